Source: an optimization exercise on an open RTL-to-GDS flow (aim: small area). Production flows keep margins and buffers that such runs may drop.
RTL that was checked went through simulation tests only; none was proved equivalent to the original.
Order is by start time. A run may have started before the one above it ended, and the first run may already hold edits.
Not every run is shown, and edits may drop behaviour that the tests do not exercise.
For runs 2 to 7, 15 and 16, only the layout was checked, not whether the RTL still works.
Power and IR drop assume default switching activity.

`design/flow/design.v`:
```
`timescale 1ns / 1ps
module Split(A, B, exponenti, mantise);
    input [15:0] A, B;
    output reg [9:0] exponenti;
    output reg [21:0] mantise;
    reg semn1, semn2;
    reg [4:0] exp1, exp2;
    reg [10:0] mant1, mant2;
    always @(*)
        begin
            semn1 = A[15];
            semn2 = B[15];
            exp1 = A[14:10];
            exp2 = B[14:10];
            mant1[9:0] = A[9:0];
            mant2[9:0] = B[9:0];
            mant1[10] = semn1;
            mant2[10] = semn2;
            exponenti = {exp1, exp2};
            mantise = {mant1, mant2}; 
        end   
endmodule
`timescale 1ns / 1ps
module Init(clear, clk, A, B, A_out, B_out);
    input clear, clk;
    input wire [15:0] A, B;
    output reg [15:0] A_out, B_out;
    always @(posedge clk)
        begin
            if(clear)
                begin
                    A_out <= 0;
                    B_out <= 0;
                end
            else
                begin
                    A_out <= A;
                    B_out <= B;
                end
        end
endmodule
`timescale 1ns / 1ps
module Exponentii(clear, load, clk, exponenti, exponenti_out);
    input clear, load, clk;
    input wire [9:0] exponenti;
    output reg [9:0] exponenti_out;
    always @(posedge clk)
        begin
                    exponenti_out <= exponenti;
        end
endmodule
`timescale 1ns / 1ps
module Mantisele(clear, load, clk, mantise, mantise_out);
    input clear, load, clk;
    input wire [27:0] mantise;
    output reg [27:0] mantise_out;
    always @(posedge clk)
        begin
            if(clear)
                mantise_out <= 0;
            else
                if(load)
                    mantise_out <= mantise;
        end
endmodule
`timescale 1ns / 1ps
module ComparaExponenti(exponenti, valoare, exponenti_out);
    input wire [9:0] exponenti;
    output reg [5:0] valoare;
    output reg [9:0] exponenti_out;
    reg [4:0] exp1, exp2;
    always @(*)
        begin
            exp1 = exponenti[9:5];
            exp2 = exponenti[4:0];
            valoare = 5'b0;
            exponenti_out = 10'b0;
            if(exp1 > exp2)
                begin
                    valoare[4:0] = exp1 - exp2;
                    valoare[5] = 1'b1;
                    exponenti_out = {exp1, exp2};
                end
            else if (exp2 > exp1)
                begin
                    valoare[4:0] = exp2 - exp1;
                    valoare[5] = 1'b0;
                    exponenti_out = {exp2, exp1};
                end
        end
endmodule
`timescale 1ns / 1ps
module Concatenare(mantise, valoare, out);
    input wire [21:0] mantise;
    input wire [5:0] valoare;
    output reg [27:0] out;
    always @(*)
        begin
            out = {valoare, mantise};
        end
endmodule
`timescale 1ns / 1ps
module AlegeExponent(exponenti, exponent);
    input wire [9:0] exponenti;
    output reg [4:0] exponent;
    always @(*)
        begin
            exponent = exponenti[9:5];
        end
endmodule
`timescale 1ns / 1ps
module AliniereMantise(mantise, mantise_out, semn);
    input wire [27:0] mantise;
    output reg [21:0] mantise_out;
    output reg semn;
    reg [5:0] valoare;
	reg [10:0] mantisa1, mantisa2;
	reg semn1, semn2;
    always @(*)
        begin
            valoare = mantise[27:22];
            mantisa1 = mantise[21:11];
			mantisa2 = mantise[10:0];
			semn1 = mantisa1[10];
			semn2 = mantisa2[10];
			mantisa1[10] = 1'b1;
			mantisa2[10] = 1'b1;
			semn = semn1 ^ semn2;
			if (valoare[5] == 1'b1)  
				begin
					mantisa2 = mantisa2 >> valoare[4:0];
					mantise_out = {mantisa1, mantisa2};
				end
			else  
				begin
					mantisa1 = mantisa1 >> valoare[4:0];
					mantise_out = {mantisa2, mantisa1};
				end
        end
endmodule
`timescale 1ns / 1ps
module Exponent(clear, load, clk, exponent, exponent_out);
    input clear, load, clk;
    input wire [4:0] exponent;
    output reg [4:0] exponent_out;
    always @(posedge clk)
        begin
            if(clear)
                exponent_out <= 0;
            else
                if(load)
                    exponent_out <= exponent;
        end
endmodule
`timescale 1ns / 1ps
module AdunaScadeMantisele(mantise, semn, operatie, mantisa_out);
    input wire [21:0] mantise;
    input wire semn, operatie;
    output reg [11:0] mantisa_out;
    reg [9:0] mantisa1, mantisa2;
    always @(*)
        begin
            mantisa1 = mantise[20:11];
            mantisa2 = mantise[9:0];
            if(operatie == 1)
			     begin 
			         mantisa_out[10:0] = mantisa1 + ~mantisa2 + 1'b1;
			     end 
			 else 
			     begin 
			         mantisa_out[10:0] = mantisa1 + mantisa2;
			     end
			mantisa_out[11] = semn;	
        end
endmodule
`timescale 1ns / 1ps
module Mantisa(clear, load, clk, mantisa, mantisa_out);
    input clear, load, clk;
    input wire [11:0] mantisa;
    output reg [11:0] mantisa_out;
    always @(posedge clk)
        begin
            if(clear)
                mantisa_out <= 0;
            else
                if(load)
                    mantisa_out <= mantisa;
        end
endmodule
`timescale 1ns / 1ps
module Normalizare (mantise, valoare, mantisa_out);
	input wire [11:0] mantise;
	output reg valoare;
	output reg [10:0] mantisa_out;
	reg [9:0] mantisa;
	reg depasire;
	reg semn;
    always @(*)
        begin
            semn = mantise[11];
            depasire = mantise[10];
            mantisa = mantise[9:0];
            valoare = 1'b0;
            if(depasire == 1'b1)
                begin
                    mantisa_out[9:0] = mantisa >> 1'b1;
                    valoare = 1'b1;
                end
            else
                begin
                    mantisa_out = mantisa;
                end
            mantisa_out[10] = semn;
        end
endmodule
`timescale 1ns / 1ps
module AjustareExponent (exponent, valoarea2, exponent_out);
	input wire [4:0] exponent;
	input wire valoarea2;
	output reg [4:0] exponent_out;
    always @(*)
        begin
            if (valoarea2 == 1'b1)
                begin
                    exponent_out = exponent + 1'b1;		
                end
            else
                begin
                    exponent_out = exponent;
                end
        end
endmodule
`timescale 1ns / 1ps
module BandaAsamblare(clear, load, clk, A, B, operatie, Result, exp);
    input clear, load, clk;
    input wire [15:0] A, B;
    input wire operatie;
    output wire [15:0] Result;
    output wire [9:0] exp;
    wire [15:0]  A1, B1;
    wire [9:0] exponenti_0_in, exponenti_0_out;
    wire [27:0] mantise_0_in, mantise_0_out;
    Init init(clear, clk, A, B, A1, B1);
    Split split(A1, B1, exponenti_0_in, mantise_0_in);
    Exponentii e0(clear, load, clk, exponenti_0_in, exponenti_0_out);
    Mantisele m0(clear, load, clk, mantise_0_in, mantise_0_out);
    wire [5:0] valoare;  
    wire [9:0] exponenti_1_in, exponenti_1_out;
    wire [27:0] mantise_1_in, mantise_1_out;     
    ComparaExponenti comparaExponenti(exponenti_0_out, valoare, exponenti_1_in);
    Concatenare concatenare(mantise_0_out, valoare, mantise_1_in);
    Exponentii e1(clear, load, clk, exponenti_1_in, exponenti_1_out);
    Mantisele m1(clear, load, clk, mantise_1_in, mantise_1_out);
    wire [4:0] exponenti_2_in, exponenti_2_out;
    wire [21:0] mantise_2_in, mantise_2_out;
    wire semn, operatie_2_out;
    AlegeExponent alegeExponent(exponenti_1_out, exponenti_2_in);
    AliniereMantise aliniereMantise(mantise_1_out, mantise_2_in, semn);
    Exponent e2(clear, load, clk, exponenti_2_in, exponenti_2_out);
    Mantisele m2(clear, load, clk, mantise_2_in, mantise_2_out);
    Exponent op2(clear, load, clk, operatie, operatie_2_out);
    wire [4:0] exponent_3_out;
    wire [11:0] mantise_3_in, mantise_3_out;
    AdunaScadeMantisele adunaScadeMantisele(mantise_2_out, semn, operatie_2_out, mantise_3_in);
    Exponent e3(clear, load, clk, exponenti_2_out, exponent_3_out);
    Mantisa m3(clear, load, clk, mantise_3_in, mantise_3_out);
    wire [4:0] exponent_4_in, exponent_4_out;
    wire [11:0] mantise_4_in, mantise_4_out;
    wire valoare2;
    Normalizare norm(mantise_3_out, valoare2, mantise_4_in);
    AjustareExponent ajustareExponent(exponent_3_out, valoare2, exponent_4_in);
    Exponent e4(clear, load, clk, exponent_4_in, exponent_4_out);
    Mantisa m4(clear, load, clk, mantise_4_in, mantise_4_out);
    assign exp = mantise_4_out;
    assign Result = {mantise_4_out[10], exponent_4_out, mantise_4_out[9:0]};
endmodule
```
`design/flow/run.sh`:
```
#!/bin/bash
# synth_recipe.tcl (not shown) runs the flow's synth.tcl, then flattens the netlist and writes it again
# the make line also repeats each setting of config.mk as NAME=value (left out here)
make -C /OpenROAD-flow-scripts/flow DESIGN_CONFIG=/design/flow/config.mk WORK_HOME=/design/flow/orfs CLKGATE_MAP_FILE= SYNTH_SCRIPT=/design/flow/synth_recipe.tcl finish
```
`design/flow/config.mk`:
```
export PLATFORM = sky130hd
export DESIGN_NAME = BandaAsamblare
export DESIGN_NICKNAME = BandaAsamblare
export VERILOG_FILES = /design/flow/design.v
export SDC_FILE = /design/flow/constraint.sdc
export NUM_CORES = 4
export LEC_CHECK = 0
export CAP_MARGIN = 20
export CORE_MARGIN = 2
export CORE_UTILIZATION = 40
export SLEW_MARGIN = 20
```
`design/flow/constraint.sdc`:
```
create_clock -name core_clock -period 4.0 [get_ports {clk}]
set_input_delay 0.8000 -clock core_clock [delete_from_list [all_inputs] [get_ports {clk}]]
set_output_delay 0.8000 -clock core_clock [all_outputs]
set_load 0.01 [all_outputs]
```
==> impl_metrics.env, run 1 <==
export IMPL_outcome="complete, no violations"
export IMPL_reg2reg_depth=8
export IMPL_crit_path_top_delay_cell="nor4b_4"
export IMPL_insertion_delay_ns=0.42
export IMPL_synth_edff_count=0
export IMPL_met2_usage=0.266
export IMPL_cts_root_buffer="clkbuf_16"
export IMPL_hp_start="init.A_out[12]$_SDFF_PP0_"
export IMPL_finalHoldViolCount=0
export IMPL_relSlewSlack=0.296
export IMPL_die_h_um=138
export IMPL_vdd_ir_drop_max_mv=0.304
export IMPL_viasPerCell=5.12
export IMPL_async_flop_share=0
export IMPL_finalCriticalPeriod_ns=2.37
export IMPL_setup_viol=0
export IMPL_drv_slew=0
export IMPL_ioPinCount=62
export IMPL_port_buffers=61
export IMPL_post_cts_setup_buffer_count=0
export IMPL_die_area_sq_mm=0.0190
export IMPL_layout_worst_path_cycle_share=0.592
export IMPL_finalPower_mw=3.73
export IMPL_power_density_mw_per_mm2=443
export IMPL_cts_resized=0
export IMPL_cp_arrival_ns=2.70
export IMPL_max_freq_mhz=422
export IMPL_holdWs_ns=0.325
export IMPL_num_antenna_cells=0
export IMPL_worst_slew_pin_transition_ns=1.06
export IMPL_use_met1=0.212
export IMPL_drt_iter0_drc=343
export IMPL_ys_seq_area_frac=0.436
export IMPL_hpwl_um=10300
export IMPL_clkSinkCount=156
export IMPL_grt_pass1_wl_um=24400
export IMPL_crit_path_max_fanout=9
export IMPL_core_sq_mm=0.0174
export IMPL_ys_warnings_count=20
export IMPL_drt_pre_antenna_iters=8
export IMPL_gr_usage_all_layers=0.163
export IMPL_cts_htree_levels=4
export IMPL_cap_violations=0
export IMPL_grt_max_degree=134
export IMPL_path_cells="inv_1 -> ha_1 -> nor2b_1 -> o31a_4 -> o21ai_2 -> nor4b_4 -> a22oi_1 -> a211oi_1"
export IMPL_die_w_um=138
export IMPL_synth_cells=745
export IMPL_cp_data_required_time_ns=4.33
export IMPL_tns_ns=0
export IMPL_avgSynthCellArea_sq_um=9.62
export IMPL_clock_skew_ns=0.00498
export IMPL_worstReg2RegStart="e0.exponenti_out[1]$_DFF_P_"
export IMPL_min_path_type="flip-flop to flip-flop"
export IMPL_grt_pass1_vias=4957
export IMPL_grt_setup_unrepaired="no"
export IMPL_wire_per_inst_um=14.3
export IMPL_multi_input_area_sq_mm=0.00363
export IMPL_routabilityCongestion=0.902
export IMPL_cts_buffer_depth=2
export IMPL_crit_type="flip-flop to flip-flop"
export IMPL_globalRouteOverflowTotal=0
export IMPL_holdPathStages=0
export IMPL_ys_ff_latch=156
export IMPL_grtUsageMet3=0.0417
export IMPL_worst_setup_path_start_kind="flip-flop"
export IMPL_fin_nets=844
export IMPL_p_leak_nw=3.36
export IMPL_slowest_delay_ns=0.47
export IMPL_area_growth_syn_to_layout_pct=17.5
export IMPL_dp_slack_ns=1.64
export IMPL_worst_setup_path_end_kind="flip-flop"
export IMPL_via_count=5174
export IMPL_busiest_layer="met2"
export IMPL_tritoncts="yes"
export IMPL_syn_cell_area_sq_mm=0.00717
export IMPL_fin_ws_ns=1.63
export IMPL_yosysUniqueCellTypes=55
export IMPL_cts_hold_buf=0
export IMPL_synth_top_flop_cell="dfxtp_1"
export IMPL_routed_wl_um=14500
export IMPL_clkTransAtPathRegs_ns=0.06
export IMPL_layout_area_seq_sq_mm=0.00312
export IMPL_initial_utilization=0.412
export IMPL_hold_end="e0.exponenti_out[7]$_DFF_P_"
export IMPL_antenna_found_initial=0
export IMPL_row_count=48
export IMPL_fillerInstances=1619
export IMPL_timing_rr_end="m1.mantise_out[24]$_SDFFE_PP0P_"
export IMPL_cts_made_buffers=17
export IMPL_drc=0
export IMPL_r2r_slack_ns=1.63
export IMPL_drtAntennaViolNets=0
export IMPL_layout_drive_gt1_share=0.0700
kinds of logic after synthesis:
logic type	after synthesis	share of synthesized area
compound gates	133	0.130
simple gates	216	0.138
buf+inv	93	0.0576
flops	156	0.436
mux	97	0.155
fa+ha+maj	35	0.0653
xor+xnor	15	0.0183
power breakdown:
group / switching [mW] / leakage (nW) / total [mW] / internal (mW)
clock: 0.610 / 0.294 / 1.59 / 0.985
sequential: 0.0697 / 1.28 / 1.70 / 1.63
combinational: 0.221 / 1.79 / 0.435 / 0.214
total: 0.900 / 3.36 / 3.73 / 2.83
area by class of cell:
cell class	instances	share of cell area
Clock buffer	23	0.0579
Clock inverter	9	0.0129
Inverter	38	0.0169
Multi-Input combinational cell	496	0.431
Sequential cell	156	0.371
Tap cell	225	0.0334
Timing Repair Buffer	64	0.0765
per-layer routing:
metal  routed length (um)  part of all wire
met5                    0                 0
met2                 6700              0.46
met3                  764             0.053
met1                 6780              0.47
met4                  222             0.015
metrics by stage:
step	util	instance area, sq um	cells
finish	0.483	8420	1011
global route	0.483	8420	1011
CTS	0.483	8420	1011
detailed placement	0.449	7820	979
global placement	0.449	7820	979
floorplan	-	7170	745
Yosys cell counts (5+ instances only):
cell type | instances | area share
nand2_1 | 28 | 0.015
buf_2 | 12 | 0.0084
inv_1 | 38 | 0.020
xor2_1 | 5 | 0.0061
xnor2_1 | 10 | 0.012
a211oi_1 | 35 | 0.037
ha_1 | 31 | 0.054
mux2i_1 | 83 | 0.12
dfxtp_1 | 156 | 0.44
buf_4 | 11 | 0.012
nor2_1 | 122 | 0.064
a22o_1 | 5 | 0.0061
mux4_2 | 11 | 0.035
nor2b_1 | 39 | 0.034
nand2b_1 | 5 | 0.0044
a21oi_1 | 26 | 0.018
a31oi_1 | 9 | 0.0079
o21ai_1 | 6 | 0.0042
nor3_1 | 10 | 0.0070
clkbuf_1 | 31 | 0.016
o21ai_0 | 9 | 0.0063
state kept, by name (all words and copies together) (netlist names), 10 cells and up:
signal	count
init.B_out	16
m1.mantise_out	28
init.A_out	16
m3.mantisa_out	12
m4.mantisa_out	11
m2.mantise_out	20
m0.mantise_out	22
e0.exponenti_out	10
worst max-delay path, delay by kind of cell (launching register included):
family | cells | cell delay, ns
AO/OA/AOI/OAI | 4 | 0.84
adder cells (fa/ha/maj) | 1 | 0.31
buffers and inverters | 1 | 0.07
flip-flops | 1 | 0.44
AND/OR/NAND/NOR | 2 | 0.62
placed cells by master, fill, tap and decap left out, types with 11 or more instances in the layout:
cell / instances
clkdlybuf4s50_1: 59
clkbuf_16: 17
mux2i_1: 83
nand2_1: 28
ha_1: 31
a21oi_1: 26
nor2b_1: 39
inv_1: 38
dfxtp_1: 156
mux4_2: 11
nor2_1: 122
a211oi_1: 35
worst max-delay path by stage:
| stage | end | slack (ns) | cells past startpoint | from |
|---|---|---|---|---|
| after global routing | m1.mantise_out[24]$_SDFFE_PP0P_ | 1.39 | 8 | e0.exponenti_out[1]$_DFF_P_ |
| after floorplan | m1.mantise_out[24]$_SDFFE_PP0P_ | 1.89 | 8 | e0.exponenti_out[1]$_DFF_P_ |
| final | m1.mantise_out[24]$_SDFFE_PP0P_ | 1.63 | 8 | e0.exponenti_out[1]$_DFF_P_ |
| after detailed placement | m1.mantise_out[24]$_SDFFE_PP0P_ | 1.64 | 8 | e0.exponenti_out[1]$_DFF_P_ |
| after CTS | m1.mantise_out[24]$_SDFFE_PP0P_ | 1.63 | 8 | e0.exponenti_out[1]$_DFF_P_ |
| after global placement | m1.mantise_out[26]$_SDFFE_PP0P_ | 1.67 | 8 | e0.exponenti_out[1]$_DFF_P_ |
==> run 2: changes to the inputs <==
==> design/flow/design.v (replaced) <==
`timescale 1ns / 1ps
module BandaAsamblare(clear, load, clk, A, B, operatie, Result, exp);
    input clear, load, clk;
    input wire [15:0] A, B;
    input wire operatie;
    output wire [15:0] Result;
    output wire [9:0] exp;
    reg [9:0]  e0;    
    reg [19:0] f0;    
    reg        s0;    
    always @(posedge clk) begin
        e0 <= clear ? 10'd0 : {A[14:10], B[14:10]};
        f0 <= clear ? 20'd0 : {A[9:0], B[9:0]};
        s0 <= clear ? 1'b0  : A[15] ^ B[15];
    end
    reg [9:0] e1;
    reg [4:0] e2;
    wire [4:0] ea = e1[9:5];
    wire [4:0] eb = e1[4:0];
    wire gt = ea > eb;
    wire lt = eb > ea;
    wire [4:0] d = gt ? ea - eb : eb - ea;
    wire [4:0] emax = gt ? ea : (lt ? eb : 5'd0);
    always @(posedge clk) begin
        e1 <= e0;
        e2 <= emax;
    end
    reg [19:0] f1;
    reg        s1;
    always @(posedge clk) begin
        if (clear) begin
            f1 <= 20'd0;
            s1 <= 1'b0;
        end else if (load) begin
            f1 <= f0;
            s1 <= s0;
        end
    end
    wire [9:0]  fa = f1[19:10];
    wire [9:0]  fb = f1[9:0];
    wire [9:0]  xb = gt ? fa : fb;
    wire [10:0] sm = {1'b1, gt ? fb : fa};
    wire [10:0] sh = sm >> d;
    reg  [9:0]  x2, y2;
    reg         s2;
    always @(posedge clk) begin
        if (clear) begin
            x2 <= 10'd0;
            y2 <= 10'd0;
            s2 <= 1'b0;
        end else if (load) begin
            x2 <= xb;
            y2 <= sh[9:0];
            s2 <= s1;
        end
    end
    wire [10:0] r  = operatie ? {1'b0, x2} - {1'b0, y2} : {1'b0, x2} + {1'b0, y2};
    wire [9:0]  fn = r[10] ? {1'b0, r[9:1]} : r[9:0];
    wire [4:0]  en = e2 + {4'd0, r[10]};
    reg  [14:0] m3;
    always @(posedge clk) begin
        if (clear)
            m3 <= 15'd0;
        else if (load)
            m3 <= {en, fn};
    end
    reg [15:0] m4, m5;
    always @(posedge clk) begin
        if (clear) begin
            m4 <= 16'd0;
            m5 <= 16'd0;
        end else if (load) begin
            m4 <= {s2, m3};
            m5 <= m4;
        end
    end
    assign Result = m5;
    assign exp = m5[9:0];
endmodule
==> run 2 against run 1 <==
Compared with the run above:
- sequential power is 11% lower
- count of clock-buffer cells in the layout rose by 1
- cell area decreased by 12%
- die area shrank 14%
- total power grew 4.1%
- fmax shrank 34%
- critical path type is now primary input to flip-flop
- critical endpoint is now m3[14]$_SDFFE_PP0P_
==> impl_metrics.env, run 2 <==
export IMPL_ys_warnings_count=1
export IMPL_finalHoldViolCount=0
export IMPL_vdd_ir_drop_max_mv=0.319
export IMPL_clkSinkCount=135
export IMPL_cts_hold_buf=0
export IMPL_drc=0
export IMPL_synth_top_area_cell="dfxtp_1"
export IMPL_row_count=45
export IMPL_worst_setup_path_start_kind="primary input"
export IMPL_die_area_sq_mm=0.0163
export IMPL_clock_skew_ns=0.00794
export IMPL_worst_setup_path_end_kind="flip-flop"
export IMPL_hpwl_um=8410
export IMPL_path_cells="clkdlybuf4s50_1 -> mux2i_1 -> fa_1 -> a21oi_1 -> o2111ai_1 -> a31o_2 -> a21oi_1 -> xor2_1 -> ha_1 -> ha_1 -> nand3_1 -> xor2_1 -> a211oi_1"
export IMPL_min_path_type="flip-flop to flip-flop"
export IMPL_holdWs_ns=0.324
export IMPL_dp_slack_ns=-0.0431
export IMPL_die_w_um=128
export IMPL_clkTransAtPathRegs_ns=0.05
export IMPL_cp_arrival_ns=3.94
export IMPL_slowest_delay_ns=0.53
export IMPL_drt_pre_antenna_iters=4
export IMPL_layout_common_cells="dfxtp_1 (135), nor2_1 (96), mux2i_1 (82)"
export IMPL_cp_data_required_time_ns=4.33
export IMPL_cts_root_buffer="clkbuf_16"
export IMPL_globalRouteOverflowTotal=0
export IMPL_synth_edff_count=0
export IMPL_final_cells=855
export IMPL_area_growth_syn_to_layout_pct=21.1
export IMPL_routed_wl_um=11500
export IMPL_ys_top_cells_by_area="dfxtp_1 (44%), mux2i_1 (13%), nor2_1 (5.9%)"
export IMPL_synth_top_flop_cell="dfxtp_1"
export IMPL_relSlewSlack=0.548
export IMPL_grt_pass1_vias=4039
export IMPL_ys_top_cells_by_count="dfxtp_1 (135), nor2_1 (96), mux2i_1 (82)"
export IMPL_r2r_slack_ns=0.51
export IMPL_crit_path_max_fanout=3
export IMPL_drv_slew=0
export IMPL_antenna_found_initial=0
export IMPL_fin_area_sq_mm=0.00740
export IMPL_layout_worst_path_cycle_share=0.903
export IMPL_top_regs="f0 x20, f1 x20"
export IMPL_async_flop_share=0
export IMPL_finalPower_mw=3.88
export IMPL_cts_made_buffers=17
export IMPL_layout_drive_gt1_share=0.100
export IMPL_ys_ff_latch=135
export IMPL_synth_most_common_cell="dfxtp_1"
export IMPL_via_count=4250
export IMPL_cap_violations=0
export IMPL_final_common_cell="dfxtp_1"
export IMPL_ys_seq_area_frac=0.442
export IMPL_finalCriticalPeriod_ns=3.61
export IMPL_ioPinCount=62
export IMPL_drtAntennaViolNets=0
export IMPL_synth_top_area_share=0.442
export IMPL_p_leak_nw=2.99
export IMPL_yosysUniqueCellTypes=53
export IMPL_synth_cells=605
export IMPL_die_h_um=128
export IMPL_cts_htree_levels=4
export IMPL_outcome="complete, no violations"
export IMPL_cts_buffer_depth=2
export IMPL_worst_slew_pin_transition_ns=0.674
export IMPL_core_sq_mm=0.0151
export IMPL_crit_type="primary input to flip-flop"
export IMPL_drt_iter0_drc=184
export IMPL_port_buffers=61
export IMPL_placed_area_sq_mm=0.00683
export IMPL_gr_usage_all_layers=0.150
export IMPL_viasPerCell=4.97
export IMPL_grt_max_degree=82
export IMPL_syn_cell_area_sq_mm=0.00611
export IMPL_fin_ws_ns=0.387
export IMPL_setup_viol=0
export IMPL_post_cts_setup_buffer_count=0
export IMPL_wire_per_inst_um=13.5
export IMPL_max_freq_mhz=277
export IMPL_grt_pass1_wl_um=19300
export IMPL_initial_utilization=0.405
export IMPL_insertion_delay_ns=0.41
export IMPL_fin_nets=716
export IMPL_routabilityCongestion=0.807
export IMPL_grt_setup_unrepaired="no"
export IMPL_cts_resized=0
export IMPL_cpLargestDelayFamily="compound AO/OA/AOI/OAI gates"
export IMPL_avgSynthCellArea_sq_um=10.1
export IMPL_fin_util=0.490
export IMPL_tns_ns=0
export IMPL_num_antenna_cells=0
export IMPL_crit_path_top_delay_cell="clkdlybuf4s50_1"
export IMPL_dp_cells=823
export IMPL_tritoncts="yes"
export IMPL_crit_buf_inv=1
export IMPL_power_density_mw_per_mm2=525
run 2: cell families after synthesis:
kind of cell / share of synthesized area
flip-flops: 0.442
buffers and inverters: 0.0477
AO/OA/AOI/OAI: 0.102
AND/OR/NAND/NOR: 0.133
XOR/XNOR: 0.0389
multiplexers: 0.179
adder cells (fa/ha/maj): 0.0569
run 2: final timing paths:
kind	cells past startpoint	endpoint	from
max reg2reg	15	m3[14]$_SDFFE_PP0P_	y2[2]$_SDFFE_PP0P_
min	0	e1[9]$_DFF_P_	e0[9]$_SDFF_PP0_
max	13	m3[14]$_SDFFE_PP0P_	operatie
min reg2reg	0	e1[9]$_DFF_P_	e0[9]$_SDFF_PP0_
run 2: report_power, final:
group          internal, mW  switching (mW)  leakage (nW)  total, mW
combinational         0.426           0.462          1.60      0.887
sequential             1.45          0.0639          1.11       1.51
clock                 0.947           0.539         0.282       1.49
total                  2.82            1.06          2.99       3.88
run 2: layer usage:
metal	wire length (um)	track usage
met1	5290	0.177
met2	5510	0.248
met3	431	0.0482
met4	316	0.0730
met5	0	0
run 2: cell type report:
cell class	instances	area (sq um)
repair buffers	72	701
clock buffers	24	472
fillers	1415	7690
inverters	20	75.1
flip-flops and latches	135	2700
multi-input cells	408	3120
clock inverters	8	97.6
well taps	188	235
==> run 3: changes to the inputs <==
==> design/flow/design.v (replaced) <==
`timescale 1ns / 1ps
module BandaAsamblare(clear, load, clk, A, B, operatie, Result, exp);
    input clear, load, clk;
    input wire [15:0] A, B;
    input wire operatie;
    output wire [15:0] Result;
    output wire [9:0] exp;
    wire le = load & ~clear;     
    wire hd = ~load & ~clear;    
    reg [9:0]  e0n;    
    reg [19:0] f0n;    
    reg        s0n;    
    always @(posedge clk) begin
        e0n <= ~({A[14:10], B[14:10]} & {10{~clear}});
        f0n <= ~({A[9:0], B[9:0]} & {20{~clear}});
        s0n <= ~((A[15] ^ B[15]) & ~clear);
    end
    reg [9:0] e1n;
    reg [4:0] e2;
    wire [4:0] ea = ~e1n[9:5];
    wire [4:0] eb = ~e1n[4:0];
    wire gt = ea > eb;
    wire lt = eb > ea;
    wire [4:0] d = gt ? ea - eb : eb - ea;
    wire [4:0] emax = gt ? ea : (lt ? eb : 5'd0);
    always @(posedge clk) begin
        e1n <= e0n;
        e2 <= emax;
    end
    reg [19:0] f1;
    reg        s1;
    always @(posedge clk) begin
        f1 <= (~f0n & {20{le}}) | (f1 & {20{hd}});
        s1 <= (~s0n & le) | (s1 & hd);
    end
    wire [9:0]  fa = f1[19:10];
    wire [9:0]  fb = f1[9:0];
    wire [9:0]  xb = gt ? fa : fb;
    wire [10:0] sm = {1'b1, gt ? fb : fa};
    wire [10:0] sh = sm >> d;
    reg  [9:0]  x2, y2;
    reg         s2;
    always @(posedge clk) begin
        x2 <= (xb & {10{le}}) | (x2 & {10{hd}});
        y2 <= (sh[9:0] & {10{le}}) | (y2 & {10{hd}});
        s2 <= (s1 & le) | (s2 & hd);
    end
    wire [10:0] r  = operatie ? {1'b0, x2} - {1'b0, y2} : {1'b0, x2} + {1'b0, y2};
    wire [9:0]  fn = r[10] ? {1'b0, r[9:1]} : r[9:0];
    wire [4:0]  en = e2 + {4'd0, r[10]};
    reg  [14:0] m3;
    always @(posedge clk)
        m3 <= ({en, fn} & {15{le}}) | (m3 & {15{hd}});
    reg [15:0] m4, m5;
    always @(posedge clk) begin
        m4 <= ({s2, m3} & {16{le}}) | (m4 & {16{hd}});
        m5 <= (m4 & {16{le}}) | (m5 & {16{hd}});
    end
    assign Result = m5;
    assign exp = m5[9:0];
endmodule
--- a/design/flow/config.mk
+++ b/design/flow/config.mk
@@ -7,2 +7,3 @@
 export LEC_CHECK = 0
+export ABC_AREA = 1
 export CAP_MARGIN = 20
@@ -10,2 +11,5 @@
 export CORE_UTILIZATION = 40
+export CTS_BUF_LIST = sky130_fd_sc_hd__clkbuf_8
+export CTS_CLUSTER_DIAMETER = 100
+export CTS_CLUSTER_SIZE = 50
 export SLEW_MARGIN = 20
==> run 3 against run 2 <==
Compared with the run above:
- still clean on timing, DRC and antenna
- global-route usage increased by 2.8 points
- non-clock buffer count is 1 lower
- core utilization down 0.65 points
==> impl_metrics.env, run 3 <==
export IMPL_routabilityCongestion=0.879
export IMPL_worst_slew_pin_transition_ns=0.738
export IMPL_drt_iter0_drc=300
export IMPL_viasPerCell=4.92
export IMPL_worst_setup_path_start_kind="primary input"
export IMPL_finalPower_mw=3.93
export IMPL_die_area_sq_mm=0.0156
export IMPL_synth_top_flop_cell="dfxtp_1"
export IMPL_drt_pre_antenna_iters=5
export IMPL_cp_data_required_time_ns=4.36
export IMPL_power_density_mw_per_mm2=563
export IMPL_grt_max_degree=56
export IMPL_synthMuxAreaShare=0
export IMPL_final_common_cell="nand2_1"
export IMPL_outcome="complete, no violations"
export IMPL_ioPinCount=62
export IMPL_finalHoldViolCount=0
export IMPL_placed_area_sq_mm=0.00655
export IMPL_tns_ns=0
export IMPL_holdWs_ns=0.327
export IMPL_die_w_um=125
export IMPL_post_cts_setup_buffer_count=0
export IMPL_synth_compound_area_frac=0.137
export IMPL_tritoncts="yes"
export IMPL_layout_area_seq_sq_mm=0.00270
export IMPL_ys_ff_latch=135
export IMPL_num_antenna_cells=0
export IMPL_ys_warnings_count=1
export IMPL_fin_util=0.484
export IMPL_synth_top_area_share=0.462
export IMPL_finalCriticalPeriod_ns=3.45
export IMPL_p_leak_nw=2.97
export IMPL_final_cells=998
export IMPL_ys_seq_area_frac=0.462
export IMPL_multi_input_area_sq_mm=0.00256
export IMPL_max_freq_mhz=290
export IMPL_cp_startpoint="operatie"
export IMPL_ys_top_cells_by_count="nand2_1 (177), dfxtp_1 (135), inv_1 (94)"
export IMPL_grt_setup_unrepaired="no"
export IMPL_row_count=44
export IMPL_via_count=4914
export IMPL_fin_area_sq_mm=0.00698
export IMPL_insertion_delay_ns=0.44
export IMPL_dp_cells=968
export IMPL_syn_cell_area_sq_mm=0.00585
export IMPL_hp_start="e0n[0]$_DFF_P_"
export IMPL_layout_drive_gt1_share=0.0688
export IMPL_fin_nets=865
export IMPL_cap_violations=0
export IMPL_fillerInstances=1417
export IMPL_crit_path_max_fanout=7
export IMPL_avgSynthCellArea_sq_um=7.76
export IMPL_clkSinkCount=135
export IMPL_drtAntennaViolNets=0
export IMPL_top_regs="f0n x20, f1 x20"
export IMPL_drv_slew=0
export IMPL_hpwl_um=9720
export IMPL_cp_arrival_ns=3.81
export IMPL_dp_slack_ns=0.129
export IMPL_core_sq_mm=0.0144
export IMPL_antenna_found_initial=0
export IMPL_cts_root_buffer="clkbuf_8"
export IMPL_initial_utilization=0.405
export IMPL_grt_pass1_vias=4858
export IMPL_ys_top_cells_by_area="dfxtp_1 (46%), nand2_1 (11%), o21ai_0 (6.4%)"
export IMPL_cts_hold_buf=0
export IMPL_synth_top_family_by_area="simple AND/OR/NAND/NOR gates"
export IMPL_globalRouteOverflowTotal=0
export IMPL_crit_type="primary input to flip-flop"
export IMPL_routed_wl_um=13400
export IMPL_synth_xor_area_share=0.0270
export IMPL_drc=0
export IMPL_synth_top_area_cell="dfxtp_1"
export IMPL_min_path_type="flip-flop to flip-flop"
export IMPL_port_buffers=61
export IMPL_synth_fa_ha_area_frac=0.0595
export IMPL_area_growth_syn_to_layout_pct=19.4
export IMPL_worstReg2RegStart="y2[0]$_DFF_P_"
export IMPL_layout_worst_path_cycle_share=0.863
export IMPL_fin_ws_ns=0.548
export IMPL_cts_buffer_depth=2
export IMPL_synth_most_common_cell="nand2_1"
export IMPL_vdd_ir_drop_max_mv=0.285
export IMPL_die_h_um=125
export IMPL_cts_made_buffers=17
export IMPL_yosys_area_share_simple=0.213
export IMPL_layout_common_cells="nand2_1 (177), dfxtp_1 (135), inv_1 (96)"
export IMPL_cts_htree_levels=4
export IMPL_clock_skew_ns=0.0129
export IMPL_worst_setup_path_end_kind="flip-flop"
export IMPL_setup_viol=0
export IMPL_synth_cells=753
export IMPL_relSlewSlack=0.508
export IMPL_grt_pass1_wl_um=22600
export IMPL_async_flop_share=0
export IMPL_clkTransAtPathRegs_ns=0.07
export IMPL_synth_edff_count=0
export IMPL_cts_resized=0
export IMPL_wire_per_inst_um=13.4
export IMPL_gr_usage_all_layers=0.178
export IMPL_yosysUniqueCellTypes=35
[run 3: changes by cell type in the layout (fill, tap and decap cells not counted), moves of 17 or more]
cell,delta
clkbuf_16,-17
o22ai_1,+36
inv_1,+77
nor2b_1,-33
mux2i_1,-82
nand2_1,+155
a211oi_1,-20
o21ai_0,+69
nand3_1,+61
clkbuf_8,+18
nor2_1,-70
[run 3: power by group]
part	internal (mW)	total [mW]	switching [mW]
Sequential	1.47	1.53	0.0579
Combinational	0.444	1.19	0.749
Clock	0.717	1.21	0.493
Total	2.63	3.93	1.30
[run 3: path summary, 6_finish.rpt]
| check | to | slack [ns] | cells after the start |
|---|---|---|---|
| hold / removal | e1n[0]$_DFF_P_ | 0.33 | 0 |
| hold reg to reg | e1n[0]$_DFF_P_ | 0.33 | 0 |
| setup reg to reg | m3[14]$_DFF_P_ | 0.61 | 21 |
| setup / recovery | m3[14]$_DFF_P_ | 0.55 | 18 |
[run 3: layout make-up]
| cell class | count | share of cell area |
|---|---|---|
| clock buffers | 20 | 0.0394 |
| clock inverters | 10 | 0.0220 |
| well taps | 184 | 0.0330 |
| flip-flops and latches | 135 | 0.387 |
| inverters | 100 | 0.0538 |
| repair buffers | 71 | 0.0982 |
| multi-input cells | 478 | 0.366 |
[run 3: kinds of logic after synthesis]
family / count (synthesis)
compound gates: 143
xor+xnor: 18
fa+ha+maj: 26
buf+inv: 140
flops: 135
simple gates: 291
[run 3: per-layer routing]
metal | vias up | GRT usage | wire length, um
li1 | 2541 | - | -
met1 | 2230 | 0.221 | 6220
met2 | 116 | 0.294 | 6220
met3 | 27 | 0.0425 | 550
met4 | 0 | 0.0830 | 374
met5 | - | 0 | 0
[run 3: worst max-delay path, cell delays in order]
cell and delay (ns):
clkdlybuf4s50_1 0.60, inv_1 0.14, o31ai_1 0.10, xor2_1 0.16
inv_1 0.06, ha_1 0.29, inv_1 0.07, nor3_1 0.24
nand3_1 0.11, nand4_1 0.12, xor2_1 0.17, buf_4 0.16
ha_1 0.16, ha_1 0.17, nand2_1 0.09, o21ai_0 0.15
nand2_1 0.07, o22ai_1 0.13
==> run 4: changes to the inputs <==
--- a/design/flow/config.mk
+++ b/design/flow/config.mk
@@ -11,5 +11,2 @@
 export CORE_UTILIZATION = 40
-export CTS_BUF_LIST = sky130_fd_sc_hd__clkbuf_8
-export CTS_CLUSTER_DIAMETER = 100
-export CTS_CLUSTER_SIZE = 50
 export SLEW_MARGIN = 20
==> run 4 against run 3 <==
Compared with the run above:
- via count barely moved
- area after synthesis unchanged
- die area is the same
- final cell count did not move
- non-clock buffer count stayed put
- wire length increased by 0.15%
==> impl_metrics.env, run 4 <==
export IMPL_outcome="complete, no violations"
export IMPL_wire_per_inst_um=13.4
export IMPL_synth_top_family_by_area="simple AND/OR/NAND/NOR gates"
export IMPL_fin_util=0.497
export IMPL_grt_pass1_wl_um=22800
export IMPL_hold_end="e1n[5]$_DFF_P_"
export IMPL_worst_setup_path_start_kind="primary input"
export IMPL_holdPathStages=0
export IMPL_drt_pre_antenna_iters=5
export IMPL_yosys_area_share_simple=0.213
export IMPL_clkSinkCount=135
export IMPL_die_w_um=125
export IMPL_ys_seq_area_frac=0.462
export IMPL_finalHoldViolCount=0
export IMPL_worstReg2RegStart="y2[0]$_DFF_P_"
export IMPL_cts_htree_levels=4
export IMPL_num_antenna_cells=0
export IMPL_cp_data_required_time_ns=4.33
export IMPL_drt_iter0_drc=267
export IMPL_yosysUniqueCellTypes=35
export IMPL_avgSynthCellArea_sq_um=7.76
export IMPL_power_density_mw_per_mm2=606
export IMPL_synth_fa_ha_area_frac=0.0595
export IMPL_insertion_delay_ns=0.41
export IMPL_cp_arrival_ns=3.81
export IMPL_final_cells=998
export IMPL_routed_wl_um=13400
export IMPL_row_count=44
export IMPL_async_flop_share=0
export IMPL_gr_usage_all_layers=0.181
export IMPL_initial_utilization=0.405
export IMPL_synth_most_common_cell="nand2_1"
export IMPL_antenna_found_initial=0
export IMPL_synth_xor_area_share=0.0270
export IMPL_viasPerCell=4.93
export IMPL_core_sq_mm=0.0144
export IMPL_synth_top_area_cell="dfxtp_1"
export IMPL_syn_cell_area_sq_mm=0.00585
export IMPL_crit_type="primary input to flip-flop"
export IMPL_r2r_slack_ns=0.61
export IMPL_drv_slew=0
export IMPL_min_path_type="flip-flop to flip-flop"
export IMPL_setup_viol=0
export IMPL_fin_area_sq_mm=0.00717
export IMPL_worst_setup_path_end_kind="flip-flop"
export IMPL_area_growth_syn_to_layout_pct=22.7
export IMPL_cts_buffer_depth=2
export IMPL_grt_max_degree=56
export IMPL_cap_violations=0
export IMPL_grt_pass1_vias=4909
export IMPL_tns_ns=0
export IMPL_finalPower_mw=4.35
export IMPL_dp_cells=968
export IMPL_clock_skew_ns=0.00902
export IMPL_reg2reg_depth=21
export IMPL_cts_root_buffer="clkbuf_16"
export IMPL_fin_nets=865
export IMPL_routabilityCongestion=0.879
export IMPL_ys_top_cells_by_area="dfxtp_1 (46%), nand2_1 (11%), o21ai_0 (6.4%)"
export IMPL_post_cts_setup_buffer_count=0
export IMPL_port_buffers=61
export IMPL_timing_rr_end="m3[14]$_DFF_P_"
export IMPL_synth_top_area_share=0.462
export IMPL_layout_worst_path_cycle_share=0.870
export IMPL_tritoncts="yes"
export IMPL_synth_cells=753
export IMPL_globalRouteOverflowTotal=0
export IMPL_crit_path_max_fanout=7
export IMPL_max_freq_mhz=287
export IMPL_ys_top_cells_by_count="nand2_1 (177), dfxtp_1 (135), inv_1 (94)"
export IMPL_drc=0
export IMPL_synth_compound_area_frac=0.137
export IMPL_die_area_sq_mm=0.0156
export IMPL_layout_common_cells="nand2_1 (177), dfxtp_1 (135), inv_1 (94)"
export IMPL_via_count=4918
export IMPL_synth_top_flop_cell="dfxtp_1"
export IMPL_die_h_um=125
export IMPL_synth_edff_count=0
export IMPL_layout_drive_gt1_share=0.0688
export IMPL_finalCriticalPeriod_ns=3.48
export IMPL_synthMuxAreaShare=0
export IMPL_ioPinCount=62
export IMPL_grt_setup_unrepaired="no"
export IMPL_vdd_ir_drop_max_mv=0.327
export IMPL_p_leak_nw=3.05
export IMPL_ys_warnings_count=1
export IMPL_top_regs="f0n x20, f1 x20"
export IMPL_hp_start="e0n[5]$_DFF_P_"
export IMPL_placed_area_sq_mm=0.00655
export IMPL_final_common_cell="nand2_1"
export IMPL_clkTransAtPathRegs_ns=0.06
export IMPL_relSlewSlack=0.510
export IMPL_cts_resized=0
export IMPL_hpwl_um=9720
export IMPL_drtAntennaViolNets=0
export IMPL_worst_slew_pin_transition_ns=0.734
export IMPL_ys_ff_latch=135
export IMPL_cts_hold_buf=0
export IMPL_cts_made_buffers=17
-- run 4: cell count changes in the layout (fill, tap and decap cells not counted) --
cell and delta:
clkbuf_16 +17, clkbuf_8 -17, clkbuf_1 +2, inv_1 -2
-- run 4: layout make-up --
cell class              instances  area (sq um)
inverters                     100           375
well taps                     184           230
repair buffers                 71           686
flip-flops and latches        135          2700
multi-input cells             478          2560
fillers                      1405          7250
clock buffers                  22           474
clock inverters                 8           146
-- run 4: power breakdown --
| part | internal [mW] | switching, mW |
|---|---|---|
| Clock | 1.08 | 0.541 |
| Combinational | 0.444 | 0.749 |
| Sequential | 1.47 | 0.0575 |
-- run 4: through the flow --
step           worst slack (ns)  hold WS [ns]
6_report                  0.519         0.324
5_1_grt                   0.129         0.331
4_1_cts                   0.529         0.324
3_5_place_dp              0.129         0.312
3_3_place_gp              0.211         0.311
2_1_floorplan             0.791         0.310
-- run 4: worst max path at each step --
stage,startpoint,to,cells past startpoint
after global routing,operatie,m3[14]$_DFF_P_,18
after floorplan,y2[0]$_DFF_P_,m3[14]$_DFF_P_,21
after CTS,operatie,m3[14]$_DFF_P_,18
final,operatie,m3[14]$_DFF_P_,18
after detailed placement,operatie,m3[14]$_DFF_P_,18
after global placement,operatie,m3[14]$_DFF_P_,18
-- run 4: routing by layer --
layer / vias up / track usage / part of all wire
li1: 2543 / - / -
met1: 2225 / 0.222 / 0.45
met2: 125 / 0.298 / 0.47
met3: 25 / 0.0477 / 0.048
met4: 0 / 0.0784 / 0.026
met5: - / 0 / 0
-- run 4: critical path, stage by stage --
cell and delay [ns]:
clkdlybuf4s50_1 0.60, inv_1 0.14, o31ai_1 0.10, xor2_1 0.16, inv_1 0.06, ha_1 0.29
inv_1 0.07, nor3_1 0.24, nand3_1 0.11, nand4_1 0.12, xor2_1 0.17, buf_4 0.16
ha_1 0.16, ha_1 0.17, nand2_1 0.09, o21ai_0 0.15, nand2_1 0.07, o22ai_1 0.13
-- run 4: logic make-up after synthesis --
kind of cell	after synthesis
compound gates	143
xor+xnor	18
fa+ha+maj	26
buf+inv	140
flops	135
simple gates	291
==> run 5: changes to the inputs <==
==> design/flow/flow/run.sh (new file) <==
#!/bin/bash
# Own layout flow: the standard ORFS flow with
#  - an area-oriented ABC script (flow/abc_area.script) and no adder-cell mapping in synthesis,
#  - the smallest buffer for the port buffers,
#  - clock tree synthesis without dummy loads and with small clock buffers.
# Registers are those of the standard synthesis (dfflibmap runs before ABC).
set -euo pipefail
W=$(pwd)
rm -rf "$W/scripts_abc"
cp -r "$FLOW_HOME/scripts" "$W/scripts_abc"
cp "$W/flow/abc_area.script" "$W/scripts_abc/abc_area.script"
CTS="-sink_clustering_enable -repair_clock_nets -dont_use_dummy_load"
CTS="$CTS -buf_list {sky130_fd_sc_hd__clkbuf_4} -root_buf sky130_fd_sc_hd__clkbuf_8"
bash standard.sh SCRIPTS_DIR="$W/scripts_abc" ABC_AREA=1 ADDER_MAP_FILE= \
  "CTS_ARGS=$CTS" \
  "BUFFER_PORTS_ARGS=-buffer_cell sky130_fd_sc_hd__buf_1" \
  finish > flow.log 2>&1
==> design/flow/flow/abc_area.script (new file) <==
strash
dch
amap
&get -n
&st
&dch
&nf -a
&put
mfs2
strash
dch
amap
topo
stime -c
==> design/flow/standard.sh (new file) <==
#!/bin/bash
# synth_recipe.tcl (not shown) runs the flow's synth.tcl, then flattens the netlist and writes it again
# the make line also repeats each setting of config.mk as NAME=value (left out here)
make -C /OpenROAD-flow-scripts/flow DESIGN_CONFIG=/design/flow/config.mk WORK_HOME=/design/flow/orfs CLKGATE_MAP_FILE= SYNTH_SCRIPT=/design/flow/synth_recipe.tcl "${@:-finish}"
removed: design/flow/run.sh
==> run 5 against run 4 <==
Compared with the run above:
- clock skew up 0.034 ns
- fmax is 5.2% lower
- first-iteration DRC count fell by 20%
- final cell count decreased by 17%
- sequential power hardly changed
- via count fell by 16%
- total power decreased by 30%
- sequential share of layout area is 8.4 points higher
- combinational power decreased by 25%
- register-to-register slack lost 0.24 ns
- synthesized cell count shrank 25%
- critical path type unchanged
- largest cell class unchanged
==> impl_metrics.env, run 5 <==
export IMPL_tritoncts="yes"
export IMPL_grt_pass1_vias=3829
export IMPL_ys_warnings_count=1
export IMPL_cts_hold_buf=0
export IMPL_synth_top_area_share=0.542
export IMPL_crit_path_max_fanout=5
export IMPL_hp_start="e0n[7]$_DFF_P_"
export IMPL_synth_cells=561
export IMPL_grt_pass1_wl_um=17100
export IMPL_die_w_um=116
export IMPL_relSlewSlack=0.481
export IMPL_antenna_found_initial=0
export IMPL_cp_startpoint="operatie"
export IMPL_switching_share=0.319
export IMPL_p_int_mw=2.06
export IMPL_area_growth_syn_to_layout_pct=17.5
export IMPL_max_freq_mhz=272
export IMPL_die_area_sq_mm=0.0134
export IMPL_initial_utilization=0.412
export IMPL_power_frac_comb=0.296
export IMPL_synth_top_area_cell="dfxtp_1"
export IMPL_ioPinCount=62
export IMPL_cts_buffer_depth=2
export IMPL_row_count=40
export IMPL_clkSinkCount=135
export IMPL_seq_power_share=0.504
export IMPL_post_cts_setup_buffer_count=0
export IMPL_cp_data_required_time_ns=4.28
export IMPL_ys_top_cells_by_area="dfxtp_1 (54%), o21ai_0 (7.0%), o22ai_1 (6.8%)"
export IMPL_cts_htree_levels=4
export IMPL_cap_violations=0
export IMPL_finalHoldViolCount=0
export IMPL_worst_setup_path_start_kind="primary input"
export IMPL_setup_viol=0
export IMPL_outcome="complete, no violations"
export IMPL_final_common_cell="dfxtp_1"
export IMPL_cts_root_buffer="clkbuf_8"
export IMPL_fillerInstances=1220
export IMPL_routed_wl_um=9930
export IMPL_drt_pre_antenna_iters=4
export IMPL_gr_usage_all_layers=0.163
export IMPL_holdWs_ns=0.309
export IMPL_layout_common_cells="dfxtp_1 (135), buf_1 (61), nand2_1 (59), o21ai_0 (59), clkinv_1 (55)"
export IMPL_port_buffers=61
export IMPL_worst_slew_pin_transition_ns=0.777
export IMPL_drc=0
export IMPL_crit_path_top_delay_cell="a21oi_2"
export IMPL_p_leak_nw=2.11
export IMPL_drtAntennaViolNets=0
export IMPL_hpwl_um=7090
export IMPL_power_density_mw_per_mm2=516
export IMPL_drv_slew=0
export IMPL_finalCriticalPeriod_ns=3.67
export IMPL_cts_made_buffers=17
export IMPL_syn_cell_area_sq_mm=0.00499
export IMPL_viasPerCell=4.96
export IMPL_via_count=4120
export IMPL_worst_setup_path_end_kind="flip-flop"
export IMPL_async_flop_share=0
export IMPL_num_antenna_cells=0
export IMPL_worstReg2RegStart="y2[1]$_DFF_P_"
export IMPL_synth_edff_count=0
export IMPL_fin_area_sq_mm=0.00586
export IMPL_layout_worst_path_cycle_share=0.918
export IMPL_top_regs="f0n x20, f1 x20"
export IMPL_placed_area_sq_mm=0.00567
export IMPL_die_h_um=116
export IMPL_synth_most_common_cell="dfxtp_1"
export IMPL_fin_nets=700
export IMPL_clock_skew_ns=0.0434
export IMPL_ys_seq_area_frac=0.542
export IMPL_ys_top_cells_by_count="dfxtp_1 (135), o21ai_0 (70), clkinv_1 (62)"
export IMPL_clkPwrFrac=0.200
export IMPL_layout_drive_gt1_share=0.119
export IMPL_avgSynthCellArea_sq_um=8.89
export IMPL_cp_arrival_ns=3.95
export IMPL_grt_max_degree=36
export IMPL_routabilityCongestion=0.884
export IMPL_finalPower_mw=3.02
export IMPL_globalRouteOverflowTotal=0
export IMPL_fin_util=0.484
export IMPL_vdd_ir_drop_max_mv=0.214
export IMPL_p_switching_mw=0.964
export IMPL_clkTransAtPathRegs_ns=0.09
export IMPL_wire_per_inst_um=12.0
export IMPL_synth_top_flop_cell="dfxtp_1"
export IMPL_cp_common_cell="o21ai_2"
export IMPL_core_sq_mm=0.0121
export IMPL_ys_ff_latch=135
export IMPL_drt_iter0_drc=213
export IMPL_insertion_delay_ns=0.42
export IMPL_yosysUniqueCellTypes=28
export IMPL_min_path_type="flip-flop to flip-flop"
export IMPL_slowest_delay_ns=0.20
export IMPL_final_cells=830
export IMPL_dp_cells=813
export IMPL_crit_type="primary input to flip-flop"
==> run 5: cell count changes after synthesis, moves of 18 or more <==
cell	delta
inv_1	-94
o22ai_1	+18
clkinv_1	+61
nand3_1	-69
o32ai_1	+18
nor2_1	+21
ha_1	-23
nand2_1	-117
nand2b_1	+30
clkbuf_1	-23
==> run 5: stage by stage <==
stage / setup slack (ns) / setup TNS, ns
2_1_floorplan: 0.0132 / 0
3_3_place_gp: -0.180 / -1.38
3_5_place_dp: -0.416 / -3.90
4_1_cts: 0.00796 / 0
5_1_grt: -0.0162 / -0.0279
6_report: 0.329 / 0
==> run 5: final timing paths <==
path	cells past startpoint	end	slack [ns]
worst max-delay path	28	m3[13]$_DFF_P_	0.33
worst min-delay path	0	e1n[7]$_DFF_P_	0.31
worst max register to register	28	m3[13]$_DFF_P_	0.37
worst min register to register	0	e1n[7]$_DFF_P_	0.31
==> run 5: critical path: cells and delay by family <==
kind	cells	cell delay, ns
AOI/OAI and AO/OA	13	1.54
buffers and inverters	9	0.88
and+or+nand+nor	6	0.75
==> run 5: repair_timing <==
action / in CTS / in global routing
hold endpoints to repair: 0 / 0
gates resized for setup: 0 / 23
endpoints found under the setup margin: 0 / 18
==> run 5: logic make-up after synthesis <==
| family | after synthesis | share of synthesized area |
|---|---|---|
| buffers and inverters | 72 | 0.0617 |
| and+or+nand+nor | 153 | 0.137 |
| DFF | 135 | 0.542 |
| AOI/OAI and AO/OA | 201 | 0.259 |
==> run 5: power by group through the flow <==
| stage | sequential [mW] | combinational [mW] | clock [mW] |
|---|---|---|---|
| 6_report | 1.52 | 0.895 | 0.605 |
| 3_3_place_gp | 1.55 | 0.832 | 0 |
| 5_1_grt | 1.54 | 1.02 | 0.690 |
| 4_1_cts | 1.52 | 0.850 | 0.636 |
| 2_1_floorplan | 1.54 | 0.579 | 0 |
| 3_5_place_dp | 1.56 | 0.844 | 0 |
==> run 5: layout make-up <==
cell class / instances / area (sq um) / share of cell area
Timing Repair Buffer: 94 / 477 / 0.0813
Inverter: 62 / 239 / 0.0408
Clock buffer: 17 / 134 / 0.0228
Tap cell: 168 / 210 / 0.0358
Multi-Input combinational cell: 354 / 2100 / 0.358
Sequential cell: 135 / 2700 / 0.461
==> run 5: layer usage <==
metal | vias to the layer above | wire [um] | track usage
met5 | - | 0 | 0
met3 | 14 | 415 | 0.0486
li1 | 2214 | - | -
met2 | 84 | 4380 | 0.260
met4 | 0 | 209 | 0.0690
met1 | 1808 | 4930 | 0.207
==> run 6: changes to the inputs <==
==> design/flow/flow/run.sh (replaced) <==
#!/bin/bash
set -euo pipefail
W=$(pwd)
rm -rf "$W/scripts_abc"
cp -r "$FLOW_HOME/scripts" "$W/scripts_abc"
cp "$W/flow/abc_area.script" "$W/scripts_abc/abc_area.script"
CTS="-sink_clustering_enable -repair_clock_nets -dont_use_dummy_load -buf_list {sky130_fd_sc_hd__clkbuf_4} -root_buf sky130_fd_sc_hd__clkbuf_8 -sink_clustering_size 30 -sink_clustering_max_diameter 60"
bash standard.sh SCRIPTS_DIR="$W/scripts_abc" ABC_AREA=1 ADDER_MAP_FILE= \
  "CTS_ARGS=$CTS" \
  "BUFFER_PORTS_ARGS=-buffer_cell sky130_fd_sc_hd__buf_1" GPL_TIMING_DRIVEN=0 \
  finish > flow.log 2>&1
==> run 6 against run 5 <==
Compared with the run above:
- final cell count is 0.60% lower
- worst hold slack worse by 0.016 ns
- clock skew is 0.0069 ns lower
- setup slack worse by 0.051 ns
- core utilization is 0.49 points higher
- area after synthesis stayed put
- register-to-register slack hardly changed
- combinational power is 4.5% higher
==> impl_metrics.env, run 6 <==
export IMPL_outcome="complete, no violations"
export IMPL_synth_edff_count=0
export IMPL_finalHoldViolCount=0
export IMPL_finalPower_mw=3.05
export IMPL_avgSynthCellArea_sq_um=8.89
export IMPL_layout_common_cells="dfxtp_1 (135), buf_1 (59), nand2_1 (58)"
export IMPL_drt_pre_antenna_iters=4
export IMPL_cpLargestDelayFamily="compound AO/OA/AOI/OAI gates"
export IMPL_crit_buf_inv=7
export IMPL_cts_root_buffer="clkbuf_8"
export IMPL_drv_slew=0
export IMPL_cap_violations=0
export IMPL_grt_pass1_vias=3794
export IMPL_vdd_ir_drop_max_mv=0.174
export IMPL_syn_cell_area_sq_mm=0.00499
export IMPL_insertion_delay_ns=0.41
export IMPL_layout_drive_gt1_share=0.137
export IMPL_relSlewSlack=0.441
export IMPL_p_leak_nw=2.14
export IMPL_worstReg2RegStart="y2[1]$_DFF_P_"
export IMPL_die_w_um=116
export IMPL_power_density_mw_per_mm2=515
export IMPL_async_flop_share=0
export IMPL_finalCriticalPeriod_ns=3.72
export IMPL_top_layer_used="met4"
export IMPL_tritoncts="yes"
export IMPL_cts_hold_buf=0
export IMPL_slowest_delay_ns=0.24
export IMPL_synth_most_common_cell="dfxtp_1"
export IMPL_ioPinCount=62
export IMPL_cp_data_required_time_ns=4.29
export IMPL_top_regs="f0n x20, f1 x20"
export IMPL_port_buffers=61
export IMPL_ys_ff_latch=135
export IMPL_synth_top_flop_cell="dfxtp_1"
export IMPL_drt_met1_wl_um=4890
export IMPL_row_count=40
export IMPL_die_area_sq_mm=0.0134
export IMPL_cts_htree_levels=4
export IMPL_grt_pass1_wl_um=17100
export IMPL_layout_worst_path_cycle_share=0.931
export IMPL_antenna_found_initial=0
export IMPL_ys_top_cells_by_area="dfxtp_1 (54%), o21ai_0 (7.0%), o22ai_1 (6.8%)"
export IMPL_synth_top_area_cell="dfxtp_1"
export IMPL_cts_made_buffers=17
export IMPL_worst_slew_pin_transition_ns=0.835
export IMPL_holdWs_ns=0.293
export IMPL_worst_setup_path_start_kind="primary input"
export IMPL_via_count=4109
export IMPL_grt_max_degree=57
export IMPL_wire_per_inst_um=12.3
export IMPL_cts_buffer_depth=2
export IMPL_crit_path_top_delay_cell="a21oi_2"
export IMPL_core_sq_mm=0.0121
export IMPL_num_antenna_cells=0
export IMPL_fillerInstances=1210
export IMPL_cp_common_cell="o21ai_2"
export IMPL_worst_setup_path_end_kind="flip-flop"
export IMPL_setup_viol=0
export IMPL_routed_wl_um=10100
export IMPL_globalRouteOverflowTotal=0
export IMPL_yosysUniqueCellTypes=28
export IMPL_max_freq_mhz=269
export IMPL_ys_warnings_count=1
export IMPL_die_h_um=116
export IMPL_grt_setup_unrepaired="yes"
export IMPL_ys_seq_area_frac=0.542
export IMPL_clock_skew_ns=0.0365
export IMPL_viasPerCell=4.98
export IMPL_routabilityCongestion=0.896
export IMPL_clkTransAtPathRegs_ns=0.11
export IMPL_routed_wl_met3_um=459
export IMPL_synth_cells=561
export IMPL_drtAntennaViolNets=0
export IMPL_crit_path_max_fanout=10
export IMPL_initial_utilization=0.412
export IMPL_fin_util=0.489
export IMPL_cp_arrival_ns=4.01
export IMPL_fin_nets=695
export IMPL_ys_top_cells_by_count="dfxtp_1 (135), o21ai_0 (70), clkinv_1 (62)"
export IMPL_hp_start="e0n[5]$_DFF_P_"
export IMPL_drc=0
export IMPL_clkSinkCount=135
export IMPL_wl_met2_um=4660
export IMPL_cp_startpoint="operatie"
export IMPL_min_path_type="flip-flop to flip-flop"
export IMPL_hpwl_um=6590
export IMPL_final_common_cell="dfxtp_1"
export IMPL_synth_top_area_share=0.542
export IMPL_crit_type="primary input to flip-flop"
export IMPL_gr_usage_all_layers=0.162
export IMPL_drt_iter0_drc=203
export IMPL_area_growth_syn_to_layout_pct=18.7
==> run 6: cells by family (layout without fill, tap and decap cells) <==
| kind of cell | count (synthesis) | count (layout) | share of synthesized area |
|---|---|---|---|
| compound gates | 201 | 202 | 0.259 |
| buf+inv | 72 | 167 | 0.0617 |
| flops | 135 | 135 | 0.542 |
| simple gates | 153 | 153 | 0.137 |
==> run 6: stage by stage <==
| step | worst slack [ns] | instance area (sq um) | setup TNS, ns | instances |
|---|---|---|---|---|
| 3_3_place_gp | -1.32 | 5490 | -72.03 | 790 |
| 6_report | 0.277 | 5920 | 0 | 825 |
| 4_1_cts | 0.0178 | 5810 | 0 | 818 |
| 2_1_floorplan | 0.0132 | 5050 | 0 | 561 |
| 3_5_place_dp | -0.852 | 5520 | -14.34 | 791 |
| 5_1_grt | -0.0705 | 5920 | -0.116 | 825 |
==> run 6: repair_timing <==
| item | CTS | global route |
|---|---|---|
| resized for setup | 26 | 22 |
| pin swaps | 5 | 4 |
| endpoints found under the setup margin | 21 | 24 |
| buffers inserted | 8 | 6 |
| cloned | 2 | 0 |
==> run 6: path summary, 6_finish.rpt <==
check / end / slack [ns] / cells after the start
setup / recovery: m3[14]$_DFF_P_ / 0.28 / 26
hold / removal: e1n[5]$_DFF_P_ / 0.29 / 0
setup reg to reg: m3[14]$_DFF_P_ / 0.36 / 26
hold reg to reg: e1n[5]$_DFF_P_ / 0.29 / 0
==> run 6: final cells by class <==
cell class,instances,area [sq um],share of cell area
sequential,135,2700,0.456
multi-input combinational,355,2170,0.366
timing repair buffer,77,387,0.0653
inverter,62,244,0.0412
tap,168,210,0.0355
clock buffer,17,134,0.0226
buffer,10,75.1,0.0127
timing repair inverter,1,5.00,0.000845
==> run 6: power breakdown <==
group	total [mW]	internal [mW]	switching (mW)	leakage, nW
Sequential	1.52	1.47	0.0574	1.11
Combinational	0.935	0.390	0.544	0.947
Clock	0.593	0.208	0.385	0.0808
Total	3.05	2.07	0.987	2.14
==> run 6: worst register-to-register path, delay by kind of cell (launching register included) <==
kind,cells,cell delay (ns)
AO/OA/AOI/OAI,13,1.78
AND/OR/NAND/NOR,6,0.79
buffers and inverters,7,0.64
flip-flops,1,0.32
==> run 6: routing by layer <==
layer,track usage,up-vias
met3,0.0507,8
li1,-,2200
met5,0,-
met1,0.199,1809
met2,0.267,92
met4,0.0659,0
==> run 7: changes to the inputs <==
==> design/flow/flow/run.sh (replaced) <==
#!/bin/bash
set -euo pipefail
W=$(pwd)
rm -rf "$W/scripts_abc"
cp -r "$FLOW_HOME/scripts" "$W/scripts_abc"
cp "$W/flow/abc_area.script" "$W/scripts_abc/abc_area.script"
CTS="-sink_clustering_enable -repair_clock_nets -dont_use_dummy_load -buf_list {sky130_fd_sc_hd__clkbuf_4} -root_buf sky130_fd_sc_hd__clkbuf_8"
bash standard.sh SCRIPTS_DIR="$W/scripts_abc" ABC_AREA=1 ADDER_MAP_FILE= \
  "CTS_ARGS=$CTS" \
  "BUFFER_PORTS_ARGS=-buffer_cell sky130_fd_sc_hd__buf_1" GPL_TIMING_DRIVEN=0 REMOVE_ABC_BUFFERS=1 MIN_BUF_CELL_AND_PORTS='sky130_fd_sc_hd__buf_1 A X' \
  finish > flow.log 2>&1
==> run 7 against run 6 <==
Compared with the run above:
- core utilization down 0.37 points
- count of clock-buffer cells in the layout unchanged
- worst hold slack better by 0.011 ns
- first-iteration DRC count up 15%
- area after synthesis down 0.75%
- critical path type is now flip-flop to flip-flop
- largest cell class unchanged
- flip-flop and latch count unchanged
- via count down 1.9%
- highest routed layer unchanged
- sequential share of layout area up 0.54 points
==> impl_metrics.env, run 7 <==
export IMPL_outcome="complete, no violations"
export IMPL_synth_cells=561
export IMPL_worst_setup_path_start_kind="flip-flop"
export IMPL_finalHoldViolCount=0
export IMPL_drtAntennaViolNets=0
export IMPL_drc=0
export IMPL_cts_root_buffer="clkbuf_8"
export IMPL_cp_arrival_ns=4.06
export IMPL_port_buffers=61
export IMPL_clkTransAtPathRegs_ns=0.11
export IMPL_num_antenna_cells=0
export IMPL_cp_common_cell="nor2_1"
export IMPL_hold_end="e1n[0]$_DFF_P_"
export IMPL_via_count=4029
export IMPL_drv_slew=0
export IMPL_cts_made_buffers=17
export IMPL_setup_viol=0
export IMPL_final_cells=808
export IMPL_vdd_ir_drop_max_mv=0.208
export IMPL_synth_top_family_by_area="compound AO/OA/AOI/OAI gates"
export IMPL_ioPinCount=62
export IMPL_clkSinkCount=135
export IMPL_drt_pre_antenna_iters=4
export IMPL_antenna_found_initial=0
export IMPL_crit_buf_inv=4
export IMPL_slowest_delay_ns=0.38
export IMPL_fin_nets=678
export IMPL_clock_skew_ns=0.0293
export IMPL_crit_path_top_delay_cell="dfxtp_1"
export IMPL_grt_pass1_wl_um=16200
export IMPL_viasPerCell=4.99
export IMPL_cp_data_required_time_ns=4.25
export IMPL_die_w_um=115
export IMPL_path_cells="nor2_1 -> a21oi_2 -> clkinv_2 -> o31ai_2 -> o31ai_1 -> a31o_1 -> o21ai_4 -> buf_6 -> clkinv_4 -> o22ai_4 -> nor2_1 -> a21oi_4 -> clkinv_2 -> o22ai_1 -> nor2_1 -> a311oi_1 -> o32ai_1"
export IMPL_worst_setup_path_end_kind="flip-flop"
export IMPL_row_count=40
export IMPL_synth_edff_count=0
export IMPL_insertion_delay_ns=0.41
export IMPL_synth_top_area_share=0.546
export IMPL_tritoncts="yes"
export IMPL_holdPathStages=0
export IMPL_syn_cell_area_sq_mm=0.00495
export IMPL_ys_warnings_count=1
export IMPL_area_growth_syn_to_layout_pct=18.2
export IMPL_core_sq_mm=0.0121
export IMPL_drt_iter0_drc=233
export IMPL_final_common_cell="dfxtp_1"
export IMPL_hpwl_um=6520
export IMPL_path_depth=17
export IMPL_async_flop_share=0
export IMPL_reg2reg_depth=17
export IMPL_ys_seq_area_frac=0.546
export IMPL_gr_usage_all_layers=0.153
export IMPL_worst_slew_pin_transition_ns=1.04
export IMPL_grt_pass1_vias=3663
export IMPL_timing_rr_end="y2[1]$_DFF_P_"
export IMPL_synth_xor_area_share=0
export IMPL_die_area_sq_mm=0.0133
export IMPL_layout_common_cells="dfxtp_1 (135), buf_1 (59), nand2_1 (57)"
export IMPL_wire_per_inst_um=12.5
export IMPL_cpLargestDelayFamily="compound AO/OA/AOI/OAI gates"
export IMPL_synth_fa_ha_area_frac=0
export IMPL_cts_buffer_depth=2
export IMPL_cts_htree_levels=4
export IMPL_layout_worst_path_cycle_share=0.954
export IMPL_initial_utilization=0.411
export IMPL_power_density_mw_per_mm2=518
export IMPL_avgSynthCellArea_sq_um=8.83
export IMPL_die_h_um=115
export IMPL_synth_most_common_cell="dfxtp_1"
export IMPL_layout_drive_gt1_share=0.125
export IMPL_crit_path_max_fanout=23
export IMPL_min_path_type="flip-flop to flip-flop"
export IMPL_synth_top_flop_cell="dfxtp_1"
export IMPL_cp_startpoint="e1n[1]$_DFF_P_"
export IMPL_grt_max_degree=57
export IMPL_finalCriticalPeriod_ns=3.82
export IMPL_routed_wl_um=10100
export IMPL_hp_start="e0n[0]$_DFF_P_"
export IMPL_cap_violations=0
export IMPL_ys_top_cells_by_area="dfxtp_1 (55%), o21ai_0 (7.1%), o22ai_1 (6.8%)"
export IMPL_cts_hold_buf=0
export IMPL_yosys_area_share_simple=0.138
export IMPL_ys_top_cells_by_count="dfxtp_1 (135), o21ai_0 (70), clkinv_1 (62)"
export IMPL_top_regs="f0n x20, f1 x20"
export IMPL_finalPower_mw=3.03
export IMPL_r2r_slack_ns=0.18
export IMPL_crit_type="flip-flop to flip-flop"
export IMPL_dp_cells=782
export IMPL_p_leak_nw=2.05
export IMPL_routabilityCongestion=0.944
export IMPL_max_freq_mhz=262
export IMPL_globalRouteOverflowTotal=0
export IMPL_ys_ff_latch=135
export IMPL_synth_compound_area_frac=0.261
export IMPL_relSlewSlack=0.301
export IMPL_worstReg2RegStart="e1n[1]$_DFF_P_"
export IMPL_yosysUniqueCellTypes=28
export IMPL_tns_ns=0
export IMPL_synth_top_area_cell="dfxtp_1"
export IMPL_synthMuxAreaShare=0
==> run 7: cell types whose count changed in the layout (fill, tap and decap cells not counted), moves of 2 or more <==
| cell | previous run | this run |
|---|---|---|
| o22ai_4 | 1 | 3 |
| o32ai_2 | 0 | 2 |
| o21ai_2 | 10 | 5 |
| clkinv_2 | 6 | 4 |
| o22ai_2 | 3 | 1 |
| buf_4 | 25 | 9 |
| o21ai_4 | 3 | 6 |
| o32ai_1 | 18 | 16 |
==> run 7: final cells by class <==
class | instances | area [sq um]
repair buffers | 72 | 330
flip-flops and latches | 135 | 2700
clock buffers | 17 | 134
inverters | 62 | 245
fillers | 1150 | 6210
well taps | 168 | 210
multi-input cells | 354 | 2230
==> run 7: routing by layer <==
metal  global-route usage  vias up  share of wire
li1                     -     2152              -
met1                0.189     1776           0.46
met2                0.252       85           0.47
met3               0.0406       16          0.049
met4               0.0643        0          0.021
met5                    0        -              0
==> run 7: worst max path at each step <==
stage,slack [ns],endpoint
after floorplan,-1.93,y2[1]$_DFF_P_
after global placement,-3.48,y2[1]$_DFF_P_
after detailed placement,-1.25,m3[14]$_DFF_P_
after CTS,0.002,y2[1]$_DFF_P_
after global routing,-0.07,m3[14]$_DFF_P_
final,0.18,y2[1]$_DFF_P_
==> run 7: kinds of logic after synthesis <==
| group | Yosys count |
|---|---|
| AND/OR/NAND/NOR | 153 |
| flip-flops | 135 |
| AO/OA/AOI/OAI | 201 |
| buffers and inverters | 72 |
==> run 7: where the power goes <==
part / switching (mW) / internal [mW]
Clock: 0.391 / 0.208
Sequential: 0.0577 / 1.47
Combinational: 0.552 / 0.356
Total: 1.00 / 2.03
==> run 7: timing repair <==
action                                  in CTS  in global routing
pin swaps                                    3                  7
buffers inserted                             3                  5
cloned                                       0                  1
endpoints found under the setup margin      25                 25
resized for setup                           38                 44
==> run 7: stage by stage <==
step                      setup slack [ns]  cell area, sq um  utilization  hold slack, ns
final                                0.182              5850        0.485           0.305
after global routing               -0.0657              5850        0.485           0.300
after CTS                          0.00183              5650        0.469           0.306
after detailed placement             -1.25              5400        0.448           0.312
after global placement               -3.48              5350        0.444           0.316
after floorplan                      -1.93              4910            -           0.310
==> run 7: worst register-to-register path, stage by stage, from the launching register on <==
cell      delay (ns)
dfxtp_1         0.38
nor2_1          0.08
a21oi_2         0.19
clkinv_2        0.15
o31ai_2         0.32
o31ai_1         0.15
a31o_1          0.34
o21ai_4         0.19
buf_6           0.22
clkinv_4        0.17
o22ai_4         0.25
nor2_1          0.11
a21oi_4         0.23
clkinv_2        0.19
o22ai_1         0.24
nor2_1          0.07
a311oi_1        0.26
o32ai_1         0.11
==> run 8: changes to the inputs <==
--- a/design/flow/design.v
+++ b/design/flow/design.v
@@ -17,13 +17,17 @@
     end
-    reg [9:0] e1n;
+    wire [4:0] ea = ~e0n[9:5];
+    wire [4:0] eb = ~e0n[4:0];
+    wire gt0 = ea > eb;
+    wire lt0 = eb > ea;
+    wire [4:0] d0 = gt0 ? ea - eb : eb - ea;
+    wire [4:0] emax0 = gt0 ? ea : (lt0 ? eb : 5'd0);
+    reg       gt;
+    reg [4:0] d;
+    reg [4:0] emax;
     reg [4:0] e2;
-    wire [4:0] ea = ~e1n[9:5];
-    wire [4:0] eb = ~e1n[4:0];
-    wire gt = ea > eb;
-    wire lt = eb > ea;
-    wire [4:0] d = gt ? ea - eb : eb - ea;
-    wire [4:0] emax = gt ? ea : (lt ? eb : 5'd0);
     always @(posedge clk) begin
-        e1n <= e0n;
-        e2 <= emax;
+        gt   <= gt0;
+        d    <= d0;
+        emax <= emax0;
+        e2   <= emax;
     end
==> run 8 against run 7 <==
Compared with the run above:
- worst hold slack gained 0.016 ns
- synthesized cell count grew 0.18%
- clock skew shrank 0.0021 ns
- fmax shrank 1.6%
- final cell count shrank 0.37%
- critical path depth grew 8
- setup slack lost 0.062 ns
- cell area shrank 3.2%
- sequential power grew 3%
- still clean
- sequential share of layout area grew 1.9 points
- largest cell class unchanged
==> impl_metrics.env, run 8 <==
export IMPL_gr_usage_all_layers=0.156
export IMPL_initial_utilization=0.411
export IMPL_worst_setup_path_end_kind="flip-flop"
export IMPL_yosysUniqueCellTypes=28
export IMPL_drt_pre_antenna_iters=4
export IMPL_row_count=40
export IMPL_crit_path_top_delay_cell="o32ai_2"
export IMPL_synth_cells=562
export IMPL_synth_top_area_cell="dfxtp_1"
export IMPL_grt_pass1_vias=3596
export IMPL_drc=0
export IMPL_fin_util=0.470
export IMPL_grt_pass1_wl_um=16400
export IMPL_async_flop_share=0
export IMPL_num_antenna_cells=0
export IMPL_crit_buf_inv=5
export IMPL_ys_ff_latch=136
export IMPL_die_w_um=115
export IMPL_via_count=3993
export IMPL_hpwl_um=6550
export IMPL_max_freq_mhz=258
export IMPL_die_h_um=115
export IMPL_cpLargestDelayFamily="compound AO/OA/AOI/OAI gates"
export IMPL_slowest_delay_ns=0.31
export IMPL_clock_skew_ns=0.0272
export IMPL_clkTransAtPathRegs_ns=0.09
export IMPL_syn_cell_area_sq_mm=0.00495
export IMPL_power_density_mw_per_mm2=494
export IMPL_synth_edff_count=0
export IMPL_synth_top_flop_cell="dfxtp_1"
export IMPL_crit_path_max_fanout=10
export IMPL_worst_setup_path_start_kind="primary input"
export IMPL_cap_violations=0
export IMPL_worstReg2RegStart="y2[2]$_DFF_P_"
export IMPL_insertion_delay_ns=0.41
export IMPL_cp_arrival_ns=4.13
export IMPL_ioPinCount=62
export IMPL_cts_root_buffer="clkbuf_8"
export IMPL_p_leak_nw=2.00
export IMPL_fillerInstances=1173
export IMPL_cp_data_required_time_ns=4.25
export IMPL_layout_area_seq_sq_mm=0.00272
export IMPL_area_growth_syn_to_layout_pct=14.4
export IMPL_ys_warnings_count=1
export IMPL_layout_common_cells="dfxtp_1 (136), nor2_1 (59), buf_1 (59)"
export IMPL_cts_made_buffers=17
export IMPL_finalHoldViolCount=0
export IMPL_crit_type="primary input to flip-flop"
export IMPL_fin_ws_ns=0.121
export IMPL_ys_top_cells_by_area="dfxtp_1 (55%), o22ai_1 (6.8%), o21ai_0 (5.4%)"
export IMPL_grt_max_degree=53
export IMPL_setup_viol=0
export IMPL_wire_per_inst_um=11.9
export IMPL_ys_top_cells_by_count="dfxtp_1 (136), clkinv_1 (64), nor2_1 (60)"
export IMPL_tritoncts="yes"
export IMPL_min_path_type="flip-flop to flip-flop"
export IMPL_finalCriticalPeriod_ns=3.88
export IMPL_layout_drive_gt1_share=0.0816
export IMPL_clkSinkCount=136
export IMPL_synth_most_common_cell="dfxtp_1"
export IMPL_multi_input_area_sq_mm=0.00206
export IMPL_viasPerCell=4.96
export IMPL_synth_top_area_share=0.549
export IMPL_drv_slew=0
export IMPL_vdd_ir_drop_max_mv=0.177
export IMPL_core_sq_mm=0.0121
export IMPL_relSlewSlack=0.497
export IMPL_ys_seq_area_frac=0.549
export IMPL_drt_iter0_drc=180
export IMPL_tns_ns=0
export IMPL_routabilityCongestion=0.880
export IMPL_outcome="complete, no violations"
export IMPL_cts_htree_levels=4
export IMPL_cts_buffer_depth=2
export IMPL_die_area_sq_mm=0.0133
export IMPL_final_common_cell="dfxtp_1"
export IMPL_antenna_found_initial=0
export IMPL_port_buffers=61
export IMPL_globalRouteOverflowTotal=0
export IMPL_worst_slew_pin_transition_ns=0.753
export IMPL_avgSynthCellArea_sq_um=8.82
export IMPL_routed_wl_um=9560
export IMPL_hp_start="emax[4]$_DFF_P_"
export IMPL_cp_startpoint="operatie"
export IMPL_dp_slack_ns=-1.08
export IMPL_layout_worst_path_cycle_share=0.970
export IMPL_fin_nets=675
export IMPL_drtAntennaViolNets=0
export IMPL_top_regs="f0n x20, f1 x20"
-- run 8: stage by stage --
step           hold WS, ns  std cells  power [mW]  cell area [sq um]
5_1_grt              0.329        805        2.99               5670
3_5_place_dp         0.312        783        2.14               5400
3_3_place_gp         0.312        781        2.12               5360
4_1_cts              0.323        804        2.78               5600
2_1_floorplan        0.310        552        2.00               4920
6_report             0.321        805        2.80               5670
-- run 8: layer usage --
metal / part of all wire / up-vias / track usage
met1: 0.50 / 1772 / 0.197
met4: 0.014 / 0 / 0.0683
met3: 0.032 / 12 / 0.0453
met5: 0 / - / 0
li1: - / 2145 / -
met2: 0.45 / 64 / 0.249
-- run 8: kinds of logic (layout without fill, tap and decap cells) --
| family | after synthesis | count (layout) | share of synthesized area |
|---|---|---|---|
| simple gates | 157 | 157 | 0.141 |
| flops | 136 | 136 | 0.549 |
| buf+inv | 74 | 149 | 0.0561 |
| compound gates | 195 | 195 | 0.253 |
-- run 8: worst paths after layout --
kind,slack [ns],to,cells past startpoint
worst max-delay path,0.12,m3[14]$_DFF_P_,25
worst min-delay path,0.32,e2[4]$_DFF_P_,0
worst max register to register,0.34,m3[14]$_DFF_P_,24
worst min register to register,0.32,e2[4]$_DFF_P_,0
-- run 8: cell type report --
cell class | instances | share of cell area
flip-flops and latches | 136 | 0.480
multi-input cells | 352 | 0.363
repair buffers | 68 | 0.0530
inverters | 64 | 0.0431
well taps | 168 | 0.0371
clock buffers | 17 | 0.0236
-- run 8: report_power, final --
part           total, mW  internal [mW]  switching (mW)
registers           1.56           1.49          0.0790
clock network      0.600          0.208           0.392
logic              0.633          0.255           0.378
-- run 8: what timing repair did --
| action | 4_1_cts | 5_1_grt |
|---|---|---|
| cloned | 0 | 0 |
| gates resized for setup | 14 | 19 |
| buffers inserted | 4 | 1 |
| pin swaps | 4 | 2 |
| hold buffers | 0 | 0 |
| setup endpoints to repair | 15 | 15 |
==> run 9: changes to the inputs <==
--- a/design/flow/flow/run.sh
+++ b/design/flow/flow/run.sh
@@ -9,3 +9,3 @@
   "CTS_ARGS=$CTS" \
-  "BUFFER_PORTS_ARGS=-buffer_cell sky130_fd_sc_hd__buf_1" GPL_TIMING_DRIVEN=0 REMOVE_ABC_BUFFERS=1 MIN_BUF_CELL_AND_PORTS='sky130_fd_sc_hd__buf_1 A X' \
+  "BUFFER_PORTS_ARGS=-buffer_cell sky130_fd_sc_hd__buf_1"  \
   finish > flow.log 2>&1
==> run 9 against run 8 <==
Compared with the run above:
- still clean on timing, DRC and antenna
- setup slack improved by 0.29 ns
- wire length is 0.82% lower
- area after synthesis increased by 0.76%
- combinational power decreased by 5.5%
- final cell count grew 0.99%
- fmax grew 8.2%
- cell area fell by 0.38%
- clock power down 1%
- critical path type unchanged
- largest power group unchanged
- highest routed layer unchanged
==> impl_metrics.env, run 9 <==
export IMPL_synth_top_area_cell="dfxtp_1"
export IMPL_routabilityCongestion=0.893
export IMPL_p_switching_mw=0.817
export IMPL_clkTransAtPathRegs_ns=0.08
export IMPL_viasPerCell=4.92
export IMPL_drv_slew=0
export IMPL_antenna_found_initial=0
export IMPL_r2r_slack_ns=0.49
export IMPL_crit_path_top_delay_cell="o32ai_1"
export IMPL_holdPathStages=0
export IMPL_async_flop_share=0
export IMPL_max_freq_mhz=279
export IMPL_crit_type="primary input to flip-flop"
export IMPL_avgSynthCellArea_sq_um=8.88
export IMPL_gr_usage_all_layers=0.157
export IMPL_power_frac_comb=0.217
export IMPL_die_h_um=116
export IMPL_tritoncts="yes"
export IMPL_min_path_type="flip-flop to flip-flop"
export IMPL_synth_cells=562
export IMPL_top_regs="f0n x20, f1 x20"
export IMPL_finalHoldViolCount=0
export IMPL_vdd_ir_drop_max_mv=0.194
export IMPL_yosysUniqueCellTypes=28
export IMPL_insertion_delay_ns=0.42
export IMPL_ys_seq_area_frac=0.545
export IMPL_tns_ns=0
export IMPL_layout_drive_gt1_share=0.0667
export IMPL_clkPwrFrac=0.215
export IMPL_seq_power_share=0.568
export IMPL_num_antenna_cells=0
export IMPL_p_int_mw=1.94
export IMPL_die_w_um=116
export IMPL_relSlewSlack=0.505
export IMPL_layout_worst_path_cycle_share=0.897
export IMPL_initial_utilization=0.412
export IMPL_p_leak_nw=2.01
export IMPL_outcome="complete, no violations"
export IMPL_finalCriticalPeriod_ns=3.59
export IMPL_slowest_delay_ns=0.24
export IMPL_crit_path_max_fanout=4
export IMPL_synth_top_area_share=0.545
export IMPL_ys_top_cells_by_count="dfxtp_1 (136), clkinv_1 (64), nor2_1 (60)"
export IMPL_holdWs_ns=0.333
export IMPL_cts_made_buffers=17
export IMPL_fillerInstances=1212
export IMPL_core_sq_mm=0.0121
export IMPL_ioPinCount=62
export IMPL_power_density_mw_per_mm2=489
export IMPL_drt_iter0_drc=208
export IMPL_switching_share=0.296
export IMPL_worstReg2RegStart="y2[2]$_DFF_P_"
export IMPL_multi_input_area_sq_mm=0.00200
export IMPL_worst_setup_path_end_kind="flip-flop"
export IMPL_area_growth_syn_to_layout_pct=13.1
export IMPL_hp_start="emax[0]$_DFF_P_"
export IMPL_ys_top_cells_by_area="dfxtp_1 (55%), o22ai_1 (6.8%), o21ai_0 (5.3%)"
export IMPL_finalPower_mw=2.76
export IMPL_clock_skew_ns=0.0275
export IMPL_cts_root_buffer="clkbuf_8"
export IMPL_crit_buf_inv=7
export IMPL_synth_edff_count=0
export IMPL_ys_ff_latch=136
export IMPL_via_count=4002
export IMPL_layout_area_seq_sq_mm=0.00272
export IMPL_globalRouteOverflowTotal=0
export IMPL_worst_setup_path_start_kind="primary input"
export IMPL_cts_hold_buf=0
export IMPL_fin_nets=683
export IMPL_hpwl_um=6650
export IMPL_syn_cell_area_sq_mm=0.00499
export IMPL_cts_buffer_depth=2
export IMPL_grt_pass1_wl_um=16400
export IMPL_ys_warnings_count=1
export IMPL_grt_max_degree=52
export IMPL_routed_wl_um=9480
export IMPL_setup_viol=0
export IMPL_cap_violations=0
export IMPL_cpLargestDelayFamily="compound AO/OA/AOI/OAI gates"
export IMPL_wire_per_inst_um=11.7
export IMPL_grt_pass1_vias=3689
export IMPL_grt_setup_unrepaired="no"
export IMPL_final_common_cell="dfxtp_1"
export IMPL_clkSinkCount=136
export IMPL_drt_pre_antenna_iters=4
export IMPL_drtAntennaViolNets=0
export IMPL_worst_slew_pin_transition_ns=0.742
export IMPL_port_buffers=61
export IMPL_reg2reg_depth=25
export IMPL_timing_rr_end="m3[13]$_DFF_P_"
export IMPL_cts_htree_levels=4
export IMPL_die_area_sq_mm=0.0134
export IMPL_cp_arrival_ns=3.90
export IMPL_row_count=40
export IMPL_cp_data_required_time_ns=4.31
export IMPL_layout_common_cells="dfxtp_1 (136), clkinv_1 (61), buf_1 (61)"
export IMPL_hold_end="e2[0]$_DFF_P_"
export IMPL_drc=0
export IMPL_synth_top_flop_cell="dfxtp_1"
export IMPL_synth_most_common_cell="dfxtp_1"
[run 9: area by class of cell]
class,instances,share of cell area
clock buffers,17,0.0237
repair buffers,76,0.0605
multi-input cells,352,0.354
flip-flops and latches,136,0.482
well taps,168,0.0372
inverters,64,0.0426
[run 9: cells by family (layout without fill, tap and decap cells)]
group | Yosys count | in the layout | synth area share
buffers and inverters | 74 | 157 | 0.0632
flip-flops | 136 | 136 | 0.545
AO/OA/AOI/OAI | 195 | 195 | 0.251
AND/OR/NAND/NOR | 157 | 157 | 0.140
[run 9: worst max path at each step]
stage,from,to,depth (start not counted)
after floorplan,load,y2[2]$_DFF_P_,7
after global placement,operatie,m3[13]$_DFF_P_,26
after detailed placement,operatie,m3[13]$_DFF_P_,26
after CTS,operatie,m3[13]$_DFF_P_,26
after global routing,operatie,m3[13]$_DFF_P_,24
final,operatie,m3[13]$_DFF_P_,26
[run 9: power by group through the flow]
stage	combinational [mW]	sequential [mW]	clock, mW
2_1_floorplan	0.441	1.58	0
3_3_place_gp	0.580	1.60	0
3_5_place_dp	0.593	1.60	0
4_1_cts	0.597	1.57	0.632
5_1_grt	0.690	1.59	0.686
6_report	0.598	1.57	0.594
[run 9: repair_timing]
item | 4_1_cts | 5_1_grt
setup buffers | 0 | 0
setup endpoints to repair | 0 | 15
gates resized for setup | 0 | 7
[run 9: stage by stage]
| stage | area (sq um) | instances | util | worst slack [ns] |
|---|---|---|---|---|
| floorplan | 5030 | 562 | - | 0.00657 |
| global placement | 5510 | 796 | 0.455 | -0.117 |
| detailed placement | 5510 | 796 | 0.455 | -0.291 |
| CTS | 5640 | 813 | 0.466 | 0.148 |
| global route | 5650 | 813 | 0.466 | 0.0163 |
| finish | 5650 | 813 | 0.466 | 0.414 |
[run 9: layer usage]
metal | vias up | global-route usage | share of wire
met3 | 15 | 0.0471 | 0.041
met5 | - | 0 | 0
met4 | 0 | 0.0817 | 0.024
met1 | 1760 | 0.191 | 0.50
met2 | 73 | 0.251 | 0.44
li1 | 2154 | - | -
==> run 10: changes to the inputs <==
--- a/design/flow/flow/run.sh
+++ b/design/flow/flow/run.sh
@@ -9,3 +9,3 @@
   "CTS_ARGS=$CTS" \
-  "BUFFER_PORTS_ARGS=-buffer_cell sky130_fd_sc_hd__buf_1"  \
+  "BUFFER_PORTS_ARGS=-buffer_cell sky130_fd_sc_hd__buf_1" SYNTH_INSBUF=0 \
   finish > flow.log 2>&1
==> run 10 against run 9 <==
Compared with the run above:
- still clean
- fmax decreased by 3.3%
- sequential share of layout area increased by 0.16 points
- cell area is 0.33% lower
- critical endpoint unchanged
- largest power group unchanged
==> impl_metrics.env, run 10 <==
export IMPL_outcome="complete, no violations"
export IMPL_grt_pass1_vias=3631
export IMPL_cp_arrival_ns=3.99
export IMPL_drv_slew=0
export IMPL_ys_ff_latch=136
export IMPL_drt_pre_antenna_iters=4
export IMPL_switching_share=0.296
export IMPL_synth_top_flop_cell="dfxtp_1"
export IMPL_ys_top_cells_by_area="dfxtp_1 (55%), o22ai_1 (6.9%), o21ai_0 (5.4%)"
export IMPL_async_flop_share=0
export IMPL_num_antenna_cells=0
export IMPL_min_path_type="flip-flop to flip-flop"
export IMPL_p_leak_nw=2.02
export IMPL_slowest_delay_ns=0.24
export IMPL_routabilityCongestion=0.879
export IMPL_synth_top_area_cell="dfxtp_1"
export IMPL_wl_met2_um=4310
export IMPL_gr_usage_all_layers=0.153
export IMPL_globalRouteOverflowTotal=0
export IMPL_synth_top_area_share=0.554
export IMPL_synth_edff_count=0
export IMPL_ioPinCount=62
export IMPL_hp_start="emax[4]$_DFF_P_"
export IMPL_cts_root_buffer="clkbuf_8"
export IMPL_area_growth_syn_to_layout_pct=14.4
export IMPL_drt_iter0_drc=182
export IMPL_crit_path_top_delay_cell="o32ai_1"
export IMPL_clkTransAtPathRegs_ns=0.09
export IMPL_tns_ns=0
export IMPL_relSlewSlack=0.457
export IMPL_clkSinkCount=136
export IMPL_die_area_sq_mm=0.0132
export IMPL_hpwl_um=6660
export IMPL_max_freq_mhz=270
export IMPL_ys_seq_area_frac=0.554
export IMPL_insertion_delay_ns=0.41
export IMPL_avgSynthCellArea_sq_um=8.91
export IMPL_wire_per_inst_um=12.0
export IMPL_routed_wl_um=9520
export IMPL_worst_setup_path_start_kind="primary input"
export IMPL_post_cts_setup_buffer_count=0
export IMPL_worstReg2RegStart="y2[2]$_DFF_P_"
export IMPL_layout_worst_path_cycle_share=0.927
export IMPL_worst_setup_path_end_kind="flip-flop"
export IMPL_final_common_cell="dfxtp_1"
export IMPL_power_frac_comb=0.218
export IMPL_cts_made_buffers=17
export IMPL_cap_violations=0
export IMPL_grt_pass1_wl_um=16100
export IMPL_finalHoldViolCount=0
export IMPL_grt_max_degree=52
export IMPL_setup_viol=0
export IMPL_initial_utilization=0.409
export IMPL_syn_cell_area_sq_mm=0.00492
export IMPL_finalCriticalPeriod_ns=3.71
export IMPL_top_layer_used="met4"
export IMPL_synth_most_common_cell="dfxtp_1"
export IMPL_cts_buffer_depth=2
export IMPL_die_h_um=115
export IMPL_final_cells=793
export IMPL_cp_data_required_time_ns=4.28
export IMPL_fin_nets=684
export IMPL_layout_drive_gt1_share=0.0666
export IMPL_tritoncts="yes"
export IMPL_cts_hold_buf=0
export IMPL_drc=0
export IMPL_drt_met1_wl_um=4710
export IMPL_clkPwrFrac=0.215
export IMPL_drtAntennaViolNets=0
export IMPL_power_density_mw_per_mm2=491
export IMPL_dp_cells=776
export IMPL_port_buffers=61
export IMPL_p_int_mw=1.94
export IMPL_row_count=40
export IMPL_reg2reg_depth=25
export IMPL_synth_cells=552
export IMPL_ys_top_cells_by_count="dfxtp_1 (136), clkinv_1 (64), nor2_1 (60)"
export IMPL_cp_startpoint="operatie"
export IMPL_holdPathStages=0
export IMPL_layout_common_cells="dfxtp_1 (136), clkinv_1 (62), buf_1 (61)"
export IMPL_crit_type="primary input to flip-flop"
export IMPL_routed_wl_met3_um=387
export IMPL_cts_htree_levels=4
export IMPL_clock_skew_ns=0.0312
export IMPL_cp_common_cell="clkinv_1"
export IMPL_viasPerCell=5.05
export IMPL_yosysUniqueCellTypes=27
export IMPL_worst_slew_pin_transition_ns=0.810
export IMPL_finalPower_mw=2.76
export IMPL_seq_power_share=0.567
export IMPL_grt_setup_unrepaired="no"
export IMPL_core_sq_mm=0.0120
export IMPL_top_regs="f0n x20, f1 x20"
export IMPL_via_count=4001
export IMPL_vdd_ir_drop_max_mv=0.151
export IMPL_die_w_um=115
export IMPL_p_switching_mw=0.818
export IMPL_crit_path_max_fanout=4
export IMPL_ys_warnings_count=1
export IMPL_antenna_found_initial=0
## run 10: changes by cell type after synthesis, sizes merged
cell / change
buf: -10
## run 10: cell families after synthesis
group | Yosys count | share of synthesized area
DFF | 136 | 0.554
and+or+nand+nor | 157 | 0.142
buffers and inverters | 64 | 0.0489
AOI/OAI and AO/OA | 195 | 0.255
## run 10: critical path, delay by kind of cell
family	cells	cell delay, ns
AND/OR/NAND/NOR	6	0.81
AO/OA/AOI/OAI	13	1.75
buffers and inverters	7	0.64
## run 10: per-layer routing
layer	global-route usage	vias up
met1	0.191	1756
met5	0	-
met2	0.249	85
met3	0.0469	7
met4	0.0578	0
li1	-	2153
## run 10: path summary, 6_finish.rpt
| path | endpoint | slack [ns] |
|---|---|---|
| worst max-delay path | m3[13]$_DFF_P_ | 0.29 |
| worst min-delay path | e2[4]$_DFF_P_ | 0.32 |
| worst max register to register | m3[13]$_DFF_P_ | 0.39 |
| worst min register to register | e2[4]$_DFF_P_ | 0.32 |
## run 10: final cells by class
type / instances / area, sq um
Timing Repair Buffer: 77 / 349
Tap cell: 147 / 184
Fill cell: 1180 / 6380
Clock buffer: 17 / 134
Multi-Input combinational cell: 352 / 2000
Sequential cell: 136 / 2720
Inverter: 64 / 240
## run 10: through the flow
stage | cell area (sq um) | util | setup WS [ns] | hold WS, ns
CTS | 5620 | 0.468 | 0.123 | 0.326
finish | 5630 | 0.468 | 0.290 | 0.322
detailed placement | 5490 | 0.457 | -0.292 | 0.313
global placement | 5490 | 0.457 | -0.116 | 0.316
global route | 5630 | 0.468 | 0.0149 | 0.339
floorplan | 4950 | - | 0.00657 | 0.310
## run 10: power groups by stage
stage,clock network [mW],registers (mW),logic [mW]
floorplan,0,1.58,0.432
global placement,0,1.60,0.583
detailed placement,0,1.60,0.596
CTS,0.624,1.57,0.600
global route,0.683,1.59,0.686
finish,0.595,1.57,0.601
## run 10: timing repair
action / CTS / global route
endpoints found under the hold margin: 0 / 0
endpoints found under the setup margin: 0 / 12
resized for setup: 0 / 4
==> run 11: changes to the inputs <==
--- a/design/flow/flow/run.sh
+++ b/design/flow/flow/run.sh
@@ -9,3 +9,3 @@
   "CTS_ARGS=$CTS" \
-  "BUFFER_PORTS_ARGS=-buffer_cell sky130_fd_sc_hd__buf_1" SYNTH_INSBUF=0 \
+  "BUFFER_PORTS_ARGS=-buffer_cell sky130_fd_sc_hd__buf_1" GPL_KEEP_OVERFLOW=0 \
   finish > flow.log 2>&1
==> run 11 against run 10 <==
Compared with the run above:
- combinational power rose by 3.7%
- cell area rose by 0.42%
- die area up 1.5%
- flip-flop and latch count did not move
- first-iteration DRC count grew 31%
- largest cell class unchanged
- register-to-register slack gained 0.10 ns
- critical endpoint unchanged
==> impl_metrics.env, run 11 <==
export IMPL_die_h_um=116
export IMPL_dp_slack_ns=-0.645
export IMPL_initial_utilization=0.412
export IMPL_tns_ns=0
export IMPL_drtAntennaViolNets=0
export IMPL_reg2reg_depth=25
export IMPL_p_switching_mw=0.848
export IMPL_row_count=40
export IMPL_drt_pre_antenna_iters=4
export IMPL_synth_top_area_cell="dfxtp_1"
export IMPL_drv_slew=0
export IMPL_worst_setup_path_end_kind="flip-flop"
export IMPL_via_count=4042
export IMPL_grt_pass1_wl_um=16500
export IMPL_num_antenna_cells=0
export IMPL_cp_data_required_time_ns=4.33
export IMPL_synth_xor_area_share=0
export IMPL_layout_drive_gt1_share=0.0726
export IMPL_synth_top_family_by_area="compound AO/OA/AOI/OAI gates"
export IMPL_r2r_slack_ns=0.49
export IMPL_min_path_type="flip-flop to flip-flop"
export IMPL_cp_common_cell="o21ai_2"
export IMPL_power_frac_comb=0.223
export IMPL_synth_compound_area_frac=0.251
export IMPL_hp_start="emax[1]$_DFF_P_"
export IMPL_die_area_sq_mm=0.0134
export IMPL_ys_ff_latch=136
export IMPL_syn_cell_area_sq_mm=0.00499
export IMPL_cts_root_buffer="clkbuf_8"
export IMPL_ys_top_cells_by_area="dfxtp_1 (55%), o22ai_1 (6.8%), o21ai_0 (5.3%)"
export IMPL_drc=0
export IMPL_clkTransAtPathRegs_ns=0.11
export IMPL_avgSynthCellArea_sq_um=8.88
export IMPL_core_sq_mm=0.0121
export IMPL_antenna_found_initial=0
export IMPL_port_buffers=61
export IMPL_yosysUniqueCellTypes=28
export IMPL_synth_edff_count=0
export IMPL_synth_cells=562
export IMPL_switching_share=0.304
export IMPL_dp_cells=783
export IMPL_gr_usage_all_layers=0.158
export IMPL_top_layer_used="met4"
export IMPL_grt_pass1_vias=3631
export IMPL_synth_top_flop_cell="dfxtp_1"
export IMPL_insertion_delay_ns=0.42
export IMPL_routabilityCongestion=0.898
export IMPL_synthMuxAreaShare=0
export IMPL_clock_skew_ns=0.0323
export IMPL_hold_end="e2[1]$_DFF_P_"
export IMPL_die_w_um=116
export IMPL_layout_common_cells="dfxtp_1 (136), buf_1 (59), nor2_1 (58)"
export IMPL_cts_htree_levels=4
export IMPL_finalHoldViolCount=0
export IMPL_crit_path_top_delay_cell="o32ai_1"
export IMPL_cts_made_buffers=17
export IMPL_globalRouteOverflowTotal=0
export IMPL_wl_met2_um=4490
export IMPL_final_cells=802
export IMPL_max_freq_mhz=269
export IMPL_cap_violations=0
export IMPL_setup_viol=0
export IMPL_finalCriticalPeriod_ns=3.72
export IMPL_worst_setup_path_start_kind="primary input"
export IMPL_power_density_mw_per_mm2=494
export IMPL_cp_arrival_ns=4.05
export IMPL_wire_per_inst_um=12.2
export IMPL_async_flop_share=0
export IMPL_cts_buffer_depth=2
export IMPL_vdd_ir_drop_max_mv=0.203
export IMPL_seq_power_share=0.563
export IMPL_routed_wl_um=9800
export IMPL_p_int_mw=1.94
export IMPL_clkSinkCount=136
export IMPL_viasPerCell=5.04
export IMPL_drt_iter0_drc=238
export IMPL_final_common_cell="dfxtp_1"
export IMPL_p_leak_nw=1.99
export IMPL_crit_path_max_fanout=10
export IMPL_worst_slew_pin_transition_ns=0.756
export IMPL_yosys_area_share_simple=0.140
export IMPL_holdWs_ns=0.311
export IMPL_synth_most_common_cell="dfxtp_1"
export IMPL_outcome="complete, no violations"
export IMPL_top_regs="f0n x20, f1 x20"
export IMPL_fin_nets=672
export IMPL_tritoncts="yes"
export IMPL_synth_top_area_share=0.545
export IMPL_ioPinCount=62
export IMPL_placed_area_sq_mm=0.00544
export IMPL_holdPathStages=0
export IMPL_area_growth_syn_to_layout_pct=13.2
export IMPL_fin_ws_ns=0.279
export IMPL_ys_seq_area_frac=0.545
export IMPL_layout_worst_path_cycle_share=0.930
export IMPL_grt_max_degree=53
export IMPL_relSlewSlack=0.490
export IMPL_timing_rr_end="m3[13]$_DFF_P_"
export IMPL_slowest_delay_ns=0.25
export IMPL_hpwl_um=6810
export IMPL_ys_top_cells_by_count="dfxtp_1 (136), clkinv_1 (64), nor2_1 (60)"
export IMPL_fin_area_sq_mm=0.00565
export IMPL_ys_warnings_count=1
export IMPL_worstReg2RegStart="y2[2]$_DFF_P_"
export IMPL_crit_type="primary input to flip-flop"
export IMPL_drt_met1_wl_um=4790
export IMPL_clkPwrFrac=0.214
export IMPL_routed_wl_met3_um=365
export IMPL_synth_fa_ha_area_frac=0
-- run 11: cell types whose count changed after synthesis, sizes merged --
| cell | previous run | this run |
|---|---|---|
| buf | 0 | 10 |
-- run 11: area by class of cell --
| type | count | area (sq um) |
|---|---|---|
| clock buffers | 17 | 134 |
| inverters | 64 | 245 |
| fillers | 1258 | 6460 |
| multi-input cells | 352 | 2060 |
| well taps | 168 | 210 |
| repair buffers | 65 | 278 |
| flip-flops and latches | 136 | 2720 |
-- run 11: how the worst max path moves through the flow --
stage | start | end | slack (ns) | cells after the start
2_1_floorplan | load | y2[2]$_DFF_P_ | 0.007 | 7
3_3_place_gp | clear | y2[2]$_DFF_P_ | -2.18 | 8
3_5_place_dp | operatie | m3[13]$_DFF_P_ | -0.65 | 26
4_1_cts | operatie | m3[13]$_DFF_P_ | 0.02 | 26
5_1_grt | operatie | m3[13]$_DFF_P_ | -0.04 | 26
6_report | operatie | m3[13]$_DFF_P_ | 0.28 | 26
-- run 11: worst max-delay path: cells and delay by family --
kind,cells,cell delay (ns)
buffers and inverters,7,0.55
and+or+nand+nor,6,0.86
AOI/OAI and AO/OA,13,1.82
-- run 11: logic make-up (layout without fill, tap and decap cells) --
group	Yosys count	in the layout
AO/OA/AOI/OAI	195	195
AND/OR/NAND/NOR	157	157
flip-flops	136	136
buffers and inverters	74	146
-- run 11: power by group through the flow --
| stage | combinational, mW | clock [mW] | sequential [mW] |
|---|---|---|---|
| 4_1_cts | 0.582 | 0.627 | 1.57 |
| 6_report | 0.623 | 0.598 | 1.57 |
| 3_3_place_gp | 0.542 | 0 | 1.60 |
| 2_1_floorplan | 0.441 | 0 | 1.58 |
| 3_5_place_dp | 0.563 | 0 | 1.60 |
| 5_1_grt | 0.714 | 0.688 | 1.59 |
-- run 11: timing repair --
item / 4_1_cts / 5_1_grt
hold buffers: 0 / 0
resized for setup: 4 / 19
gates cloned: 0 / 0
pin swaps: 1 / 2
setup buffers: 1 / 1
setup endpoints to repair: 3 / 15
-- run 11: metal layers --
metal	GRT usage	vias up
li1	-	2144
met5	0	-
met1	0.200	1804
met3	0.0460	13
met2	0.252	81
met4	0.0683	0
-- run 11: per-stage QoR --
stage	total power, mW	util
finish	2.79	0.467
global route	2.99	0.467
CTS	2.78	0.461
detailed placement	2.16	0.449
global placement	2.14	0.445
floorplan	2.02	-
==> run 12: changes to the inputs <==
--- a/design/flow/flow/run.sh
+++ b/design/flow/flow/run.sh
@@ -9,3 +9,3 @@
   "CTS_ARGS=$CTS" \
-  "BUFFER_PORTS_ARGS=-buffer_cell sky130_fd_sc_hd__buf_1" GPL_KEEP_OVERFLOW=0 \
+  "BUFFER_PORTS_ARGS=-buffer_cell sky130_fd_sc_hd__buf_1"  \
   finish > flow.log 2>&1
--- a/design/flow/config.mk
+++ b/design/flow/config.mk
@@ -10,3 +10,3 @@
 export CORE_MARGIN = 2
-export CORE_UTILIZATION = 40
+export CORE_UTILIZATION = 70
 export SLEW_MARGIN = 20
==> run 12 against run 11 <==
Compared with the run above:
- global-route usage is 10 points higher
- synthesized cell count is the same
- critical path type unchanged
- worst hold slack gained 0.038 ns
- clock power is 1% lower
- flip-flop and latch count unchanged
- clock skew up 0.0085 ns
==> impl_metrics.env, run 12 <==
export IMPL_outcome="complete, no violations"
export IMPL_drt_pre_antenna_iters=7
export IMPL_ys_seq_area_frac=0.545
export IMPL_crit_type="primary input to flip-flop"
export IMPL_yosys_area_share_simple=0.140
export IMPL_gr_usage_all_layers=0.262
export IMPL_synth_cells=562
export IMPL_layout_drive_gt1_share=0.0711
export IMPL_top_regs="f0n x20, f1 x20"
export IMPL_num_antenna_cells=0
export IMPL_synth_xor_area_share=0
export IMPL_cts_made_buffers=17
export IMPL_multi_input_area_sq_mm=0.00200
export IMPL_min_path_type="flip-flop to flip-flop"
export IMPL_ys_top_cells_by_count="dfxtp_1 (136), clkinv_1 (64), nor2_1 (60)"
export IMPL_synth_top_family_by_area="compound AO/OA/AOI/OAI gates"
export IMPL_fin_nets=685
export IMPL_grt_max_degree=52
export IMPL_via_count=4264
export IMPL_die_area_sq_mm=0.00782
export IMPL_vdd_ir_drop_max_mv=0.294
export IMPL_area_growth_syn_to_layout_pct=12.0
export IMPL_finalCriticalPeriod_ns=3.68
export IMPL_antenna_found_initial=0
export IMPL_hpwl_um=6760
export IMPL_finalPower_mw=2.78
export IMPL_relSlewSlack=0.482
export IMPL_fillerInstances=472
export IMPL_port_buffers=61
export IMPL_worst_setup_path_end_kind="flip-flop"
export IMPL_insertion_delay_ns=0.42
export IMPL_clkSinkCount=136
export IMPL_clock_skew_ns=0.0408
export IMPL_setup_viol=0
export IMPL_worst_setup_path_start_kind="primary input"
export IMPL_die_w_um=88.5
export IMPL_ys_ff_latch=136
export IMPL_yosysUniqueCellTypes=28
export IMPL_routabilityCongestion=0.956
export IMPL_worst_slew_pin_transition_ns=0.776
export IMPL_synth_compound_area_frac=0.251
export IMPL_initial_utilization=0.731
export IMPL_grt_pass1_wl_um=15900
export IMPL_holdWs_ns=0.349
export IMPL_cts_buffer_depth=2
export IMPL_synth_edff_count=0
export IMPL_final_cells=743
export IMPL_synthMuxAreaShare=0
export IMPL_finalHoldViolCount=0
export IMPL_cap_violations=0
export IMPL_layout_area_seq_sq_mm=0.00272
export IMPL_globalRouteOverflowTotal=0
export IMPL_grt_setup_unrepaired="no"
export IMPL_cp_arrival_ns=3.98
export IMPL_drc=0
export IMPL_synth_top_flop_cell="dfxtp_1"
export IMPL_avgSynthCellArea_sq_um=8.88
export IMPL_dp_cells=724
export IMPL_cts_root_buffer="clkbuf_8"
export IMPL_fin_util=0.819
export IMPL_synth_top_area_cell="dfxtp_1"
export IMPL_ys_top_cells_by_area="dfxtp_1 (55%), o22ai_1 (6.8%), o21ai_0 (5.3%)"
export IMPL_grt_pass1_vias=3757
export IMPL_drt_iter0_drc=216
export IMPL_layout_common_cells="dfxtp_1 (136), clkinv_1 (61), buf_1 (61)"
export IMPL_cp_data_required_time_ns=4.30
export IMPL_viasPerCell=5.74
export IMPL_routed_wl_um=9690
export IMPL_row_count=30
export IMPL_syn_cell_area_sq_mm=0.00499
export IMPL_p_leak_nw=2.03
export IMPL_cts_htree_levels=4
export IMPL_layout_worst_path_cycle_share=0.919
export IMPL_clkTransAtPathRegs_ns=0.08
export IMPL_max_freq_mhz=272
export IMPL_slowest_delay_ns=0.25
export IMPL_final_common_cell="dfxtp_1"
export IMPL_crit_path_max_fanout=4
export IMPL_wire_per_inst_um=13.0
export IMPL_ys_warnings_count=1
export IMPL_power_density_mw_per_mm2=498
export IMPL_die_h_um=88.5
export IMPL_tritoncts="yes"
export IMPL_ioPinCount=62
export IMPL_drtAntennaViolNets=0
export IMPL_synth_top_area_share=0.545
export IMPL_async_flop_share=0
export IMPL_synth_fa_ha_area_frac=0
export IMPL_synth_most_common_cell="dfxtp_1"
export IMPL_drv_slew=0
export IMPL_crit_path_top_delay_cell="o32ai_1"
export IMPL_core_sq_mm=0.00683
run 12: repair_timing:
| item | CTS | global route |
|---|---|---|
| hold buffers | 0 | 0 |
| buffers inserted | 0 | 1 |
| gates resized for setup | 0 | 7 |
| hold endpoints to repair | 0 | 0 |
| endpoints found under the setup margin | 0 | 15 |
run 12: worst paths after layout:
check,depth (start not counted),end,from,slack (ns)
worst min register to register,0,e2[0]$_DFF_P_,emax[0]$_DFF_P_,0.35
worst min-delay path,0,e2[0]$_DFF_P_,emax[0]$_DFF_P_,0.35
worst max-delay path,26,m3[13]$_DFF_P_,operatie,0.32
worst max register to register,25,m3[13]$_DFF_P_,y2[2]$_DFF_P_,0.49
run 12: area by class of cell:
cell class	instances	area share
Multi-Input combinational cell	352	0.357
Timing Repair Buffer	78	0.0673
Sequential cell	136	0.487
Clock buffer	17	0.0239
Inverter	64	0.0430
Tap cell	96	0.0215
run 12: kinds of logic after synthesis:
logic type	after synthesis
AOI/OAI and AO/OA	195
buffers and inverters	74
DFF	136
and+or+nand+nor	157
run 12: critical path: cells and delay by family:
kind            cells  cell delay (ns)
simple gates        6             0.82
compound gates     13             1.77
buf+inv             7             0.60
run 12: layer usage:
layer / vias to the layer above / global-route usage / wire length [um]
met1: 1914 / 0.319 / 4340
met5: - / 0 / 0
met4: 0 / 0.123 / 260
li1: 2166 / - / -
met2: 150 / 0.436 / 4600
met3: 34 / 0.0681 / 500
run 12: through the flow:
stage / setup TNS [ns] / setup slack (ns) / area (sq um)
5_1_grt: 0 / 0.00361 / 5590
3_5_place_dp: -3.53 / -0.360 / 5420
3_3_place_gp: -0.546 / -0.119 / 5420
2_1_floorplan: 0 / 0.00657 / 5030
4_1_cts: 0 / 0.0410 / 5550
6_report: 0 / 0.323 / 5590
run 12: power by group:
part	internal (mW)	total [mW]	switching, mW
combinational	0.253	0.623	0.371
sequential	1.49	1.57	0.0844
clock	0.208	0.591	0.383
==> run 13: changes to the inputs <==
==> design/flow/flow/run.sh (replaced) <==
#!/bin/bash
# Own layout flow: the standard ORFS flow (standard.sh) with
#  - an area-oriented ABC script (flow/abc_area.script) and no adder-cell mapping in synthesis;
#    registers are untouched (dfflibmap runs before ABC, names as in the standard synthesis),
#  - the smallest buffer (buf_1) for the port buffers,
#  - clock tree synthesis without dummy loads, clkbuf_4 leaves and a clkbuf_8 root.
# All make output goes to flow.log; ORFS keeps each step's log under orfs/logs.
set -euo pipefail
W=$(pwd)
rm -rf "$W/scripts_abc"
cp -r "$FLOW_HOME/scripts" "$W/scripts_abc"
cp "$W/flow/abc_area.script" "$W/scripts_abc/abc_area.script"
CTS="-sink_clustering_enable -repair_clock_nets -dont_use_dummy_load"
CTS="$CTS -buf_list {sky130_fd_sc_hd__clkbuf_4} -root_buf sky130_fd_sc_hd__clkbuf_8"
bash standard.sh SCRIPTS_DIR="$W/scripts_abc" ABC_AREA=1 ADDER_MAP_FILE= \
  "CTS_ARGS=$CTS" \
  "BUFFER_PORTS_ARGS=-buffer_cell sky130_fd_sc_hd__buf_1" \
  finish > flow.log 2>&1
--- a/design/flow/config.mk
+++ b/design/flow/config.mk
@@ -10,3 +10,3 @@
 export CORE_MARGIN = 2
-export CORE_UTILIZATION = 70
+export CORE_UTILIZATION = 40
 export SLEW_MARGIN = 20
==> run 13 against run 12 <==
Compared with the run above:
- sequential share of layout area decreased by 0.45 points
- wire length fell by 2.2%
- first-iteration DRC count decreased by 3.7%
- total power is 0.95% lower
- fmax increased by 2.5%
- critical endpoint unchanged
- highest routed layer unchanged
==> impl_metrics.env, run 13 <==
export IMPL_crit_path_max_fanout=4
export IMPL_ys_seq_area_frac=0.545
export IMPL_timing_rr_end="m3[13]$_DFF_P_"
export IMPL_routabilityCongestion=0.893
export IMPL_crit_path_top_delay_cell="o32ai_1"
export IMPL_num_antenna_cells=0
export IMPL_hp_start="emax[0]$_DFF_P_"
export IMPL_die_w_um=116
export IMPL_outcome="complete, no violations"
export IMPL_wire_per_inst_um=11.7
export IMPL_grt_max_degree=52
export IMPL_top_regs="f0n x20, f1 x20"
export IMPL_p_switching_mw=0.817
export IMPL_finalCriticalPeriod_ns=3.59
export IMPL_holdPathStages=0
export IMPL_layout_common_cells="dfxtp_1 (136), clkinv_1 (61), buf_1 (61)"
export IMPL_tns_ns=0
export IMPL_dp_cells=796
export IMPL_worst_slew_pin_transition_ns=0.742
export IMPL_drtAntennaViolNets=0
export IMPL_final_common_cell="dfxtp_1"
export IMPL_relSlewSlack=0.505
export IMPL_grt_pass1_wl_um=16400
export IMPL_hold_end="e2[0]$_DFF_P_"
export IMPL_switching_share=0.296
export IMPL_avgSynthCellArea_sq_um=8.88
export IMPL_vdd_ir_drop_max_mv=0.194
export IMPL_hpwl_um=6650
export IMPL_via_count=4002
export IMPL_synth_top_area_cell="dfxtp_1"
export IMPL_syn_cell_area_sq_mm=0.00499
export IMPL_clock_skew_ns=0.0275
export IMPL_synth_top_area_share=0.545
export IMPL_drt_iter0_drc=208
export IMPL_cts_root_buffer="clkbuf_8"
export IMPL_grt_pass1_vias=3689
export IMPL_synth_most_common_cell="dfxtp_1"
export IMPL_layout_worst_path_cycle_share=0.897
export IMPL_drv_slew=0
export IMPL_yosysUniqueCellTypes=28
export IMPL_cap_violations=0
export IMPL_finalHoldViolCount=0
export IMPL_p_leak_nw=2.01
export IMPL_area_growth_syn_to_layout_pct=13.1
export IMPL_tritoncts="yes"
export IMPL_antenna_found_initial=0
export IMPL_drc=0
export IMPL_final_cells=813
export IMPL_ioPinCount=62
export IMPL_synth_edff_count=0
export IMPL_fin_nets=683
export IMPL_setup_viol=0
export IMPL_power_density_mw_per_mm2=489
export IMPL_slowest_delay_ns=0.24
export IMPL_placed_area_sq_mm=0.00551
export IMPL_viasPerCell=4.92
export IMPL_clkPwrFrac=0.215
export IMPL_ys_ff_latch=136
export IMPL_worst_setup_path_end_kind="flip-flop"
export IMPL_cts_buffer_depth=2
export IMPL_port_buffers=61
export IMPL_row_count=40
export IMPL_insertion_delay_ns=0.42
export IMPL_gr_usage_all_layers=0.157
export IMPL_cpLargestDelayFamily="compound AO/OA/AOI/OAI gates"
export IMPL_cp_data_required_time_ns=4.31
export IMPL_ys_top_cells_by_count="dfxtp_1 (136), clkinv_1 (64), nor2_1 (60)"
export IMPL_clkSinkCount=136
export IMPL_finalPower_mw=2.76
export IMPL_die_area_sq_mm=0.0134
export IMPL_power_frac_comb=0.217
export IMPL_grt_setup_unrepaired="no"
export IMPL_crit_buf_inv=7
export IMPL_fin_util=0.466
export IMPL_routed_wl_um=9480
export IMPL_fin_area_sq_mm=0.00565
export IMPL_p_int_mw=1.94
export IMPL_core_sq_mm=0.0121
export IMPL_cp_arrival_ns=3.90
export IMPL_reg2reg_depth=25
export IMPL_initial_utilization=0.412
export IMPL_min_path_type="flip-flop to flip-flop"
export IMPL_async_flop_share=0
export IMPL_cts_made_buffers=17
export IMPL_cp_startpoint="operatie"
export IMPL_cts_htree_levels=4
export IMPL_globalRouteOverflowTotal=0
export IMPL_max_freq_mhz=279
export IMPL_die_h_um=116
export IMPL_synth_cells=562
export IMPL_post_cts_setup_buffer_count=0
export IMPL_ys_warnings_count=1
export IMPL_r2r_slack_ns=0.49
export IMPL_clkTransAtPathRegs_ns=0.08
export IMPL_synth_top_flop_cell="dfxtp_1"
export IMPL_drt_pre_antenna_iters=4
export IMPL_crit_type="primary input to flip-flop"
export IMPL_seq_power_share=0.568
export IMPL_layout_drive_gt1_share=0.0667
export IMPL_worst_setup_path_start_kind="primary input"
export IMPL_ys_top_cells_by_area="dfxtp_1 (55%), o22ai_1 (6.8%), o21ai_0 (5.3%)"
export IMPL_worstReg2RegStart="y2[2]$_DFF_P_"
## run 13: layout make-up
type	instances	area [sq um]
well taps	168	210
clock buffers	17	134
fillers	1212	6470
repair buffers	76	342
multi-input cells	352	2000
inverters	64	240
flip-flops and latches	136	2720
## run 13: worst max path at each step
stage | to | slack, ns | cells after the start
3_3_place_gp | m3[13]$_DFF_P_ | -0.12 | 26
4_1_cts | m3[13]$_DFF_P_ | 0.15 | 26
3_5_place_dp | m3[13]$_DFF_P_ | -0.29 | 26
5_1_grt | m3[13]$_DFF_P_ | 0.02 | 24
6_report | m3[13]$_DFF_P_ | 0.41 | 26
2_1_floorplan | y2[2]$_DFF_P_ | 0.007 | 7
## run 13: cell families (layout without fill, tap and decap cells)
logic type,Yosys count,in the layout,synth area share
AO/OA/AOI/OAI,195,195,0.251
AND/OR/NAND/NOR,157,157,0.140
flip-flops,136,136,0.545
buffers and inverters,74,157,0.0632
## run 13: power by group through the flow
stage | clock [mW] | sequential [mW] | combinational (mW)
3_5_place_dp | 0 | 1.60 | 0.593
4_1_cts | 0.632 | 1.57 | 0.597
3_3_place_gp | 0 | 1.60 | 0.580
5_1_grt | 0.686 | 1.59 | 0.690
6_report | 0.594 | 1.57 | 0.598
2_1_floorplan | 0 | 1.58 | 0.441
## run 13: worst reg2reg max path, cell delays in order, from the launching register on
cell      delay [ns]
dfxtp_1         0.36
clkinv_1        0.11
o21ai_0         0.24
clkinv_1        0.12
o21ai_1         0.11
nor2_1          0.07
a21o_1          0.19
o21ai_1         0.11
inv_2           0.06
o21ai_2         0.07
inv_2           0.06
o21ai_2         0.06
clkinv_1        0.10
o22ai_2         0.18
nand2_1         0.09
o21ai_2         0.10
inv_2           0.07
o22ai_2         0.19
o32ai_2         0.13
nor2_1          0.14
a21oi_2         0.05
and2_1          0.17
and3_1          0.20
nand2_1         0.12
clkinv_1        0.07
o32ai_1         0.24
## run 13: routing by layer
layer	up-vias	global-route usage	part of all wire
met1	1760	0.191	0.50
met4	0	0.0817	0.024
met3	15	0.0471	0.041
met2	73	0.251	0.44
li1	2154	-	-
met5	-	0	0
## run 13: through the flow
step                      setup slack, ns  hold WS [ns]
after global placement             -0.117         0.315
after CTS                           0.148         0.336
after detailed placement           -0.291         0.313
after global routing               0.0163         0.347
final                               0.414         0.333
after floorplan                   0.00657         0.310
## run 13: what timing repair did
item / CTS / global route
hold buffers: 0 / 0
resized for setup: 0 / 7
endpoints found under the setup margin: 0 / 15
==> run 14: changes to the inputs <==
--- a/design/flow/design.v
+++ b/design/flow/design.v
@@ -10,9 +10,12 @@
     reg [9:0]  e0n;    
-    reg [19:0] f0n;    
-    reg        s0n;    
+    reg [19:0] f0;     
+    reg        s0;     
+    reg        c0;     
     always @(posedge clk) begin
         e0n <= ~({A[14:10], B[14:10]} & {10{~clear}});
-        f0n <= ~({A[9:0], B[9:0]} & {20{~clear}});
-        s0n <= ~((A[15] ^ B[15]) & ~clear);
+        f0  <= {A[9:0], B[9:0]};
+        s0  <= A[15] ^ B[15];
+        c0  <= clear;
     end
+    wire le1 = le & ~c0;     
     wire [4:0] ea = ~e0n[9:5];
@@ -24,3 +27,3 @@
     reg       gt;
-    reg [4:0] d;
+    reg [3:0] d;       
     reg [4:0] emax;
@@ -29,3 +32,3 @@
         gt   <= gt0;
-        d    <= d0;
+        d    <= d0[3:0] | {4{d0[4]}};
         emax <= emax0;
@@ -36,4 +39,4 @@
     always @(posedge clk) begin
-        f1 <= (~f0n & {20{le}}) | (f1 & {20{hd}});
-        s1 <= (~s0n & le) | (s1 & hd);
+        f1 <= (f0 & {20{le1}}) | (f1 & {20{hd}});
+        s1 <= (s0 & le1) | (s1 & hd);
     end
==> design/flow/flow/run.sh (replaced) <==
#!/bin/bash
# Own layout flow: the standard ORFS flow (standard.sh) with
#  - area-oriented ABC scripts and no adder-cell mapping in synthesis: synthesis is run once
#    per flow/abc_*.script (each in its own try_* folder) and the script giving the smallest
#    synthesized area is used for the layout; registers are untouched (dfflibmap runs before
#    ABC, names as in the standard synthesis),
#  - the smallest buffer (buf_1) for the port buffers,
#  - clock tree synthesis without dummy loads, clkbuf_4 leaves and a clkbuf_8 root.
# Each make run's output goes to its own log (try_*.log, flow.log); ORFS keeps each step's
# log under orfs/logs (and try_*/logs).
set -euo pipefail
W=$(pwd)
rm -rf "$W/scripts_abc"
cp -r "$FLOW_HOME/scripts" "$W/scripts_abc"

# trial syntheses
pids=()
for s in "$W"/flow/abc_*.script; do
  n=$(basename "$s" .script)
  rm -rf "$W/sd_$n" "$W/try_$n"
  cp -r "$FLOW_HOME/scripts" "$W/sd_$n"
  cp "$s" "$W/sd_$n/abc_area.script"
  sed -e "s#WORK_HOME=[^ ]*#WORK_HOME=$W/try_$n#" -e '/^if \[\[/,$d' standard.sh > "$W/try_$n.sh"
  bash "$W/try_$n.sh" SCRIPTS_DIR="$W/sd_$n" ABC_AREA=1 ADDER_MAP_FILE= synth > "$W/try_$n.log" 2>&1 &
  pids+=($!)
  if (( ${#pids[@]} >= 3 )); then wait "${pids[0]}" || true; pids=("${pids[@]:1}"); fi
done
for p in "${pids[@]}"; do wait "$p" || true; done

best=""; best_area=""
for s in "$W"/flow/abc_*.script; do
  n=$(basename "$s" .script)
  f=$(ls "$W"/try_$n/reports/*/*/*/synth_stat.txt 2>/dev/null | head -1 || true)
  [[ -n "$f" ]] || continue
  a=$(awk '/Chip area for module/ {print $NF}' "$f" | tail -1)
  echo "$n $a" >> "$W/abc_choice.log"
  if [[ -z "$best" ]] || awk -v a="$a" -v b="$best_area" 'BEGIN{exit !(a<b)}'; then best=$s; best_area=$a; fi
done
[[ -n "$best" ]] || best="$W/flow/abc_ax.script"
echo "chosen $(basename "$best") $best_area" >> "$W/abc_choice.log"
cp "$best" "$W/scripts_abc/abc_area.script"
rm -rf "$W"/sd_abc_*

CTS="-sink_clustering_enable -repair_clock_nets -dont_use_dummy_load"
CTS="$CTS -buf_list {sky130_fd_sc_hd__clkbuf_4} -root_buf sky130_fd_sc_hd__clkbuf_8"
bash standard.sh SCRIPTS_DIR="$W/scripts_abc" ABC_AREA=1 ADDER_MAP_FILE= \
  "CTS_ARGS=$CTS" \
  "BUFFER_PORTS_ARGS=-buffer_cell sky130_fd_sc_hd__buf_1" \
  finish > flow.log 2>&1
==> design/flow/flow/abc_a3.script (new file) <==
strash
dch
amap
mfs2
strash
dch
amap
mfs2
strash
dch
amap
==> design/flow/flow/abc_ax.script (new file) <==
strash
dch
amap
&get -n
&st
&dch
&nf -a
&put
mfs2
strash
dch
amap
topo
stime -c
==> design/flow/flow/abc_h1.script (new file) <==
strash
dc2
dch -f
amap
mfs2
strash
dc2
dch -f
amap
mfs2
strash
dch -f
amap
topo
==> design/flow/flow/abc_m3.script (new file) <==
strash
dch
amap
&get -n
&st
&dch
&nf -a
&put
mfs2
strash
dch
amap
mfs2
strash
dch
amap
topo
==> design/flow/flow/abc_s1.script (new file) <==
strash
dch
amap
&get -n
&st
&dch
&nf -a
&put
mfs2
strash
dch
amap
mfs2
strash
dch
amap
mfs2
strash
dch
amap
topo
==> design/flow/flow/abc_s4.script (new file) <==
strash
&get -n
&st
&synch2
&nf -a
&put
mfs2
strash
dch
amap
mfs2
strash
dch
amap
topo
removed: design/flow/flow/abc_area.script
==> run 14 against run 13 <==
Compared with the run above:
- synthesized cell count decreased by 4.8%
- core utilization decreased by 0.44 points
- total power increased by 2.7%
- critical path depth decreased by 1
- global-route usage increased by 0.54 points
- first-iteration DRC count increased by 53%
- clock skew increased by 0.0032 ns
- sequential share of layout area increased by 1.1 points
- sequential power about the same
- still clean on timing, DRC and antenna
- die area decreased by 2.1%
- non-clock buffer count increased by 1
==> impl_metrics.env, run 14 <==
export IMPL_outcome="complete, no violations"
export IMPL_fin_nets=657
export IMPL_ys_ff_latch=136
export IMPL_synthMuxAreaShare=0
export IMPL_holdWs_ns=0.329
export IMPL_worstReg2RegStart="y2[0]$_DFF_P_"
export IMPL_hpwl_um=6800
export IMPL_cp_common_cell="nand2_1"
export IMPL_row_count=40
export IMPL_multi_input_area_sq_mm=0.00191
export IMPL_synth_fa_ha_area_frac=0
export IMPL_avgSynthCellArea_sq_um=9.13
export IMPL_viasPerCell=5.22
export IMPL_p_switching_mw=0.867
export IMPL_dp_cells=747
export IMPL_switching_share=0.306
export IMPL_ys_seq_area_frac=0.557
export IMPL_initial_utilization=0.408
export IMPL_crit_path_top_delay_cell="or2_1"
export IMPL_insertion_delay_ns=0.42
export IMPL_power_frac_comb=0.230
export IMPL_synth_top_family_by_area="compound AO/OA/AOI/OAI gates"
export IMPL_routabilityCongestion=0.876
export IMPL_worst_setup_path_start_kind="primary input"
export IMPL_drv_slew=0
export IMPL_endpoint="m3[14]$_DFF_P_"
export IMPL_clkSinkCount=136
export IMPL_antenna_found_initial=0
export IMPL_yosys_area_share_simple=0.118
export IMPL_ys_top_cells_by_area="dfxtp_1 (56%), a22o_1 (6.3%), o22ai_1 (5.2%)"
export IMPL_synth_most_common_cell="dfxtp_1"
export IMPL_area_growth_syn_to_layout_pct=13.0
export IMPL_cp_data_required_time_ns=4.33
export IMPL_ys_warnings_count=1
export IMPL_routed_wl_um=9930
export IMPL_async_flop_share=0
export IMPL_vdd_ir_drop_max_mv=0.284
export IMPL_max_freq_mhz=278
export IMPL_die_area_sq_mm=0.0131
export IMPL_num_antenna_cells=0
export IMPL_timing_rr_end="m3[14]$_DFF_P_"
export IMPL_drt_iter0_drc=319
export IMPL_finalCriticalPeriod_ns=3.60
export IMPL_reg2reg_depth=25
export IMPL_cts_made_buffers=17
export IMPL_fillerInstances=1189
export IMPL_finalHoldViolCount=0
export IMPL_relSlewSlack=0.551
export IMPL_p_leak_nw=2.02
export IMPL_tritoncts="yes"
export IMPL_synth_edff_count=0
export IMPL_grt_pass1_vias=3574
export IMPL_port_buffers=61
export IMPL_slowest_delay_ns=0.24
export IMPL_r2r_slack_ns=0.50
export IMPL_layout_drive_gt1_share=0.0775
export IMPL_synth_xor_area_share=0
export IMPL_final_cells=766
export IMPL_cts_hold_buf=0
export IMPL_top_regs="f0 x20, f1 x20"
export IMPL_crit_type="primary input to flip-flop"
export IMPL_cp_startpoint="operatie"
export IMPL_cts_htree_levels=4
export IMPL_synth_top_area_cell="dfxtp_1"
export IMPL_layout_common_cells="dfxtp_1 (136), buf_1 (61), nor2_1 (58)"
export IMPL_setup_viol=0
export IMPL_drc=0
export IMPL_clkPwrFrac=0.213
export IMPL_grt_max_degree=58
export IMPL_gr_usage_all_layers=0.162
export IMPL_via_count=3996
export IMPL_syn_cell_area_sq_mm=0.00489
export IMPL_drtAntennaViolNets=0
export IMPL_cp_arrival_ns=3.93
export IMPL_synth_top_area_share=0.557
export IMPL_drt_pre_antenna_iters=7
export IMPL_layout_area_seq_sq_mm=0.00272
export IMPL_clock_skew_ns=0.0307
export IMPL_yosysUniqueCellTypes=30
export IMPL_tns_ns=0
export IMPL_crit_path_max_fanout=4
export IMPL_wire_per_inst_um=13.0
export IMPL_cap_violations=0
export IMPL_clkTransAtPathRegs_ns=0.10
export IMPL_layout_worst_path_cycle_share=0.900
export IMPL_globalRouteOverflowTotal=0
export IMPL_placed_area_sq_mm=0.00534
export IMPL_min_path_type="flip-flop to flip-flop"
export IMPL_seq_power_share=0.556
export IMPL_fin_area_sq_mm=0.00552
export IMPL_p_int_mw=1.97
export IMPL_grt_pass1_wl_um=16700
export IMPL_worst_slew_pin_transition_ns=0.674
export IMPL_synth_cells=535
export IMPL_final_common_cell="dfxtp_1"
export IMPL_cts_root_buffer="clkbuf_8"
export IMPL_die_w_um=115
export IMPL_synth_top_flop_cell="dfxtp_1"
export IMPL_core_sq_mm=0.0120
export IMPL_die_h_um=115
export IMPL_ioPinCount=62
export IMPL_synth_compound_area_frac=0.264
export IMPL_worst_setup_path_end_kind="flip-flop"
export IMPL_cts_buffer_depth=2
export IMPL_ys_top_cells_by_count="dfxtp_1 (136), nor2_1 (61), clkinv_1 (59)"
export IMPL_power_density_mw_per_mm2=513
-- run 14: cell count changes after synthesis, moves of 2 or more --
cell / before / now
a22o_1: 19 / 35
or3_1: 4 / 0
o31ai_1: 1 / 4
o22ai_1: 54 / 41
clkinv_1: 64 / 59
nand2_1: 52 / 54
o21ai_0: 53 / 42
a22oi_1: 2 / 0
nand2b_1: 31 / 10
a221oi_1: 0 / 2
a211oi_1: 2 / 0
-- run 14: worst max-delay path, delay by kind of cell --
kind                   cells  cell delay (ns)
and+or+nand+nor           13             1.65
AOI/OAI and AO/OA         10             1.31
buffers and inverters      2             0.19
-- run 14: layout make-up --
type	count	area share
clock buffers	17	0.0242
inverters	59	0.0401
flip-flops and latches	136	0.493
repair buffers	77	0.0632
multi-input cells	330	0.346
well taps	147	0.0333
-- run 14: logic make-up after synthesis --
group / after synthesis
compound gates: 191
flops: 136
simple gates: 139
buf+inv: 69
-- run 14: worst min path at each step --
stage	cells past startpoint	to	slack, ns	start
after global routing	0	e2[1]$_DFF_P_	0.34	emax[1]$_DFF_P_
after global placement	0	e2[0]$_DFF_P_	0.32	emax[0]$_DFF_P_
after detailed placement	0	e2[3]$_DFF_P_	0.32	emax[3]$_DFF_P_
after CTS	0	e2[1]$_DFF_P_	0.33	emax[1]$_DFF_P_
final	0	e2[1]$_DFF_P_	0.33	emax[1]$_DFF_P_
after floorplan	0	e2[0]$_DFF_P_	0.31	emax[0]$_DFF_P_
-- run 14: layer usage --
metal / part of all wire / wire length [um] / vias to the layer above / GRT usage
met3: 0.049 / 489 / 10 / 0.0503
met4: 0.016 / 157 / 0 / 0.0675
met1: 0.49 / 4860 / 1802 / 0.209
li1: - / - / 2091 / -
met5: 0 / 0 / - / 0
met2: 0.45 / 4430 / 93 / 0.253
-- run 14: power by group through the flow --
stage | logic (mW) | clock network, mW | registers [mW]
floorplan | 0.458 | 0 | 1.59
global placement | 0.614 | 0 | 1.60
detailed placement | 0.625 | 0 | 1.61
CTS | 0.630 | 0.634 | 1.58
global route | 0.740 | 0.690 | 1.59
finish | 0.653 | 0.604 | 1.58
-- run 14: stage by stage --
step / util / total power [mW] / worst slack (ns)
after floorplan: - / 2.05 / 0.195
after global placement: 0.446 / 2.22 / 0.0863
after detailed placement: 0.446 / 2.23 / -0.111
after CTS: 0.457 / 2.84 / 0.284
after global routing: 0.462 / 3.03 / -0.0344
final: 0.462 / 2.83 / 0.400
-- run 14: timing repair --
action                                  in CTS  in global routing
gates resized for setup                      0                 18
buffers inserted                             0                  2
endpoints found under the setup margin       0                 15
==> run 15: changes to the inputs <==
--- a/design/flow/design.v
+++ b/design/flow/design.v
@@ -9,3 +9,2 @@
     wire hd = ~load & ~clear;    
-    reg [9:0]  e0n;    
     reg [19:0] f0;     
@@ -14,3 +13,2 @@
     always @(posedge clk) begin
-        e0n <= ~({A[14:10], B[14:10]} & {10{~clear}});
         f0  <= {A[9:0], B[9:0]};
@@ -20,4 +18,4 @@
     wire le1 = le & ~c0;     
-    wire [4:0] ea = ~e0n[9:5];
-    wire [4:0] eb = ~e0n[4:0];
+    wire [4:0] ea = A[14:10];
+    wire [4:0] eb = B[14:10];
     wire gt0 = ea > eb;
@@ -26,11 +24,14 @@
     wire [4:0] emax0 = gt0 ? ea : (lt0 ? eb : 5'd0);
-    reg       gt;
-    reg [3:0] d;       
-    reg [4:0] emax;
+    reg       gtz, gt;
+    reg [3:0] dz, d;
+    reg [4:0] emaxz, emax;
     reg [4:0] e2;
     always @(posedge clk) begin
-        gt   <= gt0;
-        d    <= d0[3:0] | {4{d0[4]}};
-        emax <= emax0;
-        e2   <= emax;
+        gtz   <= gt0 & ~clear;
+        dz    <= (d0[3:0] | {4{d0[4]}}) & {4{~clear}};
+        emaxz <= emax0 & {5{~clear}};
+        gt    <= gtz;
+        d     <= dz;
+        emax  <= emaxz;
+        e2    <= emax;
     end
==> design/flow/flow/abc_q2.script (new file) <==
strash
dch
amap
&get -n
&st
&dch
&nf -a
&put
mfs2
strash
dch
amap
mfs2
strash
dch
amap
mfs2
strash
dch
amap
mfs2
strash
dch
amap
topo
==> run 15 against run 14 <==
Compared with the run above:
- clock skew rose by 0.0016 ns
- flip-flop and latch count did not move
- wire length rose by 6.4%
- setup slack got worse by 0.13 ns
- via count rose by 4.7%
- still clean on timing, DRC and antenna
- critical endpoint unchanged
- highest routed layer unchanged
- sequential share of layout area fell by 1.9 points
- die area rose by 1.6%
- global-route usage rose by 0.63 points
- count of clock-buffer cells in the layout did not move
- sequential power barely moved
- register-to-register slack got worse by 0.21 ns
==> impl_metrics.env, run 15 <==
export IMPL_outcome="complete, no violations"
export IMPL_insertion_delay_ns=0.42
export IMPL_final_common_cell="dfxtp_1"
export IMPL_initial_utilization=0.412
export IMPL_synth_top_area_share=0.548
export IMPL_clkSinkCount=136
export IMPL_area_growth_syn_to_layout_pct=15.6
export IMPL_fin_nets=707
export IMPL_num_antenna_cells=0
export IMPL_die_h_um=115
export IMPL_multi_input_area_sq_mm=0.00189
export IMPL_layout_worst_path_cycle_share=0.932
export IMPL_max_freq_mhz=268
export IMPL_globalRouteOverflowTotal=0
export IMPL_finalPower_mw=2.80
export IMPL_cts_made_buffers=17
export IMPL_fin_area_sq_mm=0.00574
export IMPL_ys_seq_area_frac=0.548
export IMPL_avgSynthCellArea_sq_um=8.61
export IMPL_drt_pre_antenna_iters=4
export IMPL_finalHoldViolCount=0
export IMPL_final_cells=837
export IMPL_fillerInstances=1182
export IMPL_relSlewSlack=0.635
export IMPL_drt_iter0_drc=193
export IMPL_worst_slew_pin_transition_ns=0.544
export IMPL_drtAntennaViolNets=0
export IMPL_vdd_ir_drop_max_mv=0.187
export IMPL_finalCriticalPeriod_ns=3.73
export IMPL_grt_max_degree=37
export IMPL_clkTransAtPathRegs_ns=0.12
export IMPL_die_area_sq_mm=0.0133
export IMPL_cpLargestDelayFamily="compound AO/OA/AOI/OAI gates"
export IMPL_placed_area_sq_mm=0.00556
export IMPL_synth_edff_count=0
export IMPL_drv_slew=0
export IMPL_async_flop_share=0
export IMPL_cp_arrival_ns=4.06
export IMPL_yosysUniqueCellTypes=26
export IMPL_hpwl_um=7660
export IMPL_routabilityCongestion=0.922
export IMPL_syn_cell_area_sq_mm=0.00497
export IMPL_cp_common_cell="nor2_1"
export IMPL_holdWs_ns=0.311
export IMPL_clock_skew_ns=0.0322
export IMPL_die_w_um=115
export IMPL_synth_most_common_cell="dfxtp_1"
export IMPL_drc=0
export IMPL_crit_type="primary input to flip-flop"
export IMPL_dp_cells=819
export IMPL_slowest_delay_ns=0.38
export IMPL_antenna_found_initial=0
export IMPL_port_buffers=61
export IMPL_p_leak_nw=2.05
export IMPL_cp_data_required_time_ns=4.33
export IMPL_layout_common_cells="dfxtp_1 (136), clkinv_1 (94), nor2_1 (69)"
export IMPL_via_count=4182
export IMPL_ioPinCount=62
export IMPL_grt_pass1_vias=3702
export IMPL_viasPerCell=5.00
export IMPL_cts_htree_levels=4
export IMPL_crit_path_top_delay_cell="o41ai_4"
export IMPL_setup_viol=0
export IMPL_synth_top_flop_cell="dfxtp_1"
export IMPL_row_count=40
export IMPL_worst_setup_path_end_kind="flip-flop"
export IMPL_power_density_mw_per_mm2=488
export IMPL_crit_path_max_fanout=8
export IMPL_layout_drive_gt1_share=0.0942
export IMPL_tritoncts="yes"
export IMPL_top_regs="f0 x20, f1 x20"
export IMPL_cts_root_buffer="clkbuf_8"
export IMPL_cts_hold_buf=0
export IMPL_ys_ff_latch=136
export IMPL_ys_warnings_count=1
export IMPL_ys_top_cells_by_count="dfxtp_1 (136), clkinv_1 (100), nor2_1 (71)"
export IMPL_core_sq_mm=0.0121
export IMPL_synth_cells=577
export IMPL_grt_pass1_wl_um=17300
export IMPL_r2r_slack_ns=0.29
export IMPL_min_path_type="flip-flop to flip-flop"
export IMPL_layout_area_seq_sq_mm=0.00272
export IMPL_gr_usage_all_layers=0.169
export IMPL_wire_per_inst_um=12.6
export IMPL_routed_wl_um=10600
export IMPL_path_cells="buf_1 -> buf_4 -> buf_4 -> o21ai_2 -> nor2_1 -> a21oi_2 -> clkinv_1 -> o21ai_1 -> inv_2 -> o21ai_2 -> clkinv_2 -> o22ai_2 -> nor2_1 -> a21oi_2 -> clkinv_1 -> o41ai_4 -> nor2_1 -> a21oi_2 -> nand2_1 -> inv_2 -> and3_4 -> and2_0 -> nor2_1 -> o32ai_1"
export IMPL_ys_top_cells_by_area="dfxtp_1 (55%), clkinv_1 (7.6%), o22ai_1 (7.1%)"
export IMPL_worst_setup_path_start_kind="primary input"
export IMPL_synth_top_area_cell="dfxtp_1"
export IMPL_cap_violations=0
export IMPL_crit_buf_inv=8
export IMPL_cts_buffer_depth=2
-- run 15: worst reg2reg max path, cell delays in order, from the launching register on --
cell and delay (ns):
dfxtp_1 0.33, clkinv_2 0.11, a21oi_4 0.17, clkinv_1 0.10, o21ai_2 0.08, inv_2 0.06, o21ai_2 0.07, nor2_1 0.09
a21oi_2 0.15, clkinv_1 0.09, o21ai_1 0.12, inv_2 0.06, o21ai_2 0.08, clkinv_2 0.09, o22ai_2 0.16, nor2_1 0.10
a21oi_2 0.15, clkinv_1 0.12, o41ai_4 0.38, nor2_1 0.10, a21oi_2 0.14, nand2_1 0.10, inv_2 0.08, and3_4 0.20
and2_0 0.16, nor2_1 0.06, o32ai_1 0.25
-- run 15: path summary, 6_finish.rpt --
| kind | startpoint | depth (start not counted) | end |
|---|---|---|---|
| hold / removal | emaxz[1]$_DFF_P_ | 0 | emax[1]$_DFF_P_ |
| setup / recovery | operatie | 24 | m3[14]$_DFF_P_ |
| hold reg to reg | emaxz[1]$_DFF_P_ | 0 | emax[1]$_DFF_P_ |
| setup reg to reg | y2[1]$_DFF_P_ | 26 | m3[14]$_DFF_P_ |
-- run 15: layout make-up --
class,instances,share of cell area
inverters,100,0.0658
flip-flops and latches,136,0.474
clock buffers,17,0.0233
repair buffers,85,0.0712
well taps,168,0.0366
multi-input cells,331,0.329
-- run 15: logic make-up (layout without fill, tap and decap cells) --
logic type | after synthesis | count (layout) | share of synthesized area
flip-flops | 136 | 136 | 0.548
AO/OA/AOI/OAI | 193 | 193 | 0.251
buffers and inverters | 110 | 202 | 0.0907
AND/OR/NAND/NOR | 138 | 138 | 0.110
-- run 15: per-layer routing --
| layer | global-route usage | routed length (um) | vias to the layer above |
|---|---|---|---|
| met5 | 0 | 0 | - |
| met4 | 0.0835 | 267 | 0 |
| met3 | 0.0513 | 471 | 22 |
| met2 | 0.270 | 4710 | 103 |
| met1 | 0.207 | 5120 | 1856 |
| li1 | - | - | 2201 |
-- run 15: through the flow --
stage | worst slack [ns] | utilization | setup TNS [ns]
after floorplan | -0.100 | - | -0.100
after global placement | -0.224 | 0.461 | -1.07
after detailed placement | -0.386 | 0.461 | -3.23
after CTS | 0.00563 | 0.472 | 0
after global routing | -0.0187 | 0.476 | -0.0362
final | 0.274 | 0.476 | 0
-- run 15: repair_timing --
action | in CTS | in global routing
setup buffers | 0 | 1
resized for setup | 2 | 15
pin swaps | 0 | 2
setup endpoints to repair | 2 | 15
-- run 15: power by group --
group | leakage, nW | internal (mW) | switching, mW | total [mW]
clock | 0.0808 | 0.208 | 0.390 | 0.598
sequential | 1.12 | 1.49 | 0.0678 | 1.55
combinational | 0.855 | 0.268 | 0.385 | 0.653
total | 2.05 | 1.96 | 0.843 | 2.80
==> run 16: changes to the inputs <==
--- a/design/flow/design.v
+++ b/design/flow/design.v
@@ -9,2 +9,3 @@
     wire hd = ~load & ~clear;    
+    reg [9:0]  e0n;    
     reg [19:0] f0;     
@@ -13,2 +14,3 @@
     always @(posedge clk) begin
+        e0n <= ~({A[14:10], B[14:10]} & {10{~clear}});
         f0  <= {A[9:0], B[9:0]};
@@ -18,4 +20,4 @@
     wire le1 = le & ~c0;     
-    wire [4:0] ea = A[14:10];
-    wire [4:0] eb = B[14:10];
+    wire [4:0] ea = ~e0n[9:5];
+    wire [4:0] eb = ~e0n[4:0];
     wire gt0 = ea > eb;
@@ -24,14 +26,11 @@
     wire [4:0] emax0 = gt0 ? ea : (lt0 ? eb : 5'd0);
-    reg       gtz, gt;
-    reg [3:0] dz, d;
-    reg [4:0] emaxz, emax;
+    reg       gt;
+    reg [3:0] d;       
+    reg [4:0] emax;
     reg [4:0] e2;
     always @(posedge clk) begin
-        gtz   <= gt0 & ~clear;
-        dz    <= (d0[3:0] | {4{d0[4]}}) & {4{~clear}};
-        emaxz <= emax0 & {5{~clear}};
-        gt    <= gtz;
-        d     <= dz;
-        emax  <= emaxz;
-        e2    <= emax;
+        gt   <= gt0;
+        d    <= d0[3:0] | {4{d0[4]}};
+        emax <= emax0;
+        e2   <= emax;
     end
@@ -55,3 +54,12 @@
     end
-    wire [10:0] r  = operatie ? {1'b0, x2} - {1'b0, y2} : {1'b0, x2} + {1'b0, y2};
+    wire [9:0]  yb = y2 ^ {10{operatie}};
+    wire [10:0] cy;
+    wire [10:0] r;
+    assign cy[0] = operatie;
+    genvar gi;
+    generate for (gi = 0; gi < 10; gi = gi + 1) begin : rc
+        assign r[gi]    = x2[gi] ^ yb[gi] ^ cy[gi];
+        assign cy[gi+1] = (x2[gi] & yb[gi]) | (cy[gi] & (x2[gi] ^ yb[gi]));
+    end endgenerate
+    assign r[10] = cy[10] ^ operatie;
     wire [9:0]  fn = r[10] ? {1'b0, r[9:1]} : r[9:0];
==> run 16 against run 15 <==
Compared with the run above:
- still clean
- synthesized cell count is 1.4% lower
- sequential power is 3% lower
- area after synthesis is 0.86% lower
- count of clock-buffer cells in the layout stayed put
- cell area is 2.3% lower
- critical path depth is 5 higher
- via count is 2.9% lower
- worst hold slack hardly changed
- combinational power is 27% lower
- die area is 0.82% lower
- clock power is 1% higher
- clock skew is 0.0087 ns lower
- largest cell class unchanged
- highest routed layer unchanged
==> impl_metrics.env, run 16 <==
export IMPL_row_count=40
export IMPL_synth_top_area_share=0.553
export IMPL_ys_ff_latch=136
export IMPL_power_density_mw_per_mm2=461
export IMPL_grt_pass1_vias=3687
export IMPL_num_antenna_cells=0
export IMPL_layout_common_cells="dfxtp_1 (136), clkinv_1 (90), nor2_1 (63)"
export IMPL_globalRouteOverflowTotal=0
export IMPL_via_count=4060
export IMPL_drv_slew=0
export IMPL_placed_area_sq_mm=0.00541
export IMPL_viasPerCell=5.05
export IMPL_finalPower_mw=2.59
export IMPL_ys_top_cells_by_count="dfxtp_1 (136), clkinv_1 (92), nor2_1 (66)"
export IMPL_relSlewSlack=0.361
export IMPL_dp_slack_ns=-0.349
export IMPL_clock_skew_ns=0.0235
export IMPL_vdd_ir_drop_max_mv=0.216
export IMPL_synth_top_family_by_area="compound AO/OA/AOI/OAI gates"
export IMPL_hpwl_um=6850
export IMPL_fin_nets=695
export IMPL_finalHoldViolCount=0
export IMPL_cp_data_required_time_ns=4.33
export IMPL_synth_top_flop_cell="dfxtp_1"
export IMPL_crit_type="primary input to flip-flop"
export IMPL_crit_path_max_fanout=4
export IMPL_fin_util=0.467
export IMPL_tritoncts="yes"
export IMPL_min_path_type="flip-flop to flip-flop"
export IMPL_drt_iter0_drc=197
export IMPL_ys_warnings_count=1
export IMPL_die_area_sq_mm=0.0132
export IMPL_setup_viol=0
export IMPL_initial_utilization=0.410
export IMPL_yosys_area_share_simple=0.127
export IMPL_fin_area_sq_mm=0.00561
export IMPL_final_common_cell="dfxtp_1"
export IMPL_clkSinkCount=136
export IMPL_slowest_delay_ns=0.22
export IMPL_avgSynthCellArea_sq_um=8.66
export IMPL_ys_seq_area_frac=0.553
export IMPL_drtAntennaViolNets=0
export IMPL_area_growth_syn_to_layout_pct=14.0
export IMPL_routed_wl_um=9920
export IMPL_cts_root_buffer="clkbuf_8"
export IMPL_core_sq_mm=0.0120
export IMPL_dp_cells=784
export IMPL_port_buffers=61
export IMPL_crit_path_top_delay_cell="o32ai_2"
export IMPL_cp_arrival_ns=3.97
export IMPL_synth_xor_area_share=0.00178
export IMPL_die_h_um=115
export IMPL_grt_pass1_wl_um=17000
export IMPL_synthMuxAreaShare=0
export IMPL_antenna_found_initial=0
export IMPL_cts_buffer_depth=2
export IMPL_yosysUniqueCellTypes=28
export IMPL_insertion_delay_ns=0.42
export IMPL_worst_slew_pin_transition_ns=0.948
export IMPL_tns_ns=0
export IMPL_worst_setup_path_start_kind="primary input"
export IMPL_layout_worst_path_cycle_share=0.910
export IMPL_grt_max_degree=56
export IMPL_gr_usage_all_layers=0.164
export IMPL_synth_edff_count=0
export IMPL_wire_per_inst_um=12.3
export IMPL_async_flop_share=0
export IMPL_fin_ws_ns=0.360
export IMPL_die_w_um=115
export IMPL_outcome="complete, no violations"
export IMPL_synth_most_common_cell="dfxtp_1"
export IMPL_syn_cell_area_sq_mm=0.00492
export IMPL_ys_top_cells_by_area="dfxtp_1 (55%), o22ai_1 (8.1%), clkinv_1 (7.0%)"
export IMPL_cts_htree_levels=4
export IMPL_clkTransAtPathRegs_ns=0.10
export IMPL_layout_drive_gt1_share=0.0807
export IMPL_synth_compound_area_frac=0.233
export IMPL_top_regs="f0 x20, f1 x20"
export IMPL_drc=0
export IMPL_p_leak_nw=1.99
export IMPL_final_cells=804
export IMPL_max_freq_mhz=275
export IMPL_synth_top_area_cell="dfxtp_1"
export IMPL_cp_common_cell="nand2_1"
export IMPL_ioPinCount=62
export IMPL_cts_made_buffers=17
export IMPL_finalCriticalPeriod_ns=3.64
export IMPL_synth_fa_ha_area_frac=0
export IMPL_drt_pre_antenna_iters=4
export IMPL_routabilityCongestion=0.824
export IMPL_holdWs_ns=0.311
export IMPL_synth_cells=569
export IMPL_cap_violations=0
export IMPL_worst_setup_path_end_kind="flip-flop"
[run 16: cell types whose count changed after synthesis, sizes merged, moves of 3 or more]
cell,delta
o21a,+7
o22ai,+8
o221ai,-9
nand2b,+10
nor2,-5
o211ai,-3
a22o,-14
clkinv,-8
a21oi,-6
o31ai,-3
o32ai,+11
[run 16: cell families (layout without fill, tap and decap cells)]
family / count (synthesis) / count (layout)
xor+xnor: 1 / 1
flops: 136 / 136
buf+inv: 102 / 190
simple gates: 149 / 149
compound gates: 181 / 181
[run 16: path summary, 6_finish.rpt]
path	startpoint	end	slack, ns	depth (start not counted)
setup / recovery	operatie	m3[14]$_DFF_P_	0.36	29
hold / removal	emax[0]$_DFF_P_	e2[0]$_DFF_P_	0.31	0
setup reg to reg	y2[1]$_DFF_P_	m3[14]$_DFF_P_	0.54	28
hold reg to reg	emax[0]$_DFF_P_	e2[0]$_DFF_P_	0.31	0
[run 16: metal layers]
layer	GRT usage	part of all wire	vias to the layer above
met5	0	0	-
met4	0.0683	0.013	0
met3	0.0554	0.051	11
met2	0.262	0.46	92
met1	0.204	0.48	1808
li1	-	-	2149
[run 16: cell type report]
cell class | instances | area (sq um)
fillers | 1204 | 6400
multi-input cells | 331 | 1840
clock buffers | 17 | 134
flip-flops and latches | 136 | 2720
well taps | 147 | 184
inverters | 92 | 350
repair buffers | 81 | 380
[run 16: repair_timing]
action / in CTS / in global routing
setup buffers: 0 / 3
endpoints found under the setup margin: 0 / 15
gates resized for setup: 0 / 18
hold buffers: 0 / 0
[run 16: power by group]
part	internal [mW]	switching [mW]	leakage (nW)
logic	0.189	0.287	0.789
registers	1.45	0.0599	1.12
clock network	0.208	0.396	0.0808
total	1.85	0.743	1.99
[run 16: critical path, delay by kind of cell]
kind,cells,cell delay (ns)
compound gates,12,1.27
buf+inv,2,0.27
simple gates,15,1.64
==> run 17: changes to the inputs <==
--- a/design/flow/design.v
+++ b/design/flow/design.v
@@ -54,12 +54,3 @@
     end
-    wire [9:0]  yb = y2 ^ {10{operatie}};
-    wire [10:0] cy;
-    wire [10:0] r;
-    assign cy[0] = operatie;
-    genvar gi;
-    generate for (gi = 0; gi < 10; gi = gi + 1) begin : rc
-        assign r[gi]    = x2[gi] ^ yb[gi] ^ cy[gi];
-        assign cy[gi+1] = (x2[gi] & yb[gi]) | (cy[gi] & (x2[gi] ^ yb[gi]));
-    end endgenerate
-    assign r[10] = cy[10] ^ operatie;
+    wire [10:0] r  = operatie ? {1'b0, x2} - {1'b0, y2} : {1'b0, x2} + {1'b0, y2};
     wire [9:0]  fn = r[10] ? {1'b0, r[9:1]} : r[9:0];
--- a/design/flow/config.mk
+++ b/design/flow/config.mk
@@ -10,3 +10,4 @@
 export CORE_MARGIN = 2
-export CORE_UTILIZATION = 40
+export CORE_UTILIZATION = 65
+export PLACE_DENSITY = 0.85
 export SLEW_MARGIN = 20
==> run 17 against run 16 <==
Compared with the run above:
- critical endpoint is now m3[13]$_DFF_P_
- highest routed layer unchanged
- die area fell by 38%
- critical path type unchanged
- area after synthesis fell by 0.79%
- clock power fell by 2%
- register-to-register slack got worse by 0.24 ns
- cell area fell by 2.5%
- global-route usage rose by 8.4 points
==> impl_metrics.env, run 17 <==
export IMPL_crit_path_top_delay_cell="or2_1"
export IMPL_worst_setup_path_start_kind="primary input"
export IMPL_clock_skew_ns=0.0477
export IMPL_die_h_um=90.7
export IMPL_worst_setup_path_end_kind="flip-flop"
export IMPL_synth_cells=535
export IMPL_grtUsageMet3=0.0518
export IMPL_num_antenna_cells=0
export IMPL_initial_utilization=0.674
export IMPL_cts_htree_levels=4
export IMPL_outcome="complete, no violations"
export IMPL_relSlewSlack=0.369
export IMPL_reg2reg_depth=25
export IMPL_path_depth=25
export IMPL_tritoncts="yes"
export IMPL_grt_max_degree=58
export IMPL_layout_worst_path_cycle_share=0.927
export IMPL_ys_warnings_count=1
export IMPL_synth_top_flop_cell="dfxtp_1"
export IMPL_min_path_type="flip-flop to flip-flop"
export IMPL_cp_arrival_ns=4.01
export IMPL_globalRouteOverflowTotal=0
export IMPL_cts_made_buffers=17
export IMPL_tns_ns=0
export IMPL_drtAntennaViolNets=0
export IMPL_grt_pass1_vias=3937
export IMPL_holdWs_ns=0.347
export IMPL_ys_ff_latch=136
export IMPL_routabilityCongestion=0.948
export IMPL_ioPinCount=62
export IMPL_gr_usage_all_layers=0.248
export IMPL_cpLargestDelayFamily="compound AO/OA/AOI/OAI gates"
export IMPL_via_count=4273
export IMPL_fin_nets=652
export IMPL_power_density_mw_per_mm2=523
export IMPL_drt_pre_antenna_iters=5
export IMPL_p_leak_nw=2.01
export IMPL_drt_iter0_drc=276
export IMPL_clkSinkCount=136
export IMPL_area_growth_syn_to_layout_pct=12.0
export IMPL_finalPower_mw=2.86
export IMPL_top_regs="f0 x20, f1 x20"
export IMPL_ys_top_cells_by_count="dfxtp_1 (136), nor2_1 (61), clkinv_1 (59)"
export IMPL_finalCriticalPeriod_ns=3.71
export IMPL_final_common_cell="dfxtp_1"
export IMPL_row_count=31
export IMPL_use_met1=0.301
export IMPL_drc=0
export IMPL_ys_seq_area_frac=0.557
export IMPL_die_area_sq_mm=0.00823
export IMPL_wire_per_inst_um=14.3
export IMPL_port_buffers=61
export IMPL_cap_violations=0
export IMPL_slowest_delay_ns=0.26
export IMPL_insertion_delay_ns=0.41
export IMPL_crit_path_max_fanout=4
export IMPL_vdd_ir_drop_max_mv=0.292
export IMPL_holdPathStages=0
export IMPL_crit_type="primary input to flip-flop"
export IMPL_cts_buffer_depth=2
export IMPL_ys_top_cells_by_area="dfxtp_1 (56%), a22o_1 (6.3%), o22ai_1 (5.2%)"
export IMPL_die_w_um=90.7
export IMPL_max_freq_mhz=270
export IMPL_drv_slew=0
export IMPL_yosysUniqueCellTypes=30
export IMPL_core_sq_mm=0.00725
export IMPL_layout_drive_gt1_share=0.0863
export IMPL_clkTransAtPathRegs_ns=0.11
export IMPL_worst_slew_pin_transition_ns=0.941
export IMPL_routed_wl_um=10200
export IMPL_synth_top_area_cell="dfxtp_1"
export IMPL_cts_root_buffer="clkbuf_8"
export IMPL_synth_top_area_share=0.557
export IMPL_layout_common_cells="dfxtp_1 (136), buf_1 (61), nor2_1 (57)"
export IMPL_avgSynthCellArea_sq_um=9.13
export IMPL_viasPerCell=5.99
export IMPL_synth_most_common_cell="dfxtp_1"
export IMPL_finalHoldViolCount=0
export IMPL_syn_cell_area_sq_mm=0.00489
export IMPL_crit_buf_inv=2
export IMPL_async_flop_share=0
export IMPL_grt_pass1_wl_um=16700
export IMPL_antenna_found_initial=0
export IMPL_cp_common_cell="nand2_1"
export IMPL_hpwl_um=6790
export IMPL_busiest_layer="met2"
export IMPL_setup_viol=0
export IMPL_cts_hold_buf=0
export IMPL_synth_edff_count=0
export IMPL_met2_usage=0.418
export IMPL_cp_data_required_time_ns=4.30
-- run 17: changes by cell type after synthesis, moves of 8 or more --
| cell | before | now |
|---|---|---|
| o21ai_0 | 51 | 42 |
| a21oi_1 | 20 | 28 |
| a22o_1 | 3 | 35 |
| o22ai_1 | 64 | 41 |
| clkinv_1 | 92 | 59 |
| o32ai_1 | 22 | 13 |
-- run 17: final timing paths --
| kind | slack [ns] | endpoint | startpoint |
|---|---|---|---|
| hold reg to reg | 0.35 | e2[0]$_DFF_P_ | emax[0]$_DFF_P_ |
| setup / recovery | 0.29 | m3[13]$_DFF_P_ | operatie |
| hold / removal | 0.35 | e2[0]$_DFF_P_ | emax[0]$_DFF_P_ |
| setup reg to reg | 0.30 | m3[13]$_DFF_P_ | y2[1]$_DFF_P_ |
-- run 17: layer usage --
metal / wire length [um] / vias to the layer above
met5: 0 / -
li1: - / 2070
met2: 4890 / 189
met1: 4320 / 1979
met4: 210 / 0
met3: 746 / 35
-- run 17: what timing repair did --
item	in CTS	in global routing
setup buffers	0	2
setup endpoints to repair	0	18
resized for setup	0	29
-- run 17: cells by family after synthesis --
| kind of cell | synth area share |
|---|---|
| AO/OA/AOI/OAI | 0.264 |
| flip-flops | 0.557 |
| AND/OR/NAND/NOR | 0.118 |
| buffers and inverters | 0.0607 |
-- run 17: power breakdown --
part | internal (mW) | switching (mW) | leakage (nW) | total [mW]
sequential | 1.49 | 0.0939 | 1.12 | 1.59
combinational | 0.269 | 0.410 | 0.809 | 0.678
clock | 0.209 | 0.385 | 0.0808 | 0.594
total | 1.97 | 0.889 | 2.01 | 2.86
-- run 17: cell type report --
type / count / area [sq um]
Sequential cell: 136 / 2720
Multi-Input combinational cell: 330 / 1960
Fill cell: 551 / 1780
Timing Repair Buffer: 72 / 312
Inverter: 59 / 221
Clock buffer: 17 / 134
Tap cell: 99 / 124
-- run 17: stage by stage --
step	instance area [sq um]	std cells	setup slack, ns	utilization
after floorplan	4890	535	0.195	-
after global placement	5240	694	0.0863	0.722
after detailed placement	5240	694	-0.207	0.722
after CTS	5370	711	0.137	0.741
after global routing	5470	713	-0.0825	0.755
final	5470	713	0.294	0.755
==> run 18: changes to the inputs <==
--- a/design/flow/config.mk
+++ b/design/flow/config.mk
@@ -10,4 +10,3 @@
 export CORE_MARGIN = 2
-export CORE_UTILIZATION = 65
-export PLACE_DENSITY = 0.85
+export CORE_UTILIZATION = 40
 export SLEW_MARGIN = 20
removed: design/flow/flow/abc_a3.script
removed: design/flow/flow/abc_ax.script
removed: design/flow/flow/abc_h1.script
removed: design/flow/flow/abc_m3.script
removed: design/flow/flow/abc_q2.script
removed: design/flow/flow/abc_s4.script
==> run 18 against run 17 <==
Compared with the run above:
- still clean on timing, DRC and antenna
- first-iteration DRC count down 18%
- final cell count up 8.6%
- cell area increased by 0.69%
- global-route usage fell by 8.5 points
- area after synthesis grew 0.31%
- sequential power barely moved
- register-to-register slack improved by 0.21 ns
- total power shrank 0.83%
- via count is 6.7% lower
- sequential share of layout area decreased by 0.34 points
- wire length fell by 1.8%
- die area is 60% higher
- largest power group unchanged
==> impl_metrics.env, run 18 <==
export IMPL_cp_data_required_time_ns=4.35
export IMPL_drt_met1_wl_um=4980
export IMPL_p_leak_nw=1.94
export IMPL_finalCriticalPeriod_ns=3.56
export IMPL_crit_type="primary input to flip-flop"
export IMPL_avgSynthCellArea_sq_um=8.94
export IMPL_cts_root_buffer="clkbuf_8"
export IMPL_ys_seq_area_frac=0.556
export IMPL_worst_slew_pin_transition_ns=0.723
export IMPL_layout_common_cells="dfxtp_1 (136), clkinv_1 (71), buf_1 (61)"
export IMPL_crit_path_max_fanout=5
export IMPL_setup_viol=0
export IMPL_tritoncts="yes"
export IMPL_synth_top_flop_cell="dfxtp_1"
export IMPL_wl_met2_um=4440
export IMPL_yosysUniqueCellTypes=32
export IMPL_multi_input_area_sq_mm=0.00188
export IMPL_finalHoldViolCount=0
export IMPL_crit_buf_inv=3
export IMPL_finalPower_mw=2.84
export IMPL_power_density_mw_per_mm2=515
export IMPL_cts_htree_levels=4
export IMPL_placed_area_sq_mm=0.00534
export IMPL_dp_slack_ns=-0.127
export IMPL_cts_hold_buf=0
export IMPL_cpLargestDelayFamily="compound AO/OA/AOI/OAI gates"
export IMPL_die_area_sq_mm=0.0132
export IMPL_drt_iter0_drc=227
export IMPL_layout_area_seq_sq_mm=0.00272
export IMPL_drv_slew=0
export IMPL_clkTransAtPathRegs_ns=0.12
export IMPL_ys_top_cells_by_area="dfxtp_1 (56%), o22ai_1 (6.9%), o21ai_0 (6.2%)"
export IMPL_antenna_found_initial=0
export IMPL_fillerInstances=1162
export IMPL_ys_ff_latch=136
export IMPL_core_sq_mm=0.0120
export IMPL_worst_setup_path_end_kind="flip-flop"
export IMPL_top_layer_used="met4"
export IMPL_die_h_um=115
export IMPL_layout_worst_path_cycle_share=0.890
export IMPL_cp_common_cell="nand2_1"
export IMPL_min_path_type="flip-flop to flip-flop"
export IMPL_grt_pass1_vias=3594
export IMPL_synth_most_common_cell="dfxtp_1"
export IMPL_routabilityCongestion=0.893
export IMPL_cap_violations=0
export IMPL_synth_top_area_cell="dfxtp_1"
export IMPL_row_count=40
export IMPL_top_regs="f0 x20, f1 x20"
export IMPL_insertion_delay_ns=0.43
export IMPL_routed_wl_um=9990
export IMPL_holdWs_ns=0.324
export IMPL_grt_max_degree=49
export IMPL_cts_buffer_depth=2
export IMPL_clkSinkCount=136
export IMPL_fin_nets=665
export IMPL_worst_setup_path_start_kind="primary input"
export IMPL_routed_wl_met3_um=410
export IMPL_clock_skew_ns=0.0412
export IMPL_globalRouteOverflowTotal=0
export IMPL_max_freq_mhz=281
export IMPL_via_count=3988
export IMPL_dp_cells=757
export IMPL_drc=0
export IMPL_die_w_um=115
export IMPL_viasPerCell=5.15
export IMPL_ys_warnings_count=1
export IMPL_hpwl_um=6790
export IMPL_final_common_cell="dfxtp_1"
export IMPL_drt_pre_antenna_iters=4
export IMPL_ys_top_cells_by_count="dfxtp_1 (136), clkinv_1 (72), o21ai_0 (61)"
export IMPL_drtAntennaViolNets=0
export IMPL_synth_edff_count=0
export IMPL_cp_arrival_ns=3.91
export IMPL_initial_utilization=0.410
export IMPL_fin_ws_ns=0.438
export IMPL_synth_top_area_share=0.556
export IMPL_final_cells=774
export IMPL_async_flop_share=0
export IMPL_layout_drive_gt1_share=0.0638
export IMPL_crit_path_top_delay_cell="o32ai_1"
export IMPL_fin_area_sq_mm=0.00551
export IMPL_cts_made_buffers=17
export IMPL_tns_ns=0
export IMPL_vdd_ir_drop_max_mv=0.225
export IMPL_gr_usage_all_layers=0.164
export IMPL_area_growth_syn_to_layout_pct=12.4
export IMPL_syn_cell_area_sq_mm=0.00490
export IMPL_ioPinCount=62
export IMPL_relSlewSlack=0.513
export IMPL_outcome="complete, no violations"
export IMPL_slowest_delay_ns=0.23
export IMPL_grt_pass1_wl_um=16900
export IMPL_wire_per_inst_um=12.9
export IMPL_port_buffers=61
export IMPL_fin_util=0.461
export IMPL_num_antenna_cells=0
export IMPL_synth_cells=548
-- run 18: path summary, 6_finish.rpt --
| path | depth (start not counted) | end | from | slack, ns |
|---|---|---|---|---|
| min | 0 | e2[4]$_DFF_P_ | emax[4]$_DFF_P_ | 0.32 |
| max | 28 | m3[14]$_DFF_P_ | operatie | 0.44 |
| min reg2reg | 0 | e2[4]$_DFF_P_ | emax[4]$_DFF_P_ | 0.32 |
| max reg2reg | 28 | m3[14]$_DFF_P_ | y2[1]$_DFF_P_ | 0.51 |
-- run 18: repair_timing --
| item | 4_1_cts | 5_1_grt |
|---|---|---|
| gates resized for setup | 0 | 14 |
| setup endpoints to repair | 0 | 14 |
| buffers inserted | 0 | 0 |
-- run 18: layout make-up --
cell class              instances  area share
clock buffers                  17      0.0243
inverters                      72      0.0490
multi-input cells             330       0.340
flip-flops and latches        136       0.494
well taps                     147      0.0334
repair buffers                 72      0.0588
-- run 18: logic make-up (layout without fill, tap and decap cells) --
kind of cell	after synthesis	after routing	share of synthesized area
AOI/OAI and AO/OA	205	205	0.268
DFF	136	136	0.556
and+or+nand+nor	125	125	0.106
buffers and inverters	82	161	0.0705
-- run 18: power breakdown --
part           leakage [nW]  switching (mW)  internal (mW)  total, mW
Combinational         0.737           0.409          0.266      0.675
Clock                0.0808           0.394          0.208      0.602
Sequential             1.12          0.0695           1.49       1.56
Total                  1.94           0.873           1.96       2.84
-- run 18: layer usage --
metal / GRT usage / vias to the layer above
met5: 0 / -
met4: 0.0578 / 0
met3: 0.0566 / 12
met2: 0.251 / 71
met1: 0.216 / 1796
li1: - / 2109
==> run 19: changes to the inputs <==
==> design/flow/flow/abc_q2.script (new file) <==
strash
dch
amap
&get -n
&st
&dch
&nf -a
&put
mfs2
strash
dch
amap
mfs2
strash
dch
amap
mfs2
strash
dch
amap
mfs2
strash
dch
amap
topo
removed: design/flow/flow/abc_s1.script
==> run 19 against run 18 <==
Compared with the run above:
- largest power group unchanged
- area after synthesis grew 0.10%
- total power grew 1.4%
- critical path depth shrank 1
- first-iteration DRC count shrank 21%
- clock skew shrank 0.0092 ns
- count of clock-buffer cells in the layout is the same
- flip-flop and latch count is the same
- still clean on timing, DRC and antenna
- combinational power grew 6.4%
- setup slack lost 0.067 ns
- via count shrank 0.13%
- largest cell class unchanged
- core utilization grew 0.44 points
- non-clock buffer count grew 6
==> impl_metrics.env, run 19 <==
export IMPL_synth_edff_count=0
export IMPL_drt_pre_antenna_iters=6
export IMPL_fin_nets=673
export IMPL_synth_top_flop_cell="dfxtp_1"
export IMPL_port_buffers=61
export IMPL_drtAntennaViolNets=0
export IMPL_reg2reg_depth=25
export IMPL_hp_start="emax[4]$_DFF_P_"
export IMPL_fin_util=0.465
export IMPL_finalCriticalPeriod_ns=3.63
export IMPL_syn_cell_area_sq_mm=0.00491
export IMPL_hpwl_um=7120
export IMPL_num_antenna_cells=0
export IMPL_setup_viol=0
export IMPL_cts_root_buffer="clkbuf_8"
export IMPL_worst_setup_path_start_kind="primary input"
export IMPL_tns_ns=0
export IMPL_area_growth_syn_to_layout_pct=13.9
export IMPL_power_frac_comb=0.250
export IMPL_clkPwrFrac=0.210
export IMPL_ys_seq_area_frac=0.555
export IMPL_cp_arrival_ns=3.94
export IMPL_drt_iter0_drc=179
export IMPL_routabilityCongestion=0.873
export IMPL_vdd_ir_drop_max_mv=0.204
export IMPL_synth_top_area_share=0.555
export IMPL_hold_end="e2[4]$_DFF_P_"
export IMPL_finalPower_mw=2.88
export IMPL_clkSinkCount=136
export IMPL_cts_htree_levels=4
export IMPL_cts_made_buffers=17
export IMPL_yosysUniqueCellTypes=28
export IMPL_final_common_cell="dfxtp_1"
export IMPL_globalRouteOverflowTotal=0
export IMPL_grt_pass1_wl_um=16500
export IMPL_crit_type="primary input to flip-flop"
export IMPL_gr_usage_all_layers=0.163
export IMPL_row_count=40
export IMPL_holdPathStages=0
export IMPL_async_flop_share=0
export IMPL_drv_slew=0
export IMPL_tritoncts="yes"
export IMPL_outcome="complete, no violations"
export IMPL_die_h_um=115
export IMPL_drc=0
export IMPL_worst_slew_pin_transition_ns=0.570
export IMPL_relSlewSlack=0.618
export IMPL_ys_top_cells_by_count="dfxtp_1 (136), clkinv_1 (74), nor2_1 (57), o21ai_0 (57), o22ai_1 (54)"
export IMPL_r2r_slack_ns=0.42
export IMPL_insertion_delay_ns=0.42
export IMPL_p_int_mw=1.98
export IMPL_grt_max_degree=41
export IMPL_ys_warnings_count=1
export IMPL_clkTransAtPathRegs_ns=0.10
export IMPL_cap_violations=0
export IMPL_timing_rr_end="m3[14]$_DFF_P_"
export IMPL_ys_top_cells_by_area="dfxtp_1 (55%), o22ai_1 (6.9%), o21ai_0 (5.8%)"
export IMPL_clock_skew_ns=0.0320
export IMPL_layout_common_cells="dfxtp_1 (136), clkinv_1 (72), buf_1 (61)"
export IMPL_synth_top_area_cell="dfxtp_1"
export IMPL_layout_worst_path_cycle_share=0.907
export IMPL_cp_data_required_time_ns=4.31
export IMPL_fillerInstances=1192
export IMPL_wire_per_inst_um=12.9
export IMPL_ys_ff_latch=136
export IMPL_max_freq_mhz=276
export IMPL_crit_path_max_fanout=4
export IMPL_worst_setup_path_end_kind="flip-flop"
export IMPL_die_w_um=115
export IMPL_avgSynthCellArea_sq_um=8.92
export IMPL_synth_cells=550
export IMPL_worstReg2RegStart="y2[1]$_DFF_P_"
export IMPL_ioPinCount=62
export IMPL_switching_share=0.310
export IMPL_p_leak_nw=1.97
export IMPL_via_count=3983
export IMPL_grt_setup_unrepaired="yes"
export IMPL_min_path_type="flip-flop to flip-flop"
export IMPL_seq_power_share=0.540
export IMPL_cp_startpoint="operatie"
export IMPL_viasPerCell=5.09
export IMPL_grt_pass1_vias=3525
export IMPL_finalHoldViolCount=0
export IMPL_core_sq_mm=0.0120
export IMPL_die_area_sq_mm=0.0132
export IMPL_initial_utilization=0.408
export IMPL_top_regs="f0 x20, f1 x20"
export IMPL_layout_drive_gt1_share=0.0850
export IMPL_antenna_found_initial=0
export IMPL_synth_most_common_cell="dfxtp_1"
export IMPL_routed_wl_um=10100
export IMPL_p_switching_mw=0.891
export IMPL_power_density_mw_per_mm2=515
export IMPL_cts_buffer_depth=2
==> run 19: worst max path at each step <==
stage,cells after the start,endpoint,slack [ns]
after global routing,27,m3[14]$_DFF_P_,-0.04
after CTS,25,m3[14]$_DFF_P_,0.17
after floorplan,3,y2[0]$_DFF_P_,0.08
after detailed placement,26,m3[14]$_DFF_P_,-0.24
after global placement,26,m3[14]$_DFF_P_,-0.09
final,27,m3[14]$_DFF_P_,0.37
==> run 19: per-stage QoR <==
| step | cells | worst slack (ns) | cell area, sq um | hold slack (ns) |
|---|---|---|---|---|
| detailed placement | 765 | -0.239 | 5370 | 0.314 |
| finish | 782 | 0.372 | 5590 | 0.320 |
| global route | 782 | -0.0433 | 5590 | 0.336 |
| floorplan | 550 | 0.0841 | 4910 | 0.310 |
| CTS | 782 | 0.166 | 5510 | 0.318 |
| global placement | 765 | -0.0862 | 5370 | 0.313 |
==> run 19: critical path, cell delays in order <==
cell and delay [ns]:
buf_1 0.12, nor2_1 0.13, nor2_1 0.05, a21oi_1 0.15, nor2b_2 0.18, o21bai_1 0.14
a21oi_1 0.11, a21oi_1 0.16, nand2_1 0.08, o21ai_0 0.10, nand2_1 0.09, o21ai_0 0.10
nand2_1 0.08, o21ai_0 0.11, nand2_1 0.12, o21ai_2 0.07, nand2_1 0.07, o21ai_0 0.10
nand2_1 0.11, o21ai_2 0.08, nand2_1 0.08, o21ai_2 0.09, and2_4 0.17, and3_2 0.19
and2_1 0.16, nor2_1 0.05, o32ai_1 0.24
==> run 19: logic make-up (layout without fill, tap and decap cells) <==
kind of cell    count (synthesis)  in the layout  share of synthesized area
compound gates                195            195                      0.255
flops                         136            136                      0.555
buf+inv                        84            169                     0.0719
simple gates                  135            135                      0.118
==> run 19: power groups by stage <==
stage,combinational (mW),clock [mW],sequential (mW)
6_report,0.718,0.604,1.55
5_1_grt,0.817,0.681,1.57
4_1_cts,0.680,0.641,1.55
3_5_place_dp,0.674,0,1.59
3_3_place_gp,0.665,0,1.58
2_1_floorplan,0.480,0,1.58
==> run 19: final cells by class <==
cell class | count | area, sq um | area share
Inverter | 74 | 278 | 0.0497
Multi-Input combinational cell | 330 | 1910 | 0.342
Timing Repair Buffer | 78 | 357 | 0.0638
Tap cell | 147 | 184 | 0.0329
Sequential cell | 136 | 2720 | 0.487
Clock buffer | 17 | 134 | 0.0240
==> run 19: repair_timing <==
action | CTS | global route
hold buffers | 0 | 0
gates resized for setup | 0 | 28
setup endpoints to repair | 0 | 15
setup buffers | 0 | 0
==> run 19: layer usage <==
| metal | wire, um | global-route usage |
|---|---|---|
| met5 | 0 | 0 |
| met4 | 126 | 0.0747 |
| met3 | 511 | 0.0459 |
| met2 | 4620 | 0.255 |
| met1 | 4820 | 0.209 |
==> run 20: changes to the inputs <==
==> design/flow/flow/abc_a3.script (new file) <==
strash
dch
amap
mfs2
strash
dch
amap
mfs2
strash
dch
amap
==> design/flow/flow/abc_ax.script (new file) <==
strash
dch
amap
&get -n
&st
&dch
&nf -a
&put
mfs2
strash
dch
amap
topo
stime -c
==> design/flow/flow/abc_h1.script (new file) <==
strash
dc2
dch -f
amap
mfs2
strash
dc2
dch -f
amap
mfs2
strash
dch -f
amap
topo
==> design/flow/flow/abc_m3.script (new file) <==
strash
dch
amap
&get -n
&st
&dch
&nf -a
&put
mfs2
strash
dch
amap
mfs2
strash
dch
amap
topo
==> design/flow/flow/abc_s1.script (new file) <==
strash
dch
amap
&get -n
&st
&dch
&nf -a
&put
mfs2
strash
dch
amap
mfs2
strash
dch
amap
mfs2
strash
dch
amap
topo
==> design/flow/flow/abc_s4.script (new file) <==
strash
&get -n
&st
&synch2
&nf -a
&put
mfs2
strash
dch
amap
mfs2
strash
dch
amap
topo
--- a/design/flow/config.mk
+++ b/design/flow/config.mk
@@ -8,5 +8,5 @@
 export ABC_AREA = 1
-export CAP_MARGIN = 20
+export CAP_MARGIN = 0
 export CORE_MARGIN = 2
 export CORE_UTILIZATION = 40
-export SLEW_MARGIN = 20
+export SLEW_MARGIN = 0
==> run 20 against run 19 <==
Compared with the run above:
- worst hold slack gained 0.0088 ns
- sequential power is essentially flat
- clock skew shrank 0.0013 ns
- count of clock-buffer cells in the layout is the same
- via count grew 0.33%
- largest cell class unchanged
==> impl_metrics.env, run 20 <==
export IMPL_outcome="complete, no violations"
export IMPL_max_freq_mhz=278
export IMPL_ys_seq_area_frac=0.557
export IMPL_ys_top_cells_by_area="dfxtp_1 (56%), a22o_1 (6.3%), o22ai_1 (5.2%)"
export IMPL_synth_top_area_cell="dfxtp_1"
export IMPL_worst_setup_path_start_kind="primary input"
export IMPL_finalHoldViolCount=0
export IMPL_core_sq_mm=0.0120
export IMPL_fin_area_sq_mm=0.00552
export IMPL_drc=0
export IMPL_clkSinkCount=136
export IMPL_syn_cell_area_sq_mm=0.00489
export IMPL_worst_slew_pin_transition_ns=0.674
export IMPL_worst_setup_path_end_kind="flip-flop"
export IMPL_grt_max_degree=58
export IMPL_cp_arrival_ns=3.93
export IMPL_drtAntennaViolNets=0
export IMPL_synth_edff_count=0
export IMPL_gr_usage_all_layers=0.162
export IMPL_fin_util=0.462
export IMPL_drt_met1_wl_um=4860
export IMPL_placed_area_sq_mm=0.00534
export IMPL_relSlewSlack=0.551
export IMPL_holdWs_ns=0.329
export IMPL_cts_buffer_depth=2
export IMPL_min_path_type="flip-flop to flip-flop"
export IMPL_viasPerCell=5.22
export IMPL_layout_common_cells="dfxtp_1 (136), buf_1 (61), nor2_1 (58)"
export IMPL_top_layer_used="met4"
export IMPL_area_growth_syn_to_layout_pct=13.0
export IMPL_finalPower_mw=2.83
export IMPL_cts_made_buffers=17
export IMPL_layout_drive_gt1_share=0.0775
export IMPL_cts_root_buffer="clkbuf_8"
export IMPL_p_leak_nw=2.02
export IMPL_routed_wl_met3_um=489
export IMPL_layout_worst_path_cycle_share=0.900
export IMPL_crit_path_max_fanout=4
export IMPL_hpwl_um=6800
export IMPL_holdPathStages=0
export IMPL_ioPinCount=62
export IMPL_drt_pre_antenna_iters=7
export IMPL_synth_top_area_share=0.557
export IMPL_final_common_cell="dfxtp_1"
export IMPL_finalCriticalPeriod_ns=3.60
export IMPL_power_density_mw_per_mm2=513
export IMPL_fillerInstances=1189
export IMPL_reg2reg_depth=25
export IMPL_clock_skew_ns=0.0307
export IMPL_cts_hold_buf=0
export IMPL_top_regs="f0 x20, f1 x20"
export IMPL_tritoncts="yes"
export IMPL_grt_pass1_vias=3574
export IMPL_vdd_ir_drop_max_mv=0.284
export IMPL_cp_common_cell="nand2_1"
export IMPL_die_w_um=115
export IMPL_globalRouteOverflowTotal=0
export IMPL_cp_data_required_time_ns=4.33
export IMPL_drt_iter0_drc=319
export IMPL_cts_htree_levels=4
export IMPL_crit_path_top_delay_cell="or2_1"
export IMPL_initial_utilization=0.408
export IMPL_wl_met2_um=4430
export IMPL_die_h_um=115
export IMPL_synth_cells=535
export IMPL_routed_wl_um=9930
export IMPL_wire_per_inst_um=13.0
export IMPL_crit_type="primary input to flip-flop"
export IMPL_ys_top_cells_by_count="dfxtp_1 (136), nor2_1 (61), clkinv_1 (59)"
export IMPL_row_count=40
export IMPL_antenna_found_initial=0
export IMPL_cap_violations=0
export IMPL_ys_warnings_count=1
export IMPL_grt_pass1_wl_um=16700
export IMPL_yosysUniqueCellTypes=30
export IMPL_insertion_delay_ns=0.42
export IMPL_async_flop_share=0
export IMPL_synth_most_common_cell="dfxtp_1"
export IMPL_num_antenna_cells=0
export IMPL_port_buffers=61
export IMPL_ys_ff_latch=136
export IMPL_fin_nets=657
export IMPL_setup_viol=0
export IMPL_avgSynthCellArea_sq_um=9.13
export IMPL_routabilityCongestion=0.876
export IMPL_drv_slew=0
export IMPL_synth_top_flop_cell="dfxtp_1"
export IMPL_via_count=3996
export IMPL_slowest_delay_ns=0.24
export IMPL_die_area_sq_mm=0.0131
export IMPL_clkTransAtPathRegs_ns=0.10
-- run 20: cell count changes after synthesis, sizes merged, moves of 3 or more --
cell    change
nor2b       -3
clkinv     -15
o21ai      -15
nor2        +4
a21oi       +4
nand2       +9
nor3        -4
o22a        -8
o22ai      -13
o221ai      +7
a22o       +16
-- run 20: repair_timing --
action	CTS	global route
endpoints found under the setup margin	0	15
resized for setup	0	18
setup buffers	0	2
endpoints found under the hold margin	0	0
-- run 20: critical path: cells and delay by family --
family / cells / cell delay (ns)
AND/OR/NAND/NOR: 13 / 1.65
AO/OA/AOI/OAI: 10 / 1.31
buffers and inverters: 2 / 0.19
-- run 20: worst paths after layout --
| kind | startpoint | to | slack (ns) |
|---|---|---|---|
| worst max register to register | y2[0]$_DFF_P_ | m3[14]$_DFF_P_ | 0.50 |
| worst min-delay path | emax[1]$_DFF_P_ | e2[1]$_DFF_P_ | 0.33 |
| worst min register to register | emax[1]$_DFF_P_ | e2[1]$_DFF_P_ | 0.33 |
| worst max-delay path | operatie | m3[14]$_DFF_P_ | 0.40 |
-- run 20: area by class of cell --
cell class                 instances  area (sq um)  area share
tap                              147           184      0.0333
clock buffer                      17           134      0.0242
timing repair buffer              77           349      0.0632
sequential                       136          2720       0.493
inverter                          59           221      0.0401
multi-input combinational        330          1910       0.346
-- run 20: cell families (layout without fill, tap and decap cells) --
group | count (synthesis) | count (layout) | synth area share
flip-flops | 136 | 136 | 0.557
AND/OR/NAND/NOR | 139 | 139 | 0.118
AO/OA/AOI/OAI | 191 | 191 | 0.264
buffers and inverters | 69 | 153 | 0.0607
-- run 20: metrics by stage --
stage	setup slack, ns	TNS, ns	std cells
detailed placement	-0.111	-0.406	747
global route	-0.0344	-0.0385	766
finish	0.400	0	766
floorplan	0.195	0	535
global placement	0.0863	0	747
CTS	0.284	0	764
-- run 20: layer usage --
layer	track usage	up-vias
met5	0	-
met4	0.0675	0
met3	0.0503	10
met2	0.253	93
met1	0.209	1802
li1	-	2091
-- run 20: power by group --
group	switching, mW	internal [mW]	leakage (nW)
clock	0.396	0.208	0.0808
sequential	0.0821	1.49	1.12
combinational	0.388	0.265	0.821
==> run 21: changes to the inputs <==
--- a/design/flow/config.mk
+++ b/design/flow/config.mk
@@ -8,5 +8,5 @@
 export ABC_AREA = 1
-export CAP_MARGIN = 0
+export CAP_MARGIN = 5
 export CORE_MARGIN = 2
 export CORE_UTILIZATION = 40
-export SLEW_MARGIN = 0
+export SLEW_MARGIN = 5
==> run 21 against run 20 <==
Compared with the run above:
- still clean on timing, DRC and antenna
- cell area unchanged
- core utilization stayed put
- worst hold slack unchanged
- critical path depth unchanged
- sequential power about the same
- sequential share of layout area did not move
- setup slack unchanged
- synthesized cell count stayed put
- clock power is essentially flat
- combinational power about the same
- via count is the same
- largest cell class unchanged
==> impl_metrics.env, run 21 <==
export IMPL_p_switching_mw=0.867
export IMPL_wire_per_inst_um=13.0
export IMPL_crit_type="primary input to flip-flop"
export IMPL_finalCriticalPeriod_ns=3.60
export IMPL_die_w_um=115
export IMPL_gr_usage_all_layers=0.162
export IMPL_grt_pass1_vias=3574
export IMPL_cts_htree_levels=4
export IMPL_cp_common_cell="nand2_1"
export IMPL_endpoint="m3[14]$_DFF_P_"
export IMPL_finalPower_mw=2.83
export IMPL_routed_wl_um=9930
export IMPL_setup_viol=0
export IMPL_fin_ws_ns=0.400
export IMPL_final_common_cell="dfxtp_1"
export IMPL_cpLargestDelayFamily="simple AND/OR/NAND/NOR gates"
export IMPL_grt_max_degree=58
export IMPL_worst_setup_path_end_kind="flip-flop"
export IMPL_crit_buf_inv=2
export IMPL_synth_cells=535
export IMPL_cp_data_required_time_ns=4.33
export IMPL_syn_cell_area_sq_mm=0.00489
export IMPL_crit_path_max_fanout=4
export IMPL_slowest_delay_ns=0.24
export IMPL_max_freq_mhz=278
export IMPL_switching_share=0.306
export IMPL_finalHoldViolCount=0
export IMPL_tns_ns=0
export IMPL_relSlewSlack=0.551
export IMPL_hpwl_um=6800
export IMPL_core_sq_mm=0.0120
export IMPL_synth_most_common_cell="dfxtp_1"
export IMPL_ioPinCount=62
export IMPL_cap_violations=0
export IMPL_min_path_type="flip-flop to flip-flop"
export IMPL_antenna_found_initial=0
export IMPL_layout_area_seq_sq_mm=0.00272
export IMPL_placed_area_sq_mm=0.00534
export IMPL_top_regs="f0 x20, f1 x20"
export IMPL_dp_cells=747
export IMPL_synth_top_area_share=0.557
export IMPL_synth_top_flop_cell="dfxtp_1"
export IMPL_fin_area_sq_mm=0.00552
export IMPL_yosysUniqueCellTypes=30
export IMPL_avgSynthCellArea_sq_um=9.13
export IMPL_worstReg2RegStart="y2[0]$_DFF_P_"
export IMPL_grt_pass1_wl_um=16700
export IMPL_multi_input_area_sq_mm=0.00191
export IMPL_cts_root_buffer="clkbuf_8"
export IMPL_cts_made_buffers=17
export IMPL_ys_seq_area_frac=0.557
export IMPL_tritoncts="yes"
export IMPL_area_growth_syn_to_layout_pct=13.0
export IMPL_drv_slew=0
export IMPL_power_density_mw_per_mm2=513
export IMPL_cts_buffer_depth=2
export IMPL_crit_path_top_delay_cell="or2_1"
export IMPL_die_area_sq_mm=0.0131
export IMPL_layout_worst_path_cycle_share=0.900
export IMPL_r2r_slack_ns=0.50
export IMPL_outcome="complete, no violations"
export IMPL_timing_rr_end="m3[14]$_DFF_P_"
export IMPL_clkPwrFrac=0.213
export IMPL_dp_slack_ns=-0.111
export IMPL_synth_top_area_cell="dfxtp_1"
export IMPL_final_cells=766
export IMPL_clkTransAtPathRegs_ns=0.10
export IMPL_hp_start="emax[1]$_DFF_P_"
export IMPL_drt_iter0_drc=319
export IMPL_clkSinkCount=136
export IMPL_die_h_um=115
export IMPL_async_flop_share=0
export IMPL_initial_utilization=0.408
export IMPL_port_buffers=61
export IMPL_synth_edff_count=0
export IMPL_row_count=40
export IMPL_ys_top_cells_by_count="dfxtp_1 (136), nor2_1 (61), clkinv_1 (59)"
export IMPL_layout_common_cells="dfxtp_1 (136), buf_1 (61), nor2_1 (58)"
export IMPL_viasPerCell=5.22
export IMPL_ys_top_cells_by_area="dfxtp_1 (56%), a22o_1 (6.3%), o22ai_1 (5.2%)"
export IMPL_globalRouteOverflowTotal=0
export IMPL_routabilityCongestion=0.876
export IMPL_fin_nets=657
export IMPL_reg2reg_depth=25
export IMPL_drtAntennaViolNets=0
export IMPL_p_leak_nw=2.02
export IMPL_drt_pre_antenna_iters=7
export IMPL_vdd_ir_drop_max_mv=0.284
export IMPL_worst_setup_path_start_kind="primary input"
export IMPL_cp_arrival_ns=3.93
export IMPL_fin_util=0.462
export IMPL_holdWs_ns=0.329
export IMPL_num_antenna_cells=0
export IMPL_ys_ff_latch=136
export IMPL_ys_warnings_count=1
export IMPL_clock_skew_ns=0.0307
export IMPL_seq_power_share=0.556
export IMPL_cp_startpoint="operatie"
export IMPL_power_frac_comb=0.230
export IMPL_worst_slew_pin_transition_ns=0.674
export IMPL_fillerInstances=1189
export IMPL_drc=0
export IMPL_layout_drive_gt1_share=0.0775
export IMPL_p_int_mw=1.97
export IMPL_insertion_delay_ns=0.42
export IMPL_via_count=3996
export IMPL_path_depth=25
## run 21: power by group through the flow
stage | logic, mW | clock network (mW) | registers, mW
6_report | 0.653 | 0.604 | 1.58
3_3_place_gp | 0.614 | 0 | 1.60
2_1_floorplan | 0.458 | 0 | 1.59
3_5_place_dp | 0.625 | 0 | 1.61
5_1_grt | 0.740 | 0.690 | 1.59
4_1_cts | 0.630 | 0.634 | 1.58
## run 21: what timing repair did
| item | in CTS | in global routing |
|---|---|---|
| endpoints found under the setup margin | 0 | 15 |
| resized for setup | 0 | 18 |
| buffers inserted | 0 | 2 |
| hold buffers | 0 | 0 |
## run 21: cell families (layout without fill, tap and decap cells)
logic type / after synthesis / in the layout / synth area share
AOI/OAI and AO/OA: 191 / 191 / 0.264
and+or+nand+nor: 139 / 139 / 0.118
DFF: 136 / 136 / 0.557
buffers and inverters: 69 / 153 / 0.0607
## run 21: worst min path at each step
| stage | endpoint | cells after the start | slack, ns |
|---|---|---|---|
| CTS | e2[1]$_DFF_P_ | 0 | 0.33 |
| global placement | e2[0]$_DFF_P_ | 0 | 0.32 |
| finish | e2[1]$_DFF_P_ | 0 | 0.33 |
| detailed placement | e2[3]$_DFF_P_ | 0 | 0.32 |
| global route | e2[1]$_DFF_P_ | 0 | 0.34 |
| floorplan | e2[0]$_DFF_P_ | 0 | 0.31 |
## run 21: cell type report
type,count,share of cell area
multi-input cells,330,0.346
inverters,59,0.0401
clock buffers,17,0.0242
flip-flops and latches,136,0.493
repair buffers,77,0.0632
well taps,147,0.0333
## run 21: layer usage
layer / track usage / part of all wire / vias to the layer above
met4: 0.0675 / 0.016 / 0
met2: 0.253 / 0.45 / 93
met1: 0.209 / 0.49 / 1802
met3: 0.0503 / 0.049 / 10
li1: - / - / 2091
met5: 0 / 0 / -
==> run 22: changes to the inputs <==
--- a/design/flow/config.mk
+++ b/design/flow/config.mk
@@ -8,5 +8,7 @@
 export ABC_AREA = 1
-export CAP_MARGIN = 5
+export CAP_MARGIN = 20
 export CORE_MARGIN = 2
-export CORE_UTILIZATION = 40
-export SLEW_MARGIN = 5
+export CORE_UTILIZATION = 50
+export GPL_ROUTABILITY_DRIVEN = 0
+export GPL_TIMING_DRIVEN = 0
+export SLEW_MARGIN = 20
==> run 22 against run 21 <==
Compared with the run above:
- clock skew is essentially flat
- still clean
- sequential share of layout area shrank 0.78 points
- global-route usage grew 2.7 points
- register-to-register slack lost 0.04 ns
- sequential power is essentially flat
- highest routed layer unchanged
- critical endpoint unchanged
==> impl_metrics.env, run 22 <==
export IMPL_layout_area_seq_sq_mm=0.00272
export IMPL_fin_nets=656
export IMPL_min_path_type="flip-flop to flip-flop"
export IMPL_cts_root_buffer="clkbuf_8"
export IMPL_syn_cell_area_sq_mm=0.00489
export IMPL_cp_arrival_ns=3.95
export IMPL_die_h_um=103
export IMPL_layout_worst_path_cycle_share=0.911
export IMPL_synth_top_area_cell="dfxtp_1"
export IMPL_fin_util=0.582
export IMPL_layout_drive_gt1_share=0.0987
export IMPL_drt_pre_antenna_iters=4
export IMPL_fillerInstances=917
export IMPL_via_count=3953
export IMPL_synth_top_flop_cell="dfxtp_1"
export IMPL_drc=0
export IMPL_crit_path_max_fanout=10
export IMPL_drtAntennaViolNets=0
export IMPL_outcome="complete, no violations"
export IMPL_use_met1=0.264
export IMPL_worstReg2RegStart="y2[0]$_DFF_P_"
export IMPL_antenna_found_initial=0
export IMPL_dp_cells=732
export IMPL_vdd_ir_drop_max_mv=0.249
export IMPL_drv_slew=0
export IMPL_routed_wl_um=9600
export IMPL_async_flop_share=0
export IMPL_clock_skew_ns=0.0306
export IMPL_top_regs="f0 x20, f1 x20"
export IMPL_wire_per_inst_um=12.8
export IMPL_ioPinCount=62
export IMPL_ys_ff_latch=136
export IMPL_globalRouteOverflowTotal=0
export IMPL_hpwl_um=6460
export IMPL_viasPerCell=5.26
export IMPL_final_common_cell="dfxtp_1"
export IMPL_core_sq_mm=0.00964
export IMPL_insertion_delay_ns=0.41
export IMPL_clkSinkCount=136
export IMPL_setup_viol=0
export IMPL_cts_made_buffers=17
export IMPL_multi_input_area_sq_mm=0.00197
export IMPL_synth_edff_count=0
export IMPL_grt_pass1_vias=3336
export IMPL_layout_common_cells="dfxtp_1 (136), buf_1 (60), nor2_1 (56)"
export IMPL_max_freq_mhz=274
export IMPL_cp_data_required_time_ns=4.30
export IMPL_grt_pass1_wl_um=15600
export IMPL_worst_setup_path_start_kind="primary input"
export IMPL_finalHoldViolCount=0
export IMPL_p_leak_nw=2.06
export IMPL_yosysUniqueCellTypes=30
export IMPL_ys_seq_area_frac=0.557
export IMPL_hp_start="emax[1]$_DFF_P_"
export IMPL_num_antenna_cells=0
export IMPL_ys_top_cells_by_count="dfxtp_1 (136), nor2_1 (61), clkinv_1 (59)"
export IMPL_crit_type="primary input to flip-flop"
export IMPL_grt_max_degree=33
export IMPL_synth_top_area_share=0.557
export IMPL_finalPower_mw=2.84
export IMPL_ys_top_cells_by_area="dfxtp_1 (56%), a22o_1 (6.3%), o22ai_1 (5.2%)"
export IMPL_initial_utilization=0.507
export IMPL_holdWs_ns=0.326
export IMPL_cts_buffer_depth=2
export IMPL_gr_usage_all_layers=0.189
export IMPL_cp_startpoint="operatie"
export IMPL_met2_usage=0.273
export IMPL_worst_setup_path_end_kind="flip-flop"
export IMPL_relSlewSlack=0.385
export IMPL_synth_most_common_cell="dfxtp_1"
export IMPL_tritoncts="yes"
export IMPL_busiest_layer="met2"
export IMPL_cap_violations=0
export IMPL_die_w_um=103
export IMPL_die_area_sq_mm=0.0106
export IMPL_grtUsageMet3=0.0576
export IMPL_avgSynthCellArea_sq_um=9.13
export IMPL_area_growth_syn_to_layout_pct=14.9
export IMPL_cts_hold_buf=0
export IMPL_row_count=36
export IMPL_final_cells=751
export IMPL_clkTransAtPathRegs_ns=0.10
export IMPL_port_buffers=61
export IMPL_power_density_mw_per_mm2=506
export IMPL_worst_slew_pin_transition_ns=0.917
export IMPL_synth_cells=535
export IMPL_ys_warnings_count=1
export IMPL_finalCriticalPeriod_ns=3.64
export IMPL_tns_ns=0
export IMPL_r2r_slack_ns=0.46
export IMPL_cts_htree_levels=4
export IMPL_drt_iter0_drc=159
==> run 22: cell counts after synthesis <==
Identical to the previous run, type by type.
==> run 22: critical path, cell delays in order <==
cell      delay [ns]
buf_6           0.13
nor2_2          0.05
nor2_1          0.08
a21oi_1         0.05
nor2b_2         0.15
o21bai_1        0.16
nand2_1         0.10
o21ai_2         0.07
nand2_1         0.07
o21ai_0         0.09
nand2_1         0.10
clkinv_1        0.09
o31ai_2         0.21
or2_1           0.19
a31oi_2         0.11
nand2_1         0.08
o21ai_0         0.09
nand2_1         0.09
o21ai_0         0.12
nor2_1          0.15
a21oi_2         0.07
nor2b_2         0.23
and3_4          0.23
and2_0          0.16
nor2_1          0.05
o32ai_1         0.24
==> run 22: layer usage <==
metal	wire (um)	up-vias
met5	0	-
met4	193	0
met3	408	14
met2	4090	79
met1	4910	1772
li1	-	2088
==> run 22: final cells by class <==
type / instances / share of cell area
Inverter: 59 / 0.0395
Tap cell: 133 / 0.0297
Buffer: 10 / 0.0134
Clock buffer: 17 / 0.0239
Timing Repair Buffer: 66 / 0.0566
Multi-Input combinational cell: 330 / 0.352
Sequential cell: 136 / 0.485
==> run 22: cells by family (layout without fill, tap and decap cells) <==
kind of cell / after synthesis / count (layout) / synth area share
simple gates: 139 / 139 / 0.118
compound gates: 191 / 191 / 0.264
buf+inv: 69 / 152 / 0.0607
flops: 136 / 136 / 0.557
==> run 22: worst paths after layout <==
| check | depth (start not counted) | to |
|---|---|---|
| min reg2reg | 0 | e2[1]$_DFF_P_ |
| min | 0 | e2[1]$_DFF_P_ |
| max reg2reg | 26 | m3[14]$_DFF_P_ |
| max | 26 | m3[14]$_DFF_P_ |
==> run 22: timing repair <==
item,in CTS,in global routing
endpoints found under the hold margin,0,0
setup buffers,0,2
gates resized for setup,1,32
pin swaps,0,3
endpoints found under the setup margin,1,15
==> run 22: where the power goes <==
group | internal [mW] | switching [mW] | total (mW)
registers | 1.49 | 0.0904 | 1.59
clock network | 0.209 | 0.399 | 0.608
logic | 0.257 | 0.388 | 0.645
==> run 22: per-stage QoR <==
stage               worst slack, ns  instance area [sq um]
floorplan                     0.195                   4890
global placement              -1.62                   5280
detailed placement           -0.508                   5370
CTS                          0.0255                   5500
global route               -0.00401                   5610
finish                        0.356                   5610
==> run 23: changes to the inputs <==
--- a/design/flow/config.mk
+++ b/design/flow/config.mk
@@ -10,4 +10,3 @@
 export CORE_MARGIN = 2
-export CORE_UTILIZATION = 50
-export GPL_ROUTABILITY_DRIVEN = 0
+export CORE_UTILIZATION = 40
 export GPL_TIMING_DRIVEN = 0
==> run 23 against run 22 <==
Compared with the run above:
- area after synthesis stayed put
- total power is 0.75% lower
- sequential share of layout area is 0.28 points higher
- count of clock-buffer cells in the layout stayed put
- synthesized cell count stayed put
- still clean on timing, DRC and antenna
- register-to-register slack better by 0.05 ns
- final cell count is 1.6% higher
- wire length is 3.9% higher
- worst hold slack worse by 0.0083 ns
==> impl_metrics.env, run 23 <==
export IMPL_synth_top_area_share=0.557
export IMPL_drv_slew=0
export IMPL_synth_cells=535
export IMPL_area_growth_syn_to_layout_pct=14.2
export IMPL_antenna_found_initial=0
export IMPL_row_count=40
export IMPL_relSlewSlack=0.357
export IMPL_crit_type="primary input to flip-flop"
export IMPL_cp_arrival_ns=3.99
export IMPL_cp_data_required_time_ns=4.32
export IMPL_drt_iter0_drc=240
export IMPL_seq_power_share=0.563
export IMPL_final_cells=763
export IMPL_initial_utilization=0.408
export IMPL_gr_usage_all_layers=0.160
export IMPL_synth_edff_count=0
export IMPL_hp_start="emax[4]$_DFF_P_"
export IMPL_worstReg2RegStart="y2[1]$_DFF_P_"
export IMPL_tns_ns=0
export IMPL_insertion_delay_ns=0.42
export IMPL_die_area_sq_mm=0.0131
export IMPL_drtAntennaViolNets=0
export IMPL_finalHoldViolCount=0
export IMPL_finalPower_mw=2.82
export IMPL_p_switching_mw=0.864
export IMPL_routabilityCongestion=0.877
export IMPL_yosysUniqueCellTypes=30
export IMPL_ys_warnings_count=1
export IMPL_grt_max_degree=33
export IMPL_hpwl_um=6880
export IMPL_ioPinCount=62
export IMPL_cts_made_buffers=17
export IMPL_worst_setup_path_end_kind="flip-flop"
export IMPL_grt_pass1_wl_um=16400
export IMPL_fin_ws_ns=0.329
export IMPL_cts_buffer_depth=2
export IMPL_power_frac_comb=0.225
export IMPL_synth_top_flop_cell="dfxtp_1"
export IMPL_setup_viol=0
export IMPL_worst_setup_path_start_kind="primary input"
export IMPL_drt_pre_antenna_iters=4
export IMPL_ys_seq_area_frac=0.557
export IMPL_drc=0
export IMPL_clkTransAtPathRegs_ns=0.11
export IMPL_globalRouteOverflowTotal=0
export IMPL_crit_path_max_fanout=10
export IMPL_max_freq_mhz=272
export IMPL_p_leak_nw=2.04
export IMPL_finalCriticalPeriod_ns=3.67
export IMPL_switching_share=0.307
export IMPL_num_antenna_cells=0
export IMPL_clkPwrFrac=0.212
export IMPL_syn_cell_area_sq_mm=0.00489
export IMPL_vdd_ir_drop_max_mv=0.203
export IMPL_power_density_mw_per_mm2=505
export IMPL_layout_worst_path_cycle_share=0.918
export IMPL_final_common_cell="dfxtp_1"
export IMPL_outcome="complete, no violations"
export IMPL_ys_ff_latch=136
export IMPL_holdWs_ns=0.318
export IMPL_worst_slew_pin_transition_ns=0.959
export IMPL_layout_common_cells="dfxtp_1 (136), buf_1 (60), nor2_1 (57)"
export IMPL_cts_htree_levels=4
export IMPL_avgSynthCellArea_sq_um=9.13
export IMPL_clkSinkCount=136
export IMPL_dp_cells=745
export IMPL_cts_root_buffer="clkbuf_8"
export IMPL_dp_slack_ns=-0.523
export IMPL_cp_startpoint="operatie"
export IMPL_ys_top_cells_by_area="dfxtp_1 (56%), a22o_1 (6.3%), o22ai_1 (5.2%)"
export IMPL_synth_top_area_cell="dfxtp_1"
export IMPL_min_path_type="flip-flop to flip-flop"
export IMPL_cts_hold_buf=0
export IMPL_via_count=3941
export IMPL_top_regs="f0 x20, f1 x20"
export IMPL_die_w_um=115
export IMPL_cap_violations=0
export IMPL_fin_nets=654
export IMPL_grt_pass1_vias=3513
export IMPL_tritoncts="yes"
export IMPL_layout_drive_gt1_share=0.0909
export IMPL_core_sq_mm=0.0120
export IMPL_ys_top_cells_by_count="dfxtp_1 (136), nor2_1 (61), clkinv_1 (59)"
export IMPL_async_flop_share=0
export IMPL_die_h_um=115
export IMPL_p_int_mw=1.95
export IMPL_routed_wl_um=9980
export IMPL_synth_most_common_cell="dfxtp_1"
export IMPL_clock_skew_ns=0.0322
export IMPL_viasPerCell=5.17
export IMPL_port_buffers=61
export IMPL_wire_per_inst_um=13.1
run 23: cells by family after synthesis:
kind of cell	share of synthesized area
AO/OA/AOI/OAI	0.264
buffers and inverters	0.0607
flip-flops	0.557
AND/OR/NAND/NOR	0.118
run 23: power groups by stage:
stage	combinational, mW	sequential (mW)	clock (mW)
global placement	0.575	1.61	0
CTS	0.595	1.59	0.631
detailed placement	0.588	1.62	0
finish	0.633	1.59	0.597
global route	0.725	1.61	0.683
floorplan	0.458	1.59	0
run 23: worst paths after layout:
check	end	cells past startpoint	slack [ns]
worst max-delay path	m3[14]$_DFF_P_	25	0.33
worst min-delay path	e2[4]$_DFF_P_	0	0.32
worst max register to register	m3[14]$_DFF_P_	25	0.51
worst min register to register	e2[4]$_DFF_P_	0	0.32
run 23: metrics by stage:
stage,utilization,cell area (sq um)
floorplan,-,4890
global placement,0.443,5300
detailed placement,0.447,5350
CTS,0.459,5490
global route,0.466,5580
finish,0.466,5580
run 23: cell type report:
| class | instances | area (sq um) |
|---|---|---|
| fill | 1194 | 6380 |
| sequential | 136 | 2720 |
| multi-input combinational | 330 | 1970 |
| timing repair buffer | 64 | 272 |
| inverter | 59 | 221 |
| tap | 147 | 184 |
| clock buffer | 17 | 134 |
| buffer | 10 | 75.1 |
run 23: critical path: stages:
cell and delay [ns]:
clkbuf_4 0.18, a21oi_4 0.17, nor2_2 0.08, a21oi_2 0.20, nor2_1 0.09, a21oi_2 0.13, nand2_1 0.10, o21ai_2 0.09
nand2_1 0.06, o21ai_0 0.09, nand2_1 0.09, clkinv_1 0.07, o31ai_1 0.07, or2_1 0.26, a31oi_1 0.17, nand2_1 0.08
o21ai_0 0.10, nand2_1 0.09, o21ai_1 0.12, a21oi_2 0.10, nor2b_2 0.18, and3_4 0.22, and2_0 0.15, nor2_1 0.05
o32ai_1 0.23
run 23: repair_timing:
action                     4_1_cts  5_1_grt
gates resized for setup          1       30
pin swaps                        0        2
setup endpoints to repair        2       15
setup buffers                    0        1
run 23: metal layers:
metal  up-vias  track usage  part of all wire
li1       2080            -                 -
met3        16       0.0450             0.044
met1      1755        0.204              0.49
met2        90        0.252              0.44
met5         -            0                 0
met4         0       0.0732             0.019

-- static timing again, ports no longer ideal --
How much do the figures lean on ideal ports? The routed layouts below were timed once more, with nothing changed but the port constraints. Step 1, drivers: a clkbuf_16 drives clk and a buf_2 each remaining input, both assumed. Step 2, shift: input delay + t, output delay - t, t = (earliest + latest rising clock arrival at the registers) / 2. This alone moves slack from input paths to output paths. Slacks: ideal ports / drivers / drivers and shift; pairs: ideal ports / drivers.
| run | t, ns | setup WS [ns] | worst hold slack (ns) | clock arrival spread, ns | worst register clock-pin slew, ns |
|---|---|---|---|---|---|
| run 1 | 0.458 | 1.633 / 1.633 / 1.633 | 0.325 / 0.325 / 0.325 | 0.006 / 0.006 | 0.06 / 0.06 |
| run 2 | 0.450 | 0.387 / 0.406 / -0.044 | 0.324 / 0.324 / 0.324 | 0.008 / 0.008 | 0.06 / 0.06 |
| run 3 | 0.465 | 0.548 / 0.560 / 0.096 | 0.327 / 0.327 / 0.327 | 0.015 / 0.015 | 0.08 / 0.08 |
| run 4 | 0.443 | 0.519 / 0.536 / 0.094 | 0.324 / 0.324 / 0.324 | 0.011 / 0.011 | 0.06 / 0.06 |
| run 5 | 0.438 | 0.329 / 0.326 / -0.111 | 0.309 / 0.309 / 0.309 | 0.043 / 0.043 | 0.12 / 0.12 |
| run 6 | 0.424 | 0.277 / 0.292 / -0.132 | 0.293 / 0.293 / 0.293 | 0.037 / 0.037 | 0.11 / 0.11 |
| run 7 | 0.433 | 0.182 / 0.182 / -0.177 | 0.305 / 0.305 / 0.305 | 0.030 / 0.030 | 0.11 / 0.11 |
| run 8 | 0.432 | 0.121 / 0.134 / -0.299 | 0.321 / 0.321 / 0.321 | 0.028 / 0.029 | 0.10 / 0.10 |
| run 9 | 0.438 | 0.414 / 0.415 / -0.023 | 0.333 / 0.333 / 0.333 | 0.030 / 0.030 | 0.11 / 0.11 |
| run 10 | 0.422 | 0.290 / 0.294 / -0.128 | 0.322 / 0.322 / 0.322 | 0.038 / 0.037 | 0.12 / 0.12 |
| run 11 | 0.439 | 0.279 / 0.293 / -0.146 | 0.311 / 0.311 / 0.311 | 0.034 / 0.035 | 0.11 / 0.11 |
| run 12 | 0.429 | 0.323 / 0.327 / -0.103 | 0.349 / 0.349 / 0.349 | 0.043 / 0.043 | 0.12 / 0.12 |
| run 13 | 0.438 | 0.414 / 0.415 / -0.023 | 0.333 / 0.333 / 0.333 | 0.030 / 0.030 | 0.11 / 0.11 |
| run 14 | 0.438 | 0.400 / 0.403 / -0.035 | 0.329 / 0.329 / 0.329 | 0.033 / 0.033 | 0.11 / 0.11 |
| run 15 | 0.441 | 0.274 / 0.281 / -0.160 | 0.311 / 0.311 / 0.311 | 0.043 / 0.042 | 0.12 / 0.12 |
| run 16 | 0.438 | 0.360 / 0.365 / -0.073 | 0.311 / 0.311 / 0.311 | 0.023 / 0.024 | 0.10 / 0.10 |
| run 17 | 0.422 | 0.294 / 0.299 / -0.117 | 0.347 / 0.347 / 0.347 | 0.049 / 0.048 | 0.12 / 0.12 |
| run 18 | 0.445 | 0.438 / 0.451 / 0.006 | 0.324 / 0.324 / 0.324 | 0.042 / 0.042 | 0.12 / 0.12 |
| run 19 | 0.441 | 0.372 / 0.385 / -0.056 | 0.320 / 0.320 / 0.320 | 0.037 / 0.037 | 0.11 / 0.11 |
| run 20 | 0.438 | 0.400 / 0.403 / -0.035 | 0.329 / 0.329 / 0.329 | 0.033 / 0.033 | 0.11 / 0.11 |
| run 21 | 0.438 | 0.400 / 0.403 / -0.035 | 0.329 / 0.329 / 0.329 | 0.033 / 0.033 | 0.11 / 0.11 |
| run 22 | 0.430 | 0.356 / 0.353 / -0.077 | 0.326 / 0.326 / 0.326 | 0.035 / 0.034 | 0.11 / 0.11 |
| run 23 | 0.440 | 0.329 / 0.341 / -0.098 | 0.318 / 0.318 / 0.318 | 0.032 / 0.033 | 0.11 / 0.11 |
With both steps, setup timing fails in 19 of these runs, where it was met with ideal ports. For run 3, which loses most, drivers alone change the setup slack by +0.012 ns; drivers and shift together by -0.452 ns.
